This is an optimization exercise on Yosys and OpenROAD, whose aim is small area and a short achievable clock period, not a production implementation.
At most, simulation tests tie the RTL to the original design; equivalence was not proved.
The runs stand in the order in which they began. Some may have run side by side, so a run need not build on the results above it, and the first need not be the original design.
Not every run is shown, and edits may drop behaviour that the tests do not exercise.
Only the layout flow was run in runs 1 and 3; the RTL was not checked for function there.
No activity file was given, so power comes from the tool's default toggle rates.

<file path="flow/config.mk">
export PLATFORM = sky130hd
export DESIGN_NAME = glm_update_datapath
export DESIGN_NICKNAME = glm_update_datapath
export VERILOG_FILES = /design/flow/design.v
export SDC_FILE = /design/flow/constraint.sdc
export NUM_CORES = 4
export LEC_CHECK = 0
export CAP_MARGIN = 20
export CORE_MARGIN = 2
export CORE_UTILIZATION = 55
export SLEW_MARGIN = 20
</file>
<file path="flow/design.v">
module glm_update_datapath
#(
    parameter VALUES_PER_LINE = 4
)
(
    input  logic clk,
    input  logic reset,
    input  logic trigger,
    input  logic [31:0] scalar,
    input  logic [32*VALUES_PER_LINE-1:0] vector,
    input  logic [32*VALUES_PER_LINE-1:0] model,
    output logic [32*VALUES_PER_LINE-1:0] result,
    output logic result_valid
);
    localparam LAT = 6;
    logic [LAT-1:0] valid;
    always_ff @(posedge clk)
    begin
        if (reset)
            valid <= '0;
        else
            valid <= {valid[LAT-2:0], trigger};
    end
    assign result_valid = valid[LAT-1];
    logic [31:0] c0_scalar;
    always_ff @(posedge clk)
        c0_scalar <= scalar;
    genvar i;
    generate
        for (i = 0; i < VALUES_PER_LINE; i = i + 1)
        begin: gen_lane
            glm_update_lane lane (
                .clk(clk),
                .scalar(c0_scalar),
                .vector(vector[32*i +: 32]),
                .model(model[32*i +: 32]),
                .result(result[32*i +: 32]));
        end
    endgenerate
endmodule  
module glm_update_lane
(
    input  logic        clk,
    input  logic [31:0] scalar,
    input  logic [31:0] vector,
    input  logic [31:0] model,
    output logic [31:0] result
);
    logic [31:0] c0_b, c0_m;
    always_ff @(posedge clk)
    begin
        c0_b <= vector;
        c0_m <= model;
    end
    wire [31:0] a = scalar;
    wire [31:0] b = c0_b;
    wire       m1_za = (a[30:23] == 8'd0);
    wire       m1_zb = (b[30:23] == 8'd0);
    wire       m1_ea = (a[30:23] == 8'hFF);
    wire       m1_eb = (b[30:23] == 8'hFF);
    wire       m1_fa = (a[22:0] != 23'd0);
    wire       m1_fb = (b[22:0] != 23'd0);
    wire       m1_ia = m1_ea & ~m1_fa;
    wire       m1_ib = m1_eb & ~m1_fb;
    wire       m1_na = m1_ea & m1_fa;
    wire       m1_nb = m1_eb & m1_fb;
    wire [23:0] ma = {1'b1, a[22:0]};
    wire [23:0] mb = {1'b1, b[22:0]};
    wire [35:0] plo = ma * mb[11:0];
    wire [35:0] phi = ma * mb[23:12];
    logic        c1_sign, c1_nan, c1_inf, c1_zero, c1_stlo;
    logic [9:0]  c1_exp;
    logic [35:0] c1_phi;
    logic [23:0] c1_plo;
    logic [31:0] c1_m;
    always_ff @(posedge clk)
    begin
        c1_sign <= a[31] ^ b[31];
        c1_nan  <= m1_na | m1_nb | (m1_ia & m1_zb) | (m1_za & m1_ib);
        c1_inf  <= m1_ia | m1_ib;
        c1_zero <= m1_za | m1_zb;
        c1_exp  <= {2'b00, a[30:23]} + {2'b00, b[30:23]} - 10'd127;
        c1_phi  <= phi;
        c1_plo  <= plo[35:12];
        c1_stlo <= |plo[11:0];
        c1_m    <= c0_m;
    end
    wire [35:0] pu     = c1_phi + {12'd0, c1_plo};    
    wire        p_top  = pu[35];
    wire [22:0] n_mant = p_top ? pu[34:12] : pu[33:11];
    wire        n_g    = p_top ? pu[11] : pu[10];
    wire        n_st   = (p_top ? (|pu[10:0]) : (|pu[9:0])) | c1_stlo;
    wire [9:0]  n_exp  = c1_exp + {9'd0, p_top};
    wire        n_rnd  = n_g & (n_st | n_mant[0]);
    wire [23:0] r_mant = {1'b0, n_mant} + {23'd0, n_rnd};
    wire [9:0]  r_exp  = n_exp + {9'd0, r_mant[23]};
    wire        m_ovf  = !r_exp[9] && (r_exp[8:0] >= 9'd255);
    wire        m_unf  = r_exp[9] || (r_exp == 10'd0);
    logic [31:0] c2_p, c2_m;
    always_ff @(posedge clk)
    begin
        if (c1_nan)
            c2_p <= 32'h7FC00000;
        else if (c1_inf || (!c1_zero && m_ovf))
            c2_p <= {c1_sign, 8'hFF, 23'd0};
        else if (c1_zero || m_unf)
            c2_p <= {c1_sign, 31'd0};
        else
            c2_p <= {c1_sign, r_exp[7:0], r_mant[22:0]};
        c2_m <= c1_m;
    end
    wire        sa = c2_m[31];
    wire        sb = ~c2_p[31];
    wire [7:0]  ea = c2_m[30:23];
    wire [7:0]  eb = c2_p[30:23];
    wire        za = (ea == 8'd0);
    wire        zb = (eb == 8'd0);
    wire        xa = (ea == 8'hFF);
    wire        xb = (eb == 8'hFF);
    wire        fa = (c2_m[22:0] != 23'd0);
    wire        fb = (c2_p[22:0] != 23'd0);
    wire        ia = xa & ~fa;
    wire        ib = xb & ~fb;
    wire        na = xa & fa;
    wire        nb = xb & fb;
    wire        a_big  = c2_m[30:0] >= c2_p[30:0];
    wire        big_s  = a_big ? sa : sb;
    wire [7:0]  big_e  = a_big ? ea : eb;
    wire [22:0] big_f  = a_big ? c2_m[22:0] : c2_p[22:0];
    wire [7:0]  sml_e  = a_big ? eb : ea;
    wire [22:0] sml_f  = a_big ? c2_p[22:0] : c2_m[22:0];
    wire        sml_z  = a_big ? zb : za;
    wire [23:0] sml_m  = sml_z ? 24'd0 : {1'b1, sml_f};
    wire [7:0]  diff_e = big_e - sml_e;
    wire        far    = diff_e > 8'd26;
    wire [4:0]  sh     = far ? 5'd26 : diff_e[4:0];
    wire [49:0] sml_ext = {sml_m, 26'd0} >> sh;
    wire [26:0] sml_al  = far ? {26'd0, ~sml_z} : {sml_ext[49:24], |sml_ext[23:0]};
    logic        c3_sign, c3_sub, c3_nan, c3_inf, c3_bz, c3_ss;
    logic [7:0]  c3_exp;
    logic [22:0] c3_big;
    logic [26:0] c3_sml;
    always_ff @(posedge clk)
    begin
        c3_sign <= big_s;
        c3_sub  <= sa ^ sb;
        c3_nan  <= na | nb | (ia & ib & (sa != sb));
        c3_inf  <= ia | ib;
        c3_bz   <= za & zb;
        c3_ss   <= (ia | ib) ? (ia ? sa : sb) : (sa & sb);
        c3_exp  <= big_e;
        c3_big  <= big_f;
        c3_sml  <= sml_al;
    end
    wire [27:0] big27 = {2'b01, c3_big, 3'd0};
    wire [27:0] sum   = c3_sub ? (big27 - {1'b0, c3_sml}) : (big27 + {1'b0, c3_sml});
    wire [31:0] z0 = {sum[26:0], 5'd0};
    wire        l4 = (z0[31:16] == 16'd0);
    wire [31:0] z1 = l4 ? {z0[15:0], 16'd0} : z0;
    wire        l3 = (z1[31:24] == 8'd0);
    wire [31:0] z2 = l3 ? {z1[23:0], 8'd0} : z1;
    wire        l2 = (z2[31:28] == 4'd0);
    wire [31:0] z3 = l2 ? {z2[27:0], 4'd0} : z2;
    wire        l1 = (z3[31:30] == 2'd0);
    wire [31:0] z4 = l1 ? {z3[29:0], 2'd0} : z3;
    wire        l0 = ~z4[31];
    wire [31:0] z5 = l0 ? {z4[30:0], 1'd0} : z4;
    wire [4:0]  lz = {l4, l3, l2, l1, l0};
    wire [26:0] s_mant = sum[27] ? {sum[27:2], sum[1] | sum[0]} : z5[31:5];
    wire [9:0]  s_exp  = sum[27] ? ({2'b00, c3_exp} + 10'd1) : ({2'b00, c3_exp} - {5'd0, lz});
    logic        c4_sign, c4_nan, c4_inf, c4_bz, c4_ss, c4_cancel;
    logic [9:0]  c4_exp;
    logic [26:0] c4_mant;
    always_ff @(posedge clk)
    begin
        c4_sign   <= c3_sign;
        c4_nan    <= c3_nan;
        c4_inf    <= c3_inf;
        c4_bz     <= c3_bz;
        c4_ss     <= c3_ss;
        c4_cancel <= (sum == 28'd0);
        c4_exp    <= s_exp;
        c4_mant   <= s_mant;
    end
    wire        rnd   = c4_mant[2] & ((|c4_mant[1:0]) | c4_mant[3]);
    wire [24:0] r_m   = {1'b0, c4_mant[26:3]} + {24'd0, rnd};
    wire [9:0]  f_exp = c4_exp + {9'd0, r_m[24]};
    wire [22:0] f_fr  = r_m[24] ? r_m[23:1] : r_m[22:0];
    wire        ovf   = !f_exp[9] && (f_exp[8:0] >= 9'd255);
    wire        unf   = f_exp[9] || (f_exp == 10'd0);
    logic [31:0] c5_q;
    always_ff @(posedge clk)
    begin
        if (c4_nan)
            c5_q <= 32'h7FC00000;
        else if (c4_inf)
            c5_q <= {c4_ss, 8'hFF, 23'd0};
        else if (c4_bz)
            c5_q <= {c4_ss, 31'd0};
        else if (c4_cancel)
            c5_q <= 32'd0;
        else if (ovf)
            c5_q <= {c4_sign, 8'hFF, 23'd0};
        else if (unf)
            c5_q <= {c4_sign, 31'd0};
        else
            c5_q <= {c4_sign, f_exp[7:0], f_fr};
    end
    assign result = c5_q;
endmodule  
</file>
<file path="flow/constraint.sdc">
create_clock -name core_clock -period 10.0 [get_ports {clk}]
set_input_delay 2.0000 -clock core_clock [delete_from_list [all_inputs] [get_ports {clk}]]
set_output_delay 2.0000 -clock core_clock [all_outputs]
set_load 0.01 [all_outputs]
</file>
<file path="flow/run.sh">
#!/bin/bash
# synth_recipe.tcl (not shown) runs the flow's synth.tcl, then flattens the netlist and writes it again
# the make line also repeats each setting of config.mk as NAME=value (left out here)
make -C /OpenROAD-flow-scripts/flow DESIGN_CONFIG=/design/flow/config.mk WORK_HOME=/design/flow/orfs CLKGATE_MAP_FILE= SYNTH_SCRIPT=/design/flow/synth_recipe.tcl finish
</file>
==> impl_metrics.tcl, run 1 <==
set metrics [dict create \
    synth_area_um2 148400 \
    synth_ff_type "dfxtp_1" \
    final_antenna_net_count 0 \
    root_buffer "clkbuf_16" \
    clk_pin_slew_ns 0.07 \
    path_buf_inv 6 \
    wire_per_inst_um 20.46 \
    path_delay_family "compound AO/OA/AOI/OAI gates" \
    grt_pass1_wl_um 678700 \
    n_fill_cell 24280 \
    crit_type "reg2reg" \
    max_cap_viol_count 0 \
    synth_fp_nets 20510 \
    ios 420 \
    synth_cell_types 130 \
    critical_path.max_stage_delay_ns 0.59 \
    cts_tree "yes" \
    worst_slew_pin_slew_ns 1.178 \
    outcome "timing/DRC/antenna clean" \
    ys_ff_latch 1534 \
    areaGrowthSynthToFinish_pct 9.069 \
    grt_util_all_layers 0.3128 \
    yosysMostFrequentCell "inv_1" \
    drv_slew 0 \
    final_nets 20520 \
    yosysTopAreaCellShare 0.2401 \
    setup_viol 0 \
    synthCells 17360 \
    synth_common_cells "2365 x inv_1, 2248 x nand2_1, 1780 x fa_1" \
    cts_setup_buffers 0 \
    dr_total_vias 120400 \
    max_freq_mhz 114.0 \
    yosys_warnings 2 \
    crit_path_start_kind "register" \
    end_kind "register" \
    synth-async-reset-ratio 0 \
    relSlewSlack 0.2148 \
    cp.required_ns 10.82 \
    rows 190 \
    cts_hold_buffers 0 \
    drive_above_1_share 0.04450 \
    dpl.hpwl_um 329700 \
    antenna_found_initial 36 \
    die_w_um 523.4 \
    drt_pass1_iterations 8 \
    die_area_um2 274000 \
    initialDrtViolationCount 9488 \
    cp_data_arrival_time_ns 9.60 \
    skew_ns 0.08771 \
    io_buffers 419 \
    numCtsBuffers 174 \
    cpMaxStageDelayCell "or4_1" \
    ctsLongestPathBuffers 4 \
    cts_resized 0 \
    min_period_ns 8.774 \
    wirelength_um 431000 \
    hold_path_class "reg2reg" \
    synth_edf_count 0 \
    rsz0062_at_grt "false" \
    timing.final.crit_share 0.8774 \
    htreeDepth 4 \
    fin_tns_setup_ns 0 \
    grt_pass1_vias 118900 \
    grt_max_degree 98 \
    path_max_fanout 31 \
    yosys-top-cells-area "fa_1 24%, dfxtp_1 21%, ha_1 9.1%" \
    drcViolationCount 0 \
    synth_sequential_area_ratio 0.2070 \
    clock-sinks 1534 \
    hold_viol 0 \
    syn_avg_cell_area_um2 8.548 \
    start_util 0.5534 \
    grt_overflow_total 0 \
    gp_congestion 0.9666 \
    clk_latency_ns 0.89 \
    die_h_um 523.4 \
    via_per_inst 5.715 \
    synth_top_area_cell "fa_1" \
    core-area_um2 268200 \
]
## layout make-up
cell class | count | area [um^2] | share of cell area
multi-input combinational | 12660 | 105700 | 0.6529
sequential | 1534 | 30800 | 0.1903
inverter | 2383 | 8950 | 0.05530
timing repair buffer | 613 | 5788 | 0.03576
clock buffer | 229 | 4906 | 0.03031
tap | 3552 | 4444 | 0.02746
clock inverter | 87 | 1264 | 0.007808
antenna | 12 | 30.03 | 0.0001855
## path summary, 6_finish.rpt
path	from	to	slack, ns	depth (start not counted)
worst max-delay path	gen_lane[0].lane.c3_sml[0]$_DFF_P_	gen_lane[0].lane.c4_exp[8]$_DFF_P_	1.23	30
worst min-delay path	gen_lane[0].lane.c0_m[21]$_DFF_P_	gen_lane[0].lane.c1_m[21]$_DFF_P_	0.30	0
worst max register to register	gen_lane[0].lane.c3_sml[0]$_DFF_P_	gen_lane[0].lane.c4_exp[8]$_DFF_P_	1.23	30
worst min register to register	gen_lane[0].lane.c0_m[21]$_DFF_P_	gen_lane[0].lane.c1_m[21]$_DFF_P_	0.30	0
## per-layer routing
metal	GRT usage	up-vias	wire length [um]
li1	-	56710	-
met1	0.4514	58790	196400
met2	0.4911	4227	190700
met3	0.04639	669	32790
met4	0.08124	14	11120
met5	0	-	90
## logic make-up after synthesis
kind of cell / share of synthesized area
flops: 0.2070
mux: 0.02419
simple gates: 0.1849
buf+inv: 0.08131
xor+xnor: 0.04285
compound gates: 0.1281
fa+ha+maj: 0.3318
## stage by stage
stage / std cells / worst slack, ns / util / hold WS, ns / area [um^2]
2_1_floorplan: 17360 / 2.518 / - / 0.3096 / 148400
3_3_place_gp: 20740 / 1.609 / 0.5804 / 0.3097 / 155600
3_5_place_dp: 20740 / 1.423 / 0.5804 / 0.3121 / 155600
4_1_cts: 21060 / 1.379 / 0.6034 / 0.3041 / 161800
5_1_grt: 21060 / 0.4924 / 0.6035 / 0.3034 / 161800
6_report: 21070 / 1.226 / 0.6036 / 0.2986 / 161800
## placed cells by master, fill, tap and decap left out, drive strengths merged, types with 53 or more instances in the layout
cell type / n
a211oi: 144
a21boi: 53
a21o: 182
a21oi: 885
a31oi: 106
and2: 886
and3: 124
buf: 194
clkbuf: 229
clkdlybuf4s50: 419
dfxtp: 1534
fa: 1780
ha: 1084
inv: 2396
mux2: 93
mux2i: 251
nand2: 2249
nand2b: 120
nand3: 317
nand4: 136
nor2: 1078
nor2b: 120
nor3: 296
nor4: 146
o211ai: 83
o21a: 98
o21ai: 679
o21bai: 95
o22ai: 58
o31ai: 83
or2: 58
or3: 99
xnor2: 477
xor2: 249
## flip-flops by register name, summed over array words and instances, names as in the netlist, 6 cells and up
signal and count:
gen_lane.lane.c1_exp 40, gen_lane.lane.c5_q 128, valid 6, gen_lane.lane.c2_p 128, gen_lane.lane.c2_m 128, gen_lane.lane.c3_sml 108
gen_lane.lane.c0_m 128, gen_lane.lane.c4_mant 108, gen_lane.lane.c3_big 92, gen_lane.lane.c0_b 128, gen_lane.lane.c1_plo 96, gen_lane.lane.c4_exp 40
c0_scalar 32, gen_lane.lane.c3_exp 32, gen_lane.lane.c1_m 128, gen_lane.lane.c1_phi 144
Power of run 1 is not shown: the default activity estimate is doubtful for this run.
==> run 2, diff against run 1 <==
==> flow/design.v (replaced) <==
module glm_mul (
    input  wire        clk,
    input  wire [12:0] one,
    input  wire [12:0] two,
    input  wire [12:0] neg,
    input  wire [23:0] a,
    output wire [47:0] x,
    output wire [47:0] y
);
    wire pp0_0 = ((one[0] & a[0])) ^ neg[0];
    wire pp0_1 = ((one[0] & a[1]) | (two[0] & a[0])) ^ neg[0];
    wire pp0_2 = ((one[0] & a[2]) | (two[0] & a[1])) ^ neg[0];
    wire pp0_3 = ((one[0] & a[3]) | (two[0] & a[2])) ^ neg[0];
    wire pp0_4 = ((one[0] & a[4]) | (two[0] & a[3])) ^ neg[0];
    wire pp0_5 = ((one[0] & a[5]) | (two[0] & a[4])) ^ neg[0];
    wire pp0_6 = ((one[0] & a[6]) | (two[0] & a[5])) ^ neg[0];
    wire pp0_7 = ((one[0] & a[7]) | (two[0] & a[6])) ^ neg[0];
    wire pp0_8 = ((one[0] & a[8]) | (two[0] & a[7])) ^ neg[0];
    wire pp0_9 = ((one[0] & a[9]) | (two[0] & a[8])) ^ neg[0];
    wire pp0_10 = ((one[0] & a[10]) | (two[0] & a[9])) ^ neg[0];
    wire pp0_11 = ((one[0] & a[11]) | (two[0] & a[10])) ^ neg[0];
    wire pp0_12 = ((one[0] & a[12]) | (two[0] & a[11])) ^ neg[0];
    wire pp0_13 = ((one[0] & a[13]) | (two[0] & a[12])) ^ neg[0];
    wire pp0_14 = ((one[0] & a[14]) | (two[0] & a[13])) ^ neg[0];
    wire pp0_15 = ((one[0] & a[15]) | (two[0] & a[14])) ^ neg[0];
    wire pp0_16 = ((one[0] & a[16]) | (two[0] & a[15])) ^ neg[0];
    wire pp0_17 = ((one[0] & a[17]) | (two[0] & a[16])) ^ neg[0];
    wire pp0_18 = ((one[0] & a[18]) | (two[0] & a[17])) ^ neg[0];
    wire pp0_19 = ((one[0] & a[19]) | (two[0] & a[18])) ^ neg[0];
    wire pp0_20 = ((one[0] & a[20]) | (two[0] & a[19])) ^ neg[0];
    wire pp0_21 = ((one[0] & a[21]) | (two[0] & a[20])) ^ neg[0];
    wire pp0_22 = ((one[0] & a[22]) | (two[0] & a[21])) ^ neg[0];
    wire pp0_23 = ((one[0] & a[23]) | (two[0] & a[22])) ^ neg[0];
    wire pp0_24 = ((two[0] & a[23])) ^ neg[0];
    wire pn0 = ~neg[0];
    wire pp1_0 = ((one[1] & a[0])) ^ neg[1];
    wire pp1_1 = ((one[1] & a[1]) | (two[1] & a[0])) ^ neg[1];
    wire pp1_2 = ((one[1] & a[2]) | (two[1] & a[1])) ^ neg[1];
    wire pp1_3 = ((one[1] & a[3]) | (two[1] & a[2])) ^ neg[1];
    wire pp1_4 = ((one[1] & a[4]) | (two[1] & a[3])) ^ neg[1];
    wire pp1_5 = ((one[1] & a[5]) | (two[1] & a[4])) ^ neg[1];
    wire pp1_6 = ((one[1] & a[6]) | (two[1] & a[5])) ^ neg[1];
    wire pp1_7 = ((one[1] & a[7]) | (two[1] & a[6])) ^ neg[1];
    wire pp1_8 = ((one[1] & a[8]) | (two[1] & a[7])) ^ neg[1];
    wire pp1_9 = ((one[1] & a[9]) | (two[1] & a[8])) ^ neg[1];
    wire pp1_10 = ((one[1] & a[10]) | (two[1] & a[9])) ^ neg[1];
    wire pp1_11 = ((one[1] & a[11]) | (two[1] & a[10])) ^ neg[1];
    wire pp1_12 = ((one[1] & a[12]) | (two[1] & a[11])) ^ neg[1];
    wire pp1_13 = ((one[1] & a[13]) | (two[1] & a[12])) ^ neg[1];
    wire pp1_14 = ((one[1] & a[14]) | (two[1] & a[13])) ^ neg[1];
    wire pp1_15 = ((one[1] & a[15]) | (two[1] & a[14])) ^ neg[1];
    wire pp1_16 = ((one[1] & a[16]) | (two[1] & a[15])) ^ neg[1];
    wire pp1_17 = ((one[1] & a[17]) | (two[1] & a[16])) ^ neg[1];
    wire pp1_18 = ((one[1] & a[18]) | (two[1] & a[17])) ^ neg[1];
    wire pp1_19 = ((one[1] & a[19]) | (two[1] & a[18])) ^ neg[1];
    wire pp1_20 = ((one[1] & a[20]) | (two[1] & a[19])) ^ neg[1];
    wire pp1_21 = ((one[1] & a[21]) | (two[1] & a[20])) ^ neg[1];
    wire pp1_22 = ((one[1] & a[22]) | (two[1] & a[21])) ^ neg[1];
    wire pp1_23 = ((one[1] & a[23]) | (two[1] & a[22])) ^ neg[1];
    wire pp1_24 = ((two[1] & a[23])) ^ neg[1];
    wire pn1 = ~neg[1];
    wire pp2_0 = ((one[2] & a[0])) ^ neg[2];
    wire pp2_1 = ((one[2] & a[1]) | (two[2] & a[0])) ^ neg[2];
    wire pp2_2 = ((one[2] & a[2]) | (two[2] & a[1])) ^ neg[2];
    wire pp2_3 = ((one[2] & a[3]) | (two[2] & a[2])) ^ neg[2];
    wire pp2_4 = ((one[2] & a[4]) | (two[2] & a[3])) ^ neg[2];
    wire pp2_5 = ((one[2] & a[5]) | (two[2] & a[4])) ^ neg[2];
    wire pp2_6 = ((one[2] & a[6]) | (two[2] & a[5])) ^ neg[2];
    wire pp2_7 = ((one[2] & a[7]) | (two[2] & a[6])) ^ neg[2];
    wire pp2_8 = ((one[2] & a[8]) | (two[2] & a[7])) ^ neg[2];
    wire pp2_9 = ((one[2] & a[9]) | (two[2] & a[8])) ^ neg[2];
    wire pp2_10 = ((one[2] & a[10]) | (two[2] & a[9])) ^ neg[2];
    wire pp2_11 = ((one[2] & a[11]) | (two[2] & a[10])) ^ neg[2];
    wire pp2_12 = ((one[2] & a[12]) | (two[2] & a[11])) ^ neg[2];
    wire pp2_13 = ((one[2] & a[13]) | (two[2] & a[12])) ^ neg[2];
    wire pp2_14 = ((one[2] & a[14]) | (two[2] & a[13])) ^ neg[2];
    wire pp2_15 = ((one[2] & a[15]) | (two[2] & a[14])) ^ neg[2];
    wire pp2_16 = ((one[2] & a[16]) | (two[2] & a[15])) ^ neg[2];
    wire pp2_17 = ((one[2] & a[17]) | (two[2] & a[16])) ^ neg[2];
    wire pp2_18 = ((one[2] & a[18]) | (two[2] & a[17])) ^ neg[2];
    wire pp2_19 = ((one[2] & a[19]) | (two[2] & a[18])) ^ neg[2];
    wire pp2_20 = ((one[2] & a[20]) | (two[2] & a[19])) ^ neg[2];
    wire pp2_21 = ((one[2] & a[21]) | (two[2] & a[20])) ^ neg[2];
    wire pp2_22 = ((one[2] & a[22]) | (two[2] & a[21])) ^ neg[2];
    wire pp2_23 = ((one[2] & a[23]) | (two[2] & a[22])) ^ neg[2];
    wire pp2_24 = ((two[2] & a[23])) ^ neg[2];
    wire pn2 = ~neg[2];
    wire pp3_0 = ((one[3] & a[0])) ^ neg[3];
    wire pp3_1 = ((one[3] & a[1]) | (two[3] & a[0])) ^ neg[3];
    wire pp3_2 = ((one[3] & a[2]) | (two[3] & a[1])) ^ neg[3];
    wire pp3_3 = ((one[3] & a[3]) | (two[3] & a[2])) ^ neg[3];
    wire pp3_4 = ((one[3] & a[4]) | (two[3] & a[3])) ^ neg[3];
    wire pp3_5 = ((one[3] & a[5]) | (two[3] & a[4])) ^ neg[3];
    wire pp3_6 = ((one[3] & a[6]) | (two[3] & a[5])) ^ neg[3];
    wire pp3_7 = ((one[3] & a[7]) | (two[3] & a[6])) ^ neg[3];
    wire pp3_8 = ((one[3] & a[8]) | (two[3] & a[7])) ^ neg[3];
    wire pp3_9 = ((one[3] & a[9]) | (two[3] & a[8])) ^ neg[3];
    wire pp3_10 = ((one[3] & a[10]) | (two[3] & a[9])) ^ neg[3];
    wire pp3_11 = ((one[3] & a[11]) | (two[3] & a[10])) ^ neg[3];
    wire pp3_12 = ((one[3] & a[12]) | (two[3] & a[11])) ^ neg[3];
    wire pp3_13 = ((one[3] & a[13]) | (two[3] & a[12])) ^ neg[3];
    wire pp3_14 = ((one[3] & a[14]) | (two[3] & a[13])) ^ neg[3];
    wire pp3_15 = ((one[3] & a[15]) | (two[3] & a[14])) ^ neg[3];
    wire pp3_16 = ((one[3] & a[16]) | (two[3] & a[15])) ^ neg[3];
    wire pp3_17 = ((one[3] & a[17]) | (two[3] & a[16])) ^ neg[3];
    wire pp3_18 = ((one[3] & a[18]) | (two[3] & a[17])) ^ neg[3];
    wire pp3_19 = ((one[3] & a[19]) | (two[3] & a[18])) ^ neg[3];
    wire pp3_20 = ((one[3] & a[20]) | (two[3] & a[19])) ^ neg[3];
    wire pp3_21 = ((one[3] & a[21]) | (two[3] & a[20])) ^ neg[3];
    wire pp3_22 = ((one[3] & a[22]) | (two[3] & a[21])) ^ neg[3];
    wire pp3_23 = ((one[3] & a[23]) | (two[3] & a[22])) ^ neg[3];
    wire pp3_24 = ((two[3] & a[23])) ^ neg[3];
    wire pn3 = ~neg[3];
    wire pp4_0 = ((one[4] & a[0])) ^ neg[4];
    wire pp4_1 = ((one[4] & a[1]) | (two[4] & a[0])) ^ neg[4];
    wire pp4_2 = ((one[4] & a[2]) | (two[4] & a[1])) ^ neg[4];
    wire pp4_3 = ((one[4] & a[3]) | (two[4] & a[2])) ^ neg[4];
    wire pp4_4 = ((one[4] & a[4]) | (two[4] & a[3])) ^ neg[4];
    wire pp4_5 = ((one[4] & a[5]) | (two[4] & a[4])) ^ neg[4];
    wire pp4_6 = ((one[4] & a[6]) | (two[4] & a[5])) ^ neg[4];
    wire pp4_7 = ((one[4] & a[7]) | (two[4] & a[6])) ^ neg[4];
    wire pp4_8 = ((one[4] & a[8]) | (two[4] & a[7])) ^ neg[4];
    wire pp4_9 = ((one[4] & a[9]) | (two[4] & a[8])) ^ neg[4];
    wire pp4_10 = ((one[4] & a[10]) | (two[4] & a[9])) ^ neg[4];
    wire pp4_11 = ((one[4] & a[11]) | (two[4] & a[10])) ^ neg[4];
    wire pp4_12 = ((one[4] & a[12]) | (two[4] & a[11])) ^ neg[4];
    wire pp4_13 = ((one[4] & a[13]) | (two[4] & a[12])) ^ neg[4];
    wire pp4_14 = ((one[4] & a[14]) | (two[4] & a[13])) ^ neg[4];
    wire pp4_15 = ((one[4] & a[15]) | (two[4] & a[14])) ^ neg[4];
    wire pp4_16 = ((one[4] & a[16]) | (two[4] & a[15])) ^ neg[4];
    wire pp4_17 = ((one[4] & a[17]) | (two[4] & a[16])) ^ neg[4];
    wire pp4_18 = ((one[4] & a[18]) | (two[4] & a[17])) ^ neg[4];
    wire pp4_19 = ((one[4] & a[19]) | (two[4] & a[18])) ^ neg[4];
    wire pp4_20 = ((one[4] & a[20]) | (two[4] & a[19])) ^ neg[4];
    wire pp4_21 = ((one[4] & a[21]) | (two[4] & a[20])) ^ neg[4];
    wire pp4_22 = ((one[4] & a[22]) | (two[4] & a[21])) ^ neg[4];
    wire pp4_23 = ((one[4] & a[23]) | (two[4] & a[22])) ^ neg[4];
    wire pp4_24 = ((two[4] & a[23])) ^ neg[4];
    wire pn4 = ~neg[4];
    wire pp5_0 = ((one[5] & a[0])) ^ neg[5];
    wire pp5_1 = ((one[5] & a[1]) | (two[5] & a[0])) ^ neg[5];
    wire pp5_2 = ((one[5] & a[2]) | (two[5] & a[1])) ^ neg[5];
    wire pp5_3 = ((one[5] & a[3]) | (two[5] & a[2])) ^ neg[5];
    wire pp5_4 = ((one[5] & a[4]) | (two[5] & a[3])) ^ neg[5];
    wire pp5_5 = ((one[5] & a[5]) | (two[5] & a[4])) ^ neg[5];
    wire pp5_6 = ((one[5] & a[6]) | (two[5] & a[5])) ^ neg[5];
    wire pp5_7 = ((one[5] & a[7]) | (two[5] & a[6])) ^ neg[5];
    wire pp5_8 = ((one[5] & a[8]) | (two[5] & a[7])) ^ neg[5];
    wire pp5_9 = ((one[5] & a[9]) | (two[5] & a[8])) ^ neg[5];
    wire pp5_10 = ((one[5] & a[10]) | (two[5] & a[9])) ^ neg[5];
    wire pp5_11 = ((one[5] & a[11]) | (two[5] & a[10])) ^ neg[5];
    wire pp5_12 = ((one[5] & a[12]) | (two[5] & a[11])) ^ neg[5];
    wire pp5_13 = ((one[5] & a[13]) | (two[5] & a[12])) ^ neg[5];
    wire pp5_14 = ((one[5] & a[14]) | (two[5] & a[13])) ^ neg[5];
    wire pp5_15 = ((one[5] & a[15]) | (two[5] & a[14])) ^ neg[5];
    wire pp5_16 = ((one[5] & a[16]) | (two[5] & a[15])) ^ neg[5];
    wire pp5_17 = ((one[5] & a[17]) | (two[5] & a[16])) ^ neg[5];
    wire pp5_18 = ((one[5] & a[18]) | (two[5] & a[17])) ^ neg[5];
    wire pp5_19 = ((one[5] & a[19]) | (two[5] & a[18])) ^ neg[5];
    wire pp5_20 = ((one[5] & a[20]) | (two[5] & a[19])) ^ neg[5];
    wire pp5_21 = ((one[5] & a[21]) | (two[5] & a[20])) ^ neg[5];
    wire pp5_22 = ((one[5] & a[22]) | (two[5] & a[21])) ^ neg[5];
    wire pp5_23 = ((one[5] & a[23]) | (two[5] & a[22])) ^ neg[5];
    wire pp5_24 = ((two[5] & a[23])) ^ neg[5];
    wire pn5 = ~neg[5];
    wire pp6_0 = ((one[6] & a[0])) ^ neg[6];
    wire pp6_1 = ((one[6] & a[1]) | (two[6] & a[0])) ^ neg[6];
    wire pp6_2 = ((one[6] & a[2]) | (two[6] & a[1])) ^ neg[6];
    wire pp6_3 = ((one[6] & a[3]) | (two[6] & a[2])) ^ neg[6];
    wire pp6_4 = ((one[6] & a[4]) | (two[6] & a[3])) ^ neg[6];
    wire pp6_5 = ((one[6] & a[5]) | (two[6] & a[4])) ^ neg[6];
    wire pp6_6 = ((one[6] & a[6]) | (two[6] & a[5])) ^ neg[6];
    wire pp6_7 = ((one[6] & a[7]) | (two[6] & a[6])) ^ neg[6];
    wire pp6_8 = ((one[6] & a[8]) | (two[6] & a[7])) ^ neg[6];
    wire pp6_9 = ((one[6] & a[9]) | (two[6] & a[8])) ^ neg[6];
    wire pp6_10 = ((one[6] & a[10]) | (two[6] & a[9])) ^ neg[6];
    wire pp6_11 = ((one[6] & a[11]) | (two[6] & a[10])) ^ neg[6];
    wire pp6_12 = ((one[6] & a[12]) | (two[6] & a[11])) ^ neg[6];
    wire pp6_13 = ((one[6] & a[13]) | (two[6] & a[12])) ^ neg[6];
    wire pp6_14 = ((one[6] & a[14]) | (two[6] & a[13])) ^ neg[6];
    wire pp6_15 = ((one[6] & a[15]) | (two[6] & a[14])) ^ neg[6];
    wire pp6_16 = ((one[6] & a[16]) | (two[6] & a[15])) ^ neg[6];
    wire pp6_17 = ((one[6] & a[17]) | (two[6] & a[16])) ^ neg[6];
    wire pp6_18 = ((one[6] & a[18]) | (two[6] & a[17])) ^ neg[6];
    wire pp6_19 = ((one[6] & a[19]) | (two[6] & a[18])) ^ neg[6];
    wire pp6_20 = ((one[6] & a[20]) | (two[6] & a[19])) ^ neg[6];
    wire pp6_21 = ((one[6] & a[21]) | (two[6] & a[20])) ^ neg[6];
    wire pp6_22 = ((one[6] & a[22]) | (two[6] & a[21])) ^ neg[6];
    wire pp6_23 = ((one[6] & a[23]) | (two[6] & a[22])) ^ neg[6];
    wire pp6_24 = ((two[6] & a[23])) ^ neg[6];
    wire pn6 = ~neg[6];
    wire pp7_0 = ((one[7] & a[0])) ^ neg[7];
    wire pp7_1 = ((one[7] & a[1]) | (two[7] & a[0])) ^ neg[7];
    wire pp7_2 = ((one[7] & a[2]) | (two[7] & a[1])) ^ neg[7];
    wire pp7_3 = ((one[7] & a[3]) | (two[7] & a[2])) ^ neg[7];
    wire pp7_4 = ((one[7] & a[4]) | (two[7] & a[3])) ^ neg[7];
    wire pp7_5 = ((one[7] & a[5]) | (two[7] & a[4])) ^ neg[7];
    wire pp7_6 = ((one[7] & a[6]) | (two[7] & a[5])) ^ neg[7];
    wire pp7_7 = ((one[7] & a[7]) | (two[7] & a[6])) ^ neg[7];
    wire pp7_8 = ((one[7] & a[8]) | (two[7] & a[7])) ^ neg[7];
    wire pp7_9 = ((one[7] & a[9]) | (two[7] & a[8])) ^ neg[7];
    wire pp7_10 = ((one[7] & a[10]) | (two[7] & a[9])) ^ neg[7];
    wire pp7_11 = ((one[7] & a[11]) | (two[7] & a[10])) ^ neg[7];
    wire pp7_12 = ((one[7] & a[12]) | (two[7] & a[11])) ^ neg[7];
    wire pp7_13 = ((one[7] & a[13]) | (two[7] & a[12])) ^ neg[7];
    wire pp7_14 = ((one[7] & a[14]) | (two[7] & a[13])) ^ neg[7];
    wire pp7_15 = ((one[7] & a[15]) | (two[7] & a[14])) ^ neg[7];
    wire pp7_16 = ((one[7] & a[16]) | (two[7] & a[15])) ^ neg[7];
    wire pp7_17 = ((one[7] & a[17]) | (two[7] & a[16])) ^ neg[7];
    wire pp7_18 = ((one[7] & a[18]) | (two[7] & a[17])) ^ neg[7];
    wire pp7_19 = ((one[7] & a[19]) | (two[7] & a[18])) ^ neg[7];
    wire pp7_20 = ((one[7] & a[20]) | (two[7] & a[19])) ^ neg[7];
    wire pp7_21 = ((one[7] & a[21]) | (two[7] & a[20])) ^ neg[7];
    wire pp7_22 = ((one[7] & a[22]) | (two[7] & a[21])) ^ neg[7];
    wire pp7_23 = ((one[7] & a[23]) | (two[7] & a[22])) ^ neg[7];
    wire pp7_24 = ((two[7] & a[23])) ^ neg[7];
    wire pn7 = ~neg[7];
    wire pp8_0 = ((one[8] & a[0])) ^ neg[8];
    wire pp8_1 = ((one[8] & a[1]) | (two[8] & a[0])) ^ neg[8];
    wire pp8_2 = ((one[8] & a[2]) | (two[8] & a[1])) ^ neg[8];
    wire pp8_3 = ((one[8] & a[3]) | (two[8] & a[2])) ^ neg[8];
    wire pp8_4 = ((one[8] & a[4]) | (two[8] & a[3])) ^ neg[8];
    wire pp8_5 = ((one[8] & a[5]) | (two[8] & a[4])) ^ neg[8];
    wire pp8_6 = ((one[8] & a[6]) | (two[8] & a[5])) ^ neg[8];
    wire pp8_7 = ((one[8] & a[7]) | (two[8] & a[6])) ^ neg[8];
    wire pp8_8 = ((one[8] & a[8]) | (two[8] & a[7])) ^ neg[8];
    wire pp8_9 = ((one[8] & a[9]) | (two[8] & a[8])) ^ neg[8];
    wire pp8_10 = ((one[8] & a[10]) | (two[8] & a[9])) ^ neg[8];
    wire pp8_11 = ((one[8] & a[11]) | (two[8] & a[10])) ^ neg[8];
    wire pp8_12 = ((one[8] & a[12]) | (two[8] & a[11])) ^ neg[8];
    wire pp8_13 = ((one[8] & a[13]) | (two[8] & a[12])) ^ neg[8];
    wire pp8_14 = ((one[8] & a[14]) | (two[8] & a[13])) ^ neg[8];
    wire pp8_15 = ((one[8] & a[15]) | (two[8] & a[14])) ^ neg[8];
    wire pp8_16 = ((one[8] & a[16]) | (two[8] & a[15])) ^ neg[8];
    wire pp8_17 = ((one[8] & a[17]) | (two[8] & a[16])) ^ neg[8];
    wire pp8_18 = ((one[8] & a[18]) | (two[8] & a[17])) ^ neg[8];
    wire pp8_19 = ((one[8] & a[19]) | (two[8] & a[18])) ^ neg[8];
    wire pp8_20 = ((one[8] & a[20]) | (two[8] & a[19])) ^ neg[8];
    wire pp8_21 = ((one[8] & a[21]) | (two[8] & a[20])) ^ neg[8];
    wire pp8_22 = ((one[8] & a[22]) | (two[8] & a[21])) ^ neg[8];
    wire pp8_23 = ((one[8] & a[23]) | (two[8] & a[22])) ^ neg[8];
    wire pp8_24 = ((two[8] & a[23])) ^ neg[8];
    wire pn8 = ~neg[8];
    wire pp9_0 = ((one[9] & a[0])) ^ neg[9];
    wire pp9_1 = ((one[9] & a[1]) | (two[9] & a[0])) ^ neg[9];
    wire pp9_2 = ((one[9] & a[2]) | (two[9] & a[1])) ^ neg[9];
    wire pp9_3 = ((one[9] & a[3]) | (two[9] & a[2])) ^ neg[9];
    wire pp9_4 = ((one[9] & a[4]) | (two[9] & a[3])) ^ neg[9];
    wire pp9_5 = ((one[9] & a[5]) | (two[9] & a[4])) ^ neg[9];
    wire pp9_6 = ((one[9] & a[6]) | (two[9] & a[5])) ^ neg[9];
    wire pp9_7 = ((one[9] & a[7]) | (two[9] & a[6])) ^ neg[9];
    wire pp9_8 = ((one[9] & a[8]) | (two[9] & a[7])) ^ neg[9];
    wire pp9_9 = ((one[9] & a[9]) | (two[9] & a[8])) ^ neg[9];
    wire pp9_10 = ((one[9] & a[10]) | (two[9] & a[9])) ^ neg[9];
    wire pp9_11 = ((one[9] & a[11]) | (two[9] & a[10])) ^ neg[9];
    wire pp9_12 = ((one[9] & a[12]) | (two[9] & a[11])) ^ neg[9];
    wire pp9_13 = ((one[9] & a[13]) | (two[9] & a[12])) ^ neg[9];
    wire pp9_14 = ((one[9] & a[14]) | (two[9] & a[13])) ^ neg[9];
    wire pp9_15 = ((one[9] & a[15]) | (two[9] & a[14])) ^ neg[9];
    wire pp9_16 = ((one[9] & a[16]) | (two[9] & a[15])) ^ neg[9];
    wire pp9_17 = ((one[9] & a[17]) | (two[9] & a[16])) ^ neg[9];
    wire pp9_18 = ((one[9] & a[18]) | (two[9] & a[17])) ^ neg[9];
    wire pp9_19 = ((one[9] & a[19]) | (two[9] & a[18])) ^ neg[9];
    wire pp9_20 = ((one[9] & a[20]) | (two[9] & a[19])) ^ neg[9];
    wire pp9_21 = ((one[9] & a[21]) | (two[9] & a[20])) ^ neg[9];
    wire pp9_22 = ((one[9] & a[22]) | (two[9] & a[21])) ^ neg[9];
    wire pp9_23 = ((one[9] & a[23]) | (two[9] & a[22])) ^ neg[9];
    wire pp9_24 = ((two[9] & a[23])) ^ neg[9];
    wire pn9 = ~neg[9];
    wire pp10_0 = ((one[10] & a[0])) ^ neg[10];
    wire pp10_1 = ((one[10] & a[1]) | (two[10] & a[0])) ^ neg[10];
    wire pp10_2 = ((one[10] & a[2]) | (two[10] & a[1])) ^ neg[10];
    wire pp10_3 = ((one[10] & a[3]) | (two[10] & a[2])) ^ neg[10];
    wire pp10_4 = ((one[10] & a[4]) | (two[10] & a[3])) ^ neg[10];
    wire pp10_5 = ((one[10] & a[5]) | (two[10] & a[4])) ^ neg[10];
    wire pp10_6 = ((one[10] & a[6]) | (two[10] & a[5])) ^ neg[10];
    wire pp10_7 = ((one[10] & a[7]) | (two[10] & a[6])) ^ neg[10];
    wire pp10_8 = ((one[10] & a[8]) | (two[10] & a[7])) ^ neg[10];
    wire pp10_9 = ((one[10] & a[9]) | (two[10] & a[8])) ^ neg[10];
    wire pp10_10 = ((one[10] & a[10]) | (two[10] & a[9])) ^ neg[10];
    wire pp10_11 = ((one[10] & a[11]) | (two[10] & a[10])) ^ neg[10];
    wire pp10_12 = ((one[10] & a[12]) | (two[10] & a[11])) ^ neg[10];
    wire pp10_13 = ((one[10] & a[13]) | (two[10] & a[12])) ^ neg[10];
    wire pp10_14 = ((one[10] & a[14]) | (two[10] & a[13])) ^ neg[10];
    wire pp10_15 = ((one[10] & a[15]) | (two[10] & a[14])) ^ neg[10];
    wire pp10_16 = ((one[10] & a[16]) | (two[10] & a[15])) ^ neg[10];
    wire pp10_17 = ((one[10] & a[17]) | (two[10] & a[16])) ^ neg[10];
    wire pp10_18 = ((one[10] & a[18]) | (two[10] & a[17])) ^ neg[10];
    wire pp10_19 = ((one[10] & a[19]) | (two[10] & a[18])) ^ neg[10];
    wire pp10_20 = ((one[10] & a[20]) | (two[10] & a[19])) ^ neg[10];
    wire pp10_21 = ((one[10] & a[21]) | (two[10] & a[20])) ^ neg[10];
    wire pp10_22 = ((one[10] & a[22]) | (two[10] & a[21])) ^ neg[10];
    wire pp10_23 = ((one[10] & a[23]) | (two[10] & a[22])) ^ neg[10];
    wire pp10_24 = ((two[10] & a[23])) ^ neg[10];
    wire pn10 = ~neg[10];
    wire pp11_0 = ((one[11] & a[0])) ^ neg[11];
    wire pp11_1 = ((one[11] & a[1]) | (two[11] & a[0])) ^ neg[11];
    wire pp11_2 = ((one[11] & a[2]) | (two[11] & a[1])) ^ neg[11];
    wire pp11_3 = ((one[11] & a[3]) | (two[11] & a[2])) ^ neg[11];
    wire pp11_4 = ((one[11] & a[4]) | (two[11] & a[3])) ^ neg[11];
    wire pp11_5 = ((one[11] & a[5]) | (two[11] & a[4])) ^ neg[11];
    wire pp11_6 = ((one[11] & a[6]) | (two[11] & a[5])) ^ neg[11];
    wire pp11_7 = ((one[11] & a[7]) | (two[11] & a[6])) ^ neg[11];
    wire pp11_8 = ((one[11] & a[8]) | (two[11] & a[7])) ^ neg[11];
    wire pp11_9 = ((one[11] & a[9]) | (two[11] & a[8])) ^ neg[11];
    wire pp11_10 = ((one[11] & a[10]) | (two[11] & a[9])) ^ neg[11];
    wire pp11_11 = ((one[11] & a[11]) | (two[11] & a[10])) ^ neg[11];
    wire pp11_12 = ((one[11] & a[12]) | (two[11] & a[11])) ^ neg[11];
    wire pp11_13 = ((one[11] & a[13]) | (two[11] & a[12])) ^ neg[11];
    wire pp11_14 = ((one[11] & a[14]) | (two[11] & a[13])) ^ neg[11];
    wire pp11_15 = ((one[11] & a[15]) | (two[11] & a[14])) ^ neg[11];
    wire pp11_16 = ((one[11] & a[16]) | (two[11] & a[15])) ^ neg[11];
    wire pp11_17 = ((one[11] & a[17]) | (two[11] & a[16])) ^ neg[11];
    wire pp11_18 = ((one[11] & a[18]) | (two[11] & a[17])) ^ neg[11];
    wire pp11_19 = ((one[11] & a[19]) | (two[11] & a[18])) ^ neg[11];
    wire pp11_20 = ((one[11] & a[20]) | (two[11] & a[19])) ^ neg[11];
    wire pp11_21 = ((one[11] & a[21]) | (two[11] & a[20])) ^ neg[11];
    wire pp11_22 = ((one[11] & a[22]) | (two[11] & a[21])) ^ neg[11];
    wire pp11_23 = ((one[11] & a[23]) | (two[11] & a[22])) ^ neg[11];
    wire pp11_24 = ((two[11] & a[23])) ^ neg[11];
    wire pn11 = ~neg[11];
    wire pp12_0 = one[12] & a[0];
    wire pp12_1 = one[12] & a[1];
    wire pp12_2 = one[12] & a[2];
    wire pp12_3 = one[12] & a[3];
    wire pp12_4 = one[12] & a[4];
    wire pp12_5 = one[12] & a[5];
    wire pp12_6 = one[12] & a[6];
    wire pp12_7 = one[12] & a[7];
    wire pp12_8 = one[12] & a[8];
    wire pp12_9 = one[12] & a[9];
    wire pp12_10 = one[12] & a[10];
    wire pp12_11 = one[12] & a[11];
    wire pp12_12 = one[12] & a[12];
    wire pp12_13 = one[12] & a[13];
    wire pp12_14 = one[12] & a[14];
    wire pp12_15 = one[12] & a[15];
    wire pp12_16 = one[12] & a[16];
    wire pp12_17 = one[12] & a[17];
    wire pp12_18 = one[12] & a[18];
    wire pp12_19 = one[12] & a[19];
    wire pp12_20 = one[12] & a[20];
    wire pp12_21 = one[12] & a[21];
    wire pp12_22 = one[12] & a[22];
    wire pp12_23 = one[12] & a[23];
    wire s1 = pn0 ^ pp1_23;
    wire c2 = pn0 & pp1_23;
    wire s3 = pp1_24 ^ pp2_22;
    wire c4 = pp1_24 & pp2_22;
    wire s5 = pp0_16 ^ pp1_14;
    wire c6 = pp0_16 & pp1_14;
    wire s7 = pp0_17 ^ pp1_15;
    wire c8 = pp0_17 & pp1_15;
    wire s9 = pp0_18 ^ pp1_16 ^ pp2_14;
    wire c10 = (pp0_18 & pp1_16) | (pp0_18 & pp2_14) | (pp1_16 & pp2_14);
    wire s11 = pp3_12 ^ pp4_10;
    wire c12 = pp3_12 & pp4_10;
    wire s13 = pp0_19 ^ pp1_17 ^ pp2_15;
    wire c14 = (pp0_19 & pp1_17) | (pp0_19 & pp2_15) | (pp1_17 & pp2_15);
    wire s15 = pp3_13 ^ pp4_11;
    wire c16 = pp3_13 & pp4_11;
    wire s17 = pp0_20 ^ pp1_18 ^ pp2_16;
    wire c18 = (pp0_20 & pp1_18) | (pp0_20 & pp2_16) | (pp1_18 & pp2_16);
    wire s19 = pp3_14 ^ pp4_12 ^ pp5_10;
    wire c20 = (pp3_14 & pp4_12) | (pp3_14 & pp5_10) | (pp4_12 & pp5_10);
    wire s21 = pp6_8 ^ pp7_6;
    wire c22 = pp6_8 & pp7_6;
    wire s23 = pp0_21 ^ pp1_19 ^ pp2_17;
    wire c24 = (pp0_21 & pp1_19) | (pp0_21 & pp2_17) | (pp1_19 & pp2_17);
    wire s25 = pp3_15 ^ pp4_13 ^ pp5_11;
    wire c26 = (pp3_15 & pp4_13) | (pp3_15 & pp5_11) | (pp4_13 & pp5_11);
    wire s27 = pp6_9 ^ pp7_7;
    wire c28 = pp6_9 & pp7_7;
    wire s29 = pp0_22 ^ pp1_20 ^ pp2_18;
    wire c30 = (pp0_22 & pp1_20) | (pp0_22 & pp2_18) | (pp1_20 & pp2_18);
    wire s31 = pp3_16 ^ pp4_14 ^ pp5_12;
    wire c32 = (pp3_16 & pp4_14) | (pp3_16 & pp5_12) | (pp4_14 & pp5_12);
    wire s33 = pp6_10 ^ pp7_8 ^ pp8_6;
    wire c34 = (pp6_10 & pp7_8) | (pp6_10 & pp8_6) | (pp7_8 & pp8_6);
    wire s35 = pp9_4 ^ pp10_2;
    wire c36 = pp9_4 & pp10_2;
    wire s37 = pp0_23 ^ pp1_21 ^ pp2_19;
    wire c38 = (pp0_23 & pp1_21) | (pp0_23 & pp2_19) | (pp1_21 & pp2_19);
    wire s39 = pp3_17 ^ pp4_15 ^ pp5_13;
    wire c40 = (pp3_17 & pp4_15) | (pp3_17 & pp5_13) | (pp4_15 & pp5_13);
    wire s41 = pp6_11 ^ pp7_9 ^ pp8_7;
    wire c42 = (pp6_11 & pp7_9) | (pp6_11 & pp8_7) | (pp7_9 & pp8_7);
    wire s43 = pp9_5 ^ pp10_3;
    wire c44 = pp9_5 & pp10_3;
    wire s45 = pp0_24 ^ pp1_22 ^ pp2_20;
    wire c46 = (pp0_24 & pp1_22) | (pp0_24 & pp2_20) | (pp1_22 & pp2_20);
    wire s47 = pp3_18 ^ pp4_16 ^ pp5_14;
    wire c48 = (pp3_18 & pp4_16) | (pp3_18 & pp5_14) | (pp4_16 & pp5_14);
    wire s49 = pp6_12 ^ pp7_10 ^ pp8_8;
    wire c50 = (pp6_12 & pp7_10) | (pp6_12 & pp8_8) | (pp7_10 & pp8_8);
    wire s51 = pp9_6 ^ pp10_4 ^ pp11_2;
    wire c52 = (pp9_6 & pp10_4) | (pp9_6 & pp11_2) | (pp10_4 & pp11_2);
    wire s53 = pp2_21 ^ pp3_19 ^ pp4_17;
    wire c54 = (pp2_21 & pp3_19) | (pp2_21 & pp4_17) | (pp3_19 & pp4_17);
    wire s55 = pp5_15 ^ pp6_13 ^ pp7_11;
    wire c56 = (pp5_15 & pp6_13) | (pp5_15 & pp7_11) | (pp6_13 & pp7_11);
    wire s57 = pp8_9 ^ pp9_7 ^ pp10_5;
    wire c58 = (pp8_9 & pp9_7) | (pp8_9 & pp10_5) | (pp9_7 & pp10_5);
    wire s59 = pp11_3 ^ pp12_1 ^ 1'b1;
    wire c60 = (pp11_3 & pp12_1) | (pp11_3 & 1'b1) | (pp12_1 & 1'b1);
    wire s61 = pp3_20 ^ pp4_18 ^ pp5_16;
    wire c62 = (pp3_20 & pp4_18) | (pp3_20 & pp5_16) | (pp4_18 & pp5_16);
    wire s63 = pp6_14 ^ pp7_12 ^ pp8_10;
    wire c64 = (pp6_14 & pp7_12) | (pp6_14 & pp8_10) | (pp7_12 & pp8_10);
    wire s65 = pp9_8 ^ pp10_6 ^ pp11_4;
    wire c66 = (pp9_8 & pp10_6) | (pp9_8 & pp11_4) | (pp10_6 & pp11_4);
    wire s67 = pp12_2 ^ 1'b1 ^ s3;
    wire c68 = (pp12_2 & 1'b1) | (pp12_2 & s3) | (1'b1 & s3);
    wire s69 = pn1 ^ pp2_23 ^ pp3_21;
    wire c70 = (pn1 & pp2_23) | (pn1 & pp3_21) | (pp2_23 & pp3_21);
    wire s71 = pp4_19 ^ pp5_17 ^ pp6_15;
    wire c72 = (pp4_19 & pp5_17) | (pp4_19 & pp6_15) | (pp5_17 & pp6_15);
    wire s73 = pp7_13 ^ pp8_11 ^ pp9_9;
    wire c74 = (pp7_13 & pp8_11) | (pp7_13 & pp9_9) | (pp8_11 & pp9_9);
    wire s75 = pp10_7 ^ pp11_5 ^ pp12_3;
    wire c76 = (pp10_7 & pp11_5) | (pp10_7 & pp12_3) | (pp11_5 & pp12_3);
    wire s77 = pp2_24 ^ pp3_22 ^ pp4_20;
    wire c78 = (pp2_24 & pp3_22) | (pp2_24 & pp4_20) | (pp3_22 & pp4_20);
    wire s79 = pp5_18 ^ pp6_16 ^ pp7_14;
    wire c80 = (pp5_18 & pp6_16) | (pp5_18 & pp7_14) | (pp6_16 & pp7_14);
    wire s81 = pp8_12 ^ pp9_10 ^ pp10_8;
    wire c82 = (pp8_12 & pp9_10) | (pp8_12 & pp10_8) | (pp9_10 & pp10_8);
    wire s83 = pp11_6 ^ pp12_4;
    wire c84 = pp11_6 & pp12_4;
    wire s85 = pn2 ^ pp3_23 ^ pp4_21;
    wire c86 = (pn2 & pp3_23) | (pn2 & pp4_21) | (pp3_23 & pp4_21);
    wire s87 = pp5_19 ^ pp6_17 ^ pp7_15;
    wire c88 = (pp5_19 & pp6_17) | (pp5_19 & pp7_15) | (pp6_17 & pp7_15);
    wire s89 = pp8_13 ^ pp9_11 ^ pp10_9;
    wire c90 = (pp8_13 & pp9_11) | (pp8_13 & pp10_9) | (pp9_11 & pp10_9);
    wire s91 = pp3_24 ^ pp4_22 ^ pp5_20;
    wire c92 = (pp3_24 & pp4_22) | (pp3_24 & pp5_20) | (pp4_22 & pp5_20);
    wire s93 = pp6_18 ^ pp7_16 ^ pp8_14;
    wire c94 = (pp6_18 & pp7_16) | (pp6_18 & pp8_14) | (pp7_16 & pp8_14);
    wire s95 = pp9_12 ^ pp10_10;
    wire c96 = pp9_12 & pp10_10;
    wire s97 = pn3 ^ pp4_23 ^ pp5_21;
    wire c98 = (pn3 & pp4_23) | (pn3 & pp5_21) | (pp4_23 & pp5_21);
    wire s99 = pp6_19 ^ pp7_17 ^ pp8_15;
    wire c100 = (pp6_19 & pp7_17) | (pp6_19 & pp8_15) | (pp7_17 & pp8_15);
    wire s101 = pp4_24 ^ pp5_22 ^ pp6_20;
    wire c102 = (pp4_24 & pp5_22) | (pp4_24 & pp6_20) | (pp5_22 & pp6_20);
    wire s103 = pp7_18 ^ pp8_16;
    wire c104 = pp7_18 & pp8_16;
    wire s105 = pn4 ^ pp5_23 ^ pp6_21;
    wire c106 = (pn4 & pp5_23) | (pn4 & pp6_21) | (pp5_23 & pp6_21);
    wire s107 = pp5_24 ^ pp6_22;
    wire c108 = pp5_24 & pp6_22;
    wire s109 = pp0_10 ^ pp1_8;
    wire c110 = pp0_10 & pp1_8;
    wire s111 = pp0_11 ^ pp1_9;
    wire c112 = pp0_11 & pp1_9;
    wire s113 = pp0_12 ^ pp1_10 ^ pp2_8;
    wire c114 = (pp0_12 & pp1_10) | (pp0_12 & pp2_8) | (pp1_10 & pp2_8);
    wire s115 = pp3_6 ^ pp4_4;
    wire c116 = pp3_6 & pp4_4;
    wire s117 = pp0_13 ^ pp1_11 ^ pp2_9;
    wire c118 = (pp0_13 & pp1_11) | (pp0_13 & pp2_9) | (pp1_11 & pp2_9);
    wire s119 = pp3_7 ^ pp4_5;
    wire c120 = pp3_7 & pp4_5;
    wire s121 = pp0_14 ^ pp1_12 ^ pp2_10;
    wire c122 = (pp0_14 & pp1_12) | (pp0_14 & pp2_10) | (pp1_12 & pp2_10);
    wire s123 = pp3_8 ^ pp4_6 ^ pp5_4;
    wire c124 = (pp3_8 & pp4_6) | (pp3_8 & pp5_4) | (pp4_6 & pp5_4);
    wire s125 = pp6_2 ^ pp7_0;
    wire c126 = pp6_2 & pp7_0;
    wire s127 = pp0_15 ^ pp1_13 ^ pp2_11;
    wire c128 = (pp0_15 & pp1_13) | (pp0_15 & pp2_11) | (pp1_13 & pp2_11);
    wire s129 = pp3_9 ^ pp4_7 ^ pp5_5;
    wire c130 = (pp3_9 & pp4_7) | (pp3_9 & pp5_5) | (pp4_7 & pp5_5);
    wire s131 = pp6_3 ^ pp7_1;
    wire c132 = pp6_3 & pp7_1;
    wire s133 = pp2_12 ^ pp3_10 ^ pp4_8;
    wire c134 = (pp2_12 & pp3_10) | (pp2_12 & pp4_8) | (pp3_10 & pp4_8);
    wire s135 = pp5_6 ^ pp6_4 ^ pp7_2;
    wire c136 = (pp5_6 & pp6_4) | (pp5_6 & pp7_2) | (pp6_4 & pp7_2);
    wire s137 = pp8_0 ^ neg[8] ^ s5;
    wire c138 = (pp8_0 & neg[8]) | (pp8_0 & s5) | (neg[8] & s5);
    wire s139 = pp2_13 ^ pp3_11 ^ pp4_9;
    wire c140 = (pp2_13 & pp3_11) | (pp2_13 & pp4_9) | (pp3_11 & pp4_9);
    wire s141 = pp5_7 ^ pp6_5 ^ pp7_3;
    wire c142 = (pp5_7 & pp6_5) | (pp5_7 & pp7_3) | (pp6_5 & pp7_3);
    wire s143 = pp8_1 ^ s7 ^ c6;
    wire c144 = (pp8_1 & s7) | (pp8_1 & c6) | (s7 & c6);
    wire s145 = pp5_8 ^ pp6_6 ^ pp7_4;
    wire c146 = (pp5_8 & pp6_6) | (pp5_8 & pp7_4) | (pp6_6 & pp7_4);
    wire s147 = pp8_2 ^ pp9_0 ^ neg[9];
    wire c148 = (pp8_2 & pp9_0) | (pp8_2 & neg[9]) | (pp9_0 & neg[9]);
    wire s149 = s9 ^ s11 ^ c8;
    wire c150 = (s9 & s11) | (s9 & c8) | (s11 & c8);
    wire s151 = pp5_9 ^ pp6_7 ^ pp7_5;
    wire c152 = (pp5_9 & pp6_7) | (pp5_9 & pp7_5) | (pp6_7 & pp7_5);
    wire s153 = pp8_3 ^ pp9_1 ^ s13;
    wire c154 = (pp8_3 & pp9_1) | (pp8_3 & s13) | (pp9_1 & s13);
    wire s155 = s15 ^ c10 ^ c12;
    wire c156 = (s15 & c10) | (s15 & c12) | (c10 & c12);
    wire s157 = pp8_4 ^ pp9_2 ^ pp10_0;
    wire c158 = (pp8_4 & pp9_2) | (pp8_4 & pp10_0) | (pp9_2 & pp10_0);
    wire s159 = neg[10] ^ s17 ^ s19;
    wire c160 = (neg[10] & s17) | (neg[10] & s19) | (s17 & s19);
    wire s161 = s21 ^ c14 ^ c16;
    wire c162 = (s21 & c14) | (s21 & c16) | (c14 & c16);
    wire s163 = pp8_5 ^ pp9_3 ^ pp10_1;
    wire c164 = (pp8_5 & pp9_3) | (pp8_5 & pp10_1) | (pp9_3 & pp10_1);
    wire s165 = s23 ^ s25 ^ s27;
    wire c166 = (s23 & s25) | (s23 & s27) | (s25 & s27);
    wire s167 = c18 ^ c20 ^ c22;
    wire c168 = (c18 & c20) | (c18 & c22) | (c20 & c22);
    wire s169 = pp11_0 ^ neg[11] ^ s29;
    wire c170 = (pp11_0 & neg[11]) | (pp11_0 & s29) | (neg[11] & s29);
    wire s171 = s31 ^ s33 ^ s35;
    wire c172 = (s31 & s33) | (s31 & s35) | (s33 & s35);
    wire s173 = c24 ^ c26 ^ c28;
    wire c174 = (c24 & c26) | (c24 & c28) | (c26 & c28);
    wire s175 = pp11_1 ^ s37 ^ s39;
    wire c176 = (pp11_1 & s37) | (pp11_1 & s39) | (s37 & s39);
    wire s177 = s41 ^ s43 ^ c30;
    wire c178 = (s41 & s43) | (s41 & c30) | (s43 & c30);
    wire s179 = c32 ^ c34 ^ c36;
    wire c180 = (c32 & c34) | (c32 & c36) | (c34 & c36);
    wire s181 = pp12_0 ^ s45 ^ s47;
    wire c182 = (pp12_0 & s45) | (pp12_0 & s47) | (s45 & s47);
    wire s183 = s49 ^ s51 ^ c38;
    wire c184 = (s49 & s51) | (s49 & c38) | (s51 & c38);
    wire s185 = c40 ^ c42 ^ c44;
    wire c186 = (c40 & c42) | (c40 & c44) | (c42 & c44);
    wire s187 = s1 ^ s53 ^ s55;
    wire c188 = (s1 & s53) | (s1 & s55) | (s53 & s55);
    wire s189 = s57 ^ s59 ^ c46;
    wire c190 = (s57 & s59) | (s57 & c46) | (s59 & c46);
    wire s191 = c48 ^ c50 ^ c52;
    wire c192 = (c48 & c50) | (c48 & c52) | (c50 & c52);
    wire s193 = c2 ^ s61 ^ s63;
    wire c194 = (c2 & s61) | (c2 & s63) | (s61 & s63);
    wire s195 = s65 ^ s67 ^ c54;
    wire c196 = (s65 & s67) | (s65 & c54) | (s67 & c54);
    wire s197 = c56 ^ c58 ^ c60;
    wire c198 = (c56 & c58) | (c56 & c60) | (c58 & c60);
    wire s199 = c4 ^ s69 ^ s71;
    wire c200 = (c4 & s69) | (c4 & s71) | (s69 & s71);
    wire s201 = s73 ^ s75 ^ c62;
    wire c202 = (s73 & s75) | (s73 & c62) | (s75 & c62);
    wire s203 = c64 ^ c66 ^ c68;
    wire c204 = (c64 & c66) | (c64 & c68) | (c66 & c68);
    wire s205 = 1'b1 ^ s77 ^ s79;
    wire c206 = (1'b1 & s77) | (1'b1 & s79) | (s77 & s79);
    wire s207 = s81 ^ s83 ^ c70;
    wire c208 = (s81 & s83) | (s81 & c70) | (s83 & c70);
    wire s209 = c72 ^ c74 ^ c76;
    wire c210 = (c72 & c74) | (c72 & c76) | (c74 & c76);
    wire s211 = pp11_7 ^ pp12_5 ^ s85;
    wire c212 = (pp11_7 & pp12_5) | (pp11_7 & s85) | (pp12_5 & s85);
    wire s213 = s87 ^ s89 ^ c78;
    wire c214 = (s87 & s89) | (s87 & c78) | (s89 & c78);
    wire s215 = c80 ^ c82 ^ c84;
    wire c216 = (c80 & c82) | (c80 & c84) | (c82 & c84);
    wire s217 = pp11_8 ^ pp12_6 ^ 1'b1;
    wire c218 = (pp11_8 & pp12_6) | (pp11_8 & 1'b1) | (pp12_6 & 1'b1);
    wire s219 = s91 ^ s93 ^ s95;
    wire c220 = (s91 & s93) | (s91 & s95) | (s93 & s95);
    wire s221 = c86 ^ c88 ^ c90;
    wire c222 = (c86 & c88) | (c86 & c90) | (c88 & c90);
    wire s223 = pp9_13 ^ pp10_11 ^ pp11_9;
    wire c224 = (pp9_13 & pp10_11) | (pp9_13 & pp11_9) | (pp10_11 & pp11_9);
    wire s225 = pp12_7 ^ s97 ^ s99;
    wire c226 = (pp12_7 & s97) | (pp12_7 & s99) | (s97 & s99);
    wire s227 = c92 ^ c94 ^ c96;
    wire c228 = (c92 & c94) | (c92 & c96) | (c94 & c96);
    wire s229 = pp9_14 ^ pp10_12 ^ pp11_10;
    wire c230 = (pp9_14 & pp10_12) | (pp9_14 & pp11_10) | (pp10_12 & pp11_10);
    wire s231 = pp12_8 ^ 1'b1 ^ s101;
    wire c232 = (pp12_8 & 1'b1) | (pp12_8 & s101) | (1'b1 & s101);
    wire s233 = s103 ^ c98 ^ c100;
    wire c234 = (s103 & c98) | (s103 & c100) | (c98 & c100);
    wire s235 = pp7_19 ^ pp8_17 ^ pp9_15;
    wire c236 = (pp7_19 & pp8_17) | (pp7_19 & pp9_15) | (pp8_17 & pp9_15);
    wire s237 = pp10_13 ^ pp11_11 ^ pp12_9;
    wire c238 = (pp10_13 & pp11_11) | (pp10_13 & pp12_9) | (pp11_11 & pp12_9);
    wire s239 = s105 ^ c102 ^ c104;
    wire c240 = (s105 & c102) | (s105 & c104) | (c102 & c104);
    wire s241 = pp7_20 ^ pp8_18 ^ pp9_16;
    wire c242 = (pp7_20 & pp8_18) | (pp7_20 & pp9_16) | (pp8_18 & pp9_16);
    wire s243 = pp10_14 ^ pp11_12 ^ pp12_10;
    wire c244 = (pp10_14 & pp11_12) | (pp10_14 & pp12_10) | (pp11_12 & pp12_10);
    wire s245 = 1'b1 ^ s107 ^ c106;
    wire c246 = (1'b1 & s107) | (1'b1 & c106) | (s107 & c106);
    wire s247 = pn5 ^ pp6_23 ^ pp7_21;
    wire c248 = (pn5 & pp6_23) | (pn5 & pp7_21) | (pp6_23 & pp7_21);
    wire s249 = pp8_19 ^ pp9_17 ^ pp10_15;
    wire c250 = (pp8_19 & pp9_17) | (pp8_19 & pp10_15) | (pp9_17 & pp10_15);
    wire s251 = pp11_13 ^ pp12_11 ^ c108;
    wire c252 = (pp11_13 & pp12_11) | (pp11_13 & c108) | (pp12_11 & c108);
    wire s253 = pp6_24 ^ pp7_22 ^ pp8_20;
    wire c254 = (pp6_24 & pp7_22) | (pp6_24 & pp8_20) | (pp7_22 & pp8_20);
    wire s255 = pp9_18 ^ pp10_16 ^ pp11_14;
    wire c256 = (pp9_18 & pp10_16) | (pp9_18 & pp11_14) | (pp10_16 & pp11_14);
    wire s257 = pp12_12 ^ 1'b1;
    wire c258 = pp12_12 & 1'b1;
    wire s259 = pn6 ^ pp7_23 ^ pp8_21;
    wire c260 = (pn6 & pp7_23) | (pn6 & pp8_21) | (pp7_23 & pp8_21);
    wire s261 = pp9_19 ^ pp10_17 ^ pp11_15;
    wire c262 = (pp9_19 & pp10_17) | (pp9_19 & pp11_15) | (pp10_17 & pp11_15);
    wire s263 = pp7_24 ^ pp8_22 ^ pp9_20;
    wire c264 = (pp7_24 & pp8_22) | (pp7_24 & pp9_20) | (pp8_22 & pp9_20);
    wire s265 = pp10_18 ^ pp11_16;
    wire c266 = pp10_18 & pp11_16;
    wire s267 = pn7 ^ pp8_23 ^ pp9_21;
    wire c268 = (pn7 & pp8_23) | (pn7 & pp9_21) | (pp8_23 & pp9_21);
    wire s269 = pp8_24 ^ pp9_22;
    wire c270 = pp8_24 & pp9_22;
    wire s271 = pp0_6 ^ pp1_4;
    wire c272 = pp0_6 & pp1_4;
    wire s273 = pp0_7 ^ pp1_5;
    wire c274 = pp0_7 & pp1_5;
    wire s275 = pp0_8 ^ pp1_6 ^ pp2_4;
    wire c276 = (pp0_8 & pp1_6) | (pp0_8 & pp2_4) | (pp1_6 & pp2_4);
    wire s277 = pp3_2 ^ pp4_0;
    wire c278 = pp3_2 & pp4_0;
    wire s279 = pp0_9 ^ pp1_7 ^ pp2_5;
    wire c280 = (pp0_9 & pp1_7) | (pp0_9 & pp2_5) | (pp1_7 & pp2_5);
    wire s281 = pp3_3 ^ pp4_1;
    wire c282 = pp3_3 & pp4_1;
    wire s283 = pp2_6 ^ pp3_4 ^ pp4_2;
    wire c284 = (pp2_6 & pp3_4) | (pp2_6 & pp4_2) | (pp3_4 & pp4_2);
    wire s285 = pp5_0 ^ neg[5] ^ s109;
    wire c286 = (pp5_0 & neg[5]) | (pp5_0 & s109) | (neg[5] & s109);
    wire s287 = pp2_7 ^ pp3_5 ^ pp4_3;
    wire c288 = (pp2_7 & pp3_5) | (pp2_7 & pp4_3) | (pp3_5 & pp4_3);
    wire s289 = pp5_1 ^ s111 ^ c110;
    wire c290 = (pp5_1 & s111) | (pp5_1 & c110) | (s111 & c110);
    wire s291 = pp5_2 ^ pp6_0 ^ neg[6];
    wire c292 = (pp5_2 & pp6_0) | (pp5_2 & neg[6]) | (pp6_0 & neg[6]);
    wire s293 = s113 ^ s115 ^ c112;
    wire c294 = (s113 & s115) | (s113 & c112) | (s115 & c112);
    wire s295 = pp5_3 ^ pp6_1 ^ s117;
    wire c296 = (pp5_3 & pp6_1) | (pp5_3 & s117) | (pp6_1 & s117);
    wire s297 = s119 ^ c114 ^ c116;
    wire c298 = (s119 & c114) | (s119 & c116) | (c114 & c116);
    wire s299 = neg[7] ^ s121 ^ s123;
    wire c300 = (neg[7] & s121) | (neg[7] & s123) | (s121 & s123);
    wire s301 = s125 ^ c118 ^ c120;
    wire c302 = (s125 & c118) | (s125 & c120) | (c118 & c120);
    wire s303 = s127 ^ s129 ^ s131;
    wire c304 = (s127 & s129) | (s127 & s131) | (s129 & s131);
    wire s305 = c122 ^ c124 ^ c126;
    wire c306 = (c122 & c124) | (c122 & c126) | (c124 & c126);
    wire s307 = s133 ^ s135 ^ s137;
    wire c308 = (s133 & s135) | (s133 & s137) | (s135 & s137);
    wire s309 = c128 ^ c130 ^ c132;
    wire c310 = (c128 & c130) | (c128 & c132) | (c130 & c132);
    wire s311 = s139 ^ s141 ^ s143;
    wire c312 = (s139 & s141) | (s139 & s143) | (s141 & s143);
    wire s313 = c134 ^ c136 ^ c138;
    wire c314 = (c134 & c136) | (c134 & c138) | (c136 & c138);
    wire s315 = s145 ^ s147 ^ s149;
    wire c316 = (s145 & s147) | (s145 & s149) | (s147 & s149);
    wire s317 = c140 ^ c142 ^ c144;
    wire c318 = (c140 & c142) | (c140 & c144) | (c142 & c144);
    wire s319 = s151 ^ s153 ^ s155;
    wire c320 = (s151 & s153) | (s151 & s155) | (s153 & s155);
    wire s321 = c146 ^ c148 ^ c150;
    wire c322 = (c146 & c148) | (c146 & c150) | (c148 & c150);
    wire s323 = s157 ^ s159 ^ s161;
    wire c324 = (s157 & s159) | (s157 & s161) | (s159 & s161);
    wire s325 = c152 ^ c154 ^ c156;
    wire c326 = (c152 & c154) | (c152 & c156) | (c154 & c156);
    wire s327 = s163 ^ s165 ^ s167;
    wire c328 = (s163 & s165) | (s163 & s167) | (s165 & s167);
    wire s329 = c158 ^ c160 ^ c162;
    wire c330 = (c158 & c160) | (c158 & c162) | (c160 & c162);
    wire s331 = s169 ^ s171 ^ s173;
    wire c332 = (s169 & s171) | (s169 & s173) | (s171 & s173);
    wire s333 = c164 ^ c166 ^ c168;
    wire c334 = (c164 & c166) | (c164 & c168) | (c166 & c168);
    wire s335 = s175 ^ s177 ^ s179;
    wire c336 = (s175 & s177) | (s175 & s179) | (s177 & s179);
    wire s337 = c170 ^ c172 ^ c174;
    wire c338 = (c170 & c172) | (c170 & c174) | (c172 & c174);
    wire s339 = s181 ^ s183 ^ s185;
    wire c340 = (s181 & s183) | (s181 & s185) | (s183 & s185);
    wire s341 = c176 ^ c178 ^ c180;
    wire c342 = (c176 & c178) | (c176 & c180) | (c178 & c180);
    wire s343 = s187 ^ s189 ^ s191;
    wire c344 = (s187 & s189) | (s187 & s191) | (s189 & s191);
    wire s345 = c182 ^ c184 ^ c186;
    wire c346 = (c182 & c184) | (c182 & c186) | (c184 & c186);
    wire s347 = s193 ^ s195 ^ s197;
    wire c348 = (s193 & s195) | (s193 & s197) | (s195 & s197);
    wire s349 = c188 ^ c190 ^ c192;
    wire c350 = (c188 & c190) | (c188 & c192) | (c190 & c192);
    wire s351 = s199 ^ s201 ^ s203;
    wire c352 = (s199 & s201) | (s199 & s203) | (s201 & s203);
    wire s353 = c194 ^ c196 ^ c198;
    wire c354 = (c194 & c196) | (c194 & c198) | (c196 & c198);
    wire s355 = s205 ^ s207 ^ s209;
    wire c356 = (s205 & s207) | (s205 & s209) | (s207 & s209);
    wire s357 = c200 ^ c202 ^ c204;
    wire c358 = (c200 & c202) | (c200 & c204) | (c202 & c204);
    wire s359 = s211 ^ s213 ^ s215;
    wire c360 = (s211 & s213) | (s211 & s215) | (s213 & s215);
    wire s361 = c206 ^ c208 ^ c210;
    wire c362 = (c206 & c208) | (c206 & c210) | (c208 & c210);
    wire s363 = s217 ^ s219 ^ s221;
    wire c364 = (s217 & s219) | (s217 & s221) | (s219 & s221);
    wire s365 = c212 ^ c214 ^ c216;
    wire c366 = (c212 & c214) | (c212 & c216) | (c214 & c216);
    wire s367 = s223 ^ s225 ^ s227;
    wire c368 = (s223 & s225) | (s223 & s227) | (s225 & s227);
    wire s369 = c218 ^ c220 ^ c222;
    wire c370 = (c218 & c220) | (c218 & c222) | (c220 & c222);
    wire s371 = s229 ^ s231 ^ s233;
    wire c372 = (s229 & s231) | (s229 & s233) | (s231 & s233);
    wire s373 = c224 ^ c226 ^ c228;
    wire c374 = (c224 & c226) | (c224 & c228) | (c226 & c228);
    wire s375 = s235 ^ s237 ^ s239;
    wire c376 = (s235 & s237) | (s235 & s239) | (s237 & s239);
    wire s377 = c230 ^ c232 ^ c234;
    wire c378 = (c230 & c232) | (c230 & c234) | (c232 & c234);
    wire s379 = s241 ^ s243 ^ s245;
    wire c380 = (s241 & s243) | (s241 & s245) | (s243 & s245);
    wire s381 = c236 ^ c238 ^ c240;
    wire c382 = (c236 & c238) | (c236 & c240) | (c238 & c240);
    wire s383 = s247 ^ s249 ^ s251;
    wire c384 = (s247 & s249) | (s247 & s251) | (s249 & s251);
    wire s385 = c242 ^ c244 ^ c246;
    wire c386 = (c242 & c244) | (c242 & c246) | (c244 & c246);
    wire s387 = s253 ^ s255 ^ s257;
    wire c388 = (s253 & s255) | (s253 & s257) | (s255 & s257);
    wire s389 = c248 ^ c250 ^ c252;
    wire c390 = (c248 & c250) | (c248 & c252) | (c250 & c252);
    wire s391 = pp12_13 ^ s259 ^ s261;
    wire c392 = (pp12_13 & s259) | (pp12_13 & s261) | (s259 & s261);
    wire s393 = c254 ^ c256 ^ c258;
    wire c394 = (c254 & c256) | (c254 & c258) | (c256 & c258);
    wire s395 = pp12_14 ^ 1'b1 ^ s263;
    wire c396 = (pp12_14 & 1'b1) | (pp12_14 & s263) | (1'b1 & s263);
    wire s397 = s265 ^ c260 ^ c262;
    wire c398 = (s265 & c260) | (s265 & c262) | (c260 & c262);
    wire s399 = pp10_19 ^ pp11_17 ^ pp12_15;
    wire c400 = (pp10_19 & pp11_17) | (pp10_19 & pp12_15) | (pp11_17 & pp12_15);
    wire s401 = s267 ^ c264 ^ c266;
    wire c402 = (s267 & c264) | (s267 & c266) | (c264 & c266);
    wire s403 = pp10_20 ^ pp11_18 ^ pp12_16;
    wire c404 = (pp10_20 & pp11_18) | (pp10_20 & pp12_16) | (pp11_18 & pp12_16);
    wire s405 = 1'b1 ^ s269 ^ c268;
    wire c406 = (1'b1 & s269) | (1'b1 & c268) | (s269 & c268);
    wire s407 = pn8 ^ pp9_23 ^ pp10_21;
    wire c408 = (pn8 & pp9_23) | (pn8 & pp10_21) | (pp9_23 & pp10_21);
    wire s409 = pp11_19 ^ pp12_17 ^ c270;
    wire c410 = (pp11_19 & pp12_17) | (pp11_19 & c270) | (pp12_17 & c270);
    wire s411 = pp9_24 ^ pp10_22 ^ pp11_20;
    wire c412 = (pp9_24 & pp10_22) | (pp9_24 & pp11_20) | (pp10_22 & pp11_20);
    wire s413 = pp12_18 ^ 1'b1;
    wire c414 = pp12_18 & 1'b1;
    wire s415 = pn9 ^ pp10_23 ^ pp11_21;
    wire c416 = (pn9 & pp10_23) | (pn9 & pp11_21) | (pp10_23 & pp11_21);
    wire s417 = pp10_24 ^ pp11_22;
    wire c418 = pp10_24 & pp11_22;
    wire s419 = pp0_4 ^ pp1_2;
    wire c420 = pp0_4 & pp1_2;
    wire s421 = pp0_5 ^ pp1_3;
    wire c422 = pp0_5 & pp1_3;
    wire s423 = pp2_2 ^ pp3_0 ^ neg[3];
    wire c424 = (pp2_2 & pp3_0) | (pp2_2 & neg[3]) | (pp3_0 & neg[3]);
    wire s425 = pp2_3 ^ pp3_1 ^ s273;
    wire c426 = (pp2_3 & pp3_1) | (pp2_3 & s273) | (pp3_1 & s273);
    wire s427 = neg[4] ^ s275 ^ s277;
    wire c428 = (neg[4] & s275) | (neg[4] & s277) | (s275 & s277);
    wire s429 = s279 ^ s281 ^ c276;
    wire c430 = (s279 & s281) | (s279 & c276) | (s281 & c276);
    wire s431 = s283 ^ s285 ^ c280;
    wire c432 = (s283 & s285) | (s283 & c280) | (s285 & c280);
    wire s433 = s287 ^ s289 ^ c284;
    wire c434 = (s287 & s289) | (s287 & c284) | (s289 & c284);
    wire s435 = s291 ^ s293 ^ c288;
    wire c436 = (s291 & s293) | (s291 & c288) | (s293 & c288);
    wire s437 = s295 ^ s297 ^ c292;
    wire c438 = (s295 & s297) | (s295 & c292) | (s297 & c292);
    wire s439 = s299 ^ s301 ^ c296;
    wire c440 = (s299 & s301) | (s299 & c296) | (s301 & c296);
    wire s441 = s303 ^ s305 ^ c300;
    wire c442 = (s303 & s305) | (s303 & c300) | (s305 & c300);
    wire s443 = s307 ^ s309 ^ c304;
    wire c444 = (s307 & s309) | (s307 & c304) | (s309 & c304);
    wire s445 = s311 ^ s313 ^ c308;
    wire c446 = (s311 & s313) | (s311 & c308) | (s313 & c308);
    wire s447 = s315 ^ s317 ^ c312;
    wire c448 = (s315 & s317) | (s315 & c312) | (s317 & c312);
    wire s449 = s319 ^ s321 ^ c316;
    wire c450 = (s319 & s321) | (s319 & c316) | (s321 & c316);
    wire s451 = s323 ^ s325 ^ c320;
    wire c452 = (s323 & s325) | (s323 & c320) | (s325 & c320);
    wire s453 = s327 ^ s329 ^ c324;
    wire c454 = (s327 & s329) | (s327 & c324) | (s329 & c324);
    wire s455 = s331 ^ s333 ^ c328;
    wire c456 = (s331 & s333) | (s331 & c328) | (s333 & c328);
    wire s457 = s335 ^ s337 ^ c332;
    wire c458 = (s335 & s337) | (s335 & c332) | (s337 & c332);
    wire s459 = s339 ^ s341 ^ c336;
    wire c460 = (s339 & s341) | (s339 & c336) | (s341 & c336);
    wire s461 = s343 ^ s345 ^ c340;
    wire c462 = (s343 & s345) | (s343 & c340) | (s345 & c340);
    wire s463 = s347 ^ s349 ^ c344;
    wire c464 = (s347 & s349) | (s347 & c344) | (s349 & c344);
    wire s465 = s351 ^ s353 ^ c348;
    wire c466 = (s351 & s353) | (s351 & c348) | (s353 & c348);
    wire s467 = s355 ^ s357 ^ c352;
    wire c468 = (s355 & s357) | (s355 & c352) | (s357 & c352);
    wire s469 = s359 ^ s361 ^ c356;
    wire c470 = (s359 & s361) | (s359 & c356) | (s361 & c356);
    wire s471 = s363 ^ s365 ^ c360;
    wire c472 = (s363 & s365) | (s363 & c360) | (s365 & c360);
    wire s473 = s367 ^ s369 ^ c364;
    wire c474 = (s367 & s369) | (s367 & c364) | (s369 & c364);
    wire s475 = s371 ^ s373 ^ c368;
    wire c476 = (s371 & s373) | (s371 & c368) | (s373 & c368);
    wire s477 = s375 ^ s377 ^ c372;
    wire c478 = (s375 & s377) | (s375 & c372) | (s377 & c372);
    wire s479 = s379 ^ s381 ^ c376;
    wire c480 = (s379 & s381) | (s379 & c376) | (s381 & c376);
    wire s481 = s383 ^ s385 ^ c380;
    wire c482 = (s383 & s385) | (s383 & c380) | (s385 & c380);
    wire s483 = s387 ^ s389 ^ c384;
    wire c484 = (s387 & s389) | (s387 & c384) | (s389 & c384);
    wire s485 = s391 ^ s393 ^ c388;
    wire c486 = (s391 & s393) | (s391 & c388) | (s393 & c388);
    wire s487 = s395 ^ s397 ^ c392;
    wire c488 = (s395 & s397) | (s395 & c392) | (s397 & c392);
    wire s489 = s399 ^ s401 ^ c396;
    wire c490 = (s399 & s401) | (s399 & c396) | (s401 & c396);
    wire s491 = s403 ^ s405 ^ c400;
    wire c492 = (s403 & s405) | (s403 & c400) | (s405 & c400);
    wire s493 = s407 ^ s409 ^ c404;
    wire c494 = (s407 & s409) | (s407 & c404) | (s409 & c404);
    wire s495 = s411 ^ s413 ^ c408;
    wire c496 = (s411 & s413) | (s411 & c408) | (s413 & c408);
    wire s497 = pp12_19 ^ s415 ^ c412;
    wire c498 = (pp12_19 & s415) | (pp12_19 & c412) | (s415 & c412);
    wire s499 = pp12_20 ^ 1'b1 ^ s417;
    wire c500 = (pp12_20 & 1'b1) | (pp12_20 & s417) | (1'b1 & s417);
    wire s501 = pn10 ^ pp11_23 ^ pp12_21;
    wire c502 = (pn10 & pp11_23) | (pn10 & pp12_21) | (pp11_23 & pp12_21);
    wire s503 = pp11_24 ^ pp12_22;
    wire c504 = pp11_24 & pp12_22;
    wire s505 = pp0_2 ^ pp1_0;
    wire c506 = pp0_2 & pp1_0;
    wire s507 = pp0_3 ^ pp1_1;
    wire c508 = pp0_3 & pp1_1;
    wire s509 = pp2_0 ^ neg[2] ^ s419;
    wire c510 = (pp2_0 & neg[2]) | (pp2_0 & s419) | (neg[2] & s419);
    wire s511 = pp2_1 ^ s421 ^ c420;
    wire c512 = (pp2_1 & s421) | (pp2_1 & c420) | (s421 & c420);
    wire s513 = s271 ^ s423 ^ c422;
    wire c514 = (s271 & s423) | (s271 & c422) | (s423 & c422);
    wire s515 = c272 ^ s425 ^ c424;
    wire c516 = (c272 & s425) | (c272 & c424) | (s425 & c424);
    wire s517 = c274 ^ s427 ^ c426;
    wire c518 = (c274 & s427) | (c274 & c426) | (s427 & c426);
    wire s519 = c278 ^ s429 ^ c428;
    wire c520 = (c278 & s429) | (c278 & c428) | (s429 & c428);
    wire s521 = c282 ^ s431 ^ c430;
    wire c522 = (c282 & s431) | (c282 & c430) | (s431 & c430);
    wire s523 = c286 ^ s433 ^ c432;
    wire c524 = (c286 & s433) | (c286 & c432) | (s433 & c432);
    wire s525 = c290 ^ s435 ^ c434;
    wire c526 = (c290 & s435) | (c290 & c434) | (s435 & c434);
    wire s527 = c294 ^ s437 ^ c436;
    wire c528 = (c294 & s437) | (c294 & c436) | (s437 & c436);
    wire s529 = c298 ^ s439 ^ c438;
    wire c530 = (c298 & s439) | (c298 & c438) | (s439 & c438);
    wire s531 = c302 ^ s441 ^ c440;
    wire c532 = (c302 & s441) | (c302 & c440) | (s441 & c440);
    wire s533 = c306 ^ s443 ^ c442;
    wire c534 = (c306 & s443) | (c306 & c442) | (s443 & c442);
    wire s535 = c310 ^ s445 ^ c444;
    wire c536 = (c310 & s445) | (c310 & c444) | (s445 & c444);
    wire s537 = c314 ^ s447 ^ c446;
    wire c538 = (c314 & s447) | (c314 & c446) | (s447 & c446);
    wire s539 = c318 ^ s449 ^ c448;
    wire c540 = (c318 & s449) | (c318 & c448) | (s449 & c448);
    wire s541 = c322 ^ s451 ^ c450;
    wire c542 = (c322 & s451) | (c322 & c450) | (s451 & c450);
    wire s543 = c326 ^ s453 ^ c452;
    wire c544 = (c326 & s453) | (c326 & c452) | (s453 & c452);
    wire s545 = c330 ^ s455 ^ c454;
    wire c546 = (c330 & s455) | (c330 & c454) | (s455 & c454);
    wire s547 = c334 ^ s457 ^ c456;
    wire c548 = (c334 & s457) | (c334 & c456) | (s457 & c456);
    wire s549 = c338 ^ s459 ^ c458;
    wire c550 = (c338 & s459) | (c338 & c458) | (s459 & c458);
    wire s551 = c342 ^ s461 ^ c460;
    wire c552 = (c342 & s461) | (c342 & c460) | (s461 & c460);
    wire s553 = c346 ^ s463 ^ c462;
    wire c554 = (c346 & s463) | (c346 & c462) | (s463 & c462);
    wire s555 = c350 ^ s465 ^ c464;
    wire c556 = (c350 & s465) | (c350 & c464) | (s465 & c464);
    wire s557 = c354 ^ s467 ^ c466;
    wire c558 = (c354 & s467) | (c354 & c466) | (s467 & c466);
    wire s559 = c358 ^ s469 ^ c468;
    wire c560 = (c358 & s469) | (c358 & c468) | (s469 & c468);
    wire s561 = c362 ^ s471 ^ c470;
    wire c562 = (c362 & s471) | (c362 & c470) | (s471 & c470);
    wire s563 = c366 ^ s473 ^ c472;
    wire c564 = (c366 & s473) | (c366 & c472) | (s473 & c472);
    wire s565 = c370 ^ s475 ^ c474;
    wire c566 = (c370 & s475) | (c370 & c474) | (s475 & c474);
    wire s567 = c374 ^ s477 ^ c476;
    wire c568 = (c374 & s477) | (c374 & c476) | (s477 & c476);
    wire s569 = c378 ^ s479 ^ c478;
    wire c570 = (c378 & s479) | (c378 & c478) | (s479 & c478);
    wire s571 = c382 ^ s481 ^ c480;
    wire c572 = (c382 & s481) | (c382 & c480) | (s481 & c480);
    wire s573 = c386 ^ s483 ^ c482;
    wire c574 = (c386 & s483) | (c386 & c482) | (s483 & c482);
    wire s575 = c390 ^ s485 ^ c484;
    wire c576 = (c390 & s485) | (c390 & c484) | (s485 & c484);
    wire s577 = c394 ^ s487 ^ c486;
    wire c578 = (c394 & s487) | (c394 & c486) | (s487 & c486);
    wire s579 = c398 ^ s489 ^ c488;
    wire c580 = (c398 & s489) | (c398 & c488) | (s489 & c488);
    wire s581 = c402 ^ s491 ^ c490;
    wire c582 = (c402 & s491) | (c402 & c490) | (s491 & c490);
    wire s583 = c406 ^ s493 ^ c492;
    wire c584 = (c406 & s493) | (c406 & c492) | (s493 & c492);
    wire s585 = c410 ^ s495 ^ c494;
    wire c586 = (c410 & s495) | (c410 & c494) | (s495 & c494);
    wire s587 = c414 ^ s497 ^ c496;
    wire c588 = (c414 & s497) | (c414 & c496) | (s497 & c496);
    wire s589 = c416 ^ s499 ^ c498;
    wire c590 = (c416 & s499) | (c416 & c498) | (s499 & c498);
    wire s591 = c418 ^ s501 ^ c500;
    wire c592 = (c418 & s501) | (c418 & c500) | (s501 & c500);
    wire s593 = 1'b1 ^ s503 ^ c502;
    wire c594 = (1'b1 & s503) | (1'b1 & c502) | (s503 & c502);
    wire s595 = pn11 ^ pp12_23 ^ c504;
    wire c596 = (pn11 & pp12_23) | (pn11 & c504) | (pp12_23 & c504);
    assign x = {s595, s593, s591, s589, s587, s585, s583, s581, s579, s577, s575, s573, s571, s569, s567, s565, s563, s561, s559, s557, s555, s553, s551, s549, s547, s545, s543, s541, s539, s537, s535, s533, s531, s529, s527, s525, s523, s521, s519, s517, s515, s513, s511, s509, s507, neg[1], pp0_1, pp0_0};
    assign y = {c594, c592, c590, c588, c586, c584, c582, c580, c578, c576, c574, c572, c570, c568, c566, c564, c562, c560, c558, c556, c554, c552, c550, c548, c546, c544, c542, c540, c538, c536, c534, c532, c530, c528, c526, c524, c522, c520, c518, c516, c514, c512, c510, c508, c506, s505, 1'b0, neg[0]};
endmodule  
module glm_update_datapath
#(
    parameter VALUES_PER_LINE = 4
)
(
    input  logic clk,
    input  logic reset,
    input  logic trigger,
    input  logic [31:0] scalar,
    input  logic [32*VALUES_PER_LINE-1:0] vector,
    input  logic [32*VALUES_PER_LINE-1:0] model,
    output logic [32*VALUES_PER_LINE-1:0] result,
    output logic result_valid
);
    localparam LAT = 9;
    logic [LAT-1:0] valid;
    always_ff @(posedge clk)
    begin
        if (reset)
            valid <= '0;
        else
            valid <= {valid[LAT-2:0], trigger};
    end
    assign result_valid = valid[LAT-1];
    wire [25:0] bm = {2'b00, 1'b1, scalar[22:0]};
    logic [12:0] enc_one, enc_two, enc_neg;
    always_comb
    begin
        for (int j = 0; j < 13; j++)
        begin
            logic b1, b0, bl;
            b1 = bm[2*j+1];
            b0 = bm[2*j];
            bl = (j > 0) ? bm[2*j-1] : 1'b0;
            enc_one[j] = b0 ^ bl;
            enc_two[j] = (b1 & ~b0 & ~bl) | (~b1 & b0 & bl);
            enc_neg[j] = b1;
        end
    end
    logic [12:0] c0_one, c0_two, c0_neg;
    logic        c0_sa, c0_za, c0_ia, c0_na;
    logic [7:0]  c0_ea;
    always_ff @(posedge clk)
    begin
        c0_one <= enc_one;
        c0_two <= enc_two;
        c0_neg <= enc_neg;
        c0_sa  <= scalar[31];
        c0_ea  <= scalar[30:23];
        c0_za  <= (scalar[30:23] == 8'd0);
        c0_ia  <= (scalar[30:23] == 8'hFF) && (scalar[22:0] == 23'd0);
        c0_na  <= (scalar[30:23] == 8'hFF) && (scalar[22:0] != 23'd0);
    end
    genvar i;
    generate
        for (i = 0; i < VALUES_PER_LINE; i = i + 1)
        begin: gen_lane
            glm_update_lane lane (
                .clk(clk),
                .one(c0_one),
                .two(c0_two),
                .neg(c0_neg),
                .sa(c0_sa),
                .ea(c0_ea),
                .za(c0_za),
                .ia(c0_ia),
                .na(c0_na),
                .vector(vector[32*i +: 32]),
                .model(model[32*i +: 32]),
                .result(result[32*i +: 32]));
        end
    endgenerate
endmodule  
module glm_update_lane
(
    input  logic        clk,
    input  logic [12:0] one,
    input  logic [12:0] two,
    input  logic [12:0] neg,
    input  logic        sa,
    input  logic [7:0]  ea,
    input  logic        za,
    input  logic        ia,
    input  logic        na,
    input  logic [31:0] vector,
    input  logic [31:0] model,
    output logic [31:0] result
);
    logic [31:0] c0_b, c0_m;
    always_ff @(posedge clk)
    begin
        c0_b <= vector;
        c0_m <= model;
    end
    wire [31:0] b = c0_b;
    wire       zb = (b[30:23] == 8'd0);
    wire       xb = (b[30:23] == 8'hFF);
    wire       fb = (b[22:0] != 23'd0);
    wire       ib = xb & ~fb;
    wire       nb = xb & fb;
    wire [47:0] px, py;
    glm_mul mul (
        .clk(clk),
        .one(one),
        .two(two),
        .neg(neg),
        .a({1'b1, b[22:0]}),
        .x(px),
        .y(py));
    logic        c1_sign, c1_nan, c1_inf, c1_zero;
    logic [9:0]  c1_exp;
    logic [47:0] c1_x, c1_y;
    logic [31:0] c1_m;
    always_ff @(posedge clk)
    begin
        c1_sign <= sa ^ b[31];
        c1_nan  <= na | nb | (ia & zb) | (za & ib);
        c1_inf  <= ia | ib;
        c1_zero <= za | zb;
        c1_exp  <= {2'b00, ea} + {2'b00, b[30:23]} - 10'd127;
        c1_x    <= px;
        c1_y    <= py;
        c1_m    <= c0_m;
    end
    wire [47:0] prod = c1_x + c1_y;
    wire [9:0]  e_sum = c1_exp;
    wire        e_neg = e_sum[9];
    logic        c2_sign, c2_nan, c2_inf, c2_zero, c2_st;
    logic [7:0]  c2_exp;
    logic [2:0]  c2_ovf, c2_unf;
    logic [25:0] c2_prod;
    logic [31:0] c2_m;
    always_ff @(posedge clk)
    begin
        c2_sign <= c1_sign;
        c2_nan  <= c1_nan;
        c2_inf  <= c1_inf;
        c2_zero <= c1_zero;
        c2_exp  <= e_sum[7:0];
        c2_ovf  <= {!e_neg && (e_sum[8:0] >= 9'd253),
                    !e_neg && (e_sum[8:0] >= 9'd254),
                    !e_neg && (e_sum[8:0] >= 9'd255)};
        c2_unf  <= {e_neg && (e_sum != 10'h3FF),
                    e_neg,
                    e_neg || (e_sum == 10'd0)};
        c2_prod <= prod[47:22];
        c2_st   <= |prod[21:0];
        c2_m    <= c1_m;
    end
    wire        p_top  = c2_prod[25];
    wire [22:0] n_mant = p_top ? c2_prod[24:2] : c2_prod[23:1];
    wire        n_g    = p_top ? c2_prod[1] : c2_prod[0];
    wire        n_st   = (p_top & c2_prod[0]) | c2_st;
    wire        n_all1 = p_top ? (&c2_prod[24:2]) : (&c2_prod[23:1]);
    wire        n_rnd  = n_g & (n_st | n_mant[0]);
    wire        n_cy   = n_rnd & n_all1;
    wire [22:0] r_frac = n_mant + {22'd0, n_rnd};
    wire        t0     = ~p_top & ~n_cy;
    wire        t2     = p_top & n_cy;
    wire        t1     = ~t0 & ~t2;
    wire [7:0]  r_exp  = c2_exp + {6'd0, t2, t1};
    wire        m_ovf  = (t0 & c2_ovf[0]) | (t1 & c2_ovf[1]) | (t2 & c2_ovf[2]);
    wire        m_unf  = (t0 & c2_unf[0]) | (t1 & c2_unf[1]) | (t2 & c2_unf[2]);
    logic [31:0] c3_p, c3_m;
    always_ff @(posedge clk)
    begin
        if (c2_nan)
            c3_p <= 32'h7FC00000;
        else if (c2_inf || (!c2_zero && m_ovf))
            c3_p <= {c2_sign, 8'hFF, 23'd0};
        else if (c2_zero || m_unf)
            c3_p <= {c2_sign, 31'd0};
        else
            c3_p <= {c2_sign, r_exp, r_frac};
        c3_m <= c2_m;
    end
    wire        ua = c3_m[31];
    wire        ub = ~c3_p[31];
    wire [7:0]  ga = c3_m[30:23];
    wire [7:0]  gb = c3_p[30:23];
    wire        wa = (ga == 8'd0);
    wire        wb = (gb == 8'd0);
    wire        xa = (ga == 8'hFF);
    wire        xc = (gb == 8'hFF);
    wire        fa = (c3_m[22:0] != 23'd0);
    wire        fc = (c3_p[22:0] != 23'd0);
    wire        ja = xa & ~fa;
    wire        jb = xc & ~fc;
    wire        ka = xa & fa;
    wire        kb = xc & fc;
    wire        a_big  = c3_m[30:0] >= c3_p[30:0];
    logic        c4_sign, c4_sub, c4_nan, c4_inf, c4_bz, c4_ss, c4_smlz;
    logic [7:0]  c4_exp, c4_diff;
    logic [22:0] c4_big, c4_sml;
    always_ff @(posedge clk)
    begin
        c4_sign <= a_big ? ua : ub;
        c4_sub  <= ua ^ ub;
        c4_nan  <= ka | kb | (ja & jb & (ua != ub));
        c4_inf  <= ja | jb;
        c4_bz   <= wa & wb;
        c4_ss   <= (ja | jb) ? (ja ? ua : ub) : (ua & ub);
        c4_smlz <= a_big ? wb : wa;
        c4_exp  <= a_big ? ga : gb;
        c4_diff <= a_big ? (ga - gb) : (gb - ga);
        c4_big  <= a_big ? c3_m[22:0] : c3_p[22:0];
        c4_sml  <= a_big ? c3_p[22:0] : c3_m[22:0];
    end
    wire [23:0] sml_m   = c4_smlz ? 24'd0 : {1'b1, c4_sml};
    wire        far     = c4_diff > 8'd26;
    wire [4:0]  sh      = far ? 5'd26 : c4_diff[4:0];
    wire [49:0] sml_ext = {sml_m, 26'd0} >> sh;
    wire [26:0] sml_al  = far ? {26'd0, ~c4_smlz} : {sml_ext[49:24], |sml_ext[23:0]};
    logic        c5_sign, c5_sub, c5_nan, c5_inf, c5_bz, c5_ss;
    logic [7:0]  c5_exp;
    logic [22:0] c5_big;
    logic [26:0] c5_sml;
    always_ff @(posedge clk)
    begin
        c5_sign <= c4_sign;
        c5_sub  <= c4_sub;
        c5_nan  <= c4_nan;
        c5_inf  <= c4_inf;
        c5_bz   <= c4_bz;
        c5_ss   <= c4_ss;
        c5_exp  <= c4_exp;
        c5_big  <= c4_big;
        c5_sml  <= sml_al;
    end
    wire [27:0] big27 = {2'b01, c5_big, 3'd0};
    wire [27:0] sum   = c5_sub ? (big27 - {1'b0, c5_sml}) : (big27 + {1'b0, c5_sml});
    logic        c6_sign, c6_nan, c6_inf, c6_bz, c6_ss;
    logic [7:0]  c6_exp;
    logic [27:0] c6_sum;
    always_ff @(posedge clk)
    begin
        c6_sign <= c5_sign;
        c6_nan  <= c5_nan;
        c6_inf  <= c5_inf;
        c6_bz   <= c5_bz;
        c6_ss   <= c5_ss;
        c6_exp  <= c5_exp;
        c6_sum  <= sum;
    end
    wire [31:0] z0 = {c6_sum[26:0], 5'd0};
    wire        l4 = (z0[31:16] == 16'd0);
    wire [31:0] z1 = l4 ? {z0[15:0], 16'd0} : z0;
    wire        l3 = (z1[31:24] == 8'd0);
    wire [31:0] z2 = l3 ? {z1[23:0], 8'd0} : z1;
    wire        l2 = (z2[31:28] == 4'd0);
    wire [31:0] z3 = l2 ? {z2[27:0], 4'd0} : z2;
    wire        l1 = (z3[31:30] == 2'd0);
    wire [31:0] z4 = l1 ? {z3[29:0], 2'd0} : z3;
    wire        l0 = ~z4[31];
    wire [31:0] z5 = l0 ? {z4[30:0], 1'd0} : z4;
    wire [4:0]  lz = {l4, l3, l2, l1, l0};
    wire [26:0] s_mant = c6_sum[27] ? {c6_sum[27:2], c6_sum[1] | c6_sum[0]} : z5[31:5];
    logic        c7_sign, c7_nan, c7_inf, c7_bz, c7_ss, c7_cancel;
    logic [8:0]  c7_exp;
    logic [4:0]  c7_lz;
    logic [26:0] c7_mant;
    always_ff @(posedge clk)
    begin
        c7_sign   <= c6_sign;
        c7_nan    <= c6_nan;
        c7_inf    <= c6_inf;
        c7_bz     <= c6_bz;
        c7_ss     <= c6_ss;
        c7_cancel <= (c6_sum == 28'd0);
        c7_exp    <= {1'b0, c6_exp} + {8'd0, c6_sum[27]};
        c7_lz     <= c6_sum[27] ? 5'd0 : lz;
        c7_mant   <= s_mant;
    end
    wire        rnd   = c7_mant[2] & ((|c7_mant[1:0]) | c7_mant[3]);
    wire        cy    = rnd & (&c7_mant[26:3]);
    wire [22:0] f_fr  = c7_mant[25:3] + {22'd0, rnd};
    wire [9:0]  e1    = {1'b0, c7_exp} - {5'd0, c7_lz};
    wire [7:0]  f_exp = e1[7:0] + {7'd0, cy};
    wire        ovf   = !e1[9] && (cy ? (e1[8:0] >= 9'd254) : (e1[8:0] >= 9'd255));
    wire        unf   = e1[9] || (!cy && (e1 == 10'd0));
    logic [31:0] c8_q;
    always_ff @(posedge clk)
    begin
        if (c7_nan)
            c8_q <= 32'h7FC00000;
        else if (c7_inf)
            c8_q <= {c7_ss, 8'hFF, 23'd0};
        else if (c7_bz)
            c8_q <= {c7_ss, 31'd0};
        else if (c7_cancel)
            c8_q <= 32'd0;
        else if (ovf)
            c8_q <= {c7_sign, 8'hFF, 23'd0};
        else if (unf)
            c8_q <= {c7_sign, 31'd0};
        else
            c8_q <= {c7_sign, f_exp, f_fr};
    end
    assign result = c8_q;
endmodule  
--- a/flow/config.mk
+++ b/flow/config.mk
@@ -9,3 +9,4 @@
 export CORE_MARGIN = 2
 export CORE_UTILIZATION = 55
+export SETUP_SLACK_MARGIN = 5
 export SLEW_MARGIN = 20
==> impl_metrics.tcl, run 2 <==
set metrics [dict create \
    outcome "timing/DRC/antenna clean" \
    drt_pass1_iterations 9 \
    worst_slew_pin_slew_ns 1.172 \
    numCtsBuffers 269 \
    die_h_um 520.6 \
    synth_sequential_area_ratio 0.3336 \
    syn_avg_cell_area_um2 9.321 \
    timing.rr.end "gen_lane[0].lane.c1_x[33]$_DFF_P_" \
    synth_ff_type "dfxtp_1" \
    rr_worst_depth 9 \
    grt_max_degree 102 \
    largest_register "gen_lane.lane.c1_x" \
    drcViolationCount 0 \
    fin_tns_setup_ns 0 \
    n_fill_cell 22420 \
    dpl.hpwl_um 317500 \
    largest_reg_flops 189 \
    ios 420 \
    seqCellArea_um2 49120 \
    final_area_um2 162800 \
    hold_depth 0 \
    yosys_warnings 2 \
    total_power_mw 57.90 \
    clk_latency_ns 0.93 \
    grt_util_all_layers 0.3284 \
    yosys-top-cells-area "dfxtp_1 33%, fa_1 14%, ha_1 6.9%" \
    via_per_inst 6.009 \
    areaGrowthSynthToFinish_pct 10.93 \
    cpMaxStageDelayCell "dfxtp_4" \
    yosysTopAreaCellShare 0.3336 \
    core-area_um2 265300 \
    synth-async-reset-ratio 0 \
    dp_cells 18890 \
    initialDrtViolationCount 12050 \
    preCtsSetupSlack_ns 4.427 \
    crit_type "reg2reg" \
    final_cell_mix "2392 x dfxtp_1, 1643 x inv_1, 1048 x xnor2_1" \
    rows 189 \
    synthCells 15750 \
    dr_total_vias 116500 \
    critical_path.max_stage_delay_ns 0.82 \
    worst_hold_slack_ns 0.2869 \
    r2r-start "c0_two[4]$_DFF_P_" \
    io_buffers 419 \
    clk_pin_slew_ns 0.06 \
    cts_hold_buffers 0 \
    min_period_ns 4.998 \
    crit_path_start_kind "register" \
    min_to "gen_lane[3].lane.c2_nan$_DFF_P_" \
    synth_area_um2 146800 \
    synth_edf_count 0 \
    max_cap_viol_count 0 \
    start_util 0.5533 \
    max_freq_mhz 200.1 \
    critical_path.most_common_cell "fa_1" \
    mostFrequentLayoutCell "dfxtp_1" \
    multi_input_area_um2 87900 \
    synth_top_area_cell "dfxtp_1" \
    cp_data_arrival_time_ns 5.75 \
    drv_slew 0 \
    clock-sinks 2446 \
    hold_path_class "reg2reg" \
    grt_pass1_vias 117600 \
    placed_cell_area_um2 153200 \
    p_leak_nw 69.50 \
    path_cells "buf_4, xnor2_1, buf_4, fa_1, fa_1, fa_1, fa_1, inv_1, fa_1" \
    path_buf_inv 3 \
    cts_tree "yes" \
    hold_viol 0 \
    die_area_um2 271100 \
    ctsLongestPathBuffers 4 \
    skew_ns 0.06135 \
    antenna_found_initial 18 \
    end_kind "register" \
    wirelength_um 457600 \
    final_antenna_net_count 0 \
    synth_cell_types 104 \
    htreeDepth 5 \
    setup_viol 0 \
    fin_ws_ns 5.002 \
    rsz0062_at_grt "false" \
    largestRegisters "gen_lane.lane.c1_x (189), gen_lane.lane.c1_y (185)" \
    regToRegSetupSlack_ns 5.00 \
    grt_pass1_wl_um 698500 \
    drive_above_1_share 0.05966 \
    hp-start "gen_lane[3].lane.c1_nan$_DFF_P_" \
    path_delay_family "adder cells" \
    timing.final.crit_share 0.4998 \
    path_max_fanout 40 \
    root_buffer "clkbuf_16" \
    power_density_nw_per_um2 355.5 \
    yosysMostFrequentCell "dfxtp_1" \
    fin_cells 19390 \
    final_nets 17730 \
    postLayoutCoreUtil 0.6137 \
    synth_fp_nets 17850 \
    grt_overflow_total 0 \
    wire_per_inst_um 23.60 \
    synth_common_cells "2446 x dfxtp_1, 1645 x inv_1, 1051 x xnor2_1" \
    relSlewSlack 0.2183 \
    ys_ff_latch 2446 \
    gp_congestion 0.9381 \
    die_w_um 520.6 \
    irDropWorstVdd_v 0.0002650 \
    cp.required_ns 10.75 \
]
==> run 2: cell types whose count changed after synthesis, moves of 279 or more <==
cell and delta:
xor2_1 +333, nand2_1 -1290, fa_1 -772, ha_1 -279
a22oi_1 +1010, inv_1 -720, and2_1 -825, dfxtp_1 +912
xnor2_1 +574
==> run 2: timing repair <==
item                                    in CTS  in global routing
setup buffers                                0                  6
endpoints found under the setup margin     112                 69
gates resized for setup                      9                 19
==> run 2: cell families after synthesis <==
logic type,synth area share
DFF,0.3336
muxes,0.03165
adders and majority gates,0.2061
and+or+nand+nor,0.1026
buffers and inverters,0.06881
xor gates and xnor gates,0.09743
AOI/OAI and AO/OA,0.1599
==> run 2: report_power, final <==
part           switching [mW]  internal (mW)
logic                    18.3           12.9
registers                2.84           13.5
clock network            4.23           6.12
==> run 2: final cells by class <==
type	instances	share of cell area
flip-flops and latches	2446	0.3016
well taps	3533	0.02715
clock inverters	126	0.01076
clock buffers	354	0.04639
multi-input cells	10650	0.5398
inverters	1650	0.03823
repair buffers	617	0.03574
diodes	19	0.0002920
==> run 2: how the worst max path moves through the flow <==
stage	start	endpoint	slack, ns	cells past startpoint
floorplan	c0_neg[10]$_DFF_P_	gen_lane[2].lane.c1_x[26]$_DFF_P_	5.27	13
global placement	c0_neg[7]$_DFF_P_	gen_lane[3].lane.c1_x[27]$_DFF_P_	4.49	11
CTS	c0_two[9]$_DFF_P_	gen_lane[3].lane.c1_x[25]$_DFF_P_	5.00	12
detailed placement	c0_neg[7]$_DFF_P_	gen_lane[3].lane.c1_x[23]$_DFF_P_	4.43	11
finish	c0_two[4]$_DFF_P_	gen_lane[0].lane.c1_x[33]$_DFF_P_	5.00	9
global route	gen_lane[0].lane.c1_x[2]$_DFF_P_	gen_lane[1].lane.c2_prod[25]$_DFF_P_	5.00	13
==> run 2: routing by layer <==
metal / part of all wire / global-route usage / up-vias / wire (um)
met1: 0.42 / 0.4464 / 56100 / 193100
li1: - / - / 52970 / -
met5: 0.000068 / 0.0005265 / - / 31
met2: 0.43 / 0.4925 / 6068 / 194600
met3: 0.10 / 0.07957 / 1376 / 45970
met4: 0.052 / 0.1533 / 4 / 23970
==> run 3, diff against run 2 <==
--- a/flow/design.v
+++ b/flow/design.v
@@ -982,12 +982,8 @@
         end
     end
-    logic [12:0] c0_one, c0_two, c0_neg;
     logic        c0_sa, c0_za, c0_ia, c0_na;
     logic [7:0]  c0_ea;
     always_ff @(posedge clk)
     begin
-        c0_one <= enc_one;
-        c0_two <= enc_two;
-        c0_neg <= enc_neg;
         c0_sa  <= scalar[31];
         c0_ea  <= scalar[30:23];
@@ -1002,7 +998,7 @@
             glm_update_lane lane (
                 .clk(clk),
-                .one(c0_one),
-                .two(c0_two),
-                .neg(c0_neg),
+                .one(enc_one),
+                .two(enc_two),
+                .neg(enc_neg),
                 .sa(c0_sa),
                 .ea(c0_ea),
@@ -1031,9 +1027,14 @@
     output logic [31:0] result
 );
+    wire        vnz = (vector[30:23] != 8'd0);
     logic [31:0] c0_b, c0_m;
+    logic [12:0] c0_one, c0_two, c0_neg;
     always_ff @(posedge clk)
     begin
-        c0_b <= vector;
-        c0_m <= model;
+        c0_b   <= vector;
+        c0_m   <= model;
+        c0_one <= one & {13{vnz}};
+        c0_two <= two & {13{vnz}};
+        c0_neg <= neg & {13{vnz}};
     end
     wire [31:0] b = c0_b;
@@ -1046,7 +1047,7 @@
     glm_mul mul (
         .clk(clk),
-        .one(one),
-        .two(two),
-        .neg(neg),
+        .one(c0_one),
+        .two(c0_two),
+        .neg(c0_neg),
         .a({1'b1, b[22:0]}),
         .x(px),
==> flow/flow/run.sh (new file) <==
#!/bin/bash
set -euo pipefail
MARGIN=${MARGIN:-6}
sed -E "s/SETUP_SLACK_MARGIN=[0-9.]+/SETUP_SLACK_MARGIN=${MARGIN}/" standard.sh > standard_margin.sh
bash standard_margin.sh > standard.log 2>&1
==> flow/standard.sh (new file) <==
#!/bin/bash
# synth_recipe.tcl (not shown) runs the flow's synth.tcl, then flattens the netlist and writes it again
# the make line also repeats each setting of config.mk as NAME=value (left out here)
make -C /OpenROAD-flow-scripts/flow DESIGN_CONFIG=/design/flow/config.mk WORK_HOME=/design/flow/orfs CLKGATE_MAP_FILE= SYNTH_SCRIPT=/design/flow/synth_recipe.tcl "${@:-finish}"
removed: flow/run.sh
==> impl_metrics.tcl, run 3 <==
set metrics [dict create \
    grt_pass1_wl_um 714400 \
    power_density_nw_per_um2 352.3 \
    synth_common_cells "2561 x dfxtp_1, 1587 x inv_1, 1193 x xnor2_1" \
    ios 420 \
    p_sw_mw 26.30 \
    die_area_um2 279800 \
    outcome "timing/DRC/antenna clean" \
    min_period_ns 3.980 \
    yosys-top-cells-area "dfxtp_1 34%, fa_1 13%, xnor2_1 6.9%" \
    grt_max_degree 105 \
    p_clk_frac 0.180 \
    syn_avg_cell_area_um2 9.375 \
    pwr-share-comb 0.539 \
    relSlewSlack 0.2470 \
    grt_util_all_layers 0.3262 \
    synthCells 16170 \
    hold_path_class "reg2reg" \
    p_leak_nw 72.74 \
    worst_hold_slack_ns 0.3035 \
    areaGrowthSynthToFinish_pct 12.41 \
    gp_congestion 0.9436 \
    rows 192 \
    max_cap_viol_count 0 \
    core-area_um2 273900 \
    mostFrequentLayoutCell "dfxtp_1" \
    grt_overflow_total 0 \
    ctsLongestPathBuffers 4 \
    irDropWorstVdd_v 0.0002831 \
    synth_edf_count 0 \
    die_w_um 529.0 \
    timing.final.crit_share 0.3980 \
    largest_register "gen_lane.lane.c1_x" \
    grt_pass1_vias 120600 \
    clk_pin_slew_ns 0.06 \
    synth_area_um2 151600 \
    clk_latency_ns 0.91 \
    crit_path_start_kind "register" \
    io_buffers 419 \
    synth_top_area_cell "dfxtp_1" \
    final_cell_mix "2530 x dfxtp_1, 1578 x inv_1, 1182 x xnor2_1" \
    path_max_fanout 26 \
    drcViolationCount 0 \
    start_util 0.5535 \
    synth_cell_types 97 \
    die_h_um 529.0 \
    synth_ff_type "dfxtp_1" \
    yosys_warnings 2 \
    cts_hold_buffers 0 \
    regToRegSetupSlack_ns 6.02 \
    clock-sinks 2561 \
    drt_pass1_iterations 8 \
    initialDrtViolationCount 12350 \
    drive_above_1_share 0.07493 \
    wirelength_um 469500 \
    cp.required_ns 10.77 \
    synth-async-reset-ratio 0 \
    cts_tree "yes" \
    synth-compound-area-share 0.1583 \
    synth_xor_area_frac 0.1017 \
    rsz0062_at_grt "true" \
    yosysMostFrequentCell "dfxtp_1" \
    swShare 0.4382 \
    drv_slew 0 \
    antenna_found_initial 18 \
    setup_viol 0 \
    final_antenna_net_count 0 \
    root_buffer "clkbuf_16" \
    synth_sequential_area_ratio 0.3382 \
    via_per_inst 5.990 \
    dpl.hpwl_um 334700 \
    ys_ff_latch 2561 \
    yosysTopAreaCellShare 0.3382 \
    wire_per_inst_um 23.41 \
    largestRegisters "gen_lane.lane.c1_x (192), gen_lane.lane.c1_y (188)" \
    cp_data_arrival_time_ns 4.75 \
    hold_viol 0 \
    synthAdderAreaFrac 0.1989 \
    numCtsBuffers 283 \
    htreeDepth 5 \
    worst_slew_pin_slew_ns 1.129 \
    skew_ns 0.05591 \
    p_seq_frac 0.281 \
    internal_power_mw 33.73 \
    fin_tns_setup_ns 0 \
    end_kind "register" \
    dr_total_vias 120100 \
    final_nets 18330 \
    synth-simple-area-share 0.1051 \
    largest_reg_flops 192 \
    max_freq_mhz 251.3 \
    synthMuxAreaShare 0.03263 \
    crit_type "reg2reg" \
    synth_fp_nets 18270 \
    synth_top_family_by_area "adder cells" \
]
run 3: layer usage:
| layer | track usage | vias up | part of all wire |
|---|---|---|---|
| met5 | 0.001039 | - | 0.00035 |
| met4 | 0.1558 | 20 | 0.053 |
| met3 | 0.07560 | 1408 | 0.095 |
| met2 | 0.5065 | 6064 | 0.44 |
| met1 | 0.4284 | 57760 | 0.41 |
| li1 | - | 54870 | - |
run 3: final cells by class:
class                           count  area (um^2)
Multi-Input combinational cell  11000        91020
Antenna cell                        8        20.02
Fill cell                       22900       103500
Inverter                         1606         6116
Clock buffer                      366         7900
Sequential cell                  2561        51340
Timing Repair Buffer              782         7702
Tap cell                         3589         4491
Clock inverter                    138         1808
run 3: kinds of logic (layout without fill, tap and decap cells):
family          count (synthesis)  in the layout
compound gates               3600           3602
xor+xnor                     1761           1761
fa+ha+maj                    1805           1805
buf+inv                      2608           2892
flops                        2561           2561
mux                           462            462
other cells                     0              8
simple gates                 3372           3372
run 3: path summary, 6_finish.rpt:
path                                                         from                                 to  cells past startpoint
worst max-delay path            gen_lane[0].lane.c0_b[13]$_DFF_P_  gen_lane[0].lane.c1_x[23]$_DFF_P_                     12
worst min-delay path             gen_lane[3].lane.c2_m[0]$_DFF_P_   gen_lane[3].lane.c3_m[0]$_DFF_P_                      0
worst max register to register  gen_lane[0].lane.c0_b[13]$_DFF_P_  gen_lane[0].lane.c1_x[23]$_DFF_P_                     12
worst min register to register   gen_lane[3].lane.c2_m[0]$_DFF_P_   gen_lane[3].lane.c3_m[0]$_DFF_P_                      0
run 3: stage by stage:
step	utilization	cell area (um^2)	worst slack (ns)	total power, mW	instances
floorplan	-	151600	6.002	38.58	16170
global placement	0.5790	158600	4.948	47.60	19450
detailed placement	0.5790	158600	4.874	48.68	19450
CTS	0.6166	168900	5.994	59.74	19990
global route	0.6222	170400	5.971	64.93	20050
finish	0.6222	170400	6.020	60.03	20050
run 3: timing repair:
action,CTS,global route
setup buffers,33,55
hold endpoints to repair,0,0
gates cloned,1,2
gates resized for setup,95,258
pin swaps,3,10
endpoints found under the setup margin,377,361
run 3: worst max-delay path, cell delays in order, from the launching register on:
cell     delay [ns]
dfxtp_1        0.30
buf_4          0.40
a22oi_1        0.21
xnor2_1        0.21
fa_1           0.55
inv_1          0.06
fa_1           0.53
inv_1          0.05
fa_1           0.48
inv_1          0.06
fa_1           0.47
inv_1          0.05
fa_1           0.43
run 3: power groups by stage:
stage | Clock (mW) | Sequential (mW) | Combinational (mW)
finish | 10.8 | 16.9 | 32.4
global route | 11.4 | 17.2 | 36.3
CTS | 11.0 | 16.8 | 31.9
detailed placement | 0 | 17.0 | 31.7
global placement | 0 | 16.9 | 30.7
floorplan | 0 | 15.7 | 22.9
==> run 4, diff against run 3 <==
--- a/flow/design.v
+++ b/flow/design.v
@@ -982,8 +982,12 @@
         end
     end
+    logic [12:0] c0_one, c0_two, c0_neg;
     logic        c0_sa, c0_za, c0_ia, c0_na;
     logic [7:0]  c0_ea;
     always_ff @(posedge clk)
     begin
+        c0_one <= enc_one;
+        c0_two <= enc_two;
+        c0_neg <= enc_neg;
         c0_sa  <= scalar[31];
         c0_ea  <= scalar[30:23];
@@ -998,7 +1002,7 @@
             glm_update_lane lane (
                 .clk(clk),
-                .one(enc_one),
-                .two(enc_two),
-                .neg(enc_neg),
+                .one(c0_one),
+                .two(c0_two),
+                .neg(c0_neg),
                 .sa(c0_sa),
                 .ea(c0_ea),
@@ -1027,14 +1031,9 @@
     output logic [31:0] result
 );
-    wire        vnz = (vector[30:23] != 8'd0);
     logic [31:0] c0_b, c0_m;
-    logic [12:0] c0_one, c0_two, c0_neg;
     always_ff @(posedge clk)
     begin
-        c0_b   <= vector;
-        c0_m   <= model;
-        c0_one <= one & {13{vnz}};
-        c0_two <= two & {13{vnz}};
-        c0_neg <= neg & {13{vnz}};
+        c0_b <= vector;
+        c0_m <= model;
     end
     wire [31:0] b = c0_b;
@@ -1047,7 +1046,7 @@
     glm_mul mul (
         .clk(clk),
-        .one(c0_one),
-        .two(c0_two),
-        .neg(c0_neg),
+        .one(one),
+        .two(two),
+        .neg(neg),
         .a({1'b1, b[22:0]}),
         .x(px),
==> flow/flow/run.sh (replaced) <==
#!/bin/bash
set -euo pipefail
MARGIN=${MARGIN:-6}
CTS="-sink_clustering_enable -repair_clock_nets -dont_use_dummy_load -buf_list sky130_fd_sc_hd__clkbuf_4"
sed -E "s/SETUP_SLACK_MARGIN=[0-9.]+/SETUP_SLACK_MARGIN=${MARGIN} CTS_ARGS='${CTS}'/" standard.sh > standard_margin.sh
bash standard_margin.sh > standard.log 2>&1
==> impl_metrics.tcl, run 4 <==
set metrics [dict create \
    largest_register "gen_lane.lane.c1_x" \
    hold_path_class "reg2reg" \
    skew_ns 0.1915 \
    ios 420 \
    cts_hold_buffers 0 \
    root_buffer "clkbuf_4" \
    yosysMostFrequentCell "dfxtp_1" \
    wirelength_um 489800 \
    timing.final.crit_share 0.4101 \
    mostFrequentLayoutCell "dfxtp_1" \
    grt_max_degree 98 \
    power_density_nw_per_um2 331.1 \
    io_buffers 419 \
    synth_top_area_cell "dfxtp_1" \
    crit_path_start_kind "register" \
    die_h_um 520.6 \
    rsz0062_at_grt "true" \
    yosysTopAreaCellShare 0.3336 \
    wire_per_inst_um 24.65 \
    die_w_um 520.6 \
    start_util 0.5533 \
    synth_sequential_area_ratio 0.3336 \
    worst_slew_pin_slew_ns 1.201 \
    p_leak_nw 71.44 \
    path_max_fanout 11 \
    total_power_mw 54.88 \
    min_period_ns 4.101 \
    final_antenna_net_count 0 \
    synth_fp_nets 17850 \
    antenna_found_initial 40 \
    setup_viol 0 \
    clk_pin_slew_ns 0.07 \
    grt_pass1_wl_um 719900 \
    cp_data_arrival_time_ns 5.45 \
    max_cap_viol_count 0 \
    relSlewSlack 0.1955 \
    ys_ff_latch 2446 \
    drive_above_1_share 0.1154 \
    grt_util_all_layers 0.3411 \
    outcome "timing/DRC/antenna clean" \
    drv_slew 0 \
    max_freq_mhz 243.8 \
    drcViolationCount 0 \
    htreeDepth 6 \
    largest_reg_flops 189 \
    final_nets 18430 \
    syn_avg_cell_area_um2 9.321 \
    preCtsSetupSlack_ns 4.542 \
    grt_overflow_total 0 \
    gp_congestion 0.9456 \
    fin_ws_ns 5.899 \
    irDropWorstVdd_v 0.0002507 \
    clock-sinks 2446 \
    hold_viol 0 \
    drt_pass1_iterations 10 \
    initialDrtViolationCount 12900 \
    cts_tree "yes" \
    rows 189 \
    clk_latency_ns 1.61 \
    ctsLongestPathBuffers 4 \
    end_kind "register" \
    fin_tns_setup_ns 0 \
    synth_cell_types 104 \
    crit_type "reg2reg" \
    synthCells 15750 \
    areaGrowthSynthToFinish_pct 12.90 \
    synth_edf_count 0 \
    synth-async-reset-ratio 0 \
    core-area_um2 265300 \
    synth_area_um2 146800 \
    dr_total_vias 121200 \
    synth_common_cells "2446 x dfxtp_1, 1645 x inv_1, 1051 x xnor2_1" \
    yosys-top-cells-area "dfxtp_1 33%, fa_1 14%, ha_1 6.9%" \
    dpl.hpwl_um 313300 \
    final_cell_mix "2325 x dfxtp_1, 1630 x inv_1, 1028 x xnor2_1" \
    grt_pass1_vias 120300 \
    via_per_inst 6.097 \
    numCtsBuffers 634 \
    die_area_um2 271100 \
    cp.required_ns 11.35 \
    largestRegisters "gen_lane.lane.c1_x (189), gen_lane.lane.c1_y (185)" \
    synth_ff_type "dfxtp_1" \
    yosys_warnings 2 \
]
[run 4: logic make-up (layout without fill, tap and decap cells)]
| group | count (synthesis) | in the layout | synth area share |
|---|---|---|---|
| adder cells (fa/ha/maj) | 1813 | 1813 | 0.2061 |
| AND/OR/NAND/NOR | 3183 | 3184 | 0.1026 |
| other | 0 | 19 | 0 |
| flip-flops | 2446 | 2446 | 0.3336 |
| AO/OA/AOI/OAI | 3573 | 3574 | 0.1599 |
| XOR/XNOR | 1633 | 1633 | 0.09743 |
| multiplexers | 444 | 444 | 0.03165 |
| buffers and inverters | 2658 | 3229 | 0.06881 |
[run 4: worst max-delay path, stage by stage, from the launching register on]
cell       delay [ns]
dfxtp_4          0.35
buf_4            0.15
buf_4            0.18
clkbuf_16        0.21
a22oi_1          0.20
xnor2_1          0.12
fa_1             0.53
inv_1            0.06
fa_1             0.50
inv_1            0.06
fa_1             0.50
fa_1             0.56
inv_1            0.06
fa_1             0.44
[run 4: per-stage QoR]
stage	cells	utilization	hold WS (ns)	area, um^2
detailed placement	18900	0.5780	0.3121	153400
finish	19880	0.6247	0.1980	165700
global placement	18900	0.5779	0.3098	153300
CTS	19680	0.6077	0.1685	161200
global route	19870	0.6246	0.1960	165700
floorplan	15750	-	0.3096	147000
[run 4: cell type report]
type	count	area (um^2)
fill	22250	99580
antenna	19	47.55
timing repair inverter	2	22.52
timing repair buffer	943	11780
inverter	1650	6279
sequential	2446	49260
multi-input combinational	10650	89180
tap	3533	4420
clock buffer	634	4760
[run 4: power breakdown]
part           total [mW]  switching [mW]  internal [mW]
sequential           16.2            2.69           13.5
clock                6.43            3.57           2.86
combinational        32.2            18.9           13.3
total                54.9            25.2           29.7
[run 4: repair_timing]
item                                    in CTS  in global routing
gates cloned                                19                 50
resized for setup                          905                446
setup buffers                              124                131
endpoints found under the setup margin     575                438
pin swaps                                   12                144
[run 4: worst paths after layout]
kind                                           start                                 end  slack (ns)  cells past startpoint
setup / recovery                   c0_two[7]$_DFF_P_   gen_lane[2].lane.c1_x[31]$_DFF_P_        5.90                     13
hold / removal    gen_lane[0].lane.c5_exp[4]$_DFF_P_  gen_lane[0].lane.c6_exp[4]$_DFF_P_        0.20                      0
setup reg to reg                   c0_two[7]$_DFF_P_   gen_lane[2].lane.c1_x[31]$_DFF_P_        5.90                     13
hold reg to reg   gen_lane[0].lane.c5_exp[4]$_DFF_P_  gen_lane[0].lane.c6_exp[4]$_DFF_P_        0.20                      0
[run 4: metal layers]
metal,track usage,routed length [um],vias up
met1,0.4480,194600,57880
li1,-,-,54400
met5,0,167,-
met2,0.5114,206200,7005
met3,0.09777,57090,1874
met4,0.1750,31770,18
==> run 5, diff against run 4 <==
==> flow/flow/run.sh (replaced) <==
#!/bin/bash
set -euo pipefail
MARGIN=${MARGIN:-6}
sed -E "s/SETUP_SLACK_MARGIN=[0-9.]+/SETUP_SLACK_MARGIN=${MARGIN}/" standard.sh > standard_margin.sh
bash standard_margin.sh > standard.log 2>&1
==> impl_metrics.tcl, run 5 <==
set metrics [dict create \
    end_kind "register" \
    path_buf_inv 5 \
    synth-simple-area-share 0.1026 \
    grt_pass1_wl_um 717700 \
    internal_power_mw 33.23 \
    cts_hold_buffers 0 \
    synth_top_area_cell "dfxtp_1" \
    areaGrowthSynthToFinish_pct 15.28 \
    io_buffers 419 \
    numCtsBuffers 270 \
    root_buffer "clkbuf_16" \
    busiest_layer "met2" \
    critical_path.most_common_cell "fa_1" \
    final_antenna_net_count 0 \
    cpMaxStageDelayCell "fa_2" \
    p_sw_mw 25.82 \
    dr_total_vias 119100 \
    synth_cell_types 104 \
    irDropWorstVdd_v 0.0003321 \
    die_w_um 520.6 \
    synth-async-reset-ratio 0 \
    initialDrtViolationCount 13400 \
    dpl.hpwl_um 313300 \
    syn_avg_cell_area_um2 9.321 \
    grt_overflow_total 0 \
    p_clk_frac 0.179 \
    synth-compound-area-share 0.1599 \
    rr_worst_depth 11 \
    drt_pass1_iterations 9 \
    setup_viol 0 \
    max_freq_mhz 245.9 \
    antenna_found_initial 39 \
    hold_depth 0 \
    pwr-share-comb 0.547 \
    largestRegisters "gen_lane.lane.c1_x (189), gen_lane.lane.c1_y (185)" \
    synth_top_family_by_area "adder cells" \
    die_area_um2 271100 \
    met3_usage 0.08522 \
    worst_slew_pin_slew_ns 1.168 \
    ios 420 \
    skew_ns 0.04335 \
    path_cells "inv_8, buf_16, xnor2_2, fa_2, inv_1, fa_1, fa_1, inv_1, fa_1, inv_1, fa_1" \
    ys_ff_latch 2446 \
    yosys_warnings 2 \
    crit_path_start_kind "register" \
    yosysTopAreaCellShare 0.3336 \
    use_met2 0.5121 \
    path_delay_family "adder cells" \
    gp_congestion 0.9456 \
    hold_viol 0 \
    timing.final.crit_share 0.4066 \
    final_cell_mix "2392 x dfxtp_1, 1637 x inv_1, 1032 x xnor2_1" \
    drcViolationCount 0 \
    mostFrequentLayoutCell "dfxtp_1" \
    yosysMostFrequentCell "dfxtp_1" \
    placed_cell_area_um2 153400 \
    relSlewSlack 0.2174 \
    critical_path.max_stage_delay_ns 0.57 \
    max_cap_viol_count 0 \
    final_nets 18000 \
    synth_edf_count 0 \
    synth_fp_nets 17850 \
    synthCells 15750 \
    synth_area_um2 146800 \
    cts_tree "yes" \
    rsz0062_at_grt "true" \
    largest_reg_flops 189 \
    hold_path_class "reg2reg" \
    outcome "timing/DRC/antenna clean" \
    crit_type "reg2reg" \
    final_area_um2 169200 \
    die_h_um 520.6 \
    via_per_inst 6.056 \
    fin_tns_setup_ns 0 \
    synth_ff_type "dfxtp_1" \
    synthMuxAreaShare 0.03165 \
    drv_slew 0 \
    largest_register "gen_lane.lane.c1_x" \
    core-area_um2 265300 \
    htreeDepth 5 \
    ctsLongestPathBuffers 4 \
    drive_above_1_share 0.08482 \
    synth_xor_area_frac 0.09743 \
    grt_util_all_layers 0.3400 \
    clk_pin_slew_ns 0.06 \
    power_density_nw_per_um2 348.9 \
    clk_latency_ns 0.91 \
    clock-sinks 2446 \
    cp_data_arrival_time_ns 4.83 \
    p_seq_frac 0.274 \
    start_util 0.5533 \
    grt_max_degree 98 \
    wirelength_um 484500 \
    path_depth 11 \
    grt_pass1_vias 118000 \
    path_max_fanout 12 \
    synth_common_cells "2446 x dfxtp_1, 1645 x inv_1, 1051 x xnor2_1" \
    wire_per_inst_um 24.64 \
    use_met1 0.4549 \
    p_leak_nw 72.36 \
    synth_sequential_area_ratio 0.3336 \
    swShare 0.4373 \
    min_period_ns 4.066 \
    synthAdderAreaFrac 0.2061 \
    rows 189 \
    yosys-top-cells-area "dfxtp_1 33%, fa_1 14%, ha_1 6.9%" \
    cp.required_ns 10.76 \
]
[run 5: kinds of logic (layout without fill, tap and decap cells)]
logic type / Yosys count / count (layout)
muxes: 444 / 444
adders and majority gates: 1813 / 1813
and+or+nand+nor: 3183 / 3184
AOI/OAI and AO/OA: 3573 / 3574
DFF: 2446 / 2446
other: 0 / 21
xor gates and xnor gates: 1633 / 1633
buffers and inverters: 2658 / 3011
[run 5: worst paths after layout]
path,endpoint,slack (ns),from
worst min-delay path,gen_lane[2].lane.c2_inf$_DFF_P_,0.30,gen_lane[2].lane.c1_inf$_DFF_P_
worst max-delay path,gen_lane[3].lane.c1_x[23]$_DFF_P_,5.93,c0_neg[0]$_DFF_P_
worst min register to register,gen_lane[2].lane.c2_inf$_DFF_P_,0.30,gen_lane[2].lane.c1_inf$_DFF_P_
worst max register to register,gen_lane[3].lane.c1_x[23]$_DFF_P_,5.93,c0_neg[0]$_DFF_P_
[run 5: metal layers]
| metal | routed length (um) | share of wire |
|---|---|---|
| met1 | 195200 | 0.40 |
| met2 | 205200 | 0.42 |
| met3 | 53560 | 0.11 |
| met4 | 30380 | 0.063 |
| met5 | 162 | 0.00033 |
[run 5: layout make-up]
type	instances	area (um^2)
diodes	21	52.55
clock buffers	356	7684
clock inverters	130	1808
fillers	21650	96090
inverters	1650	6279
multi-input cells	10650	88870
flip-flops and latches	2446	49150
well taps	3533	4420
repair buffers	873	10950
repair inverters	2	22.52
[run 5: stage by stage]
stage	power, mW	utilization	worst slack, ns	hold slack (ns)	cells
after floorplan	37.64	-	5.997	0.3096	15750
after global placement	46.12	0.5779	4.633	0.3098	18900
after detailed placement	47.00	0.5780	4.542	0.3121	18900
after CTS	58.23	0.6260	5.903	0.3057	19520
after global routing	63.88	0.6377	5.879	0.3093	19650
final	59.05	0.6378	5.934	0.3031	19660
[run 5: repair_timing]
action	in CTS	in global routing
endpoints found under the setup margin	451	347
buffers inserted	119	82
gates resized for setup	263	330
endpoints found under the hold margin	0	0
pin swaps	8	69
cloned	17	36
[run 5: power groups by stage]
stage / sequential [mW] / combinational, mW / clock (mW)
after detailed placement: 16.4 / 30.6 / 0
after floorplan: 15.1 / 22.5 / 0
after CTS: 16.1 / 31.4 / 10.8
final: 16.2 / 32.3 / 10.6
after global placement: 16.3 / 29.8 / 0
after global routing: 16.5 / 36.3 / 11.1
==> run 6, diff against run 5 <==
==> flow/flow/run.sh (replaced) <==
#!/bin/bash
set -euo pipefail
MARGIN=${MARGIN:-6}
CTS="-sink_clustering_enable -repair_clock_nets -dont_use_dummy_load"
PORTS="-buffer_cell sky130_fd_sc_hd__buf_1"
sed -E "s/SETUP_SLACK_MARGIN=[0-9.]+/SETUP_SLACK_MARGIN=${MARGIN} CTS_ARGS='${CTS}' BUFFER_PORTS_ARGS='${PORTS}'/" standard.sh > standard_margin.sh
bash standard_margin.sh > standard.log 2>&1
==> impl_metrics.tcl, run 6 <==
set metrics [dict create \
    outcome "timing/DRC/antenna clean" \
    drive_above_1_share 0.08094 \
    drt_pass1_iterations 10 \
    synth-async-reset-ratio 0 \
    regToRegSetupSlack_ns 5.91 \
    wirelength_um 491000 \
    yosysMostFrequentCell "dfxtp_1" \
    synth_xor_area_frac 0.09743 \
    start_util 0.5533 \
    die_w_um 520.6 \
    clk_pin_slew_ns 0.06 \
    grt_pass1_wl_um 714800 \
    synth_top_area_cell "dfxtp_1" \
    clock-sinks 2446 \
    wire_per_inst_um 25.16 \
    largest_reg_flops 189 \
    synthAdderAreaFrac 0.2061 \
    yosysTopAreaCellShare 0.3336 \
    grt_max_degree 82 \
    dpl.hpwl_um 311600 \
    final_cell_mix "2389 x dfxtp_1, 1634 x inv_1, 1033 x xnor2_1" \
    irDropWorstVdd_v 0.0003299 \
    final_nets 18070 \
    largest_register "gen_lane.lane.c1_x" \
    root_buffer "clkbuf_16" \
    synth_cell_types 104 \
    final_antenna_net_count 0 \
    synth_sequential_area_ratio 0.3336 \
    io_buffers 419 \
    cp_data_arrival_time_ns 4.82 \
    postLayoutCoreUtil 0.6227 \
    die_area_um2 271100 \
    largestRegisters "gen_lane.lane.c1_x (189), gen_lane.lane.c1_y (185)" \
    hold_path_class "reg2reg" \
    timing.rr.end "gen_lane[3].lane.c1_x[32]$_DFF_P_" \
    via_per_inst 6.140 \
    synth_common_cells "2446 x dfxtp_1, 1645 x inv_1, 1051 x xnor2_1" \
    worst_hold_slack_ns 0.2943 \
    min_period_ns 4.086 \
    rsz0062_at_grt "true" \
    end_kind "register" \
    syn_avg_cell_area_um2 9.321 \
    synth_fp_nets 17850 \
    ios 420 \
    grt_overflow_total 0 \
    ctsLongestPathBuffers 4 \
    numCtsBuffers 266 \
    gp_congestion 0.9686 \
    cp.required_ns 10.73 \
    initialDrtViolationCount 13560 \
    min_to "gen_lane[2].lane.c2_m[27]$_DFF_P_" \
    ys_ff_latch 2446 \
    p_leak_nw 70.56 \
    n_fill_cell 22230 \
    core-area_um2 265300 \
    areaGrowthSynthToFinish_pct 12.55 \
    hp-start "gen_lane[2].lane.c1_m[27]$_DFF_P_" \
    preCtsSetupSlack_ns 4.517 \
    synth-compound-area-share 0.1599 \
    crit_type "reg2reg" \
    synthCells 15750 \
    synthMuxAreaShare 0.03165 \
    synth_area_um2 146800 \
    worst_slew_pin_slew_ns 1.195 \
    dr_total_vias 119800 \
    synth-simple-area-share 0.1026 \
    antenna_found_initial 51 \
    grt_util_all_layers 0.3392 \
    clk_latency_ns 0.93 \
    yosys_warnings 2 \
    hold_depth 0 \
    fin_tns_setup_ns 0 \
    die_h_um 520.6 \
    synth_edf_count 0 \
    timing.final.crit_share 0.4086 \
    path_max_fanout 7 \
    cts_hold_buffers 0 \
    drv_slew 0 \
    setup_viol 0 \
    r2r-start "c0_two[8]$_DFF_P_" \
    mostFrequentLayoutCell "dfxtp_1" \
    htreeDepth 5 \
    power_density_nw_per_um2 341.4 \
    total_power_mw 56.41 \
    grt_pass1_vias 117900 \
    hold_viol 0 \
    crit_path_start_kind "register" \
    rr_worst_depth 12 \
    max_cap_viol_count 0 \
    synth_ff_type "dfxtp_1" \
    fin_ws_ns 5.914 \
    synth_top_family_by_area "adder cells" \
    drcViolationCount 0 \
    rows 189 \
    skew_ns 0.09912 \
    cts_tree "yes" \
    max_freq_mhz 244.8 \
    yosys-top-cells-area "dfxtp_1 33%, fa_1 14%, ha_1 6.9%" \
    relSlewSlack 0.2026 \
]
## run 6: per-stage QoR
stage               cell area (um^2)  cells
floorplan                     147000  15750
global placement              150700  18890
detailed placement            150700  18890
CTS                           160800  19300
global route                  165200  19500
finish                        165200  19520
## run 6: worst max-delay path by stage
stage	end	from	depth (start not counted)	slack [ns]
after detailed placement	gen_lane[0].lane.c1_x[31]$_DFF_P_	c0_neg[7]$_DFF_P_	11	4.52
after global placement	gen_lane[0].lane.c1_x[31]$_DFF_P_	c0_neg[7]$_DFF_P_	11	4.54
after floorplan	gen_lane[2].lane.c1_x[24]$_DFF_P_	c0_neg[10]$_DFF_P_	11	6.00
after CTS	gen_lane[1].lane.c1_x[23]$_DFF_P_	c0_two[4]$_DFF_P_	10	5.95
final	gen_lane[3].lane.c1_x[32]$_DFF_P_	c0_two[8]$_DFF_P_	12	5.91
after global routing	gen_lane[3].lane.c1_x[32]$_DFF_P_	c0_two[8]$_DFF_P_	12	5.87
## run 6: repair_timing
item | CTS | global route
pin swaps | 10 | 136
setup endpoints to repair | 451 | 298
resized for setup | 275 | 377
hold endpoints to repair | 0 | 0
buffers inserted | 115 | 143
gates cloned | 24 | 54
## run 6: final cells by class
| cell class | instances | area (um^2) | share of cell area |
|---|---|---|---|
| inverter | 1650 | 6264 | 0.03791 |
| tap | 3533 | 4420 | 0.02675 |
| multi-input combinational | 10650 | 89020 | 0.5388 |
| sequential | 2446 | 49180 | 0.2976 |
| antenna | 22 | 55.05 | 0.0003332 |
| timing repair inverter | 1 | 11.26 | 0.00006815 |
| clock buffer | 266 | 6656 | 0.04029 |
| timing repair buffer | 952 | 9627 | 0.05826 |
## run 6: cell families after synthesis
group	Yosys count
DFF	2446
AOI/OAI and AO/OA	3573
adders and majority gates	1813
muxes	444
buffers and inverters	2658
and+or+nand+nor	3183
xor gates and xnor gates	1633
## run 6: worst max-delay path, stage by stage (launching register included)
cell and delay, ns:
dfxtp_4 0.43, buf_12 0.19, clkbuf_16 0.20, buf_4 0.18, a22oi_1 0.37, xnor2_1 0.13
ha_1 0.28, inv_1 0.07, fa_1 0.56, fa_1 0.45, fa_1 0.54, inv_1 0.05
fa_1 0.46
## run 6: report_power, final
group | internal [mW] | switching (mW) | leakage [nW]
Sequential | 13.5 | 2.72 | 20.5
Combinational | 13.1 | 18.8 | 46.7
Clock | 4.66 | 3.63 | 3.28
## run 6: routing by layer
| metal | global-route usage | wire length [um] |
|---|---|---|
| met2 | 0.5124 | 205500 |
| met3 | 0.08200 | 56000 |
| met5 | 0 | 235 |
| met4 | 0.1787 | 33390 |
| met1 | 0.4502 | 195900 |
==> run 7, diff against run 6 <==
==> flow/design.v (replaced) <==
module glm_mul (
    input  wire        clk,
    input  wire [12:0] one,
    input  wire [12:0] two,
    input  wire [12:0] neg,
    input  wire [23:0] a,
    output wire [47:0] x,
    output wire [47:0] y
);
    wire pp0_0 = ((one[0] & a[0])) ^ neg[0];
    wire pp0_1 = ((one[0] & a[1]) | (two[0] & a[0])) ^ neg[0];
    wire pp0_2 = ((one[0] & a[2]) | (two[0] & a[1])) ^ neg[0];
    wire pp0_3 = ((one[0] & a[3]) | (two[0] & a[2])) ^ neg[0];
    wire pp0_4 = ((one[0] & a[4]) | (two[0] & a[3])) ^ neg[0];
    wire pp0_5 = ((one[0] & a[5]) | (two[0] & a[4])) ^ neg[0];
    wire pp0_6 = ((one[0] & a[6]) | (two[0] & a[5])) ^ neg[0];
    wire pp0_7 = ((one[0] & a[7]) | (two[0] & a[6])) ^ neg[0];
    wire pp0_8 = ((one[0] & a[8]) | (two[0] & a[7])) ^ neg[0];
    wire pp0_9 = ((one[0] & a[9]) | (two[0] & a[8])) ^ neg[0];
    wire pp0_10 = ((one[0] & a[10]) | (two[0] & a[9])) ^ neg[0];
    wire pp0_11 = ((one[0] & a[11]) | (two[0] & a[10])) ^ neg[0];
    wire pp0_12 = ((one[0] & a[12]) | (two[0] & a[11])) ^ neg[0];
    wire pp0_13 = ((one[0] & a[13]) | (two[0] & a[12])) ^ neg[0];
    wire pp0_14 = ((one[0] & a[14]) | (two[0] & a[13])) ^ neg[0];
    wire pp0_15 = ((one[0] & a[15]) | (two[0] & a[14])) ^ neg[0];
    wire pp0_16 = ((one[0] & a[16]) | (two[0] & a[15])) ^ neg[0];
    wire pp0_17 = ((one[0] & a[17]) | (two[0] & a[16])) ^ neg[0];
    wire pp0_18 = ((one[0] & a[18]) | (two[0] & a[17])) ^ neg[0];
    wire pp0_19 = ((one[0] & a[19]) | (two[0] & a[18])) ^ neg[0];
    wire pp0_20 = ((one[0] & a[20]) | (two[0] & a[19])) ^ neg[0];
    wire pp0_21 = ((one[0] & a[21]) | (two[0] & a[20])) ^ neg[0];
    wire pp0_22 = ((one[0] & a[22]) | (two[0] & a[21])) ^ neg[0];
    wire pp0_23 = ((one[0] & a[23]) | (two[0] & a[22])) ^ neg[0];
    wire pp0_24 = ((two[0] & a[23])) ^ neg[0];
    wire pn0 = ~neg[0];
    wire pp1_0 = ((one[1] & a[0])) ^ neg[1];
    wire pp1_1 = ((one[1] & a[1]) | (two[1] & a[0])) ^ neg[1];
    wire pp1_2 = ((one[1] & a[2]) | (two[1] & a[1])) ^ neg[1];
    wire pp1_3 = ((one[1] & a[3]) | (two[1] & a[2])) ^ neg[1];
    wire pp1_4 = ((one[1] & a[4]) | (two[1] & a[3])) ^ neg[1];
    wire pp1_5 = ((one[1] & a[5]) | (two[1] & a[4])) ^ neg[1];
    wire pp1_6 = ((one[1] & a[6]) | (two[1] & a[5])) ^ neg[1];
    wire pp1_7 = ((one[1] & a[7]) | (two[1] & a[6])) ^ neg[1];
    wire pp1_8 = ((one[1] & a[8]) | (two[1] & a[7])) ^ neg[1];
    wire pp1_9 = ((one[1] & a[9]) | (two[1] & a[8])) ^ neg[1];
    wire pp1_10 = ((one[1] & a[10]) | (two[1] & a[9])) ^ neg[1];
    wire pp1_11 = ((one[1] & a[11]) | (two[1] & a[10])) ^ neg[1];
    wire pp1_12 = ((one[1] & a[12]) | (two[1] & a[11])) ^ neg[1];
    wire pp1_13 = ((one[1] & a[13]) | (two[1] & a[12])) ^ neg[1];
    wire pp1_14 = ((one[1] & a[14]) | (two[1] & a[13])) ^ neg[1];
    wire pp1_15 = ((one[1] & a[15]) | (two[1] & a[14])) ^ neg[1];
    wire pp1_16 = ((one[1] & a[16]) | (two[1] & a[15])) ^ neg[1];
    wire pp1_17 = ((one[1] & a[17]) | (two[1] & a[16])) ^ neg[1];
    wire pp1_18 = ((one[1] & a[18]) | (two[1] & a[17])) ^ neg[1];
    wire pp1_19 = ((one[1] & a[19]) | (two[1] & a[18])) ^ neg[1];
    wire pp1_20 = ((one[1] & a[20]) | (two[1] & a[19])) ^ neg[1];
    wire pp1_21 = ((one[1] & a[21]) | (two[1] & a[20])) ^ neg[1];
    wire pp1_22 = ((one[1] & a[22]) | (two[1] & a[21])) ^ neg[1];
    wire pp1_23 = ((one[1] & a[23]) | (two[1] & a[22])) ^ neg[1];
    wire pp1_24 = ((two[1] & a[23])) ^ neg[1];
    wire pn1 = ~neg[1];
    wire pp2_0 = ((one[2] & a[0])) ^ neg[2];
    wire pp2_1 = ((one[2] & a[1]) | (two[2] & a[0])) ^ neg[2];
    wire pp2_2 = ((one[2] & a[2]) | (two[2] & a[1])) ^ neg[2];
    wire pp2_3 = ((one[2] & a[3]) | (two[2] & a[2])) ^ neg[2];
    wire pp2_4 = ((one[2] & a[4]) | (two[2] & a[3])) ^ neg[2];
    wire pp2_5 = ((one[2] & a[5]) | (two[2] & a[4])) ^ neg[2];
    wire pp2_6 = ((one[2] & a[6]) | (two[2] & a[5])) ^ neg[2];
    wire pp2_7 = ((one[2] & a[7]) | (two[2] & a[6])) ^ neg[2];
    wire pp2_8 = ((one[2] & a[8]) | (two[2] & a[7])) ^ neg[2];
    wire pp2_9 = ((one[2] & a[9]) | (two[2] & a[8])) ^ neg[2];
    wire pp2_10 = ((one[2] & a[10]) | (two[2] & a[9])) ^ neg[2];
    wire pp2_11 = ((one[2] & a[11]) | (two[2] & a[10])) ^ neg[2];
    wire pp2_12 = ((one[2] & a[12]) | (two[2] & a[11])) ^ neg[2];
    wire pp2_13 = ((one[2] & a[13]) | (two[2] & a[12])) ^ neg[2];
    wire pp2_14 = ((one[2] & a[14]) | (two[2] & a[13])) ^ neg[2];
    wire pp2_15 = ((one[2] & a[15]) | (two[2] & a[14])) ^ neg[2];
    wire pp2_16 = ((one[2] & a[16]) | (two[2] & a[15])) ^ neg[2];
    wire pp2_17 = ((one[2] & a[17]) | (two[2] & a[16])) ^ neg[2];
    wire pp2_18 = ((one[2] & a[18]) | (two[2] & a[17])) ^ neg[2];
    wire pp2_19 = ((one[2] & a[19]) | (two[2] & a[18])) ^ neg[2];
    wire pp2_20 = ((one[2] & a[20]) | (two[2] & a[19])) ^ neg[2];
    wire pp2_21 = ((one[2] & a[21]) | (two[2] & a[20])) ^ neg[2];
    wire pp2_22 = ((one[2] & a[22]) | (two[2] & a[21])) ^ neg[2];
    wire pp2_23 = ((one[2] & a[23]) | (two[2] & a[22])) ^ neg[2];
    wire pp2_24 = ((two[2] & a[23])) ^ neg[2];
    wire pn2 = ~neg[2];
    wire pp3_0 = ((one[3] & a[0])) ^ neg[3];
    wire pp3_1 = ((one[3] & a[1]) | (two[3] & a[0])) ^ neg[3];
    wire pp3_2 = ((one[3] & a[2]) | (two[3] & a[1])) ^ neg[3];
    wire pp3_3 = ((one[3] & a[3]) | (two[3] & a[2])) ^ neg[3];
    wire pp3_4 = ((one[3] & a[4]) | (two[3] & a[3])) ^ neg[3];
    wire pp3_5 = ((one[3] & a[5]) | (two[3] & a[4])) ^ neg[3];
    wire pp3_6 = ((one[3] & a[6]) | (two[3] & a[5])) ^ neg[3];
    wire pp3_7 = ((one[3] & a[7]) | (two[3] & a[6])) ^ neg[3];
    wire pp3_8 = ((one[3] & a[8]) | (two[3] & a[7])) ^ neg[3];
    wire pp3_9 = ((one[3] & a[9]) | (two[3] & a[8])) ^ neg[3];
    wire pp3_10 = ((one[3] & a[10]) | (two[3] & a[9])) ^ neg[3];
    wire pp3_11 = ((one[3] & a[11]) | (two[3] & a[10])) ^ neg[3];
    wire pp3_12 = ((one[3] & a[12]) | (two[3] & a[11])) ^ neg[3];
    wire pp3_13 = ((one[3] & a[13]) | (two[3] & a[12])) ^ neg[3];
    wire pp3_14 = ((one[3] & a[14]) | (two[3] & a[13])) ^ neg[3];
    wire pp3_15 = ((one[3] & a[15]) | (two[3] & a[14])) ^ neg[3];
    wire pp3_16 = ((one[3] & a[16]) | (two[3] & a[15])) ^ neg[3];
    wire pp3_17 = ((one[3] & a[17]) | (two[3] & a[16])) ^ neg[3];
    wire pp3_18 = ((one[3] & a[18]) | (two[3] & a[17])) ^ neg[3];
    wire pp3_19 = ((one[3] & a[19]) | (two[3] & a[18])) ^ neg[3];
    wire pp3_20 = ((one[3] & a[20]) | (two[3] & a[19])) ^ neg[3];
    wire pp3_21 = ((one[3] & a[21]) | (two[3] & a[20])) ^ neg[3];
    wire pp3_22 = ((one[3] & a[22]) | (two[3] & a[21])) ^ neg[3];
    wire pp3_23 = ((one[3] & a[23]) | (two[3] & a[22])) ^ neg[3];
    wire pp3_24 = ((two[3] & a[23])) ^ neg[3];
    wire pn3 = ~neg[3];
    wire pp4_0 = ((one[4] & a[0])) ^ neg[4];
    wire pp4_1 = ((one[4] & a[1]) | (two[4] & a[0])) ^ neg[4];
    wire pp4_2 = ((one[4] & a[2]) | (two[4] & a[1])) ^ neg[4];
    wire pp4_3 = ((one[4] & a[3]) | (two[4] & a[2])) ^ neg[4];
    wire pp4_4 = ((one[4] & a[4]) | (two[4] & a[3])) ^ neg[4];
    wire pp4_5 = ((one[4] & a[5]) | (two[4] & a[4])) ^ neg[4];
    wire pp4_6 = ((one[4] & a[6]) | (two[4] & a[5])) ^ neg[4];
    wire pp4_7 = ((one[4] & a[7]) | (two[4] & a[6])) ^ neg[4];
    wire pp4_8 = ((one[4] & a[8]) | (two[4] & a[7])) ^ neg[4];
    wire pp4_9 = ((one[4] & a[9]) | (two[4] & a[8])) ^ neg[4];
    wire pp4_10 = ((one[4] & a[10]) | (two[4] & a[9])) ^ neg[4];
    wire pp4_11 = ((one[4] & a[11]) | (two[4] & a[10])) ^ neg[4];
    wire pp4_12 = ((one[4] & a[12]) | (two[4] & a[11])) ^ neg[4];
    wire pp4_13 = ((one[4] & a[13]) | (two[4] & a[12])) ^ neg[4];
    wire pp4_14 = ((one[4] & a[14]) | (two[4] & a[13])) ^ neg[4];
    wire pp4_15 = ((one[4] & a[15]) | (two[4] & a[14])) ^ neg[4];
    wire pp4_16 = ((one[4] & a[16]) | (two[4] & a[15])) ^ neg[4];
    wire pp4_17 = ((one[4] & a[17]) | (two[4] & a[16])) ^ neg[4];
    wire pp4_18 = ((one[4] & a[18]) | (two[4] & a[17])) ^ neg[4];
    wire pp4_19 = ((one[4] & a[19]) | (two[4] & a[18])) ^ neg[4];
    wire pp4_20 = ((one[4] & a[20]) | (two[4] & a[19])) ^ neg[4];
    wire pp4_21 = ((one[4] & a[21]) | (two[4] & a[20])) ^ neg[4];
    wire pp4_22 = ((one[4] & a[22]) | (two[4] & a[21])) ^ neg[4];
    wire pp4_23 = ((one[4] & a[23]) | (two[4] & a[22])) ^ neg[4];
    wire pp4_24 = ((two[4] & a[23])) ^ neg[4];
    wire pn4 = ~neg[4];
    wire pp5_0 = ((one[5] & a[0])) ^ neg[5];
    wire pp5_1 = ((one[5] & a[1]) | (two[5] & a[0])) ^ neg[5];
    wire pp5_2 = ((one[5] & a[2]) | (two[5] & a[1])) ^ neg[5];
    wire pp5_3 = ((one[5] & a[3]) | (two[5] & a[2])) ^ neg[5];
    wire pp5_4 = ((one[5] & a[4]) | (two[5] & a[3])) ^ neg[5];
    wire pp5_5 = ((one[5] & a[5]) | (two[5] & a[4])) ^ neg[5];
    wire pp5_6 = ((one[5] & a[6]) | (two[5] & a[5])) ^ neg[5];
    wire pp5_7 = ((one[5] & a[7]) | (two[5] & a[6])) ^ neg[5];
    wire pp5_8 = ((one[5] & a[8]) | (two[5] & a[7])) ^ neg[5];
    wire pp5_9 = ((one[5] & a[9]) | (two[5] & a[8])) ^ neg[5];
    wire pp5_10 = ((one[5] & a[10]) | (two[5] & a[9])) ^ neg[5];
    wire pp5_11 = ((one[5] & a[11]) | (two[5] & a[10])) ^ neg[5];
    wire pp5_12 = ((one[5] & a[12]) | (two[5] & a[11])) ^ neg[5];
    wire pp5_13 = ((one[5] & a[13]) | (two[5] & a[12])) ^ neg[5];
    wire pp5_14 = ((one[5] & a[14]) | (two[5] & a[13])) ^ neg[5];
    wire pp5_15 = ((one[5] & a[15]) | (two[5] & a[14])) ^ neg[5];
    wire pp5_16 = ((one[5] & a[16]) | (two[5] & a[15])) ^ neg[5];
    wire pp5_17 = ((one[5] & a[17]) | (two[5] & a[16])) ^ neg[5];
    wire pp5_18 = ((one[5] & a[18]) | (two[5] & a[17])) ^ neg[5];
    wire pp5_19 = ((one[5] & a[19]) | (two[5] & a[18])) ^ neg[5];
    wire pp5_20 = ((one[5] & a[20]) | (two[5] & a[19])) ^ neg[5];
    wire pp5_21 = ((one[5] & a[21]) | (two[5] & a[20])) ^ neg[5];
    wire pp5_22 = ((one[5] & a[22]) | (two[5] & a[21])) ^ neg[5];
    wire pp5_23 = ((one[5] & a[23]) | (two[5] & a[22])) ^ neg[5];
    wire pp5_24 = ((two[5] & a[23])) ^ neg[5];
    wire pn5 = ~neg[5];
    wire pp6_0 = ((one[6] & a[0])) ^ neg[6];
    wire pp6_1 = ((one[6] & a[1]) | (two[6] & a[0])) ^ neg[6];
    wire pp6_2 = ((one[6] & a[2]) | (two[6] & a[1])) ^ neg[6];
    wire pp6_3 = ((one[6] & a[3]) | (two[6] & a[2])) ^ neg[6];
    wire pp6_4 = ((one[6] & a[4]) | (two[6] & a[3])) ^ neg[6];
    wire pp6_5 = ((one[6] & a[5]) | (two[6] & a[4])) ^ neg[6];
    wire pp6_6 = ((one[6] & a[6]) | (two[6] & a[5])) ^ neg[6];
    wire pp6_7 = ((one[6] & a[7]) | (two[6] & a[6])) ^ neg[6];
    wire pp6_8 = ((one[6] & a[8]) | (two[6] & a[7])) ^ neg[6];
    wire pp6_9 = ((one[6] & a[9]) | (two[6] & a[8])) ^ neg[6];
    wire pp6_10 = ((one[6] & a[10]) | (two[6] & a[9])) ^ neg[6];
    wire pp6_11 = ((one[6] & a[11]) | (two[6] & a[10])) ^ neg[6];
    wire pp6_12 = ((one[6] & a[12]) | (two[6] & a[11])) ^ neg[6];
    wire pp6_13 = ((one[6] & a[13]) | (two[6] & a[12])) ^ neg[6];
    wire pp6_14 = ((one[6] & a[14]) | (two[6] & a[13])) ^ neg[6];
    wire pp6_15 = ((one[6] & a[15]) | (two[6] & a[14])) ^ neg[6];
    wire pp6_16 = ((one[6] & a[16]) | (two[6] & a[15])) ^ neg[6];
    wire pp6_17 = ((one[6] & a[17]) | (two[6] & a[16])) ^ neg[6];
    wire pp6_18 = ((one[6] & a[18]) | (two[6] & a[17])) ^ neg[6];
    wire pp6_19 = ((one[6] & a[19]) | (two[6] & a[18])) ^ neg[6];
    wire pp6_20 = ((one[6] & a[20]) | (two[6] & a[19])) ^ neg[6];
    wire pp6_21 = ((one[6] & a[21]) | (two[6] & a[20])) ^ neg[6];
    wire pp6_22 = ((one[6] & a[22]) | (two[6] & a[21])) ^ neg[6];
    wire pp6_23 = ((one[6] & a[23]) | (two[6] & a[22])) ^ neg[6];
    wire pp6_24 = ((two[6] & a[23])) ^ neg[6];
    wire pn6 = ~neg[6];
    wire pp7_0 = ((one[7] & a[0])) ^ neg[7];
    wire pp7_1 = ((one[7] & a[1]) | (two[7] & a[0])) ^ neg[7];
    wire pp7_2 = ((one[7] & a[2]) | (two[7] & a[1])) ^ neg[7];
    wire pp7_3 = ((one[7] & a[3]) | (two[7] & a[2])) ^ neg[7];
    wire pp7_4 = ((one[7] & a[4]) | (two[7] & a[3])) ^ neg[7];
    wire pp7_5 = ((one[7] & a[5]) | (two[7] & a[4])) ^ neg[7];
    wire pp7_6 = ((one[7] & a[6]) | (two[7] & a[5])) ^ neg[7];
    wire pp7_7 = ((one[7] & a[7]) | (two[7] & a[6])) ^ neg[7];
    wire pp7_8 = ((one[7] & a[8]) | (two[7] & a[7])) ^ neg[7];
    wire pp7_9 = ((one[7] & a[9]) | (two[7] & a[8])) ^ neg[7];
    wire pp7_10 = ((one[7] & a[10]) | (two[7] & a[9])) ^ neg[7];
    wire pp7_11 = ((one[7] & a[11]) | (two[7] & a[10])) ^ neg[7];
    wire pp7_12 = ((one[7] & a[12]) | (two[7] & a[11])) ^ neg[7];
    wire pp7_13 = ((one[7] & a[13]) | (two[7] & a[12])) ^ neg[7];
    wire pp7_14 = ((one[7] & a[14]) | (two[7] & a[13])) ^ neg[7];
    wire pp7_15 = ((one[7] & a[15]) | (two[7] & a[14])) ^ neg[7];
    wire pp7_16 = ((one[7] & a[16]) | (two[7] & a[15])) ^ neg[7];
    wire pp7_17 = ((one[7] & a[17]) | (two[7] & a[16])) ^ neg[7];
    wire pp7_18 = ((one[7] & a[18]) | (two[7] & a[17])) ^ neg[7];
    wire pp7_19 = ((one[7] & a[19]) | (two[7] & a[18])) ^ neg[7];
    wire pp7_20 = ((one[7] & a[20]) | (two[7] & a[19])) ^ neg[7];
    wire pp7_21 = ((one[7] & a[21]) | (two[7] & a[20])) ^ neg[7];
    wire pp7_22 = ((one[7] & a[22]) | (two[7] & a[21])) ^ neg[7];
    wire pp7_23 = ((one[7] & a[23]) | (two[7] & a[22])) ^ neg[7];
    wire pp7_24 = ((two[7] & a[23])) ^ neg[7];
    wire pn7 = ~neg[7];
    wire pp8_0 = ((one[8] & a[0])) ^ neg[8];
    wire pp8_1 = ((one[8] & a[1]) | (two[8] & a[0])) ^ neg[8];
    wire pp8_2 = ((one[8] & a[2]) | (two[8] & a[1])) ^ neg[8];
    wire pp8_3 = ((one[8] & a[3]) | (two[8] & a[2])) ^ neg[8];
    wire pp8_4 = ((one[8] & a[4]) | (two[8] & a[3])) ^ neg[8];
    wire pp8_5 = ((one[8] & a[5]) | (two[8] & a[4])) ^ neg[8];
    wire pp8_6 = ((one[8] & a[6]) | (two[8] & a[5])) ^ neg[8];
    wire pp8_7 = ((one[8] & a[7]) | (two[8] & a[6])) ^ neg[8];
    wire pp8_8 = ((one[8] & a[8]) | (two[8] & a[7])) ^ neg[8];
    wire pp8_9 = ((one[8] & a[9]) | (two[8] & a[8])) ^ neg[8];
    wire pp8_10 = ((one[8] & a[10]) | (two[8] & a[9])) ^ neg[8];
    wire pp8_11 = ((one[8] & a[11]) | (two[8] & a[10])) ^ neg[8];
    wire pp8_12 = ((one[8] & a[12]) | (two[8] & a[11])) ^ neg[8];
    wire pp8_13 = ((one[8] & a[13]) | (two[8] & a[12])) ^ neg[8];
    wire pp8_14 = ((one[8] & a[14]) | (two[8] & a[13])) ^ neg[8];
    wire pp8_15 = ((one[8] & a[15]) | (two[8] & a[14])) ^ neg[8];
    wire pp8_16 = ((one[8] & a[16]) | (two[8] & a[15])) ^ neg[8];
    wire pp8_17 = ((one[8] & a[17]) | (two[8] & a[16])) ^ neg[8];
    wire pp8_18 = ((one[8] & a[18]) | (two[8] & a[17])) ^ neg[8];
    wire pp8_19 = ((one[8] & a[19]) | (two[8] & a[18])) ^ neg[8];
    wire pp8_20 = ((one[8] & a[20]) | (two[8] & a[19])) ^ neg[8];
    wire pp8_21 = ((one[8] & a[21]) | (two[8] & a[20])) ^ neg[8];
    wire pp8_22 = ((one[8] & a[22]) | (two[8] & a[21])) ^ neg[8];
    wire pp8_23 = ((one[8] & a[23]) | (two[8] & a[22])) ^ neg[8];
    wire pp8_24 = ((two[8] & a[23])) ^ neg[8];
    wire pn8 = ~neg[8];
    wire pp9_0 = ((one[9] & a[0])) ^ neg[9];
    wire pp9_1 = ((one[9] & a[1]) | (two[9] & a[0])) ^ neg[9];
    wire pp9_2 = ((one[9] & a[2]) | (two[9] & a[1])) ^ neg[9];
    wire pp9_3 = ((one[9] & a[3]) | (two[9] & a[2])) ^ neg[9];
    wire pp9_4 = ((one[9] & a[4]) | (two[9] & a[3])) ^ neg[9];
    wire pp9_5 = ((one[9] & a[5]) | (two[9] & a[4])) ^ neg[9];
    wire pp9_6 = ((one[9] & a[6]) | (two[9] & a[5])) ^ neg[9];
    wire pp9_7 = ((one[9] & a[7]) | (two[9] & a[6])) ^ neg[9];
    wire pp9_8 = ((one[9] & a[8]) | (two[9] & a[7])) ^ neg[9];
    wire pp9_9 = ((one[9] & a[9]) | (two[9] & a[8])) ^ neg[9];
    wire pp9_10 = ((one[9] & a[10]) | (two[9] & a[9])) ^ neg[9];
    wire pp9_11 = ((one[9] & a[11]) | (two[9] & a[10])) ^ neg[9];
    wire pp9_12 = ((one[9] & a[12]) | (two[9] & a[11])) ^ neg[9];
    wire pp9_13 = ((one[9] & a[13]) | (two[9] & a[12])) ^ neg[9];
    wire pp9_14 = ((one[9] & a[14]) | (two[9] & a[13])) ^ neg[9];
    wire pp9_15 = ((one[9] & a[15]) | (two[9] & a[14])) ^ neg[9];
    wire pp9_16 = ((one[9] & a[16]) | (two[9] & a[15])) ^ neg[9];
    wire pp9_17 = ((one[9] & a[17]) | (two[9] & a[16])) ^ neg[9];
    wire pp9_18 = ((one[9] & a[18]) | (two[9] & a[17])) ^ neg[9];
    wire pp9_19 = ((one[9] & a[19]) | (two[9] & a[18])) ^ neg[9];
    wire pp9_20 = ((one[9] & a[20]) | (two[9] & a[19])) ^ neg[9];
    wire pp9_21 = ((one[9] & a[21]) | (two[9] & a[20])) ^ neg[9];
    wire pp9_22 = ((one[9] & a[22]) | (two[9] & a[21])) ^ neg[9];
    wire pp9_23 = ((one[9] & a[23]) | (two[9] & a[22])) ^ neg[9];
    wire pp9_24 = ((two[9] & a[23])) ^ neg[9];
    wire pn9 = ~neg[9];
    wire pp10_0 = ((one[10] & a[0])) ^ neg[10];
    wire pp10_1 = ((one[10] & a[1]) | (two[10] & a[0])) ^ neg[10];
    wire pp10_2 = ((one[10] & a[2]) | (two[10] & a[1])) ^ neg[10];
    wire pp10_3 = ((one[10] & a[3]) | (two[10] & a[2])) ^ neg[10];
    wire pp10_4 = ((one[10] & a[4]) | (two[10] & a[3])) ^ neg[10];
    wire pp10_5 = ((one[10] & a[5]) | (two[10] & a[4])) ^ neg[10];
    wire pp10_6 = ((one[10] & a[6]) | (two[10] & a[5])) ^ neg[10];
    wire pp10_7 = ((one[10] & a[7]) | (two[10] & a[6])) ^ neg[10];
    wire pp10_8 = ((one[10] & a[8]) | (two[10] & a[7])) ^ neg[10];
    wire pp10_9 = ((one[10] & a[9]) | (two[10] & a[8])) ^ neg[10];
    wire pp10_10 = ((one[10] & a[10]) | (two[10] & a[9])) ^ neg[10];
    wire pp10_11 = ((one[10] & a[11]) | (two[10] & a[10])) ^ neg[10];
    wire pp10_12 = ((one[10] & a[12]) | (two[10] & a[11])) ^ neg[10];
    wire pp10_13 = ((one[10] & a[13]) | (two[10] & a[12])) ^ neg[10];
    wire pp10_14 = ((one[10] & a[14]) | (two[10] & a[13])) ^ neg[10];
    wire pp10_15 = ((one[10] & a[15]) | (two[10] & a[14])) ^ neg[10];
    wire pp10_16 = ((one[10] & a[16]) | (two[10] & a[15])) ^ neg[10];
    wire pp10_17 = ((one[10] & a[17]) | (two[10] & a[16])) ^ neg[10];
    wire pp10_18 = ((one[10] & a[18]) | (two[10] & a[17])) ^ neg[10];
    wire pp10_19 = ((one[10] & a[19]) | (two[10] & a[18])) ^ neg[10];
    wire pp10_20 = ((one[10] & a[20]) | (two[10] & a[19])) ^ neg[10];
    wire pp10_21 = ((one[10] & a[21]) | (two[10] & a[20])) ^ neg[10];
    wire pp10_22 = ((one[10] & a[22]) | (two[10] & a[21])) ^ neg[10];
    wire pp10_23 = ((one[10] & a[23]) | (two[10] & a[22])) ^ neg[10];
    wire pp10_24 = ((two[10] & a[23])) ^ neg[10];
    wire pn10 = ~neg[10];
    wire pp11_0 = ((one[11] & a[0])) ^ neg[11];
    wire pp11_1 = ((one[11] & a[1]) | (two[11] & a[0])) ^ neg[11];
    wire pp11_2 = ((one[11] & a[2]) | (two[11] & a[1])) ^ neg[11];
    wire pp11_3 = ((one[11] & a[3]) | (two[11] & a[2])) ^ neg[11];
    wire pp11_4 = ((one[11] & a[4]) | (two[11] & a[3])) ^ neg[11];
    wire pp11_5 = ((one[11] & a[5]) | (two[11] & a[4])) ^ neg[11];
    wire pp11_6 = ((one[11] & a[6]) | (two[11] & a[5])) ^ neg[11];
    wire pp11_7 = ((one[11] & a[7]) | (two[11] & a[6])) ^ neg[11];
    wire pp11_8 = ((one[11] & a[8]) | (two[11] & a[7])) ^ neg[11];
    wire pp11_9 = ((one[11] & a[9]) | (two[11] & a[8])) ^ neg[11];
    wire pp11_10 = ((one[11] & a[10]) | (two[11] & a[9])) ^ neg[11];
    wire pp11_11 = ((one[11] & a[11]) | (two[11] & a[10])) ^ neg[11];
    wire pp11_12 = ((one[11] & a[12]) | (two[11] & a[11])) ^ neg[11];
    wire pp11_13 = ((one[11] & a[13]) | (two[11] & a[12])) ^ neg[11];
    wire pp11_14 = ((one[11] & a[14]) | (two[11] & a[13])) ^ neg[11];
    wire pp11_15 = ((one[11] & a[15]) | (two[11] & a[14])) ^ neg[11];
    wire pp11_16 = ((one[11] & a[16]) | (two[11] & a[15])) ^ neg[11];
    wire pp11_17 = ((one[11] & a[17]) | (two[11] & a[16])) ^ neg[11];
    wire pp11_18 = ((one[11] & a[18]) | (two[11] & a[17])) ^ neg[11];
    wire pp11_19 = ((one[11] & a[19]) | (two[11] & a[18])) ^ neg[11];
    wire pp11_20 = ((one[11] & a[20]) | (two[11] & a[19])) ^ neg[11];
    wire pp11_21 = ((one[11] & a[21]) | (two[11] & a[20])) ^ neg[11];
    wire pp11_22 = ((one[11] & a[22]) | (two[11] & a[21])) ^ neg[11];
    wire pp11_23 = ((one[11] & a[23]) | (two[11] & a[22])) ^ neg[11];
    wire pp11_24 = ((two[11] & a[23])) ^ neg[11];
    wire pn11 = ~neg[11];
    wire pp12_0 = one[12] & a[0];
    wire pp12_1 = one[12] & a[1];
    wire pp12_2 = one[12] & a[2];
    wire pp12_3 = one[12] & a[3];
    wire pp12_4 = one[12] & a[4];
    wire pp12_5 = one[12] & a[5];
    wire pp12_6 = one[12] & a[6];
    wire pp12_7 = one[12] & a[7];
    wire pp12_8 = one[12] & a[8];
    wire pp12_9 = one[12] & a[9];
    wire pp12_10 = one[12] & a[10];
    wire pp12_11 = one[12] & a[11];
    wire pp12_12 = one[12] & a[12];
    wire pp12_13 = one[12] & a[13];
    wire pp12_14 = one[12] & a[14];
    wire pp12_15 = one[12] & a[15];
    wire pp12_16 = one[12] & a[16];
    wire pp12_17 = one[12] & a[17];
    wire pp12_18 = one[12] & a[18];
    wire pp12_19 = one[12] & a[19];
    wire pp12_20 = one[12] & a[20];
    wire pp12_21 = one[12] & a[21];
    wire pp12_22 = one[12] & a[22];
    wire pp12_23 = one[12] & a[23];
    wire s1 = pp0_16 ^ pp1_14;
    wire c2 = pp0_16 & pp1_14;
    wire s3 = pp0_17 ^ pp1_15;
    wire c4 = pp0_17 & pp1_15;
    wire s5 = pp0_18 ^ pp1_16 ^ pp2_14;
    wire c6 = (pp0_18 & pp1_16) | (pp0_18 & pp2_14) | (pp1_16 & pp2_14);
    wire s7 = pp3_12 ^ pp4_10;
    wire c8 = pp3_12 & pp4_10;
    wire s9 = pp0_19 ^ pp1_17 ^ pp2_15;
    wire c10 = (pp0_19 & pp1_17) | (pp0_19 & pp2_15) | (pp1_17 & pp2_15);
    wire s11 = pp3_13 ^ pp4_11;
    wire c12 = pp3_13 & pp4_11;
    wire s13 = pp0_20 ^ pp1_18 ^ pp2_16;
    wire c14 = (pp0_20 & pp1_18) | (pp0_20 & pp2_16) | (pp1_18 & pp2_16);
    wire s15 = pp3_14 ^ pp4_12 ^ pp5_10;
    wire c16 = (pp3_14 & pp4_12) | (pp3_14 & pp5_10) | (pp4_12 & pp5_10);
    wire s17 = pp6_8 ^ pp7_6;
    wire c18 = pp6_8 & pp7_6;
    wire s19 = pp0_21 ^ pp1_19 ^ pp2_17;
    wire c20 = (pp0_21 & pp1_19) | (pp0_21 & pp2_17) | (pp1_19 & pp2_17);
    wire s21 = pp3_15 ^ pp4_13 ^ pp5_11;
    wire c22 = (pp3_15 & pp4_13) | (pp3_15 & pp5_11) | (pp4_13 & pp5_11);
    wire s23 = pp6_9 ^ pp7_7;
    wire c24 = pp6_9 & pp7_7;
    wire s25 = pp0_22 ^ pp1_20 ^ pp2_18;
    wire c26 = (pp0_22 & pp1_20) | (pp0_22 & pp2_18) | (pp1_20 & pp2_18);
    wire s27 = pp3_16 ^ pp4_14 ^ pp5_12;
    wire c28 = (pp3_16 & pp4_14) | (pp3_16 & pp5_12) | (pp4_14 & pp5_12);
    wire s29 = pp6_10 ^ pp7_8 ^ pp8_6;
    wire c30 = (pp6_10 & pp7_8) | (pp6_10 & pp8_6) | (pp7_8 & pp8_6);
    wire s31 = pp9_4 ^ pp10_2;
    wire c32 = pp9_4 & pp10_2;
    wire s33 = pp0_23 ^ pp1_21 ^ pp2_19;
    wire c34 = (pp0_23 & pp1_21) | (pp0_23 & pp2_19) | (pp1_21 & pp2_19);
    wire s35 = pp3_17 ^ pp4_15 ^ pp5_13;
    wire c36 = (pp3_17 & pp4_15) | (pp3_17 & pp5_13) | (pp4_15 & pp5_13);
    wire s37 = pp6_11 ^ pp7_9 ^ pp8_7;
    wire c38 = (pp6_11 & pp7_9) | (pp6_11 & pp8_7) | (pp7_9 & pp8_7);
    wire s39 = pp9_5 ^ pp10_3;
    wire c40 = pp9_5 & pp10_3;
    wire s41 = pp0_24 ^ pp1_22 ^ pp2_20;
    wire c42 = (pp0_24 & pp1_22) | (pp0_24 & pp2_20) | (pp1_22 & pp2_20);
    wire s43 = pp3_18 ^ pp4_16 ^ pp5_14;
    wire c44 = (pp3_18 & pp4_16) | (pp3_18 & pp5_14) | (pp4_16 & pp5_14);
    wire s45 = pp6_12 ^ pp7_10 ^ pp8_8;
    wire c46 = (pp6_12 & pp7_10) | (pp6_12 & pp8_8) | (pp7_10 & pp8_8);
    wire s47 = pp9_6 ^ pp10_4 ^ pp11_2;
    wire c48 = (pp9_6 & pp10_4) | (pp9_6 & pp11_2) | (pp10_4 & pp11_2);
    wire s49 = pp1_23 ^ pp2_21 ^ pp3_19;
    wire c50 = (pp1_23 & pp2_21) | (pp1_23 & pp3_19) | (pp2_21 & pp3_19);
    wire s51 = pp4_17 ^ pp5_15 ^ pp6_13;
    wire c52 = (pp4_17 & pp5_15) | (pp4_17 & pp6_13) | (pp5_15 & pp6_13);
    wire s53 = pp7_11 ^ pp8_9 ^ pp9_7;
    wire c54 = (pp7_11 & pp8_9) | (pp7_11 & pp9_7) | (pp8_9 & pp9_7);
    wire s55 = pp10_5 ^ pp11_3 ^ pp12_1;
    wire c56 = (pp10_5 & pp11_3) | (pp10_5 & pp12_1) | (pp11_3 & pp12_1);
    wire s57 = pp1_24 ^ pp2_22 ^ pp3_20;
    wire c58 = (pp1_24 & pp2_22) | (pp1_24 & pp3_20) | (pp2_22 & pp3_20);
    wire s59 = pp4_18 ^ pp5_16 ^ pp6_14;
    wire c60 = (pp4_18 & pp5_16) | (pp4_18 & pp6_14) | (pp5_16 & pp6_14);
    wire s61 = pp7_12 ^ pp8_10 ^ pp9_8;
    wire c62 = (pp7_12 & pp8_10) | (pp7_12 & pp9_8) | (pp8_10 & pp9_8);
    wire s63 = pp10_6 ^ pp11_4 ^ pp12_2;
    wire c64 = (pp10_6 & pp11_4) | (pp10_6 & pp12_2) | (pp11_4 & pp12_2);
    wire s65 = pn1 ^ pp2_23 ^ pp3_21;
    wire c66 = (pn1 & pp2_23) | (pn1 & pp3_21) | (pp2_23 & pp3_21);
    wire s67 = pp4_19 ^ pp5_17 ^ pp6_15;
    wire c68 = (pp4_19 & pp5_17) | (pp4_19 & pp6_15) | (pp5_17 & pp6_15);
    wire s69 = pp7_13 ^ pp8_11 ^ pp9_9;
    wire c70 = (pp7_13 & pp8_11) | (pp7_13 & pp9_9) | (pp8_11 & pp9_9);
    wire s71 = pp10_7 ^ pp11_5 ^ pp12_3;
    wire c72 = (pp10_7 & pp11_5) | (pp10_7 & pp12_3) | (pp11_5 & pp12_3);
    wire s73 = pp2_24 ^ pp3_22 ^ pp4_20;
    wire c74 = (pp2_24 & pp3_22) | (pp2_24 & pp4_20) | (pp3_22 & pp4_20);
    wire s75 = pp5_18 ^ pp6_16 ^ pp7_14;
    wire c76 = (pp5_18 & pp6_16) | (pp5_18 & pp7_14) | (pp6_16 & pp7_14);
    wire s77 = pp8_12 ^ pp9_10 ^ pp10_8;
    wire c78 = (pp8_12 & pp9_10) | (pp8_12 & pp10_8) | (pp9_10 & pp10_8);
    wire s79 = pp11_6 ^ pp12_4;
    wire c80 = pp11_6 & pp12_4;
    wire s81 = pn2 ^ pp3_23 ^ pp4_21;
    wire c82 = (pn2 & pp3_23) | (pn2 & pp4_21) | (pp3_23 & pp4_21);
    wire s83 = pp5_19 ^ pp6_17 ^ pp7_15;
    wire c84 = (pp5_19 & pp6_17) | (pp5_19 & pp7_15) | (pp6_17 & pp7_15);
    wire s85 = pp8_13 ^ pp9_11 ^ pp10_9;
    wire c86 = (pp8_13 & pp9_11) | (pp8_13 & pp10_9) | (pp9_11 & pp10_9);
    wire s87 = pp3_24 ^ pp4_22 ^ pp5_20;
    wire c88 = (pp3_24 & pp4_22) | (pp3_24 & pp5_20) | (pp4_22 & pp5_20);
    wire s89 = pp6_18 ^ pp7_16 ^ pp8_14;
    wire c90 = (pp6_18 & pp7_16) | (pp6_18 & pp8_14) | (pp7_16 & pp8_14);
    wire s91 = pp9_12 ^ pp10_10;
    wire c92 = pp9_12 & pp10_10;
    wire s93 = pn3 ^ pp4_23 ^ pp5_21;
    wire c94 = (pn3 & pp4_23) | (pn3 & pp5_21) | (pp4_23 & pp5_21);
    wire s95 = pp6_19 ^ pp7_17 ^ pp8_15;
    wire c96 = (pp6_19 & pp7_17) | (pp6_19 & pp8_15) | (pp7_17 & pp8_15);
    wire s97 = pp4_24 ^ pp5_22 ^ pp6_20;
    wire c98 = (pp4_24 & pp5_22) | (pp4_24 & pp6_20) | (pp5_22 & pp6_20);
    wire s99 = pp7_18 ^ pp8_16;
    wire c100 = pp7_18 & pp8_16;
    wire s101 = pn4 ^ pp5_23 ^ pp6_21;
    wire c102 = (pn4 & pp5_23) | (pn4 & pp6_21) | (pp5_23 & pp6_21);
    wire s103 = pp5_24 ^ pp6_22;
    wire c104 = pp5_24 & pp6_22;
    wire s105 = pp0_10 ^ pp1_8;
    wire c106 = pp0_10 & pp1_8;
    wire s107 = pp0_11 ^ pp1_9;
    wire c108 = pp0_11 & pp1_9;
    wire s109 = pp0_12 ^ pp1_10 ^ pp2_8;
    wire c110 = (pp0_12 & pp1_10) | (pp0_12 & pp2_8) | (pp1_10 & pp2_8);
    wire s111 = pp3_6 ^ pp4_4;
    wire c112 = pp3_6 & pp4_4;
    wire s113 = pp0_13 ^ pp1_11 ^ pp2_9;
    wire c114 = (pp0_13 & pp1_11) | (pp0_13 & pp2_9) | (pp1_11 & pp2_9);
    wire s115 = pp3_7 ^ pp4_5;
    wire c116 = pp3_7 & pp4_5;
    wire s117 = pp0_14 ^ pp1_12 ^ pp2_10;
    wire c118 = (pp0_14 & pp1_12) | (pp0_14 & pp2_10) | (pp1_12 & pp2_10);
    wire s119 = pp3_8 ^ pp4_6 ^ pp5_4;
    wire c120 = (pp3_8 & pp4_6) | (pp3_8 & pp5_4) | (pp4_6 & pp5_4);
    wire s121 = pp6_2 ^ pp7_0;
    wire c122 = pp6_2 & pp7_0;
    wire s123 = pp0_15 ^ pp1_13 ^ pp2_11;
    wire c124 = (pp0_15 & pp1_13) | (pp0_15 & pp2_11) | (pp1_13 & pp2_11);
    wire s125 = pp3_9 ^ pp4_7 ^ pp5_5;
    wire c126 = (pp3_9 & pp4_7) | (pp3_9 & pp5_5) | (pp4_7 & pp5_5);
    wire s127 = pp6_3 ^ pp7_1;
    wire c128 = pp6_3 & pp7_1;
    wire s129 = pp2_12 ^ pp3_10 ^ pp4_8;
    wire c130 = (pp2_12 & pp3_10) | (pp2_12 & pp4_8) | (pp3_10 & pp4_8);
    wire s131 = pp5_6 ^ pp6_4 ^ pp7_2;
    wire c132 = (pp5_6 & pp6_4) | (pp5_6 & pp7_2) | (pp6_4 & pp7_2);
    wire s133 = pp8_0 ^ neg[8] ^ s1;
    wire c134 = (pp8_0 & neg[8]) | (pp8_0 & s1) | (neg[8] & s1);
    wire s135 = pp2_13 ^ pp3_11 ^ pp4_9;
    wire c136 = (pp2_13 & pp3_11) | (pp2_13 & pp4_9) | (pp3_11 & pp4_9);
    wire s137 = pp5_7 ^ pp6_5 ^ pp7_3;
    wire c138 = (pp5_7 & pp6_5) | (pp5_7 & pp7_3) | (pp6_5 & pp7_3);
    wire s139 = pp8_1 ^ s3 ^ c2;
    wire c140 = (pp8_1 & s3) | (pp8_1 & c2) | (s3 & c2);
    wire s141 = pp5_8 ^ pp6_6 ^ pp7_4;
    wire c142 = (pp5_8 & pp6_6) | (pp5_8 & pp7_4) | (pp6_6 & pp7_4);
    wire s143 = pp8_2 ^ pp9_0 ^ neg[9];
    wire c144 = (pp8_2 & pp9_0) | (pp8_2 & neg[9]) | (pp9_0 & neg[9]);
    wire s145 = s5 ^ s7 ^ c4;
    wire c146 = (s5 & s7) | (s5 & c4) | (s7 & c4);
    wire s147 = pp5_9 ^ pp6_7 ^ pp7_5;
    wire c148 = (pp5_9 & pp6_7) | (pp5_9 & pp7_5) | (pp6_7 & pp7_5);
    wire s149 = pp8_3 ^ pp9_1 ^ s9;
    wire c150 = (pp8_3 & pp9_1) | (pp8_3 & s9) | (pp9_1 & s9);
    wire s151 = s11 ^ c6 ^ c8;
    wire c152 = (s11 & c6) | (s11 & c8) | (c6 & c8);
    wire s153 = pp8_4 ^ pp9_2 ^ pp10_0;
    wire c154 = (pp8_4 & pp9_2) | (pp8_4 & pp10_0) | (pp9_2 & pp10_0);
    wire s155 = neg[10] ^ s13 ^ s15;
    wire c156 = (neg[10] & s13) | (neg[10] & s15) | (s13 & s15);
    wire s157 = s17 ^ c10 ^ c12;
    wire c158 = (s17 & c10) | (s17 & c12) | (c10 & c12);
    wire s159 = pp8_5 ^ pp9_3 ^ pp10_1;
    wire c160 = (pp8_5 & pp9_3) | (pp8_5 & pp10_1) | (pp9_3 & pp10_1);
    wire s161 = s19 ^ s21 ^ s23;
    wire c162 = (s19 & s21) | (s19 & s23) | (s21 & s23);
    wire s163 = c14 ^ c16 ^ c18;
    wire c164 = (c14 & c16) | (c14 & c18) | (c16 & c18);
    wire s165 = pp11_0 ^ neg[11] ^ s25;
    wire c166 = (pp11_0 & neg[11]) | (pp11_0 & s25) | (neg[11] & s25);
    wire s167 = s27 ^ s29 ^ s31;
    wire c168 = (s27 & s29) | (s27 & s31) | (s29 & s31);
    wire s169 = c20 ^ c22 ^ c24;
    wire c170 = (c20 & c22) | (c20 & c24) | (c22 & c24);
    wire s171 = pp11_1 ^ s33 ^ s35;
    wire c172 = (pp11_1 & s33) | (pp11_1 & s35) | (s33 & s35);
    wire s173 = s37 ^ s39 ^ c26;
    wire c174 = (s37 & s39) | (s37 & c26) | (s39 & c26);
    wire s175 = c28 ^ c30 ^ c32;
    wire c176 = (c28 & c30) | (c28 & c32) | (c30 & c32);
    wire s177 = pp12_0 ^ s41 ^ s43;
    wire c178 = (pp12_0 & s41) | (pp12_0 & s43) | (s41 & s43);
    wire s179 = s45 ^ s47 ^ c34;
    wire c180 = (s45 & s47) | (s45 & c34) | (s47 & c34);
    wire s181 = c36 ^ c38 ^ c40;
    wire c182 = (c36 & c38) | (c36 & c40) | (c38 & c40);
    wire s183 = neg[0] ^ s49 ^ s51;
    wire c184 = (neg[0] & s49) | (neg[0] & s51) | (s49 & s51);
    wire s185 = s53 ^ s55 ^ c42;
    wire c186 = (s53 & s55) | (s53 & c42) | (s55 & c42);
    wire s187 = c44 ^ c46 ^ c48;
    wire c188 = (c44 & c46) | (c44 & c48) | (c46 & c48);
    wire s189 = neg[0] ^ s57 ^ s59;
    wire c190 = (neg[0] & s57) | (neg[0] & s59) | (s57 & s59);
    wire s191 = s61 ^ s63 ^ c50;
    wire c192 = (s61 & s63) | (s61 & c50) | (s63 & c50);
    wire s193 = c52 ^ c54 ^ c56;
    wire c194 = (c52 & c54) | (c52 & c56) | (c54 & c56);
    wire s195 = pn0 ^ s65 ^ s67;
    wire c196 = (pn0 & s65) | (pn0 & s67) | (s65 & s67);
    wire s197 = s69 ^ s71 ^ c58;
    wire c198 = (s69 & s71) | (s69 & c58) | (s71 & c58);
    wire s199 = c60 ^ c62 ^ c64;
    wire c200 = (c60 & c62) | (c60 & c64) | (c62 & c64);
    wire s201 = 1'b1 ^ s73 ^ s75;
    wire c202 = (1'b1 & s73) | (1'b1 & s75) | (s73 & s75);
    wire s203 = s77 ^ s79 ^ c66;
    wire c204 = (s77 & s79) | (s77 & c66) | (s79 & c66);
    wire s205 = c68 ^ c70 ^ c72;
    wire c206 = (c68 & c70) | (c68 & c72) | (c70 & c72);
    wire s207 = pp11_7 ^ pp12_5 ^ s81;
    wire c208 = (pp11_7 & pp12_5) | (pp11_7 & s81) | (pp12_5 & s81);
    wire s209 = s83 ^ s85 ^ c74;
    wire c210 = (s83 & s85) | (s83 & c74) | (s85 & c74);
    wire s211 = c76 ^ c78 ^ c80;
    wire c212 = (c76 & c78) | (c76 & c80) | (c78 & c80);
    wire s213 = pp11_8 ^ pp12_6 ^ 1'b1;
    wire c214 = (pp11_8 & pp12_6) | (pp11_8 & 1'b1) | (pp12_6 & 1'b1);
    wire s215 = s87 ^ s89 ^ s91;
    wire c216 = (s87 & s89) | (s87 & s91) | (s89 & s91);
    wire s217 = c82 ^ c84 ^ c86;
    wire c218 = (c82 & c84) | (c82 & c86) | (c84 & c86);
    wire s219 = pp9_13 ^ pp10_11 ^ pp11_9;
    wire c220 = (pp9_13 & pp10_11) | (pp9_13 & pp11_9) | (pp10_11 & pp11_9);
    wire s221 = pp12_7 ^ s93 ^ s95;
    wire c222 = (pp12_7 & s93) | (pp12_7 & s95) | (s93 & s95);
    wire s223 = c88 ^ c90 ^ c92;
    wire c224 = (c88 & c90) | (c88 & c92) | (c90 & c92);
    wire s225 = pp9_14 ^ pp10_12 ^ pp11_10;
    wire c226 = (pp9_14 & pp10_12) | (pp9_14 & pp11_10) | (pp10_12 & pp11_10);
    wire s227 = pp12_8 ^ 1'b1 ^ s97;
    wire c228 = (pp12_8 & 1'b1) | (pp12_8 & s97) | (1'b1 & s97);
    wire s229 = s99 ^ c94 ^ c96;
    wire c230 = (s99 & c94) | (s99 & c96) | (c94 & c96);
    wire s231 = pp7_19 ^ pp8_17 ^ pp9_15;
    wire c232 = (pp7_19 & pp8_17) | (pp7_19 & pp9_15) | (pp8_17 & pp9_15);
    wire s233 = pp10_13 ^ pp11_11 ^ pp12_9;
    wire c234 = (pp10_13 & pp11_11) | (pp10_13 & pp12_9) | (pp11_11 & pp12_9);
    wire s235 = s101 ^ c98 ^ c100;
    wire c236 = (s101 & c98) | (s101 & c100) | (c98 & c100);
    wire s237 = pp7_20 ^ pp8_18 ^ pp9_16;
    wire c238 = (pp7_20 & pp8_18) | (pp7_20 & pp9_16) | (pp8_18 & pp9_16);
    wire s239 = pp10_14 ^ pp11_12 ^ pp12_10;
    wire c240 = (pp10_14 & pp11_12) | (pp10_14 & pp12_10) | (pp11_12 & pp12_10);
    wire s241 = 1'b1 ^ s103 ^ c102;
    wire c242 = (1'b1 & s103) | (1'b1 & c102) | (s103 & c102);
    wire s243 = pn5 ^ pp6_23 ^ pp7_21;
    wire c244 = (pn5 & pp6_23) | (pn5 & pp7_21) | (pp6_23 & pp7_21);
    wire s245 = pp8_19 ^ pp9_17 ^ pp10_15;
    wire c246 = (pp8_19 & pp9_17) | (pp8_19 & pp10_15) | (pp9_17 & pp10_15);
    wire s247 = pp11_13 ^ pp12_11 ^ c104;
    wire c248 = (pp11_13 & pp12_11) | (pp11_13 & c104) | (pp12_11 & c104);
    wire s249 = pp6_24 ^ pp7_22 ^ pp8_20;
    wire c250 = (pp6_24 & pp7_22) | (pp6_24 & pp8_20) | (pp7_22 & pp8_20);
    wire s251 = pp9_18 ^ pp10_16 ^ pp11_14;
    wire c252 = (pp9_18 & pp10_16) | (pp9_18 & pp11_14) | (pp10_16 & pp11_14);
    wire s253 = pp12_12 ^ 1'b1;
    wire c254 = pp12_12 & 1'b1;
    wire s255 = pn6 ^ pp7_23 ^ pp8_21;
    wire c256 = (pn6 & pp7_23) | (pn6 & pp8_21) | (pp7_23 & pp8_21);
    wire s257 = pp9_19 ^ pp10_17 ^ pp11_15;
    wire c258 = (pp9_19 & pp10_17) | (pp9_19 & pp11_15) | (pp10_17 & pp11_15);
    wire s259 = pp7_24 ^ pp8_22 ^ pp9_20;
    wire c260 = (pp7_24 & pp8_22) | (pp7_24 & pp9_20) | (pp8_22 & pp9_20);
    wire s261 = pp10_18 ^ pp11_16;
    wire c262 = pp10_18 & pp11_16;
    wire s263 = pn7 ^ pp8_23 ^ pp9_21;
    wire c264 = (pn7 & pp8_23) | (pn7 & pp9_21) | (pp8_23 & pp9_21);
    wire s265 = pp8_24 ^ pp9_22;
    wire c266 = pp8_24 & pp9_22;
    wire s267 = pp0_6 ^ pp1_4;
    wire c268 = pp0_6 & pp1_4;
    wire s269 = pp0_7 ^ pp1_5;
    wire c270 = pp0_7 & pp1_5;
    wire s271 = pp0_8 ^ pp1_6 ^ pp2_4;
    wire c272 = (pp0_8 & pp1_6) | (pp0_8 & pp2_4) | (pp1_6 & pp2_4);
    wire s273 = pp3_2 ^ pp4_0;
    wire c274 = pp3_2 & pp4_0;
    wire s275 = pp0_9 ^ pp1_7 ^ pp2_5;
    wire c276 = (pp0_9 & pp1_7) | (pp0_9 & pp2_5) | (pp1_7 & pp2_5);
    wire s277 = pp3_3 ^ pp4_1;
    wire c278 = pp3_3 & pp4_1;
    wire s279 = pp2_6 ^ pp3_4 ^ pp4_2;
    wire c280 = (pp2_6 & pp3_4) | (pp2_6 & pp4_2) | (pp3_4 & pp4_2);
    wire s281 = pp5_0 ^ neg[5] ^ s105;
    wire c282 = (pp5_0 & neg[5]) | (pp5_0 & s105) | (neg[5] & s105);
    wire s283 = pp2_7 ^ pp3_5 ^ pp4_3;
    wire c284 = (pp2_7 & pp3_5) | (pp2_7 & pp4_3) | (pp3_5 & pp4_3);
    wire s285 = pp5_1 ^ s107 ^ c106;
    wire c286 = (pp5_1 & s107) | (pp5_1 & c106) | (s107 & c106);
    wire s287 = pp5_2 ^ pp6_0 ^ neg[6];
    wire c288 = (pp5_2 & pp6_0) | (pp5_2 & neg[6]) | (pp6_0 & neg[6]);
    wire s289 = s109 ^ s111 ^ c108;
    wire c290 = (s109 & s111) | (s109 & c108) | (s111 & c108);
    wire s291 = pp5_3 ^ pp6_1 ^ s113;
    wire c292 = (pp5_3 & pp6_1) | (pp5_3 & s113) | (pp6_1 & s113);
    wire s293 = s115 ^ c110 ^ c112;
    wire c294 = (s115 & c110) | (s115 & c112) | (c110 & c112);
    wire s295 = neg[7] ^ s117 ^ s119;
    wire c296 = (neg[7] & s117) | (neg[7] & s119) | (s117 & s119);
    wire s297 = s121 ^ c114 ^ c116;
    wire c298 = (s121 & c114) | (s121 & c116) | (c114 & c116);
    wire s299 = s123 ^ s125 ^ s127;
    wire c300 = (s123 & s125) | (s123 & s127) | (s125 & s127);
    wire s301 = c118 ^ c120 ^ c122;
    wire c302 = (c118 & c120) | (c118 & c122) | (c120 & c122);
    wire s303 = s129 ^ s131 ^ s133;
    wire c304 = (s129 & s131) | (s129 & s133) | (s131 & s133);
    wire s305 = c124 ^ c126 ^ c128;
    wire c306 = (c124 & c126) | (c124 & c128) | (c126 & c128);
    wire s307 = s135 ^ s137 ^ s139;
    wire c308 = (s135 & s137) | (s135 & s139) | (s137 & s139);
    wire s309 = c130 ^ c132 ^ c134;
    wire c310 = (c130 & c132) | (c130 & c134) | (c132 & c134);
    wire s311 = s141 ^ s143 ^ s145;
    wire c312 = (s141 & s143) | (s141 & s145) | (s143 & s145);
    wire s313 = c136 ^ c138 ^ c140;
    wire c314 = (c136 & c138) | (c136 & c140) | (c138 & c140);
    wire s315 = s147 ^ s149 ^ s151;
    wire c316 = (s147 & s149) | (s147 & s151) | (s149 & s151);
    wire s317 = c142 ^ c144 ^ c146;
    wire c318 = (c142 & c144) | (c142 & c146) | (c144 & c146);
    wire s319 = s153 ^ s155 ^ s157;
    wire c320 = (s153 & s155) | (s153 & s157) | (s155 & s157);
    wire s321 = c148 ^ c150 ^ c152;
    wire c322 = (c148 & c150) | (c148 & c152) | (c150 & c152);
    wire s323 = s159 ^ s161 ^ s163;
    wire c324 = (s159 & s161) | (s159 & s163) | (s161 & s163);
    wire s325 = c154 ^ c156 ^ c158;
    wire c326 = (c154 & c156) | (c154 & c158) | (c156 & c158);
    wire s327 = s165 ^ s167 ^ s169;
    wire c328 = (s165 & s167) | (s165 & s169) | (s167 & s169);
    wire s329 = c160 ^ c162 ^ c164;
    wire c330 = (c160 & c162) | (c160 & c164) | (c162 & c164);
    wire s331 = s171 ^ s173 ^ s175;
    wire c332 = (s171 & s173) | (s171 & s175) | (s173 & s175);
    wire s333 = c166 ^ c168 ^ c170;
    wire c334 = (c166 & c168) | (c166 & c170) | (c168 & c170);
    wire s335 = s177 ^ s179 ^ s181;
    wire c336 = (s177 & s179) | (s177 & s181) | (s179 & s181);
    wire s337 = c172 ^ c174 ^ c176;
    wire c338 = (c172 & c174) | (c172 & c176) | (c174 & c176);
    wire s339 = s183 ^ s185 ^ s187;
    wire c340 = (s183 & s185) | (s183 & s187) | (s185 & s187);
    wire s341 = c178 ^ c180 ^ c182;
    wire c342 = (c178 & c180) | (c178 & c182) | (c180 & c182);
    wire s343 = s189 ^ s191 ^ s193;
    wire c344 = (s189 & s191) | (s189 & s193) | (s191 & s193);
    wire s345 = c184 ^ c186 ^ c188;
    wire c346 = (c184 & c186) | (c184 & c188) | (c186 & c188);
    wire s347 = s195 ^ s197 ^ s199;
    wire c348 = (s195 & s197) | (s195 & s199) | (s197 & s199);
    wire s349 = c190 ^ c192 ^ c194;
    wire c350 = (c190 & c192) | (c190 & c194) | (c192 & c194);
    wire s351 = s201 ^ s203 ^ s205;
    wire c352 = (s201 & s203) | (s201 & s205) | (s203 & s205);
    wire s353 = c196 ^ c198 ^ c200;
    wire c354 = (c196 & c198) | (c196 & c200) | (c198 & c200);
    wire s355 = s207 ^ s209 ^ s211;
    wire c356 = (s207 & s209) | (s207 & s211) | (s209 & s211);
    wire s357 = c202 ^ c204 ^ c206;
    wire c358 = (c202 & c204) | (c202 & c206) | (c204 & c206);
    wire s359 = s213 ^ s215 ^ s217;
    wire c360 = (s213 & s215) | (s213 & s217) | (s215 & s217);
    wire s361 = c208 ^ c210 ^ c212;
    wire c362 = (c208 & c210) | (c208 & c212) | (c210 & c212);
    wire s363 = s219 ^ s221 ^ s223;
    wire c364 = (s219 & s221) | (s219 & s223) | (s221 & s223);
    wire s365 = c214 ^ c216 ^ c218;
    wire c366 = (c214 & c216) | (c214 & c218) | (c216 & c218);
    wire s367 = s225 ^ s227 ^ s229;
    wire c368 = (s225 & s227) | (s225 & s229) | (s227 & s229);
    wire s369 = c220 ^ c222 ^ c224;
    wire c370 = (c220 & c222) | (c220 & c224) | (c222 & c224);
    wire s371 = s231 ^ s233 ^ s235;
    wire c372 = (s231 & s233) | (s231 & s235) | (s233 & s235);
    wire s373 = c226 ^ c228 ^ c230;
    wire c374 = (c226 & c228) | (c226 & c230) | (c228 & c230);
    wire s375 = s237 ^ s239 ^ s241;
    wire c376 = (s237 & s239) | (s237 & s241) | (s239 & s241);
    wire s377 = c232 ^ c234 ^ c236;
    wire c378 = (c232 & c234) | (c232 & c236) | (c234 & c236);
    wire s379 = s243 ^ s245 ^ s247;
    wire c380 = (s243 & s245) | (s243 & s247) | (s245 & s247);
    wire s381 = c238 ^ c240 ^ c242;
    wire c382 = (c238 & c240) | (c238 & c242) | (c240 & c242);
    wire s383 = s249 ^ s251 ^ s253;
    wire c384 = (s249 & s251) | (s249 & s253) | (s251 & s253);
    wire s385 = c244 ^ c246 ^ c248;
    wire c386 = (c244 & c246) | (c244 & c248) | (c246 & c248);
    wire s387 = pp12_13 ^ s255 ^ s257;
    wire c388 = (pp12_13 & s255) | (pp12_13 & s257) | (s255 & s257);
    wire s389 = c250 ^ c252 ^ c254;
    wire c390 = (c250 & c252) | (c250 & c254) | (c252 & c254);
    wire s391 = pp12_14 ^ 1'b1 ^ s259;
    wire c392 = (pp12_14 & 1'b1) | (pp12_14 & s259) | (1'b1 & s259);
    wire s393 = s261 ^ c256 ^ c258;
    wire c394 = (s261 & c256) | (s261 & c258) | (c256 & c258);
    wire s395 = pp10_19 ^ pp11_17 ^ pp12_15;
    wire c396 = (pp10_19 & pp11_17) | (pp10_19 & pp12_15) | (pp11_17 & pp12_15);
    wire s397 = s263 ^ c260 ^ c262;
    wire c398 = (s263 & c260) | (s263 & c262) | (c260 & c262);
    wire s399 = pp10_20 ^ pp11_18 ^ pp12_16;
    wire c400 = (pp10_20 & pp11_18) | (pp10_20 & pp12_16) | (pp11_18 & pp12_16);
    wire s401 = 1'b1 ^ s265 ^ c264;
    wire c402 = (1'b1 & s265) | (1'b1 & c264) | (s265 & c264);
    wire s403 = pn8 ^ pp9_23 ^ pp10_21;
    wire c404 = (pn8 & pp9_23) | (pn8 & pp10_21) | (pp9_23 & pp10_21);
    wire s405 = pp11_19 ^ pp12_17 ^ c266;
    wire c406 = (pp11_19 & pp12_17) | (pp11_19 & c266) | (pp12_17 & c266);
    wire s407 = pp9_24 ^ pp10_22 ^ pp11_20;
    wire c408 = (pp9_24 & pp10_22) | (pp9_24 & pp11_20) | (pp10_22 & pp11_20);
    wire s409 = pp12_18 ^ 1'b1;
    wire c410 = pp12_18 & 1'b1;
    wire s411 = pn9 ^ pp10_23 ^ pp11_21;
    wire c412 = (pn9 & pp10_23) | (pn9 & pp11_21) | (pp10_23 & pp11_21);
    wire s413 = pp10_24 ^ pp11_22;
    wire c414 = pp10_24 & pp11_22;
    wire s415 = pp0_4 ^ pp1_2;
    wire c416 = pp0_4 & pp1_2;
    wire s417 = pp0_5 ^ pp1_3;
    wire c418 = pp0_5 & pp1_3;
    wire s419 = pp2_2 ^ pp3_0 ^ neg[3];
    wire c420 = (pp2_2 & pp3_0) | (pp2_2 & neg[3]) | (pp3_0 & neg[3]);
    wire s421 = pp2_3 ^ pp3_1 ^ s269;
    wire c422 = (pp2_3 & pp3_1) | (pp2_3 & s269) | (pp3_1 & s269);
    wire s423 = neg[4] ^ s271 ^ s273;
    wire c424 = (neg[4] & s271) | (neg[4] & s273) | (s271 & s273);
    wire s425 = s275 ^ s277 ^ c272;
    wire c426 = (s275 & s277) | (s275 & c272) | (s277 & c272);
    wire s427 = s279 ^ s281 ^ c276;
    wire c428 = (s279 & s281) | (s279 & c276) | (s281 & c276);
    wire s429 = s283 ^ s285 ^ c280;
    wire c430 = (s283 & s285) | (s283 & c280) | (s285 & c280);
    wire s431 = s287 ^ s289 ^ c284;
    wire c432 = (s287 & s289) | (s287 & c284) | (s289 & c284);
    wire s433 = s291 ^ s293 ^ c288;
    wire c434 = (s291 & s293) | (s291 & c288) | (s293 & c288);
    wire s435 = s295 ^ s297 ^ c292;
    wire c436 = (s295 & s297) | (s295 & c292) | (s297 & c292);
    wire s437 = s299 ^ s301 ^ c296;
    wire c438 = (s299 & s301) | (s299 & c296) | (s301 & c296);
    wire s439 = s303 ^ s305 ^ c300;
    wire c440 = (s303 & s305) | (s303 & c300) | (s305 & c300);
    wire s441 = s307 ^ s309 ^ c304;
    wire c442 = (s307 & s309) | (s307 & c304) | (s309 & c304);
    wire s443 = s311 ^ s313 ^ c308;
    wire c444 = (s311 & s313) | (s311 & c308) | (s313 & c308);
    wire s445 = s315 ^ s317 ^ c312;
    wire c446 = (s315 & s317) | (s315 & c312) | (s317 & c312);
    wire s447 = s319 ^ s321 ^ c316;
    wire c448 = (s319 & s321) | (s319 & c316) | (s321 & c316);
    wire s449 = s323 ^ s325 ^ c320;
    wire c450 = (s323 & s325) | (s323 & c320) | (s325 & c320);
    wire s451 = s327 ^ s329 ^ c324;
    wire c452 = (s327 & s329) | (s327 & c324) | (s329 & c324);
    wire s453 = s331 ^ s333 ^ c328;
    wire c454 = (s331 & s333) | (s331 & c328) | (s333 & c328);
    wire s455 = s335 ^ s337 ^ c332;
    wire c456 = (s335 & s337) | (s335 & c332) | (s337 & c332);
    wire s457 = s339 ^ s341 ^ c336;
    wire c458 = (s339 & s341) | (s339 & c336) | (s341 & c336);
    wire s459 = s343 ^ s345 ^ c340;
    wire c460 = (s343 & s345) | (s343 & c340) | (s345 & c340);
    wire s461 = s347 ^ s349 ^ c344;
    wire c462 = (s347 & s349) | (s347 & c344) | (s349 & c344);
    wire s463 = s351 ^ s353 ^ c348;
    wire c464 = (s351 & s353) | (s351 & c348) | (s353 & c348);
    wire s465 = s355 ^ s357 ^ c352;
    wire c466 = (s355 & s357) | (s355 & c352) | (s357 & c352);
    wire s467 = s359 ^ s361 ^ c356;
    wire c468 = (s359 & s361) | (s359 & c356) | (s361 & c356);
    wire s469 = s363 ^ s365 ^ c360;
    wire c470 = (s363 & s365) | (s363 & c360) | (s365 & c360);
    wire s471 = s367 ^ s369 ^ c364;
    wire c472 = (s367 & s369) | (s367 & c364) | (s369 & c364);
    wire s473 = s371 ^ s373 ^ c368;
    wire c474 = (s371 & s373) | (s371 & c368) | (s373 & c368);
    wire s475 = s375 ^ s377 ^ c372;
    wire c476 = (s375 & s377) | (s375 & c372) | (s377 & c372);
    wire s477 = s379 ^ s381 ^ c376;
    wire c478 = (s379 & s381) | (s379 & c376) | (s381 & c376);
    wire s479 = s383 ^ s385 ^ c380;
    wire c480 = (s383 & s385) | (s383 & c380) | (s385 & c380);
    wire s481 = s387 ^ s389 ^ c384;
    wire c482 = (s387 & s389) | (s387 & c384) | (s389 & c384);
    wire s483 = s391 ^ s393 ^ c388;
    wire c484 = (s391 & s393) | (s391 & c388) | (s393 & c388);
    wire s485 = s395 ^ s397 ^ c392;
    wire c486 = (s395 & s397) | (s395 & c392) | (s397 & c392);
    wire s487 = s399 ^ s401 ^ c396;
    wire c488 = (s399 & s401) | (s399 & c396) | (s401 & c396);
    wire s489 = s403 ^ s405 ^ c400;
    wire c490 = (s403 & s405) | (s403 & c400) | (s405 & c400);
    wire s491 = s407 ^ s409 ^ c404;
    wire c492 = (s407 & s409) | (s407 & c404) | (s409 & c404);
    wire s493 = pp12_19 ^ s411 ^ c408;
    wire c494 = (pp12_19 & s411) | (pp12_19 & c408) | (s411 & c408);
    wire s495 = pp12_20 ^ 1'b1 ^ s413;
    wire c496 = (pp12_20 & 1'b1) | (pp12_20 & s413) | (1'b1 & s413);
    wire s497 = pn10 ^ pp11_23 ^ pp12_21;
    wire c498 = (pn10 & pp11_23) | (pn10 & pp12_21) | (pp11_23 & pp12_21);
    wire s499 = pp11_24 ^ pp12_22;
    wire c500 = pp11_24 & pp12_22;
    wire s501 = pp0_2 ^ pp1_0;
    wire c502 = pp0_2 & pp1_0;
    wire s503 = pp0_3 ^ pp1_1;
    wire c504 = pp0_3 & pp1_1;
    wire s505 = pp2_0 ^ neg[2] ^ s415;
    wire c506 = (pp2_0 & neg[2]) | (pp2_0 & s415) | (neg[2] & s415);
    wire s507 = pp2_1 ^ s417 ^ c416;
    wire c508 = (pp2_1 & s417) | (pp2_1 & c416) | (s417 & c416);
    wire s509 = s267 ^ s419 ^ c418;
    wire c510 = (s267 & s419) | (s267 & c418) | (s419 & c418);
    wire s511 = c268 ^ s421 ^ c420;
    wire c512 = (c268 & s421) | (c268 & c420) | (s421 & c420);
    wire s513 = c270 ^ s423 ^ c422;
    wire c514 = (c270 & s423) | (c270 & c422) | (s423 & c422);
    wire s515 = c274 ^ s425 ^ c424;
    wire c516 = (c274 & s425) | (c274 & c424) | (s425 & c424);
    wire s517 = c278 ^ s427 ^ c426;
    wire c518 = (c278 & s427) | (c278 & c426) | (s427 & c426);
    wire s519 = c282 ^ s429 ^ c428;
    wire c520 = (c282 & s429) | (c282 & c428) | (s429 & c428);
    wire s521 = c286 ^ s431 ^ c430;
    wire c522 = (c286 & s431) | (c286 & c430) | (s431 & c430);
    wire s523 = c290 ^ s433 ^ c432;
    wire c524 = (c290 & s433) | (c290 & c432) | (s433 & c432);
    wire s525 = c294 ^ s435 ^ c434;
    wire c526 = (c294 & s435) | (c294 & c434) | (s435 & c434);
    wire s527 = c298 ^ s437 ^ c436;
    wire c528 = (c298 & s437) | (c298 & c436) | (s437 & c436);
    wire s529 = c302 ^ s439 ^ c438;
    wire c530 = (c302 & s439) | (c302 & c438) | (s439 & c438);
    wire s531 = c306 ^ s441 ^ c440;
    wire c532 = (c306 & s441) | (c306 & c440) | (s441 & c440);
    wire s533 = c310 ^ s443 ^ c442;
    wire c534 = (c310 & s443) | (c310 & c442) | (s443 & c442);
    wire s535 = c314 ^ s445 ^ c444;
    wire c536 = (c314 & s445) | (c314 & c444) | (s445 & c444);
    wire s537 = c318 ^ s447 ^ c446;
    wire c538 = (c318 & s447) | (c318 & c446) | (s447 & c446);
    wire s539 = c322 ^ s449 ^ c448;
    wire c540 = (c322 & s449) | (c322 & c448) | (s449 & c448);
    wire s541 = c326 ^ s451 ^ c450;
    wire c542 = (c326 & s451) | (c326 & c450) | (s451 & c450);
    wire s543 = c330 ^ s453 ^ c452;
    wire c544 = (c330 & s453) | (c330 & c452) | (s453 & c452);
    wire s545 = c334 ^ s455 ^ c454;
    wire c546 = (c334 & s455) | (c334 & c454) | (s455 & c454);
    wire s547 = c338 ^ s457 ^ c456;
    wire c548 = (c338 & s457) | (c338 & c456) | (s457 & c456);
    wire s549 = c342 ^ s459 ^ c458;
    wire c550 = (c342 & s459) | (c342 & c458) | (s459 & c458);
    wire s551 = c346 ^ s461 ^ c460;
    wire c552 = (c346 & s461) | (c346 & c460) | (s461 & c460);
    wire s553 = c350 ^ s463 ^ c462;
    wire c554 = (c350 & s463) | (c350 & c462) | (s463 & c462);
    wire s555 = c354 ^ s465 ^ c464;
    wire c556 = (c354 & s465) | (c354 & c464) | (s465 & c464);
    wire s557 = c358 ^ s467 ^ c466;
    wire c558 = (c358 & s467) | (c358 & c466) | (s467 & c466);
    wire s559 = c362 ^ s469 ^ c468;
    wire c560 = (c362 & s469) | (c362 & c468) | (s469 & c468);
    wire s561 = c366 ^ s471 ^ c470;
    wire c562 = (c366 & s471) | (c366 & c470) | (s471 & c470);
    wire s563 = c370 ^ s473 ^ c472;
    wire c564 = (c370 & s473) | (c370 & c472) | (s473 & c472);
    wire s565 = c374 ^ s475 ^ c474;
    wire c566 = (c374 & s475) | (c374 & c474) | (s475 & c474);
    wire s567 = c378 ^ s477 ^ c476;
    wire c568 = (c378 & s477) | (c378 & c476) | (s477 & c476);
    wire s569 = c382 ^ s479 ^ c478;
    wire c570 = (c382 & s479) | (c382 & c478) | (s479 & c478);
    wire s571 = c386 ^ s481 ^ c480;
    wire c572 = (c386 & s481) | (c386 & c480) | (s481 & c480);
    wire s573 = c390 ^ s483 ^ c482;
    wire c574 = (c390 & s483) | (c390 & c482) | (s483 & c482);
    wire s575 = c394 ^ s485 ^ c484;
    wire c576 = (c394 & s485) | (c394 & c484) | (s485 & c484);
    wire s577 = c398 ^ s487 ^ c486;
    wire c578 = (c398 & s487) | (c398 & c486) | (s487 & c486);
    wire s579 = c402 ^ s489 ^ c488;
    wire c580 = (c402 & s489) | (c402 & c488) | (s489 & c488);
    wire s581 = c406 ^ s491 ^ c490;
    wire c582 = (c406 & s491) | (c406 & c490) | (s491 & c490);
    wire s583 = c410 ^ s493 ^ c492;
    wire c584 = (c410 & s493) | (c410 & c492) | (s493 & c492);
    wire s585 = c412 ^ s495 ^ c494;
    wire c586 = (c412 & s495) | (c412 & c494) | (s495 & c494);
    wire s587 = c414 ^ s497 ^ c496;
    wire c588 = (c414 & s497) | (c414 & c496) | (s497 & c496);
    wire s589 = 1'b1 ^ s499 ^ c498;
    wire c590 = (1'b1 & s499) | (1'b1 & c498) | (s499 & c498);
    wire s591 = pn11 ^ pp12_23 ^ c500;
    wire c592 = (pn11 & pp12_23) | (pn11 & c500) | (pp12_23 & c500);
    assign x = {s591, s589, s587, s585, s583, s581, s579, s577, s575, s573, s571, s569, s567, s565, s563, s561, s559, s557, s555, s553, s551, s549, s547, s545, s543, s541, s539, s537, s535, s533, s531, s529, s527, s525, s523, s521, s519, s517, s515, s513, s511, s509, s507, s505, s503, neg[1], pp0_1, pp0_0};
    assign y = {c590, c588, c586, c584, c582, c580, c578, c576, c574, c572, c570, c568, c566, c564, c562, c560, c558, c556, c554, c552, c550, c548, c546, c544, c542, c540, c538, c536, c534, c532, c530, c528, c526, c524, c522, c520, c518, c516, c514, c512, c510, c508, c506, c504, c502, s501, 1'b0, neg[0]};
endmodule  
module glm_update_datapath
#(
    parameter VALUES_PER_LINE = 4
)
(
    input  logic clk,
    input  logic reset,
    input  logic trigger,
    input  logic [31:0] scalar,
    input  logic [32*VALUES_PER_LINE-1:0] vector,
    input  logic [32*VALUES_PER_LINE-1:0] model,
    output logic [32*VALUES_PER_LINE-1:0] result,
    output logic result_valid
);
    localparam LAT = 9;
    logic [LAT-1:0] valid;
    always_ff @(posedge clk)
    begin
        if (reset)
            valid <= '0;
        else
            valid <= {valid[LAT-2:0], trigger};
    end
    assign result_valid = valid[LAT-1];
    wire [25:0] bm = {2'b00, 1'b1, scalar[22:0]};
    logic [12:0] enc_one, enc_two, enc_neg;
    always_comb
    begin
        for (int j = 0; j < 13; j++)
        begin
            logic b1, b0, bl;
            b1 = bm[2*j+1];
            b0 = bm[2*j];
            bl = (j > 0) ? bm[2*j-1] : 1'b0;
            enc_one[j] = b0 ^ bl;
            enc_two[j] = (b1 & ~b0 & ~bl) | (~b1 & b0 & bl);
            enc_neg[j] = b1;
        end
    end
    logic [12:0] c0_one, c0_two, c0_neg;
    logic        c0_sa, c0_za, c0_ia, c0_na;
    logic [7:0]  c0_ea;
    always_ff @(posedge clk)
    begin
        c0_one <= enc_one;
        c0_two <= enc_two;
        c0_neg <= enc_neg;
        c0_sa  <= scalar[31];
        c0_ea  <= scalar[30:23];
        c0_za  <= (scalar[30:23] == 8'd0);
        c0_ia  <= (scalar[30:23] == 8'hFF) && (scalar[22:0] == 23'd0);
        c0_na  <= (scalar[30:23] == 8'hFF) && (scalar[22:0] != 23'd0);
    end
    genvar i;
    generate
        for (i = 0; i < VALUES_PER_LINE; i = i + 1)
        begin: gen_lane
            glm_update_lane lane (
                .clk(clk),
                .one(c0_one),
                .two(c0_two),
                .neg(c0_neg),
                .sa(c0_sa),
                .ea(c0_ea),
                .za(c0_za),
                .ia(c0_ia),
                .na(c0_na),
                .vector(vector[32*i +: 32]),
                .model(model[32*i +: 32]),
                .result(result[32*i +: 32]));
        end
    endgenerate
endmodule  
module glm_update_lane
(
    input  logic        clk,
    input  logic [12:0] one,
    input  logic [12:0] two,
    input  logic [12:0] neg,
    input  logic        sa,
    input  logic [7:0]  ea,
    input  logic        za,
    input  logic        ia,
    input  logic        na,
    input  logic [31:0] vector,
    input  logic [31:0] model,
    output logic [31:0] result
);
    logic [31:0] c0_b, c0_m;
    always_ff @(posedge clk)
    begin
        c0_b <= vector;
        c0_m <= model;
    end
    wire [31:0] b = c0_b;
    wire       zb = (b[30:23] == 8'd0);
    wire       xb = (b[30:23] == 8'hFF);
    wire       fb = (b[22:0] != 23'd0);
    wire       ib = xb & ~fb;
    wire       nb = xb & fb;
    wire [47:0] px, py;
    glm_mul mul (
        .clk(clk),
        .one(one),
        .two(two),
        .neg(neg),
        .a({1'b1, b[22:0]}),
        .x(px),
        .y(py));
    logic        c1_sign, c1_nan, c1_inf, c1_zero;
    logic [9:0]  c1_exp;
    logic [47:0] c1_x, c1_y;
    logic [31:0] c1_m;
    always_ff @(posedge clk)
    begin
        c1_sign <= sa ^ b[31];
        c1_nan  <= na | nb | (ia & zb) | (za & ib);
        c1_inf  <= ia | ib;
        c1_zero <= za | zb;
        c1_exp  <= {2'b00, ea} + {2'b00, b[30:23]} - 10'd127;
        c1_x    <= px;
        c1_y    <= py;
        c1_m    <= c0_m;
    end
    wire [47:0] prod = c1_x + c1_y;
    wire [9:0]  e_sum = c1_exp;
    wire        e_neg = e_sum[9];
    logic        c2_sign, c2_nan, c2_inf, c2_zero, c2_st;
    logic [7:0]  c2_exp;
    logic [2:0]  c2_ovf, c2_unf;
    logic [25:0] c2_prod;
    logic [31:0] c2_m;
    always_ff @(posedge clk)
    begin
        c2_sign <= c1_sign;
        c2_nan  <= c1_nan;
        c2_inf  <= c1_inf;
        c2_zero <= c1_zero;
        c2_exp  <= e_sum[7:0];
        c2_ovf  <= {!e_neg && (e_sum[8:0] >= 9'd253),
                    !e_neg && (e_sum[8:0] >= 9'd254),
                    !e_neg && (e_sum[8:0] >= 9'd255)};
        c2_unf  <= {e_neg && (e_sum != 10'h3FF),
                    e_neg,
                    e_neg || (e_sum == 10'd0)};
        c2_prod <= prod[47:22];
        c2_st   <= |prod[21:0];
        c2_m    <= c1_m;
    end
    wire        p_top  = c2_prod[25];
    wire [22:0] h_mant = c2_prod[24:2];
    wire        h_rnd  = c2_prod[1] & (c2_prod[0] | c2_st | h_mant[0]);
    wire        h_cy   = h_rnd & (&h_mant);
    wire [22:0] h_frac = h_mant + {22'd0, h_rnd};
    wire [22:0] l_mant = c2_prod[23:1];
    wire        l_rnd  = c2_prod[0] & (c2_st | l_mant[0]);
    wire        l_cy   = l_rnd & (&l_mant);
    wire [22:0] l_frac = l_mant + {22'd0, l_rnd};
    wire [22:0] r_frac = p_top ? h_frac : l_frac;
    wire        t0     = ~p_top & ~l_cy;
    wire        t2     = p_top & h_cy;
    wire        t1     = ~t0 & ~t2;
    wire [7:0]  r_exp  = c2_exp + {6'd0, t2, t1};
    wire        m_ovf  = (t0 & c2_ovf[0]) | (t1 & c2_ovf[1]) | (t2 & c2_ovf[2]);
    wire        m_unf  = (t0 & c2_unf[0]) | (t1 & c2_unf[1]) | (t2 & c2_unf[2]);
    logic [31:0] c3_p, c3_m;
    always_ff @(posedge clk)
    begin
        if (c2_nan)
            c3_p <= 32'h7FC00000;
        else if (c2_inf || (!c2_zero && m_ovf))
            c3_p <= {c2_sign, 8'hFF, 23'd0};
        else if (c2_zero || m_unf)
            c3_p <= {c2_sign, 31'd0};
        else
            c3_p <= {c2_sign, r_exp, r_frac};
        c3_m <= c2_m;
    end
    wire        ua = c3_m[31];
    wire        ub = ~c3_p[31];
    wire [7:0]  ga = c3_m[30:23];
    wire [7:0]  gb = c3_p[30:23];
    wire        wa = (ga == 8'd0);
    wire        wb = (gb == 8'd0);
    wire        xa = (ga == 8'hFF);
    wire        xc = (gb == 8'hFF);
    wire        fa = (c3_m[22:0] != 23'd0);
    wire        fc = (c3_p[22:0] != 23'd0);
    wire        ja = xa & ~fa;
    wire        jb = xc & ~fc;
    wire        ka = xa & fa;
    wire        kb = xc & fc;
    wire        a_big  = c3_m[30:0] >= c3_p[30:0];
    logic        c4_sign, c4_sub, c4_nan, c4_inf, c4_bz, c4_ss, c4_smlz;
    logic [7:0]  c4_exp, c4_diff;
    logic [22:0] c4_big, c4_sml;
    always_ff @(posedge clk)
    begin
        c4_sign <= a_big ? ua : ub;
        c4_sub  <= ua ^ ub;
        c4_nan  <= ka | kb | (ja & jb & (ua != ub));
        c4_inf  <= ja | jb;
        c4_bz   <= wa & wb;
        c4_ss   <= (ja | jb) ? (ja ? ua : ub) : (ua & ub);
        c4_smlz <= a_big ? wb : wa;
        c4_exp  <= a_big ? ga : gb;
        c4_diff <= a_big ? (ga - gb) : (gb - ga);
        c4_big  <= a_big ? c3_m[22:0] : c3_p[22:0];
        c4_sml  <= a_big ? c3_p[22:0] : c3_m[22:0];
    end
    wire [23:0] sml_m   = c4_smlz ? 24'd0 : {1'b1, c4_sml};
    wire        far     = c4_diff > 8'd26;
    wire [4:0]  sh      = far ? 5'd26 : c4_diff[4:0];
    wire [49:0] sml_ext = {sml_m, 26'd0} >> sh;
    wire [26:0] sml_al  = far ? {26'd0, ~c4_smlz} : {sml_ext[49:24], |sml_ext[23:0]};
    logic        c5_sign, c5_sub, c5_nan, c5_inf, c5_bz, c5_ss;
    logic [7:0]  c5_exp;
    logic [22:0] c5_big;
    logic [26:0] c5_sml;
    always_ff @(posedge clk)
    begin
        c5_sign <= c4_sign;
        c5_sub  <= c4_sub;
        c5_nan  <= c4_nan;
        c5_inf  <= c4_inf;
        c5_bz   <= c4_bz;
        c5_ss   <= c4_ss;
        c5_exp  <= c4_exp;
        c5_big  <= c4_big;
        c5_sml  <= sml_al;
    end
    wire [27:0] big27 = {2'b01, c5_big, 3'd0};
    wire [27:0] sum   = c5_sub ? (big27 - {1'b0, c5_sml}) : (big27 + {1'b0, c5_sml});
    logic        c6_sign, c6_nan, c6_inf, c6_bz, c6_ss;
    logic [7:0]  c6_exp;
    logic [27:0] c6_sum;
    always_ff @(posedge clk)
    begin
        c6_sign <= c5_sign;
        c6_nan  <= c5_nan;
        c6_inf  <= c5_inf;
        c6_bz   <= c5_bz;
        c6_ss   <= c5_ss;
        c6_exp  <= c5_exp;
        c6_sum  <= sum;
    end
    wire [31:0] z0 = {c6_sum[26:0], 5'd0};
    wire        l4 = (z0[31:16] == 16'd0);
    wire [31:0] z1 = l4 ? {z0[15:0], 16'd0} : z0;
    wire        l3 = (z1[31:24] == 8'd0);
    wire [31:0] z2 = l3 ? {z1[23:0], 8'd0} : z1;
    wire        l2 = (z2[31:28] == 4'd0);
    wire [31:0] z3 = l2 ? {z2[27:0], 4'd0} : z2;
    wire        l1 = (z3[31:30] == 2'd0);
    wire [31:0] z4 = l1 ? {z3[29:0], 2'd0} : z3;
    wire        l0 = ~z4[31];
    wire [31:0] z5 = l0 ? {z4[30:0], 1'd0} : z4;
    wire [4:0]  lz = {l4, l3, l2, l1, l0};
    wire [26:0] s_mant = c6_sum[27] ? {c6_sum[27:2], c6_sum[1] | c6_sum[0]} : z5[31:5];
    logic        c7_sign, c7_nan, c7_inf, c7_bz, c7_ss, c7_cancel;
    logic [8:0]  c7_exp;
    logic [4:0]  c7_lz;
    logic [26:0] c7_mant;
    always_ff @(posedge clk)
    begin
        c7_sign   <= c6_sign;
        c7_nan    <= c6_nan;
        c7_inf    <= c6_inf;
        c7_bz     <= c6_bz;
        c7_ss     <= c6_ss;
        c7_cancel <= (c6_sum == 28'd0);
        c7_exp    <= {1'b0, c6_exp} + {8'd0, c6_sum[27]};
        c7_lz     <= c6_sum[27] ? 5'd0 : lz;
        c7_mant   <= s_mant;
    end
    wire        rnd   = c7_mant[2] & ((|c7_mant[1:0]) | c7_mant[3]);
    wire        cy    = rnd & (&c7_mant[26:3]);
    wire [22:0] f_fr  = c7_mant[25:3] + {22'd0, rnd};
    wire [9:0]  e1    = {1'b0, c7_exp} - {5'd0, c7_lz};
    wire [7:0]  f_exp = e1[7:0] + {7'd0, cy};
    wire        ovf   = !e1[9] && (cy ? (e1[8:0] >= 9'd254) : (e1[8:0] >= 9'd255));
    wire        unf   = e1[9] || (!cy && (e1 == 10'd0));
    logic [31:0] c8_q;
    always_ff @(posedge clk)
    begin
        if (c7_nan)
            c8_q <= 32'h7FC00000;
        else if (c7_inf)
            c8_q <= {c7_ss, 8'hFF, 23'd0};
        else if (c7_bz)
            c8_q <= {c7_ss, 31'd0};
        else if (c7_cancel)
            c8_q <= 32'd0;
        else if (ovf)
            c8_q <= {c7_sign, 8'hFF, 23'd0};
        else if (unf)
            c8_q <= {c7_sign, 31'd0};
        else
            c8_q <= {c7_sign, f_exp, f_fr};
    end
    assign result = c8_q;
endmodule  
==> impl_metrics.tcl, run 7 <==
set metrics [dict create \
    synth_area_um2 147900 \
    largestRegisters "gen_lane.lane.c1_x (189), gen_lane.lane.c1_y (185)" \
    final_antenna_net_count 0 \
    cts_tree "yes" \
    synth_sequential_area_ratio 0.3311 \
    die_w_um 522.6 \
    fin_tns_setup_ns 0 \
    hold_path_class "reg2reg" \
    end_kind "register" \
    root_buffer "clkbuf_16" \
    core-area_um2 267700 \
    crit_path_start_kind "register" \
    rr_worst_depth 11 \
    crit_type "reg2reg" \
    gp_congestion 0.9370 \
    path_max_fanout 8 \
    largest_register "gen_lane.lane.c1_x" \
    start_util 0.5526 \
    path_delay_family "adder cells" \
    final_nets 18080 \
    dpl.hpwl_um 318900 \
    irDropWorstVdd_v 0.0002791 \
    hold_viol 0 \
    cp.required_ns 10.72 \
    clk_pin_slew_ns 0.06 \
    synth_ff_type "dfxtp_1" \
    drive_above_1_share 0.08778 \
    clk_latency_ns 0.89 \
    clock-sinks 2446 \
    power_density_nw_per_um2 342.9 \
    synth_common_cells "2446 x dfxtp_1, 1596 x inv_1, 1041 x xnor2_1" \
    ctsLongestPathBuffers 4 \
    io_buffers 419 \
    grt_pass1_vias 120400 \
    max_cap_viol_count 0 \
    mostFrequentLayoutCell "dfxtp_1" \
    hold_depth 0 \
    via_per_inst 6.214 \
    wire_per_inst_um 26.20 \
    worst_slew_pin_slew_ns 1.107 \
    drcViolationCount 0 \
    final_cell_mix "2390 x dfxtp_1, 1584 x inv_1, 1018 x xnor2_1" \
    die_h_um 522.6 \
    synth_top_area_cell "dfxtp_1" \
    dr_total_vias 121600 \
    synth_edf_count 0 \
    htreeDepth 5 \
    fin_cells 19560 \
    drv_slew 0 \
    yosys-top-cells-area "dfxtp_1 33%, fa_1 14%, ha_1 6.6%" \
    cts_hold_buffers 0 \
    setup_viol 0 \
    yosysTopAreaCellShare 0.3311 \
    areaGrowthSynthToFinish_pct 12.74 \
    syn_avg_cell_area_um2 9.361 \
    grt_overflow_total 0 \
    timing.final.crit_share 0.4041 \
    cpMaxStageDelayCell "fa_1" \
    outcome "timing/DRC/antenna clean" \
    relSlewSlack 0.2601 \
    rows 190 \
    yosys_warnings 2 \
    p_leak_nw 70.51 \
    antenna_found_initial 36 \
    drt_pass1_iterations 9 \
    cp_data_arrival_time_ns 4.76 \
    synth_fp_nets 17890 \
    synth-async-reset-ratio 0 \
    max_freq_mhz 247.5 \
    grt_max_degree 70 \
    critical_path.max_stage_delay_ns 0.55 \
    skew_ns 0.1084 \
    grt_pass1_wl_um 733600 \
    n_fill_cell 22170 \
    grt_util_all_layers 0.3485 \
    numCtsBuffers 266 \
    dp_cells 18930 \
    ios 420 \
    largest_reg_flops 189 \
    wirelength_um 512600 \
    path_cells "buf_6, a22oi_1, xor2_1, fa_1, fa_1, inv_1, fa_1, inv_1, fa_1, inv_1, fa_1" \
    yosysMostFrequentCell "dfxtp_1" \
    path_buf_inv 4 \
    synth_cell_types 105 \
    die_area_um2 273100 \
    ys_ff_latch 2446 \
    rsz0062_at_grt "true" \
    path_depth 11 \
    critical_path.most_common_cell "fa_1" \
    synthCells 15800 \
    regToRegSetupSlack_ns 5.96 \
    min_period_ns 4.041 \
    initialDrtViolationCount 13350 \
]
-- run 7: cell types whose count changed after synthesis, sizes merged, moves of 21 or more --
cell    before   now
o31ai       36    60
a21oi      792   716
xor2       582   683
clkbuf     846   867
nand2      958   918
nor3       247   201
nor2       853   895
nand2b      88   118
inv       1647  1600
nor2b      133    99
-- run 7: cell families after synthesis --
group                    Yosys count  share of synthesized area
buffers and inverters           2643                    0.06787
flip-flops                      2446                     0.3311
XOR/XNOR                        1724                     0.1021
AND/OR/NAND/NOR                 3174                     0.1020
adder cells (fa/ha/maj)         1802                     0.2040
AO/OA/AOI/OAI                   3541                     0.1589
multiplexers                     470                    0.03405
-- run 7: report_power, final --
part           switching [mW]  internal (mW)  total, mW
Combinational            19.2           13.2       32.4
Clock                    3.64           4.66       8.30
Sequential               2.90           13.5       16.4
Total                    25.7           31.4       57.2
-- run 7: worst paths after layout --
kind,from,to
worst min register to register,gen_lane[0].lane.c4_big[17]$_DFF_P_,gen_lane[0].lane.c5_big[17]$_DFF_P_
worst max-delay path,c0_one[8]$_DFF_P_,gen_lane[2].lane.c1_x[25]$_DFF_P_
worst max register to register,c0_one[8]$_DFF_P_,gen_lane[2].lane.c1_x[25]$_DFF_P_
worst min-delay path,gen_lane[0].lane.c4_big[17]$_DFF_P_,gen_lane[0].lane.c5_big[17]$_DFF_P_
-- run 7: through the flow --
stage               setup WS (ns)    util  hold WS [ns]  instance area (um^2)  power (mW)
finish                      5.959  0.6230        0.2737                166800       57.18
global route                5.900  0.6228        0.2708                166700       61.88
CTS                         5.970  0.6053        0.2712                162000       56.08
floorplan                   5.987       -        0.3096                148200       37.97
detailed placement          4.930  0.5667        0.3121                151700       47.01
global placement            4.971  0.5667        0.3102                151700       46.15
-- run 7: layer usage --
metal / GRT usage / routed length [um] / vias up
li1: - / - / 53670
met1: 0.4404 / 195900 / 58190
met2: 0.5343 / 217100 / 7232
met5: 0.002984 / 441 / -
met4: 0.1921 / 38130 / 26
met3: 0.1013 / 61050 / 2443
-- run 7: area by class of cell --
type | instances | area [um^2] | share of cell area
antenna | 25 | 62.56 | 0.0003752
sequential | 2446 | 49160 | 0.2948
timing repair inverter | 2 | 31.28 | 0.0001876
tap | 3552 | 4444 | 0.02665
clock buffer | 266 | 6656 | 0.03992
timing repair buffer | 951 | 9726 | 0.05832
inverter | 1604 | 6075 | 0.03643
multi-input combinational | 10720 | 90600 | 0.5433
-- run 7: repair_timing --
item | CTS | global route
pin swaps | 12 | 202
cloned | 19 | 62
setup endpoints to repair | 389 | 405
setup buffers | 145 | 117
resized for setup | 232 | 429

afterwards: timing with drivers on the ports:
How much do the figures lean on ideal ports? The routed layouts below were timed once more, with nothing changed but the port constraints. Step 1 sets driving cells, clkbuf_16 on the clock port and buf_2 on the other inputs (assumed; they add their load-dependent delay and slew). Step 2 moves the port delays by t, midway between the first and last clock arrival at a register: inputs arrive t later, outputs are due t later. That takes back most of the time a late clock gives input paths. Three values: no drivers, after step 1, after step 2; two values: the first two.
run	shift t [ns]	setup slack, ns	hold slack, ns	latest minus earliest clock arrival (ns)
run 1	0.956	1.226 / 1.226 / 1.226	0.299 / 0.299 / 0.299	0.088 / 0.089
run 2	1.002	5.002 / 5.002 / 5.002	0.287 / 0.287 / 0.287	0.063 / 0.063
run 3	1.003	6.020 / 5.985 / 5.549	0.303 / 0.303 / 0.303	0.065 / 0.064
run 4	1.590	5.899 / 5.899 / 5.647	0.198 / 0.198 / 0.198	0.242 / 0.242
run 5	1.007	5.934 / 5.934 / 5.699	0.303 / 0.303 / 0.303	0.055 / 0.055
run 6	0.988	5.914 / 5.914 / 5.914	0.294 / 0.294 / 0.294	0.111 / 0.111
run 7	0.948	5.959 / 5.959 / 5.826	0.274 / 0.274 / 0.274	0.110 / 0.109
After both steps setup and hold are still met in every run listed. For run 3, which loses most, drivers alone change the setup slack by -0.035 ns; drivers and shift together by -0.471 ns.
